What follows belongs to an exercise in optimizing a design on an open flow for small area; a production flow would make more cautious choices.
At most, simulation tests tie the RTL to the original design; equivalence was not proved.
Order is by start time. A run may have started before the one above it ended, and the first run may already hold edits.
Some runs may be left out. An edit can pass the tests and still lose a function that they never use.
Function not checked in runs 3 to 6: the RTL went through the layout flow alone.
No activity file was given, so power comes from the tool's default toggle rates.

==> design.v <==
module clockdiv(
  input clk,
  input clr,
  output clk_25,
  output ce_25
);
  reg[1:0]count;
  always @(posedge clk)
    begin
      if(clr)
      count<=0;
      else count<=count+1'b1;
    end
  assign clk_25 =count[1];
  assign ce_25 = (count==2'd1);
endmodule
module vgaSync(
	input clk, 
	input ce, 
	input rst,
	output reg hs,
	output reg vs,
	output reg videoen,
	output reg [9:0]hc,
	output reg [9:0]vc
);
  reg vsenable;
  always @(posedge clk)
    begin
      if(rst==1)
        begin
      	  hc<=0;
      	  vsenable<=0;
      	end
      else if(ce)
      	begin
          if(hc==10'd799)
          begin
            hc<=0;
            vsenable<=1;
          end
           else
              begin
                hc <= hc + 1'b1;
                vsenable <= 0;
              end
        end
    end
  always@ (*)
    begin
      if(hc<96)
        hs=0;
      else
        hs=1;
    end
  always@(posedge clk)
    begin
      if(rst==1)
        vc<=0;
      else if(ce)
        if(vsenable==1)
          begin
            if(vc==10'd520)
              vc<=0;
            else
              vc<=vc+1'b1;
          end
    end
  always @(*)
    begin
      if(vc<2)
        vs=0;
      else
        vs=1;
    end
  always @(*)
    begin 
      if((hc<10'd784)&&(hc>=10'd144)&&(vc<10'd511)&&(vc>=10'd31))
      videoen=1;
      else 
      videoen=0;
    end
endmodule
module vgaRGB(
  input [9:0]hc,
  input [9:0]vc,
  input clk, 
  input ce, 
  input rst,
  input videoen,
  input up,
  input start,
  output reg[2:0]r,
  output reg[2:0]g,
  output reg[1:0]b,
  output reg pass
  );
  reg [31:0]clkdiv;
  wire flyclk,sjclk,difficultclk,pipemoveclk;
  always@ (posedge clk)
    begin 
      if(rst==1)
        clkdiv <= 0;
      else if(ce)
        clkdiv <= clkdiv+1'b1;
    end
 reg [9:0]ubird;
 reg [9:0]dbird; 
 reg [9:0]ublock;
 reg [9:0]lblock;
 reg [9:0]rblock; 
 assign flyclk=ce && clkdiv[4:0]==5'h0f; 
 reg firstup;  
 reg strtgame;
 always @(posedge clk)begin
     if(rst==1)begin
        strtgame <= 0;
        firstup <= 1;
        ubird <= 10'd150;
        dbird <= 10'd181;
     end
     else if(flyclk)begin
     if(up==1)begin  
        strtgame <= 1;
     end
     if(strtgame==0)
       begin
         ubird <= 10'd150;
         dbird <= 10'd181;
       end
     else
       begin
         if(up==1&&ubird>10'd31) 
           begin
             if(firstup==1)
               begin
                 ubird <= ubird-10'd80;
                 dbird <= dbird-10'd80;
                 firstup<=0;
               end
             else if(dbird<10'd510)
               begin
                 ubird <= ubird+10'd15;
                 dbird <= dbird+10'd15;
               end
           end
          else if(dbird<10'd510)
            begin
              ubird <= ubird+10'd15;
              dbird <= dbird+10'd15;
              firstup <= 1;
            end
       end
     end
   end
 assign sjclk=ce && clkdiv[0]==1'b0; 
 reg [9:0]usuiji;
 always @(posedge clk)
   begin
     if(rst==1)
       usuiji<=10'd150;
     else if(sjclk)
       begin
         usuiji <= usuiji+1'b1;
         if(usuiji == 10'd400)
           usuiji <= 10'd35;
       end
   end
assign difficultclk = ce && clkdiv[9:0]==10'h1ff; 
reg [3:0]speed;
always @(posedge clk)
  begin
    if(rst)
        speed <= 8;
     else if(difficultclk)
      begin
        if(speed < 15)        
           speed <= speed + 1'b1;
      end
end
assign pipemoveclk = flyclk; 
always @ (posedge clk)
begin
   if(rst)
       begin
          lblock <= 10'd800;
          rblock <= 10'd850;
          ublock <= 10'd50;
        end
   else if(pipemoveclk)
    begin
     if(strtgame==0)
       begin
          lblock <= 10'd800;
          rblock <= 10'd850;
          ublock <= 10'd50;
        end
    else
      begin
        lblock <= lblock - speed;
        rblock <= rblock - speed;
        if(rblock < 140)
          begin
              lblock <= 10'd800;
              rblock <= 10'd850;
              ublock <= usuiji;   
           end
      end
    end
end
reg success;
reg first ; 
always @ (posedge clk)
begin
   if(rst)
       begin
         success <= 1;
         pass<=0;
         first <= 1;
       end
   else if(flyclk)
    begin
    if(lblock < 231 && rblock > 200) 
       begin
          if((ubird < ublock || dbird > (ublock + 150))&&start) 
            begin
             success <= 0;
             pass <= 0;
            end
             else if( first == 1&&success==1)
             begin
               pass <= 1; 
               first <= 0;
             end 
        end
     else if(dbird>=510)
       begin
         success<=0;
         pass<=0;
       end
     else
       begin
        first <= 1;
        pass <= 0;
       end
    end
end
always @ (posedge clk )
begin
 if(rst)
  begin
      r <= 3'b000;
      g <= 3'b000;
      b <= 2'b00;
  end
 else if(ce)
 begin
  if(videoen == 1)begin
       if(success == 0 && start==1)begin
          if(vc < 511 && vc >=31 && hc < 784 && hc >=144)
            begin
               r <= 3'b111;
               g <= 3'b000;
               b <= 2'b00;
            end
          else
            begin
               r <= 3'b000;
               g <= 3'b000;
               b <= 2'b00;
            end
       end
       else if(start==1 && success==1)begin
          if(vc < dbird && vc > ubird && hc < 231 && hc > 200)
            begin               
              r <= 3'b111;
              g <= 3'b000;
              b <= 2'b00;
            end
          else if(hc < rblock && hc > lblock && (vc >( ublock + 150) || vc < ublock))
            begin
              r <= 3'b000;
              g <= 3'b111;
              b <= 2'b00;
            end
          else
            begin
              r <= 3'b000;
              g <= 3'b001;
              b <= 2'b11;
            end
        end
  end  
  else begin
      r <= 3'b000;
      g <= 3'b000;
      b <= 2'b00;
    end
 end
end
endmodule
module seg_decoder(
    input clk,
    input [3:0] num,
    output reg [6:0] code
    );
always@(posedge clk)
begin
	case(num)
	4'b0000:
		code <= 7'b0000001;
	4'b0001:
		code <= 7'b1001111;
	4'b0010:
		code <= 7'b0010010;
	4'b0011:
		code <= 7'b0000110;
	4'b0100:
		code <= 7'b1001100;
	4'b0101:
		code <= 7'b0100100;
	4'b0110:
		code <= 7'b0100000;
	4'b0111:
		code <= 7'b0001111;
	4'b1000:
		code <= 7'b0000000;
	4'b1001:
		code <= 7'b0000100;
	default:
		code <= code;
	endcase
end
endmodule
module seven_seg(
    input clk,
	 input rst,
	 input pass,
    output reg [7:0] seg_select,
    output reg [6:0] seven_seg
    );
reg [3:0] num0;
reg [3:0] num1;
reg [3:0] num2;
reg [3:0] num3;
reg [1:0] cnt;
reg [6:0] clk_cnt;
reg sclk;
wire sclk_rise = (clk_cnt == 127) && (sclk == 0);
always@(posedge clk)
begin
	if(rst)
	begin
		sclk <= 0;
		clk_cnt <= 0;
	end
	else if(clk_cnt == 127)
	begin
		sclk <= ~sclk;
		clk_cnt <= 0;
	end
	else
		clk_cnt <= clk_cnt + 1;
end
wire [6:0] out0;
wire [6:0] out1;
wire [6:0] out2;
wire [6:0] out3;
seg_decoder seg0(
	.clk(clk),
	.num(num0),
	.code(out0)
	);
seg_decoder seg1(
	.clk(clk),
	.num(num1),
	.code(out1)
	);
seg_decoder seg2(
	.clk(clk),
	.num(num2),
	.code(out2)
	);
seg_decoder seg3(
	.clk(clk),
	.num(num3),
	.code(out3)
	);
always@(posedge clk)
begin
	if(rst)  
	begin
		cnt <= 0;
		seven_seg <= 7'b1111111;
		seg_select <= 8'b11111111;
	end
	else if(sclk_rise)
	begin
		case(cnt)
		2'b00:
		begin
			seven_seg <= out0;
			seg_select <= 8'b11111110;
		end	
		2'b01:
		begin
			seven_seg <= out1;
			seg_select <= 8'b11111101;
		end
		2'b10:
		begin
			seven_seg <= out2;
			seg_select <= 8'b11111011;
		end
		2'b11:
		begin
			seven_seg <= out3;
			seg_select <= 8'b11110111;
		end
		default:
		begin
			seven_seg <= seven_seg;
			seg_select <= seg_select;
		end
		endcase
		cnt <= cnt + 1;	
		if(cnt == 2'b11)
			cnt<=0;
	end
end
reg pass_d;
always@(posedge clk)
begin
	if(rst)
	begin
		pass_d <= 0;
		num0 <= 0;
		num1 <= 0;
		num2 <= 0;
		num3 <=0;
	end
	else
	begin
	pass_d <= pass;
	if(pass && !pass_d)
	begin
	if(num0 == 9)
	begin
		num0 <= 0;
		if(num1 == 9)
		begin
			num1 <= 0;
			if(num2 == 9)
			begin
				num2 <= 0;
				if(num3 == 9)
					num3 <= 0;
				else
					num3 <= num3 + 1;
			end
			else
				num2 <= num2 + 1;
		end
		else
			num1 <= num1 + 1;
	end
	else
		num0 <= num0 + 1;
	end
	end
end
endmodule
module  buffer_music  (  audio , clk , rst , button ) ;
output     audio ;
input      clk ;
input      rst ;
input      button ;
reg   [ 23 : 0 ]    counter4Hz , counter6MHz;
reg   [ 13 : 0 ]   count , origin ;
reg   audiof ;
reg    clk_6MHz, clk_4Hz;
reg   [ 4 : 0 ]   j ;
reg   [ 7 : 0 ]   len ;
reg   [ 7 : 0 ]   len_next ;
wire   tick_6MHz = ( counter6MHz == 2 ) && ! clk_6MHz ;     
wire   tick_4Hz = ( counter4Hz == 24999 ) && ! clk_4Hz ;    
assign  audio =  button ?  audiof : 1'b1 ;  
always @ ( posedge  clk )begin                
  if ( rst )begin
    counter6MHz <= 0 ;
    clk_6MHz <= 0 ;
  end
  else if ( counter6MHz == 2 )begin  
    counter6MHz <= 0 ;
    clk_6MHz <= ~ clk_6MHz ;
   end
   else begin    
        counter6MHz <= counter6MHz + 1 ;
   end
end
always @ ( posedge  clk )                   
begin
  if ( rst )begin
       counter4Hz <= 0 ;
       clk_4Hz <= 0 ;
  end
  else if ( counter4Hz == 24999 )begin
       counter4Hz <= 0 ;
        clk_4Hz <= ~ clk_4Hz ;
    end
    else begin
        counter4Hz <= counter4Hz + 1 ;
    end
end
always @ ( posedge  clk )begin
  if ( rst )begin
    count <= 0 ;
    audiof <= 0 ;
  end
  else if ( tick_6MHz )begin
    if ( count == 16383 )begin
        count <= origin ;
        audiof <= ~ audiof ;
    end
    else begin
        count <= count + 1 ;
    end
  end
end
always @ ( posedge  clk )begin
  if ( rst )
    origin <= 0 ;
  else if ( tick_4Hz )
     case ( j )
    'd0 : origin <= 'b0 ;
    'd1 : origin <= 'd4916 ;    
    'd2 : origin <= 'd6168 ;
    'd3 : origin <= 'd7281 ;
    'd4 : origin <= 'd7791 ;
    'd5 : origin <= 'd8730 ;
    'd6 : origin <= 'd9565 ;
    'd7 : origin <= 'd10310 ;
    'd8 : origin <= 'd010647 ;    
    'd9 : origin <= 'd011272 ;
    'd10 : origin <= 'd011831 ;
    'd11 : origin <= 'd012087 ;
    'd12 : origin <= 'd012556 ;
    'd13 : origin <= 'd012974 ;
    'd14 : origin <= 'd013346 ;
    'd15 : origin <= 'd13516 ;    
    'd16 : origin <= 'd13829 ;
    'd17 : origin <= 'd14108 ;
    'd18 : origin <= 'd11535 ;
    'd19 : origin <= 'd14470 ;
    'd20 : origin <= 'd14678 ;
    'd21 : origin <= 'd14864 ;
    default : origin <= 'd011111 ;
   endcase             
end
always @ ( * )begin
   if ( len == 246 )
      len_next = 0 ;
   else
      len_next = len + 1 ;
end
always @ ( posedge  clk )begin    
  if ( rst )begin
   len <= 0 ;
   j <= 0 ;
  end
  else if ( tick_4Hz )begin
   len <= len_next ;
  case ( len_next )
   0 : j <= 12 ; 1 : j <= 12 ; 2 : j <= 12 ; 3 : j <= 12 ; 4 : j <= 12 ;
   5 : j <= 12 ; 6 : j <= 13 ; 7 : j <= 13 ; 8 : j <= 12 ; 9 : j <= 12 ;
   10 : j <= 11 ; 11 : j <= 10 ; 12 : j <= 10 ; 13 : j <= 9 ; 14 : j <= 9 ;
   15 : j <= 1 ; 16 : j <= 1 ; 17 : j <= 1 ; 18 : j <= 1 ; 19 : j <= 9 ;
   20 : j <= 9 ; 21 : j <= 5 ; 22 : j <= 5 ; 23 : j <= 5 ; 24 : j <= 5 ;
   25 : j <= 5 ; 26 : j <= 5 ; 27 : j <= 6 ; 28 : j <= 6 ; 29 : j <= 6 ;
   30 : j <= 6 ; 31 : j <= 5 ; 32 : j <= 5 ; 33 : j <= 5 ; 34 : j <= 5 ;
   35 : j <= 8 ;
   36 : j <= 8 ;
   37 : j <= 10 ;
   38 : j <= 12 ;
   39 : j <= 12 ;
   40 : j <= 10 ;
   41 : j <= 10 ;
   42 : j <= 13 ;
   43 : j <= 13 ;
   44 : j <= 13 ;
   45 : j <= 13 ;
   46 : j <= 13 ;
   47 : j <= 13 ;
   48 : j <= 13 ;
   49 : j <= 13 ;
   50 : j <= 12 ;
   51 : j <= 12 ;
   52 : j <= 12 ;
   53 : j <= 12 ;
   54 : j <= 13 ;
   55 : j <= 13 ;
   56 : j <= 12 ;
   57 : j <= 12 ;
   58 : j <= 12 ;
   59 : j <= 12 ;
   60 : j <= 12 ;
   61 : j <= 10 ;
   62 : j <= 10 ;
   63 : j <= 8 ;
   64 : j <= 8 ;
   65 : j <= 9 ;
   66 : j <= 9 ;
   67 : j <= 9 ;
   68 : j <= 9 ;
   69 : j <= 10 ;
   70 : j <= 10 ;
   71 : j <= 12 ;
   72 : j <= 12 ;
   73 : j <= 9 ;
   74 : j <= 9 ;
   75 : j <= 9 ;
   76 : j <= 9 ;
   77 : j <= 12 ;
   78 : j <= 12 ;
   79 : j <= 12 ;
   80 : j <= 12 ;
   81 : j <= 12 ;
   82 : j <= 12 ;
   83 : j <= 13 ;
   84 : j <= 13 ;
   85 : j <= 12 ;
   86 : j <= 12 ;
   87 : j <= 11 ;
   88 : j <= 10 ;
   89 : j <= 10 ;
   90 : j <= 9 ;
   91 : j <= 9 ;
   92 : j <= 8 ;
   93 : j <= 8 ;
   94 : j <= 8 ;
   95 : j <= 8 ;
   96 : j <= 8 ;
   97 : j <= 9 ;
   98 : j <= 9 ;
   99 : j <= 5 ;
   100 : j <= 5 ;
   101 : j <= 5 ;
   102 : j <= 5 ;
   103 : j <= 6 ;
   104 : j <= 6 ;
   105 : j <= 6 ;
   106 : j <= 6 ;
   107 : j <= 5 ;
   108 : j <= 5 ;
   109 : j <= 5 ;
   110 : j <= 5 ;
   111 : j <= 8 ;
   112 : j <= 8 ;
   113 : j <= 10 ;
   114 : j <= 12 ;
   115 : j <= 12 ;
   116 : j <= 13 ;
   117 : j <= 13 ;
   118 : j <= 10 ;
   119 : j <= 10 ;
   120 : j <= 10 ;
   121 : j <= 10 ;
   122 : j <= 10 ;
   123 : j <= 10 ;
   124 : j <= 10 ;
   125 : j <= 10 ;
   126 : j <= 12 ;
   127 : j <= 12 ;
   128 : j <= 12 ;
   129 : j <= 12 ;
   130 : j <= 12 ;
   131 : j <= 12 ;
   132 : j <= 13 ;
   133 : j <= 13 ;
   134 : j <= 12 ;
   135 : j <= 12 ;
   136 : j <= 12 ;
   137 : j <= 12 ;
   138 : j <= 10 ;
   139 : j <= 10 ;
   140 : j <= 9 ;
   141 : j <= 9 ;
   142 : j <= 9 ;
   143 : j <= 9 ;
   144 : j <= 10 ;
   145 : j <= 10 ;
   146 : j <= 13 ;
   147 : j <= 13 ;
   148 : j <= 12 ;
   149 : j <= 12 ;
   150 : j <= 12 ;
   151 : j <= 12 ;
   152 : j <= 10 ;
   153 : j <= 10 ;
   154 : j <= 10 ;
   155 : j <= 10 ;
   156 : j <= 10 ;
   157 : j <= 10 ;
   158 : j <= 10 ;
   159 : j <= 10 ;
   160 : j <= 10 ;
   161 : j <= 10 ;
   162 : j <= 10 ;
   163 : j <= 10 ;
   164 : j <= 10 ;
   165 : j <= 9 ;
   166 : j <= 10 ;
   167 : j <= 9 ;
   168 : j <= 8 ;
   169 : j <= 6 ;
   170 : j <= 5 ;
   171 : j <= 8 ;
   172 : j <= 10 ;
   173 : j <= 12 ;
   174 : j <= 13 ;
   175 : j <= 12 ;
   175 : j <= 12 ;
   176 : j <= 0 ;
   177 : j <= 0 ;
   178 : j <= 9 ;
   179 : j <= 10 ;
   180 : j <= 10 ;
   181 : j <= 9 ;
   182 : j <= 8 ;
   183 : j <= 9 ;
   184 : j <= 9 ;
   185 : j <= 0 ;
   186 : j <= 5 ;
   187 : j <= 10 ;
   188 : j <= 10 ;
   189 : j <= 10 ;
   190 : j <= 10 ;
   191 : j <= 9 ;
   192 : j <= 9 ;
   193 : j <= 10 ;
   194 : j <= 10 ;
   195 : j <= 9 ;
   196 : j <= 10 ;
   197 : j <= 9 ;
   198 : j <= 8 ;
   199 : j <= 6 ;
   200 : j <= 6 ;
   201 : j <= 0 ;
   202 : j <= 5 ;
   203 : j <= 12 ;
   204 : j <= 12 ;
   205 : j <= 12 ;
   206 : j <= 12 ;
   207 : j <= 13 ;
   208 : j <= 13 ;
   209 : j <= 13 ;
   210 : j <= 12 ;
   211 : j <= 12 ;
   212 : j <= 9 ;
   213 : j <= 9 ;
   214 : j <= 12 ;
   215 : j <= 12 ;
   216 : j <= 0 ;
   217 : j <= 0 ;
   218 : j <= 13 ;
   219 : j <= 13 ;
   220 : j <= 12 ;
   221 : j <= 13 ;
   222 : j <= 10 ;
   223 : j <= 10 ;
   224 : j <= 0 ;
   225 : j <= 0 ;
   226 : j <= 9 ;
   227 : j <= 12 ;
   228 : j <= 10 ;
   228 : j <= 8 ;
   229 : j <= 9 ;
   230 : j <= 9 ;
   231 : j <= 0 ;
   232 : j <= 0 ;
   233 : j <= 5 ;
   234 : j <= 0 ;
   235 : j <= 8 ;
   236 : j <= 0 ;
   237 : j <= 12 ;
   238 : j <= 12 ;
   239 : j <= 0 ;
   240 : j <= 0 ;
   241 : j <= 9 ;
   242 : j <= 9 ;
   243 : j <= 13 ;
   244 : j <= 13 ;
   245 : j <= 12 ;
   246 : j <= 12 ;
  endcase
  end
end
endmodule
module flappybird(
  input  clk_100,
  input rst,
  input up,
  input start,
  input button,
  output wire audio,
  output wire[2:0]r,
  output wire[2:0]g,
  output wire[1:0]b,
  output wire hs,
  output wire vs,
  output wire[6:0]seven_seg,
  output wire[7:0]seg_select
);
  wire clk_25;
  wire ce_25; 
  wire ven; 
  wire[9:0]hc;
  wire[9:0]vc;
  wire pass;
  clockdiv clock(
    .clk(clk_100),
    .clr(rst),
    .clk_25(clk_25),
    .ce_25(ce_25)
  	);
  vgaSync syn(
  	.clk(clk_100),
  	.ce(ce_25),
  	.rst(rst),
  	.hs(hs),
    .vs(vs),
  	.videoen(ven),
  	.hc(hc),
  	.vc(vc)
  	);
  vgaRGB rgb(
  	.hc(hc),
  	.vc(vc),
  	.clk(clk_100),
  	.ce(ce_25),
  	.rst(rst),
  	.up(up),
  	.start(start),
  	.videoen(ven),
  	.r(r),
  	.g(g),
  	.b(b),
  	.pass(pass)
  	);
 seven_seg sc(
  	.pass(pass),
  	.clk(clk_100),
  	.rst(rst),
  	.seven_seg(seven_seg),
  	.seg_select(seg_select)
  	);
buffer_music mu(
    .audio(audio),
    .clk(clk_100),
    .rst(rst),
    .button(button)
);
endmodule
==> run.sh <==
#!/bin/bash
# synth_recipe.tcl (not shown) runs the flow's synth.tcl, then flattens the netlist and writes it again
# the make line also repeats each setting of config.mk as NAME=value (left out here)
make -C /OpenROAD-flow-scripts/flow DESIGN_CONFIG=/design/flow/config.mk WORK_HOME=/design/flow/orfs CLKGATE_MAP_FILE= SYNTH_SCRIPT=/design/flow/synth_recipe.tcl finish
==> config.mk <==
export PLATFORM = sky130hd
export DESIGN_NAME = flappybird
export DESIGN_NICKNAME = flappybird
export VERILOG_FILES = /design/flow/design.v
export SDC_FILE = /design/flow/constraint.sdc
export NUM_CORES = 4
export LEC_CHECK = 0
export CAP_MARGIN = 20
export CORE_MARGIN = 2
export CORE_UTILIZATION = 40
export PLACE_DENSITY = 0.6
export SLEW_MARGIN = 20
==> constraint.sdc <==
create_clock -name core_clock -period 10.0 [get_ports {clk_100}]
set_input_delay 2.0000 -clock core_clock [delete_from_list [all_inputs] [get_ports {clk_100}]]
set_output_delay 2.0000 -clock core_clock [all_outputs]
set_load 0.01 [all_outputs]
==> flow_summary.ini, run 1 <==
[synthesis]
yosysSeqAreaShare_pct = 33.3
ys_top_cells_by_area = dfxtp_1 (28%), ha_1 (9.2%), nor2_1 (5.8%)
synth_mux_area_share_pct = 0.998
synth_top_family_by_area = simple AND/OR/NAND/NOR gates
synth_area_sq_um = 16700
synth_seq_cells = 263
synthCells = 2071
synth.top_cell.area_share_pct = 28.2
synth_edf_count = 28
synth-async-reset-ratio_pct = 0
yosysMostFrequentCell = nor2_1
synth_cell_type_count = 103
syn_area_per_cell_sq_um = 8.05
synth-main-ff-cell = dfxtp_1
synth_compound_area_share_pct = 19.1
yosys_warnings = 6
synth-adder-area-share_pct = 9.53
synth_simple_gate_area_share_pct = 24.2
yosys.area.top_type = dfxtp_1
synth_xor_area_share_pct = 7.36
synth_commonest_cells = nor2_1 (256), dfxtp_1 (235), nand2_1 (195)

[clocking]
cts_root_buffer = clkbuf_16
cts_buffer_depth = 3
clkTransAtPathRegs_ns = 0.06
cts_resized = 0
cts.sinks = 263
cts_buffers = 31
cts_tree = done
cts_hold_buf = 0
htreeDepth = 1
postCtsSetupBuffers = 0
clkLatencyLatePin_ns = 0.59

[grt]
grt_max_degree = 70
grt_pass1_vias = 13900
grt_use_total_pct = 19.7
antenna_found_initial = 0
grt_pass1_wl_mm = 71.8
grt_overflow = 0

[cells_and_area]
syn_to_final_growth_pct = 9.63
drive_above_1_share_pct = 5.50
fillCellCount = 4119
diodes = 0
nets = 2158

[route]
vias = 14700
via_per_inst = 5.67
drt-initial-drc-count = 991
routedWlPerCell_um = 16.8
drt-total-wl_mm = 43.5
drtAntennaViolNets = 0
drc = 0
drtPass1Iterations = 5

[floorplanning]
row_count = 74
start_util_pct = 40.7
die_x_um = 208
io_pins = 31
die_y_um = 208
dieArea_sq_um = 43300
coreArea_sq_um = 41000

[critical_path]
cp.required_ns = 8.00
reg2reg_to = mu.j[0]$_SDFFE_PP0P_
r2r_start = mu.len[1]$_SDFFE_PP0P_
crit_path_end_kind = output port
criticalPathCategory = in2out
regToRegSetupSlack_ns = 5.58
reg2reg_depth = 11
startpoint_type = primary input
path_max_fanout = 1
crit_arrival_ns = 3.01

[outcome]
status = finished clean

[sta]
fin_tns_setup_ns = 0
final.period_utilization_pct = 50.1
slew_violations = 0
hold_viol_final = 0
fin_crit_ns = 5.01
hold_slack_ns = 0.430
worst_slew_pin_slew_ns = 1.07
setup_viol = 0
rsz0062_at_grt = no
worst_clock_skew_ns = 0.0163
max_freq_mhz = 200
maxSlewHeadroom_pct = 27.7

[hold_path]
hold_class = reg2reg
hold_depth = 1
hp-start = clock.count[0]$_SDFF_PP0_
hold_end = clock.count[0]$_SDFF_PP0_

[power_and_ir_drop]
p_leak_nw = 6.98
irDropWorstVdd_v = 0.000127
p_per_area_nw_per_um2 = 130

[placement]
place.gp.congestion = 0.952
hpwl_mm = 31.1
portBuffers = 26

[run]
max_cap_viol_count = 0
-- metal layers --
metal / track usage [%] / share of wire, % / routed length [um]
met1: 27.8 / 48 / 20900
met2: 31.9 / 45 / 19400
met3: 2.25 / 5.0 / 2180
met4: 5.23 / 2.2 / 976
met5: 0 / 0 / 0
-- cell type report --
class / instances / area, sq um / share of cell area [%]
multi-input cells: 1601 / 10200 / 55.9
clock inverters: 16 / 200 / 1.10
clock buffers: 42 / 930 / 5.09
repair buffers: 40 / 367 / 2.01
inverters: 91 / 355 / 1.94
flip-flops and latches: 263 / 5550 / 30.3
well taps: 532 / 666 / 3.64
-- per-stage QoR --
| step | setup slack (ns) | cells | total power, mW | area, sq um | utilization [%] |
|---|---|---|---|---|---|
| floorplan | 5.91 | 2074 | 1.16 | 16700 | - |
| global placement | 4.99 | 2526 | 1.17 | 17100 | 41.8 |
| detailed placement | 4.99 | 2526 | 1.18 | 17100 | 41.8 |
| CTS | 4.98 | 2584 | 2.41 | 18300 | 44.5 |
| global route | 4.93 | 2585 | 2.46 | 18300 | 44.6 |
| finish | 4.99 | 2585 | 2.38 | 18300 | 44.6 |
-- cell usage in the layout, fill, tap and decap left out, drive strengths merged, types with 15 or more instances in the layout --
master	netlist	routed
nand2b	37	37
clkbuf	79	42
a31oi	19	19
and3	35	35
clkdlybuf4s50	0	25
nor2	257	257
nor2b	29	29
a211oi	28	28
edfxtp	28	28
ha	123	123
o211ai	21	21
inv	90	91
nor4	29	29
xnor2	74	74
nand3	80	80
or3	23	23
dfxtp	235	235
nand2	196	196
a21oi	131	131
buf	40	15
nor3	75	75
nand4	29	29
o21ai	124	124
a22oi	16	16
a21o	27	27
xor2	61	61
-- power by group --
group	internal (mW)	leakage (nW)	switching [mW]	total [mW]
registers	1.07	2.23	0.0107	1.08
clock network	0.754	0.561	0.471	1.23
logic	0.0229	4.19	0.0453	0.0682
-- worst max-delay path, cell delays in order --
cell             delay, ns
clkdlybuf4s50_1       0.40
nand2b_1              0.07
clkdlybuf4s50_1       0.53
-- sequential cells by signal, indices dropped and copies added, names as in the netlist, 14 cells and up --
register and count:
mu.count 14, mu.counter4Hz 24, mu.counter6MHz 24, mu.origin 14
-- worst max path at each step --
| stage | from | endpoint | slack, ns | cells past startpoint |
|---|---|---|---|---|
| after floorplan | button | audio | 5.91 | 1 |
| after global placement | button | audio | 4.99 | 3 |
| after detailed placement | button | audio | 4.99 | 3 |
| after CTS | button | audio | 4.98 | 3 |
| after global routing | button | audio | 4.93 | 3 |
| final | button | audio | 4.99 | 3 |
-- cell families after synthesis --
| group | after synthesis |
|---|---|
| simple gates | 839 |
| compound gates | 482 |
| flops | 263 |
| buf+inv | 210 |
| xor+xnor | 135 |
| fa+ha+maj | 126 |
| mux | 15 |
| other cells | 1 |
==> inputs of run 2 (changes only) <==
==> design.v (replaced) <==
module flappybird(
  input  clk_100,
  input  rst,
  input  up,
  input  start,
  input  button,
  output wire audio,
  output wire [2:0] r,
  output wire [2:0] g,
  output wire [1:0] b,
  output wire hs,
  output wire vs,
  output wire [6:0] seven_seg,
  output wire [7:0] seg_select
);
  reg [11:0] m;
  always @(posedge clk_100)
    if (rst) m <= 12'd2;
    else     m <= m + 1'b1;
  wire ce     = (m[1:0] == 2'd3);         
  wire flyclk = (m[6:0] == 7'd63);        
  wire sjclk  = (m[2:0] == 3'd3);         
  wire diffck = (m == 12'd2047);          
  wire sclk_rise = (m[7:0] == 8'h81);     
  reg [4:0] hh;
  reg [9:0] vc;
  reg vsen;
  wire [9:0] hc = {hh, m[6:2]};
  wire hwrap = (hh == 5'd24) && (m[6:0] == 7'h7f);    
  always @(posedge clk_100)
    if (rst) begin
      hh <= 5'd0;
      vsen <= 1'b0;
      vc <= 10'd0;
    end else if (ce) begin
      if (m[6:2] == 5'd31) hh <= hwrap ? 5'd0 : hh + 1'b1;
      vsen <= hwrap;
      if (vsen) vc <= (vc == 10'd520) ? 10'd0 : vc + 1'b1;
    end
  assign hs = (hh >= 5'd3);               
  assign vs = (vc >= 10'd2);
  wire videoen = (hc >= 10'd144) && (hc < 10'd784) && (vc >= 10'd31) && (vc < 10'd511);
  reg [9:0] ub;         
  reg       firstup, strtgame;
  reg [9:0] rb;         
  reg [9:0] gap;        
  reg [2:0] spd;        
  reg [8:0] rnd_hi;     
  reg       success, first;
  wire [9:0] rnd = {rnd_hi, m[3] ^ m[2]};
  wire bird_low  = (ub >= 10'd479) && (ub <= 10'd992);    
  wire [9:0] ug  = ub - gap;
  wire coll_geom = (ug > 10'd119) && (ub < 10'd993);       
  wire in_pipe   = (rb >= 10'd201) && (rb <= 10'd280);    
  always @(posedge clk_100)
    if (rst) rnd_hi <= 9'd75;
    else if (sjclk) begin
      if (m[3]) rnd_hi <= rnd_hi + 1'b1;
      else if (rnd_hi == 9'd200) rnd_hi <= 9'd17;
    end
  always @(posedge clk_100)
    if (rst) spd <= 3'd0;
    else if (diffck && spd != 3'd7) spd <= spd + 1'b1;
  always @(posedge clk_100)
    if (rst) begin
      strtgame <= 1'b0;
      firstup <= 1'b1;
      ub <= 10'd150;
    end else if (flyclk) begin
      if (up) strtgame <= 1'b1;
      if (!strtgame) ub <= 10'd150;
      else if (up && ub > 10'd31) begin
        if (firstup) begin
          ub <= ub - 10'd80;
          firstup <= 1'b0;
        end else if (!bird_low) ub <= ub + 10'd15;
      end else if (!bird_low) begin
        ub <= ub + 10'd15;
        firstup <= 1'b1;
      end
    end
  always @(posedge clk_100)
    if (rst) begin
      rb <= 10'd850;
      gap <= 10'd50;
    end else if (flyclk) begin
      if (!strtgame) begin
        rb <= 10'd850;
        gap <= 10'd50;
      end else if (rb < 10'd140) begin
        rb <= 10'd850;
        gap <= rnd;
      end else
        rb <= rb - {6'd1, spd};
    end
  wire score = flyclk && in_pipe && !(coll_geom && start) && first && success;
  always @(posedge clk_100)
    if (rst) begin
      success <= 1'b1;
      first <= 1'b1;
    end else if (flyclk) begin
      if (in_pipe) begin
        if (coll_geom && start) success <= 1'b0;
        else if (first && success) first <= 1'b0;
      end else if (bird_low) success <= 1'b0;
      else first <= 1'b1;
    end
  wire [9:0] tb_ = vc - ub - 10'd1;
  wire bird_px = (tb_ < 10'd30) && (hc >= 10'd201) && (hc <= 10'd230);
  wire [9:0] tp_ = rb - hc - 10'd1;
  wire [9:0] tv_ = vc - gap;
  wire pipe_px = (tp_ <= 10'd48) && (tv_ > 10'd150);
  reg [1:0] col;
  always @(posedge clk_100)
    if (rst) col <= 2'd0;
    else if (ce) begin
      if (!videoen) col <= 2'd0;
      else if (start) begin
        if (!success || bird_px) col <= 2'd1;
        else if (pipe_px) col <= 2'd2;
        else col <= 2'd3;
      end
    end
  wire red = (col == 2'd1), grn = (col == 2'd2), bgc = (col == 2'd3);
  assign r = {3{red}};
  assign g = {grn, grn, col[1]};
  assign b = {2{bgc}};
  reg [3:0] n0, n1, n2, n3;
  always @(posedge clk_100)
    if (rst) begin
      n0 <= 4'd0; n1 <= 4'd0; n2 <= 4'd0; n3 <= 4'd0;
    end else if (score) begin
      if (n0 == 4'd9) begin
        n0 <= 4'd0;
        if (n1 == 4'd9) begin
          n1 <= 4'd0;
          if (n2 == 4'd9) begin
            n2 <= 4'd0;
            n3 <= (n3 == 4'd9) ? 4'd0 : n3 + 1'b1;
          end else n2 <= n2 + 1'b1;
        end else n1 <= n1 + 1'b1;
      end else n0 <= n0 + 1'b1;
    end
  reg [1:0] sh;         
  reg [3:0] dig;        
  wire [1:0] shn = sh + 1'b1;
  always @(posedge clk_100)
    if (rst) begin
      sh <= 2'd3;
      dig <= 4'd15;
    end else if (sclk_rise) begin
      sh <= shn;
      case (shn)
        2'd0: dig <= n0;
        2'd1: dig <= n1;
        2'd2: dig <= n2;
        default: dig <= n3;
      endcase
    end
  reg [6:0] seg;
  always @(*)
    case (dig)
      4'd0: seg = 7'b0000001;
      4'd1: seg = 7'b1001111;
      4'd2: seg = 7'b0010010;
      4'd3: seg = 7'b0000110;
      4'd4: seg = 7'b1001100;
      4'd5: seg = 7'b0100100;
      4'd6: seg = 7'b0100000;
      4'd7: seg = 7'b0001111;
      4'd8: seg = 7'b0000000;
      4'd9: seg = 7'b0000100;
      default: seg = 7'b1111111;
    endcase
  assign seven_seg = seg;
  wire shown = (dig != 4'd15);
  assign seg_select = {4'b1111, ~(shown && sh == 2'd3), ~(shown && sh == 2'd2),
                       ~(shown && sh == 2'd1), ~(shown && sh == 2'd0)};
  reg [1:0] t;
  always @(posedge clk_100)
    if (rst) t <= 2'd0;
    else t <= (t == 2'd2) ? 2'd0 : t + 1'b1;
  wire tick6 = (t == 2'd2) && !m[0];
  reg [11:0] nc;
  always @(posedge clk_100)
    if (rst) nc <= 12'hfff;
    else if (m[3:0] == 4'd1) nc <= (nc == 12'h4c5) ? 12'hfff : {nc[10:0], nc[11] ^ nc[10]};
  wire tick4 = (m[3:0] == 4'd9) && (nc == 12'h848);
  reg [7:0] nidx;
  always @(posedge clk_100)
    if (rst) nidx <= 8'd254;
    else if (tick4) nidx <= (nidx == 8'd246) ? 8'd0 : nidx + 1'b1;
  reg [3:0] ncode;
  reg [14:0] nload;
always @(*) case (nidx)
  8'd0: ncode = 4'd8;
  8'd1: ncode = 4'd8;
  8'd2: ncode = 4'd8;
  8'd3: ncode = 4'd8;
  8'd4: ncode = 4'd8;
  8'd5: ncode = 4'd9;
  8'd6: ncode = 4'd9;
  8'd7: ncode = 4'd8;
  8'd8: ncode = 4'd8;
  8'd9: ncode = 4'd7;
  8'd10: ncode = 4'd6;
  8'd11: ncode = 4'd6;
  8'd12: ncode = 4'd5;
  8'd13: ncode = 4'd5;
  8'd14: ncode = 4'd1;
  8'd15: ncode = 4'd1;
  8'd16: ncode = 4'd1;
  8'd17: ncode = 4'd1;
  8'd18: ncode = 4'd5;
  8'd19: ncode = 4'd5;
  8'd20: ncode = 4'd2;
  8'd21: ncode = 4'd2;
  8'd22: ncode = 4'd2;
  8'd23: ncode = 4'd2;
  8'd24: ncode = 4'd2;
  8'd25: ncode = 4'd2;
  8'd26: ncode = 4'd3;
  8'd27: ncode = 4'd3;
  8'd28: ncode = 4'd3;
  8'd29: ncode = 4'd3;
  8'd30: ncode = 4'd2;
  8'd31: ncode = 4'd2;
  8'd32: ncode = 4'd2;
  8'd33: ncode = 4'd2;
  8'd34: ncode = 4'd4;
  8'd35: ncode = 4'd4;
  8'd36: ncode = 4'd6;
  8'd37: ncode = 4'd8;
  8'd38: ncode = 4'd8;
  8'd39: ncode = 4'd6;
  8'd40: ncode = 4'd6;
  8'd41: ncode = 4'd9;
  8'd42: ncode = 4'd9;
  8'd43: ncode = 4'd9;
  8'd44: ncode = 4'd9;
  8'd45: ncode = 4'd9;
  8'd46: ncode = 4'd9;
  8'd47: ncode = 4'd9;
  8'd48: ncode = 4'd9;
  8'd49: ncode = 4'd8;
  8'd50: ncode = 4'd8;
  8'd51: ncode = 4'd8;
  8'd52: ncode = 4'd8;
  8'd53: ncode = 4'd9;
  8'd54: ncode = 4'd9;
  8'd55: ncode = 4'd8;
  8'd56: ncode = 4'd8;
  8'd57: ncode = 4'd8;
  8'd58: ncode = 4'd8;
  8'd59: ncode = 4'd8;
  8'd60: ncode = 4'd6;
  8'd61: ncode = 4'd6;
  8'd62: ncode = 4'd4;
  8'd63: ncode = 4'd4;
  8'd64: ncode = 4'd5;
  8'd65: ncode = 4'd5;
  8'd66: ncode = 4'd5;
  8'd67: ncode = 4'd5;
  8'd68: ncode = 4'd6;
  8'd69: ncode = 4'd6;
  8'd70: ncode = 4'd8;
  8'd71: ncode = 4'd8;
  8'd72: ncode = 4'd5;
  8'd73: ncode = 4'd5;
  8'd74: ncode = 4'd5;
  8'd75: ncode = 4'd5;
  8'd76: ncode = 4'd8;
  8'd77: ncode = 4'd8;
  8'd78: ncode = 4'd8;
  8'd79: ncode = 4'd8;
  8'd80: ncode = 4'd8;
  8'd81: ncode = 4'd8;
  8'd82: ncode = 4'd9;
  8'd83: ncode = 4'd9;
  8'd84: ncode = 4'd8;
  8'd85: ncode = 4'd8;
  8'd86: ncode = 4'd7;
  8'd87: ncode = 4'd6;
  8'd88: ncode = 4'd6;
  8'd89: ncode = 4'd5;
  8'd90: ncode = 4'd5;
  8'd91: ncode = 4'd4;
  8'd92: ncode = 4'd4;
  8'd93: ncode = 4'd4;
  8'd94: ncode = 4'd4;
  8'd95: ncode = 4'd4;
  8'd96: ncode = 4'd5;
  8'd97: ncode = 4'd5;
  8'd98: ncode = 4'd2;
  8'd99: ncode = 4'd2;
  8'd100: ncode = 4'd2;
  8'd101: ncode = 4'd2;
  8'd102: ncode = 4'd3;
  8'd103: ncode = 4'd3;
  8'd104: ncode = 4'd3;
  8'd105: ncode = 4'd3;
  8'd106: ncode = 4'd2;
  8'd107: ncode = 4'd2;
  8'd108: ncode = 4'd2;
  8'd109: ncode = 4'd2;
  8'd110: ncode = 4'd4;
  8'd111: ncode = 4'd4;
  8'd112: ncode = 4'd6;
  8'd113: ncode = 4'd8;
  8'd114: ncode = 4'd8;
  8'd115: ncode = 4'd9;
  8'd116: ncode = 4'd9;
  8'd117: ncode = 4'd6;
  8'd118: ncode = 4'd6;
  8'd119: ncode = 4'd6;
  8'd120: ncode = 4'd6;
  8'd121: ncode = 4'd6;
  8'd122: ncode = 4'd6;
  8'd123: ncode = 4'd6;
  8'd124: ncode = 4'd6;
  8'd125: ncode = 4'd8;
  8'd126: ncode = 4'd8;
  8'd127: ncode = 4'd8;
  8'd128: ncode = 4'd8;
  8'd129: ncode = 4'd8;
  8'd130: ncode = 4'd8;
  8'd131: ncode = 4'd9;
  8'd132: ncode = 4'd9;
  8'd133: ncode = 4'd8;
  8'd134: ncode = 4'd8;
  8'd135: ncode = 4'd8;
  8'd136: ncode = 4'd8;
  8'd137: ncode = 4'd6;
  8'd138: ncode = 4'd6;
  8'd139: ncode = 4'd5;
  8'd140: ncode = 4'd5;
  8'd141: ncode = 4'd5;
  8'd142: ncode = 4'd5;
  8'd143: ncode = 4'd6;
  8'd144: ncode = 4'd6;
  8'd145: ncode = 4'd9;
  8'd146: ncode = 4'd9;
  8'd147: ncode = 4'd8;
  8'd148: ncode = 4'd8;
  8'd149: ncode = 4'd8;
  8'd150: ncode = 4'd8;
  8'd151: ncode = 4'd6;
  8'd152: ncode = 4'd6;
  8'd153: ncode = 4'd6;
  8'd154: ncode = 4'd6;
  8'd155: ncode = 4'd6;
  8'd156: ncode = 4'd6;
  8'd157: ncode = 4'd6;
  8'd158: ncode = 4'd6;
  8'd159: ncode = 4'd6;
  8'd160: ncode = 4'd6;
  8'd161: ncode = 4'd6;
  8'd162: ncode = 4'd6;
  8'd163: ncode = 4'd6;
  8'd164: ncode = 4'd5;
  8'd165: ncode = 4'd6;
  8'd166: ncode = 4'd5;
  8'd167: ncode = 4'd4;
  8'd168: ncode = 4'd3;
  8'd169: ncode = 4'd2;
  8'd170: ncode = 4'd4;
  8'd171: ncode = 4'd6;
  8'd172: ncode = 4'd8;
  8'd173: ncode = 4'd9;
  8'd174: ncode = 4'd8;
  8'd175: ncode = 4'd0;
  8'd176: ncode = 4'd0;
  8'd177: ncode = 4'd5;
  8'd178: ncode = 4'd6;
  8'd179: ncode = 4'd6;
  8'd180: ncode = 4'd5;
  8'd181: ncode = 4'd4;
  8'd182: ncode = 4'd5;
  8'd183: ncode = 4'd5;
  8'd184: ncode = 4'd0;
  8'd185: ncode = 4'd2;
  8'd186: ncode = 4'd6;
  8'd187: ncode = 4'd6;
  8'd188: ncode = 4'd6;
  8'd189: ncode = 4'd6;
  8'd190: ncode = 4'd5;
  8'd191: ncode = 4'd5;
  8'd192: ncode = 4'd6;
  8'd193: ncode = 4'd6;
  8'd194: ncode = 4'd5;
  8'd195: ncode = 4'd6;
  8'd196: ncode = 4'd5;
  8'd197: ncode = 4'd4;
  8'd198: ncode = 4'd3;
  8'd199: ncode = 4'd3;
  8'd200: ncode = 4'd0;
  8'd201: ncode = 4'd2;
  8'd202: ncode = 4'd8;
  8'd203: ncode = 4'd8;
  8'd204: ncode = 4'd8;
  8'd205: ncode = 4'd8;
  8'd206: ncode = 4'd9;
  8'd207: ncode = 4'd9;
  8'd208: ncode = 4'd9;
  8'd209: ncode = 4'd8;
  8'd210: ncode = 4'd8;
  8'd211: ncode = 4'd5;
  8'd212: ncode = 4'd5;
  8'd213: ncode = 4'd8;
  8'd214: ncode = 4'd8;
  8'd215: ncode = 4'd0;
  8'd216: ncode = 4'd0;
  8'd217: ncode = 4'd9;
  8'd218: ncode = 4'd9;
  8'd219: ncode = 4'd8;
  8'd220: ncode = 4'd9;
  8'd221: ncode = 4'd6;
  8'd222: ncode = 4'd6;
  8'd223: ncode = 4'd0;
  8'd224: ncode = 4'd0;
  8'd225: ncode = 4'd5;
  8'd226: ncode = 4'd8;
  8'd227: ncode = 4'd6;
  8'd228: ncode = 4'd5;
  8'd229: ncode = 4'd5;
  8'd230: ncode = 4'd0;
  8'd231: ncode = 4'd0;
  8'd232: ncode = 4'd2;
  8'd233: ncode = 4'd0;
  8'd234: ncode = 4'd4;
  8'd235: ncode = 4'd0;
  8'd236: ncode = 4'd8;
  8'd237: ncode = 4'd8;
  8'd238: ncode = 4'd0;
  8'd239: ncode = 4'd0;
  8'd240: ncode = 4'd5;
  8'd241: ncode = 4'd5;
  8'd242: ncode = 4'd9;
  8'd243: ncode = 4'd9;
  8'd244: ncode = 4'd8;
  8'd245: ncode = 4'd8;
  8'd246: ncode = 4'd8;
  8'd247: ncode = 4'd0;
  8'd248: ncode = 4'd0;
  8'd249: ncode = 4'd0;
  8'd250: ncode = 4'd0;
  8'd251: ncode = 4'd0;
  8'd252: ncode = 4'd0;
  8'd253: ncode = 4'd0;
  8'd254: ncode = 4'd0;
  8'd255: ncode = 4'd0;
endcase
always @(*) case (ncode)
  4'd0: nload = 15'h7fff;  
  4'd1: nload = 15'h190c;  
  4'd2: nload = 15'h73ad;  
  4'd3: nload = 15'h0730;  
  4'd4: nload = 15'h1eed;  
  4'd5: nload = 15'h7ccb;  
  4'd6: nload = 15'h2715;  
  4'd7: nload = 15'h3f76;  
  4'd8: nload = 15'h4bc6;  
  4'd9: nload = 15'h4175;  
  default: nload = 15'h7fff;
endcase
  reg [14:0] tc;
  reg audiof;
  always @(posedge clk_100)
    if (rst) begin
      tc <= 15'h7fff;
      audiof <= 1'b0;
    end else if (tick6) begin
      if (tc == 15'h007f) begin
        tc <= nload;
        audiof <= ~audiof;
      end else
        tc <= {tc[13:0], tc[14] ^ tc[13]};
    end
  assign audio = button ? audiof : 1'b1;
endmodule
==> run 2 against run 1 <==
Net effect: critical path type unchanged; fmax up 0.32%; wire length down 37%; via count shrank 34%; sequential cell count shrank 116; global-route usage about the same; largest cell class unchanged; still clean on timing, DRC and antenna.
==> flow_summary.ini, run 2 <==
[clocking]
cts.sinks = 147
cts_buffer_depth = 2
clkLatencyLatePin_ns = 0.44
cts_resized = 0
postCtsSetupBuffers = 0
cts_tree = done
cts_root_buffer = clkbuf_16
cts_hold_buf = 0
clkTransAtPathRegs_ns = 0.06
htreeDepth = 4
cts_buffers = 17

[route]
routedWlPerCell_um = 16.0
drtPass1Iterations = 5
drt-initial-drc-count = 834
route.met2.wl_mm = 12.3
vias = 9638
drtAntennaViolNets = 0
drt-met1-wl_mm = 13.1
dr_wl_met3_mm = 1.20
via_per_inst = 5.67
drt-total-wl_mm = 27.2
topRoutingLayerUsed = met4
drc = 0

[cells_and_area]
largest_reg_flops = 15
largestRegisters = tc: 15 flops, m: 12 flops, nc: 12 flops
syn_to_final_growth_pct = 9.67
drive_above_1_share_pct = 4.69
layout_commonest_cell = dfxtp_1
fillCellCount = 2616
nets = 1462
multiInputGateArea_sq_um = 6920
layout_common_cells = dfxtp_1 (147), nand2_1 (142), nor2_1 (132)
regMostFlops = tc
diodes = 0
ff_latch_area_sq_um = 2940

[sta]
fin_tns_setup_ns = 0
worst_clock_skew_ns = 0.0152
hold_slack_ns = 0.423
rsz0062_at_grt = no
setup_viol = 0
final.period_utilization_pct = 49.9
maxSlewHeadroom_pct = 36.8
fin_crit_ns = 4.99
slew_violations = 0
worst_slew_pin_slew_ns = 0.942
hold_viol_final = 0
max_freq_mhz = 200

[synthesis]
ys_top_cells_by_area = dfxtp_1 (28%), ha_1 (12%), a21oi_1 (5.5%)
yosys.area.top_type = dfxtp_1
syn_area_per_cell_sq_um = 7.67
yosys_warnings = 1
synth_area_sq_um = 10500
synth.top_cell.area_share_pct = 28.1
synthCells = 1367
synth_simple_gate_area_share_pct = 23.6
synth_xor_area_share_pct = 5.43
synth_cell_type_count = 87
synth_top_family_by_area = simple AND/OR/NAND/NOR gates
synth_compound_area_share_pct = 22.5
synth_seq_cells = 147
yosysMostFrequentCell = dfxtp_1
synth-adder-area-share_pct = 13.0
yosysSeqAreaShare_pct = 28.1
synth_mux_area_share_pct = 1.28
synth_edf_count = 0
synth-main-ff-cell = dfxtp_1
synth_commonest_cells = dfxtp_1 (147), nand2_1 (142), nor2_1 (132)
synth-async-reset-ratio_pct = 0

[floorplanning]
io_pins = 31
die_y_um = 166
row_count = 59
die_x_um = 166
start_util_pct = 40.5
dieArea_sq_um = 27500
coreArea_sq_um = 25900

[run]
max_cap_viol_count = 0

[power_and_ir_drop]
irDropWorstVdd_v = 0.000111
p_leak_nw = 4.57
p_per_area_nw_per_um2 = 115

[critical_path]
crit_path_end_kind = output port
slowest_delay_ns = 0.53
crit_arrival_ns = 2.99
critPathSlowestCell = clkdlybuf4s50_1
regToRegSetupSlack_ns = 5.86
startpoint_type = primary input
path_cells = clkdlybuf4s50_1, nand2b_1, clkdlybuf4s50_1
cp.required_ns = 8.00
critPathTopFamily = buffers and inverters
crit_buf_inv = 2
path_max_fanout = 1
cpMostUsedCell = clkdlybuf4s50_1
criticalPathCategory = in2out

[grt]
grt_use_total_pct = 19.7
grt_overflow = 0
grt_pass1_vias = 9063
antenna_found_initial = 0
grt_pass1_wl_mm = 45.3
grt_max_degree = 51

[hold_path]
hold_class = reg2reg

[placement]
hpwl_mm = 19.5
place.gp.congestion = 0.919
portBuffers = 26

[outcome]
status = finished clean
-- run 2: cell types whose count changed in the layout (fill, tap and decap cells not counted), sizes merged, moves of 29 or more --
cell   previous run  this run
nor2            257       132
dfxtp           235       147
nand2           196       143
xnor2            74        32
nor3             75        44
nand3            80        51
-- run 2: logic make-up (layout without fill, tap and decap cells) --
group           after synthesis  after routing
fa+ha+maj                   106            106
buf+inv                     154            148
flops                       147            147
compound gates              374            374
xor+xnor                     65             65
simple gates                507            507
mux                          13             13
other cells                   1              4
-- run 2: area by class of cell --
| type | count | area share [%] |
|---|---|---|
| repair buffers | 34 | 2.74 |
| clock inverters | 14 | 1.37 |
| well taps | 335 | 3.64 |
| clock buffers | 18 | 3.82 |
| inverters | 82 | 2.68 |
| multi-input cells | 1069 | 60.2 |
| flip-flops and latches | 147 | 25.6 |
-- run 2: per-stage QoR --
step / std cells / utilization [%] / area, sq um / power, mW / setup slack (ns)
2_1_floorplan: 1370 / - / 10500 / 0.659 / 5.59
3_3_place_gp: 1667 / 42.1 / 10900 / 0.673 / 4.79
3_5_place_dp: 1667 / 42.1 / 10900 / 0.674 / 4.78
4_1_cts: 1699 / 44.4 / 11500 / 1.34 / 5.00
5_1_grt: 1699 / 44.4 / 11500 / 1.37 / 4.87
6_report: 1699 / 44.4 / 11500 / 1.32 / 5.01
-- run 2: power breakdown --
group | switching (mW) | internal (mW) | leakage [nW]
clock | 0.281 | 0.381 | 0.298
sequential | 0.00875 | 0.596 | 1.19
combinational | 0.0367 | 0.0197 | 3.08
-- run 2: metal layers --
metal	track usage, %	vias to the layer above
met5	0	-
li1	-	4849
met3	3.07	46
met2	31.9	234
met1	26.6	4509
met4	7.15	0
-- run 2: path summary, 6_finish.rpt --
check,start,to,depth (start not counted)
setup / recovery,button,audio,3
hold / removal,t[0]$_SDFF_PP0_,t[0]$_SDFF_PP0_,1
hold reg to reg,t[0]$_SDFF_PP0_,t[0]$_SDFF_PP0_,1
setup reg to reg,m[2]$_SDFF_PP0_,ncode[1]$_DFF_P_,11
==> inputs of run 3 (changes only) <==
==> design.v (replaced) <==
module fb_mel_rom ( 
    x0, x1, x2, x3, x4, x5, x6, x7,
    z0, z1, z2, z3  );
  input  x0, x1, x2, x3, x4, x5, x6, x7;
  output z0, z1, z2, z3;
  wire new_n13, new_n14, new_n15, new_n16, new_n17, new_n18, new_n19,
    new_n20, new_n21, new_n22, new_n23, new_n24, new_n25, new_n26, new_n27,
    new_n28, new_n29, new_n30, new_n31, new_n32, new_n33, new_n34, new_n35,
    new_n36, new_n37, new_n38, new_n39, new_n40, new_n41, new_n42, new_n43,
    new_n44, new_n45, new_n46, new_n47, new_n48, new_n49, new_n50, new_n51,
    new_n52, new_n53, new_n54, new_n55, new_n56, new_n57, new_n58, new_n59,
    new_n60, new_n61, new_n62, new_n63, new_n64, new_n65, new_n66, new_n67,
    new_n68, new_n69, new_n70, new_n71, new_n72, new_n73, new_n74, new_n75,
    new_n76, new_n77, new_n78, new_n79, new_n80, new_n81, new_n82, new_n83,
    new_n84, new_n85, new_n86, new_n87, new_n88, new_n89, new_n90, new_n91,
    new_n92, new_n93, new_n94, new_n95, new_n96, new_n97, new_n98, new_n99,
    new_n100, new_n101, new_n102, new_n103, new_n104, new_n105, new_n106,
    new_n107, new_n108, new_n109, new_n110, new_n111, new_n112, new_n113,
    new_n114, new_n115, new_n116, new_n117, new_n118, new_n119, new_n120,
    new_n121, new_n122, new_n123, new_n124, new_n125, new_n126, new_n127,
    new_n128, new_n129, new_n130, new_n131, new_n132, new_n133, new_n134,
    new_n135, new_n136, new_n137, new_n138, new_n139, new_n140, new_n141,
    new_n142, new_n143, new_n144, new_n145, new_n146, new_n147, new_n148,
    new_n149, new_n150, new_n151, new_n152, new_n153, new_n154, new_n155,
    new_n156, new_n157, new_n158, new_n159, new_n160, new_n161, new_n162,
    new_n163, new_n164, new_n165, new_n166, new_n167, new_n168, new_n169,
    new_n170, new_n171, new_n172, new_n173, new_n174, new_n175, new_n176,
    new_n177, new_n178, new_n179, new_n180, new_n181, new_n182, new_n183,
    new_n184, new_n185, new_n186, new_n187, new_n188, new_n189, new_n190,
    new_n191, new_n192, new_n193, new_n194, new_n195, new_n196, new_n197,
    new_n198, new_n199, new_n200, new_n201, new_n202, new_n203, new_n204,
    new_n205, new_n206, new_n207, new_n208, new_n209, new_n210, new_n211,
    new_n212, new_n213, new_n214, new_n215, new_n216, new_n217, new_n218,
    new_n219, new_n220, new_n221, new_n222, new_n223, new_n224, new_n225,
    new_n226, new_n227, new_n228, new_n229, new_n230, new_n231, new_n232,
    new_n233, new_n234, new_n235, new_n236, new_n237, new_n238, new_n239,
    new_n240, new_n241, new_n242, new_n243, new_n244, new_n245, new_n246,
    new_n247, new_n248, new_n249, new_n250, new_n251, new_n252, new_n253,
    new_n254, new_n255, new_n256, new_n257, new_n258, new_n259, new_n260,
    new_n261, new_n262, new_n263, new_n264, new_n265, new_n266, new_n267,
    new_n268, new_n269, new_n270, new_n271, new_n272, new_n273, new_n274,
    new_n275, new_n276, new_n277, new_n278, new_n279, new_n280, new_n281,
    new_n282, new_n283, new_n284, new_n285, new_n286, new_n287, new_n288,
    new_n289, new_n290, new_n291, new_n292, new_n293, new_n294, new_n295,
    new_n296, new_n297, new_n298, new_n299, new_n300, new_n301, new_n302,
    new_n303, new_n304, new_n305, new_n306, new_n307, new_n308, new_n309,
    new_n310, new_n311, new_n312, new_n313, new_n314, new_n315, new_n316,
    new_n317, new_n318, new_n319, new_n320, new_n321, new_n322, new_n323,
    new_n324, new_n325, new_n326, new_n327, new_n328, new_n329, new_n330,
    new_n331, new_n332, new_n333, new_n334, new_n335, new_n336, new_n337,
    new_n338, new_n339, new_n340, new_n341, new_n342, new_n343, new_n344,
    new_n345, new_n346, new_n347, new_n348, new_n349, new_n350, new_n351,
    new_n352, new_n353, new_n354, new_n355, new_n356, new_n357, new_n358,
    new_n359, new_n360, new_n361, new_n362, new_n363, new_n364, new_n365,
    new_n366, new_n367, new_n368, new_n369, new_n370, new_n371, new_n372,
    new_n373, new_n374, new_n375, new_n376, new_n377, new_n378, new_n379,
    new_n380, new_n381, new_n382, new_n383, new_n384, new_n385, new_n386,
    new_n387, new_n388, new_n389, new_n390, new_n391, new_n392, new_n393,
    new_n394, new_n395, new_n396, new_n397, new_n398, new_n399, new_n400,
    new_n401, new_n402, new_n403, new_n404, new_n405, new_n406, new_n407,
    new_n408, new_n409, new_n410, new_n411, new_n412, new_n413, new_n414,
    new_n415, new_n416, new_n417, new_n418, new_n419, new_n420, new_n421,
    new_n422, new_n423, new_n424, new_n425, new_n426, new_n427, new_n428,
    new_n429, new_n430, new_n431, new_n432, new_n433, new_n434, new_n435,
    new_n436, new_n437, new_n438, new_n439, new_n440, new_n441, new_n442,
    new_n443, new_n444, new_n445, new_n446, new_n447, new_n448, new_n449,
    new_n450, new_n451, new_n452, new_n453, new_n454, new_n455, new_n456,
    new_n457, new_n458, new_n459, new_n460, new_n461, new_n462, new_n463,
    new_n464, new_n465, new_n466, new_n467, new_n468, new_n469, new_n470,
    new_n471, new_n472, new_n473, new_n474, new_n475, new_n476, new_n477,
    new_n478, new_n479, new_n480, new_n481, new_n482, new_n483, new_n484,
    new_n485, new_n486, new_n487, new_n488, new_n489, new_n490, new_n491,
    new_n492, new_n494, new_n495, new_n496, new_n497, new_n498, new_n499,
    new_n500, new_n501, new_n502, new_n503, new_n504, new_n506, new_n507,
    new_n508, new_n509, new_n510, new_n511;
  assign new_n13 = ~x1 & ~x3;
  assign new_n14 = ~x2 & x4;
  assign new_n15 = ~x7 & new_n14;
  assign new_n16 = x5 & new_n15;
  assign new_n17 = x5 & ~x7;
  assign new_n18 = new_n14 & new_n17;
  assign new_n19 = ~x0 & x5;
  assign new_n20 = x0 & ~x5;
  assign new_n21 = ~x6 & x7;
  assign new_n22 = ~new_n20 & new_n21;
  assign new_n23 = ~new_n19 & ~new_n22;
  assign new_n24 = x4 & ~new_n23;
  assign new_n25 = ~new_n19 & ~new_n21;
  assign new_n26 = x4 & ~new_n20;
  assign new_n27 = ~new_n25 & new_n26;
  assign new_n28 = ~new_n470 & ~new_n471;
  assign new_n29 = new_n13 & ~new_n28;
  assign new_n30 = ~x0 & ~x5;
  assign new_n31 = x1 & ~x3;
  assign new_n32 = ~x6 & new_n31;
  assign new_n33 = ~x4 & new_n32;
  assign new_n34 = new_n30 & new_n33;
  assign new_n35 = x6 & ~x7;
  assign new_n36 = ~new_n21 & ~new_n35;
  assign new_n37 = x1 & x3;
  assign new_n38 = ~x5 & new_n37;
  assign new_n39 = ~new_n36 & new_n38;
  assign new_n40 = new_n14 & new_n39;
  assign new_n41 = new_n14 & new_n38;
  assign new_n42 = ~new_n36 & new_n41;
  assign new_n43 = ~x2 & new_n37;
  assign new_n44 = x4 & ~x5;
  assign new_n45 = ~new_n36 & new_n44;
  assign new_n46 = new_n43 & new_n45;
  assign new_n47 = ~new_n34 & ~new_n472;
  assign new_n48 = ~x1 & x3;
  assign new_n49 = new_n30 & new_n48;
  assign new_n50 = ~x6 & ~x7;
  assign new_n51 = new_n49 & new_n50;
  assign new_n52 = x6 & x7;
  assign new_n53 = new_n37 & new_n52;
  assign new_n54 = ~x5 & new_n53;
  assign new_n55 = ~new_n51 & ~new_n54;
  assign new_n56 = ~x4 & ~new_n55;
  assign new_n57 = new_n47 & ~new_n56;
  assign new_n58 = x6 & new_n30;
  assign new_n59 = ~x2 & ~x4;
  assign new_n60 = new_n58 & new_n59;
  assign new_n61 = x3 & new_n60;
  assign new_n62 = x3 & new_n59;
  assign new_n63 = new_n58 & new_n62;
  assign new_n64 = x2 & x4;
  assign new_n65 = x6 & new_n64;
  assign new_n66 = ~x0 & new_n13;
  assign new_n67 = new_n65 & new_n66;
  assign new_n68 = ~new_n473 & ~new_n67;
  assign new_n69 = ~x5 & new_n59;
  assign new_n70 = ~new_n13 & ~new_n37;
  assign new_n71 = new_n69 & new_n70;
  assign new_n72 = new_n37 & new_n59;
  assign new_n73 = ~x0 & new_n72;
  assign new_n74 = ~x0 & new_n59;
  assign new_n75 = new_n37 & new_n74;
  assign new_n76 = x2 & ~x4;
  assign new_n77 = x5 & new_n48;
  assign new_n78 = new_n76 & new_n77;
  assign new_n79 = ~new_n474 & ~new_n78;
  assign new_n80 = ~new_n71 & new_n79;
  assign new_n81 = ~new_n71 & ~new_n78;
  assign new_n82 = ~new_n474 & new_n81;
  assign new_n83 = new_n35 & ~new_n475;
  assign new_n84 = new_n30 & new_n31;
  assign new_n85 = new_n19 & ~new_n36;
  assign new_n86 = new_n13 & new_n85;
  assign new_n87 = ~new_n84 & ~new_n86;
  assign new_n88 = ~x2 & ~new_n87;
  assign new_n89 = ~new_n83 & ~new_n88;
  assign new_n90 = new_n68 & new_n89;
  assign new_n91 = new_n57 & new_n90;
  assign new_n92 = x0 & x5;
  assign new_n93 = new_n14 & new_n31;
  assign new_n94 = x2 & new_n48;
  assign new_n95 = ~new_n93 & ~new_n94;
  assign new_n96 = new_n92 & ~new_n95;
  assign new_n97 = x6 & new_n96;
  assign new_n98 = x6 & new_n92;
  assign new_n99 = ~new_n95 & new_n98;
  assign new_n100 = new_n76 & new_n92;
  assign new_n101 = ~x1 & ~x7;
  assign new_n102 = ~new_n32 & ~new_n101;
  assign new_n103 = new_n100 & ~new_n102;
  assign new_n104 = x2 & new_n20;
  assign new_n105 = ~x4 & new_n104;
  assign new_n106 = new_n20 & new_n76;
  assign new_n107 = x1 & new_n21;
  assign new_n108 = ~new_n37 & ~new_n107;
  assign new_n109 = new_n477 & ~new_n108;
  assign new_n110 = ~new_n103 & ~new_n109;
  assign new_n111 = ~new_n476 & new_n110;
  assign new_n112 = ~x3 & ~x4;
  assign new_n113 = ~new_n43 & ~new_n112;
  assign new_n114 = new_n50 & new_n92;
  assign new_n115 = ~new_n113 & new_n114;
  assign new_n116 = ~x4 & new_n20;
  assign new_n117 = new_n19 & new_n76;
  assign new_n118 = ~new_n116 & ~new_n117;
  assign new_n119 = new_n37 & ~new_n118;
  assign new_n120 = new_n50 & new_n119;
  assign new_n121 = new_n37 & new_n50;
  assign new_n122 = ~new_n118 & new_n121;
  assign new_n123 = ~new_n115 & ~new_n478;
  assign new_n124 = new_n13 & new_n52;
  assign new_n125 = ~x2 & new_n20;
  assign new_n126 = new_n124 & new_n125;
  assign new_n127 = ~new_n69 & new_n118;
  assign new_n128 = new_n21 & ~new_n127;
  assign new_n129 = new_n48 & new_n128;
  assign new_n130 = new_n21 & new_n48;
  assign new_n131 = ~new_n127 & new_n130;
  assign new_n132 = ~new_n126 & ~new_n479;
  assign new_n133 = new_n123 & new_n132;
  assign new_n134 = new_n111 & new_n133;
  assign new_n135 = new_n91 & new_n134;
  assign new_n136 = ~new_n29 & new_n135;
  assign new_n137 = ~x4 & new_n51;
  assign new_n138 = ~x4 & new_n50;
  assign new_n139 = new_n49 & new_n138;
  assign new_n140 = ~x2 & new_n84;
  assign new_n141 = ~new_n480 & ~new_n140;
  assign new_n142 = ~x2 & new_n86;
  assign new_n143 = ~x2 & new_n13;
  assign new_n144 = new_n19 & new_n143;
  assign new_n145 = ~new_n36 & new_n144;
  assign new_n146 = ~new_n479 & ~new_n481;
  assign new_n147 = new_n141 & new_n146;
  assign new_n148 = ~new_n103 & ~new_n115;
  assign new_n149 = ~new_n472 & ~new_n109;
  assign new_n150 = new_n148 & new_n149;
  assign new_n151 = ~new_n29 & new_n150;
  assign new_n152 = new_n147 & new_n151;
  assign new_n153 = ~x4 & new_n53;
  assign new_n154 = ~x5 & new_n153;
  assign new_n155 = ~new_n67 & ~new_n126;
  assign new_n156 = ~new_n473 & new_n155;
  assign new_n157 = ~new_n154 & new_n156;
  assign new_n158 = ~new_n34 & ~new_n476;
  assign new_n159 = ~new_n478 & new_n158;
  assign new_n160 = ~new_n83 & new_n159;
  assign new_n161 = new_n157 & new_n160;
  assign new_n162 = new_n152 & new_n161;
  assign new_n163 = ~new_n473 & new_n141;
  assign new_n164 = ~new_n103 & new_n155;
  assign new_n165 = new_n163 & new_n164;
  assign new_n166 = ~new_n29 & ~new_n479;
  assign new_n167 = new_n165 & new_n166;
  assign new_n168 = ~new_n115 & ~new_n154;
  assign new_n169 = ~new_n109 & ~new_n481;
  assign new_n170 = new_n168 & new_n169;
  assign new_n171 = ~new_n476 & ~new_n478;
  assign new_n172 = new_n47 & new_n171;
  assign new_n173 = new_n170 & new_n172;
  assign new_n174 = ~new_n83 & new_n173;
  assign new_n175 = new_n167 & new_n174;
  assign new_n176 = new_n20 & new_n64;
  assign new_n177 = x7 & new_n176;
  assign new_n178 = ~x3 & ~x7;
  assign new_n179 = ~x6 & new_n178;
  assign new_n180 = ~x3 & new_n50;
  assign new_n181 = ~new_n124 & ~new_n483;
  assign new_n182 = ~new_n107 & new_n181;
  assign new_n183 = ~new_n107 & ~new_n483;
  assign new_n184 = ~new_n124 & new_n183;
  assign new_n185 = ~new_n107 & ~new_n124;
  assign new_n186 = ~new_n483 & new_n185;
  assign new_n187 = new_n117 & ~new_n484;
  assign new_n188 = new_n13 & new_n76;
  assign new_n189 = ~x5 & ~x6;
  assign new_n190 = x0 & new_n21;
  assign new_n191 = ~new_n189 & ~new_n190;
  assign new_n192 = ~x6 & ~new_n19;
  assign new_n193 = ~new_n17 & new_n192;
  assign new_n194 = new_n188 & new_n485;
  assign new_n195 = ~new_n187 & ~new_n194;
  assign new_n196 = ~new_n177 & new_n195;
  assign new_n197 = x4 & new_n92;
  assign new_n198 = x3 & new_n21;
  assign new_n199 = ~new_n124 & ~new_n198;
  assign new_n200 = new_n197 & ~new_n199;
  assign new_n201 = ~new_n66 & ~new_n77;
  assign new_n202 = x6 & ~new_n201;
  assign new_n203 = new_n20 & new_n35;
  assign new_n204 = ~x5 & new_n21;
  assign new_n205 = ~new_n203 & ~new_n204;
  assign new_n206 = ~x1 & ~new_n205;
  assign new_n207 = ~x0 & x6;
  assign new_n208 = ~x1 & ~x5;
  assign new_n209 = ~new_n207 & new_n208;
  assign new_n210 = ~new_n36 & new_n209;
  assign new_n211 = ~new_n202 & ~new_n486;
  assign new_n212 = new_n14 & ~new_n211;
  assign new_n213 = ~new_n200 & ~new_n212;
  assign new_n214 = x4 & new_n50;
  assign new_n215 = ~new_n64 & ~new_n214;
  assign new_n216 = new_n38 & ~new_n215;
  assign new_n217 = ~x2 & ~new_n50;
  assign new_n218 = new_n44 & ~new_n217;
  assign new_n219 = new_n37 & new_n218;
  assign new_n220 = new_n37 & new_n44;
  assign new_n221 = ~new_n217 & new_n220;
  assign new_n222 = new_n52 & new_n59;
  assign new_n223 = new_n50 & new_n64;
  assign new_n224 = ~new_n222 & ~new_n223;
  assign new_n225 = x3 & ~new_n224;
  assign new_n226 = ~new_n52 & ~new_n64;
  assign new_n227 = ~new_n50 & ~new_n59;
  assign new_n228 = x3 & ~new_n227;
  assign new_n229 = x3 & new_n50;
  assign new_n230 = ~new_n62 & ~new_n229;
  assign new_n231 = ~new_n226 & ~new_n488;
  assign new_n232 = ~new_n153 & ~new_n489;
  assign new_n233 = x5 & ~new_n232;
  assign new_n234 = ~new_n487 & ~new_n233;
  assign new_n235 = new_n213 & new_n234;
  assign new_n236 = new_n196 & new_n235;
  assign new_n237 = new_n20 & new_n50;
  assign new_n238 = new_n70 & new_n237;
  assign new_n239 = ~new_n14 & new_n19;
  assign new_n240 = ~new_n125 & ~new_n239;
  assign new_n241 = new_n32 & ~new_n240;
  assign new_n242 = new_n64 & new_n77;
  assign new_n243 = ~x2 & new_n49;
  assign new_n244 = ~new_n242 & ~new_n243;
  assign new_n245 = ~x6 & ~new_n244;
  assign new_n246 = ~new_n241 & ~new_n245;
  assign new_n247 = ~new_n238 & new_n246;
  assign new_n248 = x0 & ~x6;
  assign new_n249 = ~new_n20 & ~new_n248;
  assign new_n250 = x4 & ~new_n249;
  assign new_n251 = x5 & x6;
  assign new_n252 = x0 & x4;
  assign new_n253 = ~new_n251 & new_n252;
  assign new_n254 = new_n19 & new_n59;
  assign new_n255 = ~new_n490 & ~new_n254;
  assign new_n256 = new_n48 & ~new_n255;
  assign new_n257 = ~x4 & new_n19;
  assign new_n258 = ~new_n197 & ~new_n257;
  assign new_n259 = new_n37 & ~new_n258;
  assign new_n260 = ~new_n30 & ~new_n92;
  assign new_n261 = x2 & new_n31;
  assign new_n262 = ~new_n260 & new_n261;
  assign new_n263 = ~x1 & new_n477;
  assign new_n264 = ~new_n262 & ~new_n263;
  assign new_n265 = ~new_n259 & new_n264;
  assign new_n266 = x6 & ~new_n265;
  assign new_n267 = ~new_n256 & ~new_n266;
  assign new_n268 = new_n52 & new_n116;
  assign new_n269 = new_n31 & new_n268;
  assign new_n270 = new_n20 & new_n52;
  assign new_n271 = ~x4 & new_n31;
  assign new_n272 = new_n270 & new_n271;
  assign new_n273 = new_n31 & new_n52;
  assign new_n274 = new_n116 & new_n273;
  assign new_n275 = new_n30 & new_n50;
  assign new_n276 = x2 & ~new_n70;
  assign new_n277 = new_n275 & new_n276;
  assign new_n278 = x2 & new_n275;
  assign new_n279 = ~new_n70 & new_n278;
  assign new_n280 = x2 & new_n30;
  assign new_n281 = new_n50 & ~new_n70;
  assign new_n282 = new_n280 & new_n281;
  assign new_n283 = ~new_n491 & ~new_n492;
  assign new_n284 = new_n267 & new_n283;
  assign new_n285 = new_n247 & new_n284;
  assign new_n286 = new_n236 & new_n285;
  assign new_n287 = ~new_n200 & ~new_n238;
  assign new_n288 = ~new_n487 & new_n287;
  assign new_n289 = ~new_n245 & new_n288;
  assign new_n290 = ~new_n266 & new_n289;
  assign new_n291 = ~new_n212 & ~new_n233;
  assign new_n292 = ~new_n187 & ~new_n256;
  assign new_n293 = ~new_n241 & ~new_n492;
  assign new_n294 = ~new_n177 & ~new_n491;
  assign new_n295 = ~new_n194 & new_n294;
  assign new_n296 = new_n293 & new_n295;
  assign new_n297 = new_n292 & new_n296;
  assign new_n298 = new_n291 & new_n297;
  assign new_n299 = new_n290 & new_n298;
  assign new_n300 = ~new_n238 & ~new_n491;
  assign new_n301 = ~new_n177 & ~new_n487;
  assign new_n302 = new_n300 & new_n301;
  assign new_n303 = new_n293 & new_n302;
  assign new_n304 = ~new_n187 & ~new_n245;
  assign new_n305 = new_n303 & new_n304;
  assign new_n306 = ~new_n194 & ~new_n200;
  assign new_n307 = ~new_n256 & new_n306;
  assign new_n308 = ~new_n233 & new_n307;
  assign new_n309 = ~new_n212 & ~new_n266;
  assign new_n310 = new_n308 & new_n309;
  assign new_n311 = new_n305 & new_n310;
  assign new_n312 = x2 & new_n92;
  assign new_n313 = new_n52 & new_n312;
  assign new_n314 = ~new_n48 & ~new_n101;
  assign new_n315 = new_n100 & ~new_n314;
  assign new_n316 = x5 & ~new_n52;
  assign new_n317 = ~new_n270 & ~new_n316;
  assign new_n318 = new_n13 & ~new_n317;
  assign new_n319 = ~x5 & ~new_n52;
  assign new_n320 = ~new_n20 & new_n52;
  assign new_n321 = new_n13 & ~new_n320;
  assign new_n322 = ~new_n319 & new_n321;
  assign new_n323 = new_n30 & ~new_n50;
  assign new_n324 = ~new_n237 & ~new_n323;
  assign new_n325 = x1 & ~new_n324;
  assign new_n326 = ~new_n494 & ~new_n325;
  assign new_n327 = new_n14 & ~new_n326;
  assign new_n328 = x0 & new_n53;
  assign new_n329 = x1 & new_n92;
  assign new_n330 = x0 & x1;
  assign new_n331 = x5 & new_n330;
  assign new_n332 = new_n50 & new_n495;
  assign new_n333 = x1 & new_n114;
  assign new_n334 = ~new_n328 & ~new_n496;
  assign new_n335 = new_n59 & ~new_n334;
  assign new_n336 = new_n35 & new_n69;
  assign new_n337 = new_n31 & new_n336;
  assign new_n338 = new_n31 & new_n35;
  assign new_n339 = new_n69 & new_n338;
  assign new_n340 = ~new_n13 & new_n477;
  assign new_n341 = ~x6 & new_n340;
  assign new_n342 = ~x6 & ~new_n13;
  assign new_n343 = new_n477 & new_n342;
  assign new_n344 = ~new_n497 & ~new_n498;
  assign new_n345 = ~new_n335 & new_n344;
  assign new_n346 = ~new_n327 & new_n345;
  assign new_n347 = ~new_n315 & new_n346;
  assign new_n348 = ~new_n315 & ~new_n335;
  assign new_n349 = ~new_n498 & new_n348;
  assign new_n350 = ~new_n497 & new_n349;
  assign new_n351 = ~new_n315 & new_n344;
  assign new_n352 = ~new_n335 & new_n351;
  assign new_n353 = ~new_n327 & new_n499;
  assign new_n354 = new_n53 & new_n92;
  assign new_n355 = new_n500 & ~new_n354;
  assign new_n356 = ~new_n313 & new_n355;
  assign new_n357 = new_n58 & new_n188;
  assign new_n358 = new_n49 & new_n59;
  assign new_n359 = ~new_n357 & ~new_n358;
  assign new_n360 = new_n14 & new_n19;
  assign new_n361 = ~new_n70 & new_n360;
  assign new_n362 = new_n359 & ~new_n361;
  assign new_n363 = new_n356 & new_n362;
  assign new_n364 = new_n64 & new_n203;
  assign new_n365 = new_n35 & new_n176;
  assign new_n366 = x6 & new_n100;
  assign new_n367 = ~new_n501 & ~new_n366;
  assign new_n368 = ~x3 & ~new_n367;
  assign new_n369 = new_n33 & ~new_n260;
  assign new_n370 = ~new_n140 & ~new_n369;
  assign new_n371 = ~new_n368 & new_n370;
  assign new_n372 = x5 & new_n70;
  assign new_n373 = ~new_n330 & ~new_n372;
  assign new_n374 = new_n65 & ~new_n373;
  assign new_n375 = new_n37 & new_n64;
  assign new_n376 = x0 & new_n375;
  assign new_n377 = x3 & new_n64;
  assign new_n378 = new_n330 & new_n377;
  assign new_n379 = ~new_n107 & ~new_n229;
  assign new_n380 = new_n20 & ~new_n379;
  assign new_n381 = x2 & new_n380;
  assign new_n382 = new_n104 & ~new_n379;
  assign new_n383 = ~new_n502 & ~new_n503;
  assign new_n384 = ~new_n374 & new_n383;
  assign new_n385 = new_n371 & new_n384;
  assign new_n386 = new_n363 & new_n385;
  assign new_n387 = ~new_n313 & ~new_n357;
  assign new_n388 = ~new_n369 & new_n387;
  assign new_n389 = ~new_n354 & ~new_n361;
  assign new_n390 = ~new_n503 & new_n389;
  assign new_n391 = new_n388 & new_n390;
  assign new_n392 = ~new_n140 & ~new_n502;
  assign new_n393 = ~new_n358 & new_n392;
  assign new_n394 = ~new_n374 & new_n393;
  assign new_n395 = new_n391 & new_n394;
  assign new_n396 = ~new_n368 & new_n395;
  assign new_n397 = ~new_n361 & ~new_n502;
  assign new_n398 = new_n359 & new_n397;
  assign new_n399 = ~new_n140 & ~new_n313;
  assign new_n400 = ~new_n503 & new_n399;
  assign new_n401 = new_n398 & new_n400;
  assign new_n402 = ~new_n33 & ~new_n328;
  assign new_n403 = ~new_n260 & ~new_n402;
  assign new_n404 = ~new_n368 & ~new_n403;
  assign new_n405 = ~new_n374 & new_n404;
  assign new_n406 = new_n401 & new_n405;
  assign new_n407 = new_n500 & new_n504;
  assign new_n408 = ~new_n84 & new_n500;
  assign new_n409 = new_n53 & new_n197;
  assign new_n410 = ~new_n77 & ~new_n495;
  assign new_n411 = new_n65 & ~new_n410;
  assign new_n412 = ~new_n48 & ~new_n330;
  assign new_n413 = new_n64 & new_n251;
  assign new_n414 = ~new_n412 & new_n413;
  assign new_n415 = ~x1 & new_n313;
  assign new_n416 = ~new_n506 & ~new_n415;
  assign new_n417 = ~new_n409 & new_n416;
  assign new_n418 = new_n408 & new_n417;
  assign new_n419 = ~x1 & ~x6;
  assign new_n420 = ~new_n178 & ~new_n419;
  assign new_n421 = new_n176 & ~new_n420;
  assign new_n422 = ~x2 & new_n48;
  assign new_n423 = ~new_n261 & ~new_n422;
  assign new_n424 = ~x0 & ~new_n423;
  assign new_n425 = ~x5 & new_n64;
  assign new_n426 = ~x4 & new_n92;
  assign new_n427 = ~new_n425 & ~new_n426;
  assign new_n428 = new_n31 & ~new_n427;
  assign new_n429 = ~new_n64 & ~new_n92;
  assign new_n430 = x4 & x5;
  assign new_n431 = new_n31 & ~new_n430;
  assign new_n432 = ~new_n429 & new_n431;
  assign new_n433 = ~new_n424 & ~new_n507;
  assign new_n434 = ~new_n421 & new_n433;
  assign new_n435 = ~x5 & new_n32;
  assign new_n436 = x4 & new_n435;
  assign new_n437 = new_n32 & new_n44;
  assign new_n438 = new_n30 & new_n76;
  assign new_n439 = ~x3 & new_n438;
  assign new_n440 = ~x3 & new_n76;
  assign new_n441 = new_n30 & new_n440;
  assign new_n442 = new_n112 & new_n280;
  assign new_n443 = ~new_n508 & ~new_n509;
  assign new_n444 = ~new_n31 & new_n360;
  assign new_n445 = new_n443 & ~new_n444;
  assign new_n446 = new_n434 & new_n445;
  assign new_n447 = new_n418 & new_n446;
  assign new_n448 = ~new_n84 & ~new_n409;
  assign new_n449 = ~new_n506 & new_n448;
  assign new_n450 = ~new_n508 & ~new_n444;
  assign new_n451 = ~new_n421 & ~new_n509;
  assign new_n452 = new_n450 & new_n451;
  assign new_n453 = ~new_n415 & ~new_n507;
  assign new_n454 = new_n452 & new_n453;
  assign new_n455 = new_n449 & new_n454;
  assign new_n456 = ~new_n424 & new_n455;
  assign new_n457 = ~new_n84 & ~new_n506;
  assign new_n458 = new_n176 & new_n178;
  assign new_n459 = ~new_n409 & ~new_n458;
  assign new_n460 = new_n457 & new_n459;
  assign new_n461 = ~new_n424 & new_n460;
  assign new_n462 = ~x6 & new_n176;
  assign new_n463 = ~new_n313 & ~new_n462;
  assign new_n464 = ~x1 & ~new_n463;
  assign new_n465 = ~new_n507 & ~new_n444;
  assign new_n466 = new_n443 & new_n465;
  assign new_n467 = ~new_n464 & new_n466;
  assign new_n468 = new_n461 & new_n467;
  assign new_n469 = new_n500 & new_n510;
  assign new_n470 = new_n18 | new_n16;
  assign new_n471 = new_n27 | new_n24;
  assign new_n472 = new_n40 | new_n46 | new_n42;
  assign new_n473 = new_n63 | new_n61;
  assign new_n474 = new_n75 | new_n73;
  assign new_n475 = new_n82 | new_n80;
  assign new_n476 = new_n99 | new_n97;
  assign new_n477 = new_n106 | new_n105;
  assign new_n478 = new_n122 | new_n120;
  assign new_n479 = new_n131 | new_n129;
  assign new_n480 = new_n139 | new_n137;
  assign new_n481 = new_n145 | new_n142;
  assign new_n482 = new_n136 | new_n175 | new_n162;
  assign new_n483 = new_n180 | new_n179;
  assign new_n484 = new_n182 | new_n186 | new_n184;
  assign new_n485 = new_n193 | ~new_n191;
  assign new_n486 = new_n210 | new_n206;
  assign new_n487 = new_n216 | new_n221 | new_n219;
  assign new_n488 = new_n230 | ~new_n228;
  assign new_n489 = new_n231 | new_n225;
  assign new_n490 = new_n253 | new_n250;
  assign new_n491 = new_n269 | new_n274 | new_n272;
  assign new_n492 = new_n277 | new_n282 | new_n279;
  assign z1 = new_n286 | new_n311 | new_n299;
  assign new_n494 = new_n322 | new_n318;
  assign new_n495 = new_n331 | new_n329;
  assign new_n496 = new_n333 | new_n332;
  assign new_n497 = new_n339 | new_n337;
  assign new_n498 = new_n343 | new_n341;
  assign new_n499 = new_n352 | new_n350;
  assign new_n500 = new_n353 | new_n347;
  assign new_n501 = new_n365 | new_n364;
  assign new_n502 = new_n378 | new_n376;
  assign new_n503 = new_n382 | new_n381;
  assign new_n504 = new_n406 | new_n396;
  assign z2 = new_n407 | new_n386;
  assign new_n506 = new_n414 | new_n411;
  assign new_n507 = new_n432 | new_n428;
  assign new_n508 = new_n437 | new_n436;
  assign new_n509 = new_n439 | new_n442 | new_n441;
  assign new_n510 = new_n468 | new_n456;
  assign new_n511 = new_n469 | new_n447;
  assign z0 = ~new_n482;
  assign z3 = ~new_n511;
endmodule
module fb_tone_rom ( 
    x0, x1, x2, x3,
    z00, z01, z02, z03, z04, z05, z06, z07, z08, z09, z10, z11, z12, z13,
    z14  );
  input  x0, x1, x2, x3;
  output z00, z01, z02, z03, z04, z05, z06, z07, z08, z09, z10, z11, z12, z13,
    z14;
  wire new_n20, new_n21, new_n22, new_n23, new_n24, new_n25, new_n26,
    new_n27, new_n28, new_n29, new_n30, new_n31, new_n32, new_n33, new_n34,
    new_n35, new_n36, new_n37, new_n38, new_n39, new_n40, new_n41, new_n42,
    new_n43, new_n44, new_n45, new_n46, new_n47, new_n48, new_n49, new_n50,
    new_n51, new_n52, new_n53, new_n54, new_n55, new_n56, new_n57, new_n58,
    new_n59, new_n60, new_n61, new_n62, new_n63, new_n64, new_n65, new_n66,
    new_n67, new_n68, new_n69, new_n70, new_n71, new_n72, new_n73, new_n74,
    new_n75, new_n76, new_n77, new_n78, new_n79, new_n80, new_n81, new_n82,
    new_n83, new_n84, new_n85, new_n86, new_n87, new_n88, new_n89, new_n90,
    new_n91, new_n92, new_n93, new_n94, new_n95, new_n96, new_n97, new_n98,
    new_n99, new_n100, new_n101, new_n102, new_n103, new_n104, new_n105,
    new_n106, new_n107, new_n108, new_n109, new_n110, new_n111;
  assign new_n20 = ~x0 & ~x1;
  assign new_n21 = x3 & new_n20;
  assign new_n22 = ~x0 & x3;
  assign new_n23 = ~x1 & new_n22;
  assign new_n24 = ~x2 & x3;
  assign new_n25 = x0 & x1;
  assign new_n26 = new_n24 & new_n25;
  assign new_n27 = ~new_n98 & ~new_n26;
  assign new_n28 = x2 & ~x3;
  assign new_n29 = x1 & new_n28;
  assign new_n30 = new_n27 & ~new_n29;
  assign new_n31 = ~x1 & new_n28;
  assign new_n32 = new_n27 & ~new_n31;
  assign new_n33 = ~new_n98 & ~new_n24;
  assign new_n34 = x0 & ~x1;
  assign new_n35 = new_n28 & new_n34;
  assign new_n36 = x0 & new_n28;
  assign new_n37 = ~x1 & new_n36;
  assign new_n38 = new_n33 & ~new_n99;
  assign new_n39 = ~x0 & x1;
  assign new_n40 = ~new_n34 & ~new_n39;
  assign new_n41 = new_n28 & ~new_n40;
  assign new_n42 = ~new_n20 & new_n28;
  assign new_n43 = ~new_n25 & new_n42;
  assign new_n44 = ~new_n24 & ~new_n100;
  assign new_n45 = x3 & new_n39;
  assign new_n46 = x1 & new_n22;
  assign new_n47 = new_n24 & ~new_n34;
  assign new_n48 = ~new_n31 & ~new_n47;
  assign new_n49 = ~new_n101 & new_n48;
  assign new_n50 = ~new_n101 & ~new_n47;
  assign new_n51 = ~new_n31 & new_n50;
  assign new_n52 = ~new_n31 & ~new_n101;
  assign new_n53 = ~new_n47 & new_n52;
  assign new_n54 = ~x0 & x2;
  assign new_n55 = ~new_n22 & ~new_n31;
  assign new_n56 = ~new_n54 & new_n55;
  assign new_n57 = ~new_n22 & ~new_n54;
  assign new_n58 = ~new_n31 & new_n57;
  assign new_n59 = ~x1 & new_n24;
  assign new_n60 = ~new_n28 & ~new_n59;
  assign new_n61 = ~new_n54 & new_n60;
  assign new_n62 = ~new_n28 & ~new_n54;
  assign new_n63 = ~new_n59 & new_n62;
  assign new_n64 = x1 & new_n24;
  assign new_n65 = new_n28 & new_n39;
  assign new_n66 = ~new_n64 & ~new_n65;
  assign new_n67 = ~new_n98 & new_n66;
  assign new_n68 = ~new_n98 & ~new_n64;
  assign new_n69 = ~new_n65 & new_n68;
  assign new_n70 = ~new_n98 & ~new_n65;
  assign new_n71 = ~new_n64 & new_n70;
  assign new_n72 = ~new_n42 & ~new_n47;
  assign new_n73 = ~new_n22 & ~new_n36;
  assign new_n74 = new_n20 & new_n24;
  assign new_n75 = x2 & new_n101;
  assign new_n76 = new_n28 & ~new_n39;
  assign new_n77 = ~new_n75 & ~new_n76;
  assign new_n78 = ~new_n74 & new_n77;
  assign new_n79 = ~new_n74 & ~new_n76;
  assign new_n80 = ~new_n75 & new_n79;
  assign new_n81 = x2 & new_n20;
  assign new_n82 = ~x1 & new_n54;
  assign new_n83 = new_n24 & ~new_n25;
  assign new_n84 = ~new_n28 & ~new_n83;
  assign new_n85 = ~new_n107 & new_n84;
  assign new_n86 = ~new_n28 & ~new_n107;
  assign new_n87 = ~new_n83 & new_n86;
  assign new_n88 = ~new_n100 & ~new_n74;
  assign new_n89 = ~new_n26 & new_n88;
  assign new_n90 = ~new_n39 & new_n47;
  assign new_n91 = ~new_n100 & ~new_n90;
  assign new_n92 = x0 & new_n29;
  assign new_n93 = new_n25 & new_n28;
  assign new_n94 = ~new_n107 & ~new_n110;
  assign new_n95 = ~new_n47 & new_n94;
  assign new_n96 = ~new_n47 & ~new_n107;
  assign new_n97 = ~new_n110 & new_n96;
  assign new_n98 = new_n23 | new_n21;
  assign new_n99 = new_n37 | new_n35;
  assign new_n100 = new_n43 | new_n41;
  assign new_n101 = new_n46 | new_n45;
  assign new_n102 = new_n49 | new_n53 | new_n51;
  assign new_n103 = new_n58 | new_n56;
  assign new_n104 = new_n63 | new_n61;
  assign new_n105 = new_n67 | new_n71 | new_n69;
  assign new_n106 = new_n80 | new_n78;
  assign new_n107 = new_n82 | new_n81;
  assign new_n108 = new_n87 | new_n85;
  assign new_n109 = new_n91 | new_n89;
  assign new_n110 = new_n93 | new_n92;
  assign new_n111 = new_n97 | new_n95;
  assign z00 = ~new_n30;
  assign z01 = ~new_n32;
  assign z02 = ~new_n38;
  assign z03 = ~new_n44;
  assign z04 = ~new_n102;
  assign z05 = ~new_n103;
  assign z06 = ~new_n104;
  assign z07 = ~new_n105;
  assign z08 = ~new_n72;
  assign z09 = ~new_n73;
  assign z10 = ~new_n106;
  assign z11 = ~new_n33;
  assign z12 = ~new_n108;
  assign z13 = ~new_n109;
  assign z14 = ~new_n111;
endmodule
module flappybird(
  input  clk_100,
  input  rst,
  input  up,
  input  start,
  input  button,
  output wire audio,
  output wire [2:0] r,
  output wire [2:0] g,
  output wire [1:0] b,
  output wire hs,
  output wire vs,
  output wire [6:0] seven_seg,
  output wire [7:0] seg_select
);
  reg [11:0] m;
  always @(posedge clk_100)
    if (rst) m <= 12'd2;
    else     m <= m + 1'b1;
  wire ce     = (m[1:0] == 2'd3);         
  wire flyclk = (m[6:0] == 7'd63);        
  wire sjclk  = (m[2:0] == 3'd3);         
  wire diffck = (m == 12'd2047);          
  wire sclk_rise = (m[7:0] == 8'h81);     
  reg [4:0] hh;
  reg [9:0] vc;
  reg vsen;
  wire [9:0] hc = {hh, m[6:2]};
  wire hwrap = (hh == 5'd24) && (m[6:0] == 7'h7f);    
  always @(posedge clk_100)
    if (rst) begin
      hh <= 5'd0;
      vsen <= 1'b0;
      vc <= 10'd0;
    end else if (ce) begin
      if (m[6:2] == 5'd31) hh <= hwrap ? 5'd0 : hh + 1'b1;
      vsen <= hwrap;
      if (vsen) vc <= (vc == 10'd520) ? 10'd0 : vc + 1'b1;
    end
  assign hs = (hh >= 5'd3);               
  assign vs = (vc >= 10'd2);
  wire videoen = (hc >= 10'd144) && (hc < 10'd784) && (vc >= 10'd31) && (vc < 10'd511);
  reg [9:0] ub;         
  reg       firstup, strtgame;
  reg [9:0] rb;         
  reg [9:0] gap;        
  reg [2:0] spd;        
  reg [8:0] rnd_hi;     
  reg       success, first;
  wire [9:0] rnd = {rnd_hi, m[3] ^ m[2]};
  wire bird_low  = (ub >= 10'd479) && (ub <= 10'd992);    
  wire [9:0] ug  = ub - gap;
  wire coll_geom = (ug > 10'd119) && (ub < 10'd993);       
  wire in_pipe   = (rb >= 10'd201) && (rb <= 10'd280);    
  always @(posedge clk_100)
    if (rst) rnd_hi <= 9'd75;
    else if (sjclk) begin
      if (m[3]) rnd_hi <= rnd_hi + 1'b1;
      else if (rnd_hi == 9'd200) rnd_hi <= 9'd17;
    end
  always @(posedge clk_100)
    if (rst) spd <= 3'd0;
    else if (diffck && spd != 3'd7) spd <= spd + 1'b1;
  always @(posedge clk_100)
    if (rst) begin
      strtgame <= 1'b0;
      firstup <= 1'b1;
      ub <= 10'd150;
    end else if (flyclk) begin
      if (up) strtgame <= 1'b1;
      if (!strtgame) ub <= 10'd150;
      else if (up && ub > 10'd31) begin
        if (firstup) begin
          ub <= ub - 10'd80;
          firstup <= 1'b0;
        end else if (!bird_low) ub <= ub + 10'd15;
      end else if (!bird_low) begin
        ub <= ub + 10'd15;
        firstup <= 1'b1;
      end
    end
  always @(posedge clk_100)
    if (rst) begin
      rb <= 10'd850;
      gap <= 10'd50;
    end else if (flyclk) begin
      if (!strtgame) begin
        rb <= 10'd850;
        gap <= 10'd50;
      end else if (rb < 10'd140) begin
        rb <= 10'd850;
        gap <= rnd;
      end else
        rb <= rb - {6'd1, spd};
    end
  wire score = flyclk && in_pipe && !(coll_geom && start) && first && success;
  always @(posedge clk_100)
    if (rst) begin
      success <= 1'b1;
      first <= 1'b1;
    end else if (flyclk) begin
      if (in_pipe) begin
        if (coll_geom && start) success <= 1'b0;
        else if (first && success) first <= 1'b0;
      end else if (bird_low) success <= 1'b0;
      else first <= 1'b1;
    end
  wire [9:0] tb_ = vc - ub - 10'd1;
  wire bird_px = (tb_ < 10'd30) && (hc >= 10'd201) && (hc <= 10'd230);
  wire [9:0] tp_ = rb - hc - 10'd1;
  wire [9:0] tv_ = vc - gap;
  wire pipe_px = (tp_ <= 10'd48) && (tv_ > 10'd150);
  reg [1:0] col;
  always @(posedge clk_100)
    if (rst) col <= 2'd0;
    else if (ce) begin
      if (!videoen) col <= 2'd0;
      else if (start) begin
        if (!success || bird_px) col <= 2'd1;
        else if (pipe_px) col <= 2'd2;
        else col <= 2'd3;
      end
    end
  wire red = (col == 2'd1), grn = (col == 2'd2), bgc = (col == 2'd3);
  assign r = {3{red}};
  assign g = {grn, grn, col[1]};
  assign b = {2{bgc}};
  reg [3:0] n0, n1, n2, n3;
  always @(posedge clk_100)
    if (rst) begin
      n0 <= 4'd0; n1 <= 4'd0; n2 <= 4'd0; n3 <= 4'd0;
    end else if (score) begin
      if (n0 == 4'd9) begin
        n0 <= 4'd0;
        if (n1 == 4'd9) begin
          n1 <= 4'd0;
          if (n2 == 4'd9) begin
            n2 <= 4'd0;
            n3 <= (n3 == 4'd9) ? 4'd0 : n3 + 1'b1;
          end else n2 <= n2 + 1'b1;
        end else n1 <= n1 + 1'b1;
      end else n0 <= n0 + 1'b1;
    end
  reg [1:0] sh;         
  reg [3:0] dig;        
  wire [1:0] shn = sh + 1'b1;
  always @(posedge clk_100)
    if (rst) begin
      sh <= 2'd3;
      dig <= 4'd15;
    end else if (sclk_rise) begin
      sh <= shn;
      case (shn)
        2'd0: dig <= n0;
        2'd1: dig <= n1;
        2'd2: dig <= n2;
        default: dig <= n3;
      endcase
    end
  wire [6:0] seg = (dig == 4'd0) ? 7'b0000001 :
                   (dig == 4'd1) ? 7'b1001111 :
                   (dig == 4'd2) ? 7'b0010010 :
                   (dig == 4'd3) ? 7'b0000110 :
                   (dig == 4'd4) ? 7'b1001100 :
                   (dig == 4'd5) ? 7'b0100100 :
                   (dig == 4'd6) ? 7'b0100000 :
                   (dig == 4'd7) ? 7'b0001111 :
                   (dig == 4'd8) ? 7'b0000000 :
                   (dig == 4'd9) ? 7'b0000100 : 7'b1111111;
  assign seven_seg = seg;
  wire shown = (dig != 4'd15);
  assign seg_select = {4'b1111, ~(shown && sh == 2'd3), ~(shown && sh == 2'd2),
                       ~(shown && sh == 2'd1), ~(shown && sh == 2'd0)};
  reg [1:0] t;
  always @(posedge clk_100)
    if (rst) t <= 2'd0;
    else t <= (t == 2'd2) ? 2'd0 : t + 1'b1;
  wire tick6 = (t == 2'd2) && !m[0];
  reg [11:0] nc;
  always @(posedge clk_100)
    if (rst) nc <= 12'hfff;
    else if (m[3:0] == 4'd1) nc <= (nc == 12'h4c5) ? 12'hfff : {nc[10:0], nc[11] ^ nc[10]};
  wire tick4 = (m[3:0] == 4'd9) && (nc == 12'h848);
  reg [7:0] nidx;
  localparam [7:0] NIDX_BEG = 8'd0, NIDX_END = 8'd246, NIDX_RST = 8'd254;
  always @(posedge clk_100)
    if (rst) nidx <= NIDX_RST;
    else if (tick4) nidx <= (nidx == NIDX_END) ? NIDX_BEG : nidx + 1'b1;
  wire [3:0] ncode;
  wire [14:0] nload;
fb_mel_rom mel_rom(nidx[7], nidx[6], nidx[5], nidx[4], nidx[3], nidx[2], nidx[1], nidx[0],
                     ncode[3], ncode[2], ncode[1], ncode[0]);
  fb_tone_rom tone_rom(ncode[3], ncode[2], ncode[1], ncode[0],
                       nload[14], nload[13], nload[12], nload[11], nload[10], nload[9], nload[8], nload[7],
                       nload[6], nload[5], nload[4], nload[3], nload[2], nload[1], nload[0]);
  reg [14:0] tc;
  reg audiof;
  always @(posedge clk_100)
    if (rst) begin
      tc <= 15'h7fff;
      audiof <= 1'b0;
    end else if (tick6) begin
      if (tc == 15'h007f) begin
        tc <= nload;
        audiof <= ~audiof;
      end else
        tc <= {tc[13:0], tc[14] ^ tc[13]};
    end
  assign audio = button ? audiof : 1'b1;
endmodule
==> flow/run.sh (new file) <==
#!/bin/bash
# Standard ORFS layout, but synthesis maps the logic for area: an area-oriented ABC script in
# place of the speed script, and no half/full-adder cell mapping. Registers, their names and
# cell types are those of the standard synthesis (same synth_recipe.tcl, same flop mapping).
set -euo pipefail
rm -rf myscripts
cp -r "$FLOW_HOME/scripts" myscripts
cp flow/abc_area.script myscripts/abc_speed.script
bash standard.sh SCRIPTS_DIR="$PWD/myscripts" ADDER_MAP_FILE= synth > synth.log 2>&1
bash standard.sh > layout.log 2>&1
==> flow/abc_area.script (new file) <==
strash
dc2
dch -f
amap
topo
==> standard.sh (new file) <==
#!/bin/bash
# synth_recipe.tcl (not shown) runs the flow's synth.tcl, then flattens the netlist and writes it again
# the make line also repeats each setting of config.mk as NAME=value (left out here)
make -C /OpenROAD-flow-scripts/flow DESIGN_CONFIG=/design/flow/config.mk WORK_HOME=/design/flow/orfs CLKGATE_MAP_FILE= SYNTH_SCRIPT=/design/flow/synth_recipe.tcl "${@:-finish}"
removed: run.sh
==> run 3 against run 2 <==
Net effect: still clean; sequential power down 7.9%; clock-buffer cell count rose by 4; fmax down 5.5%; first-iteration DRC count shrank 6.4%; wire length shrank 18%; utilization increased by 2.3 points; synthesized cell count decreased by 16%; clock power shrank 2%; worst hold slack gained 0.0075 ns; global-route usage grew 2.6 points; power shrank 6.2%; largest cell class unchanged.
==> flow_summary.ini, run 3 <==
[power_and_ir_drop]
p_switching_mw = 0.280
p_leak_nw = 2.96
p_int_mw = 0.962
pwr-share-clk_pct = 52.1
seqPwrFrac_pct = 44.8
p_per_area_nw_per_um2 = 136
combPwrFrac_pct = 3.1
power_mw = 1.24
switching_share_pct = 22.5
irDropWorstVdd_v = 0.000123

[grt]
grt_overflow = 0
grt_use_total_pct = 22.3
grt_pass1_wl_mm = 37.7
grt_max_degree = 49
antenna_found_initial = 0
grt_pass1_vias = 7715

[floorplanning]
row_count = 51
dieArea_sq_um = 21000
io_pins = 31
die_x_um = 145
die_y_um = 145
start_util_pct = 40.7
coreArea_sq_um = 19500

[cells_and_area]
diodes = 0
syn_to_final_growth_pct = 14.8
regMostFlops = tc
layout_common_cells = nor2_1 (238), clkinv_1 (176), dfxtp_1 (136)
largestRegisters = tc: 15 flops, m: 12 flops, nc: 12 flops
nets = 1203
ff_latch_area_sq_um = 2720
fillCellCount = 1997
layout_commonest_cell = nor2_1
multiInputGateArea_sq_um = 4460
drive_above_1_share_pct = 3.30
largest_reg_flops = 15

[placement]
portBuffers = 26
hpwl_mm = 16.5
place.gp.congestion = 0.990

[sta]
setup_viol = 0
max_freq_mhz = 189
rsz0062_at_grt = no
slew_violations = 0
worst_slew_pin_slew_ns = 0.926
hold_viol_final = 0
fin_tns_setup_ns = 0
maxSlewHeadroom_pct = 37.8
final.period_utilization_pct = 52.8
fin_crit_ns = 5.28
worst_clock_skew_ns = 0.0113

[critical_path]
cp.required_ns = 10.33
crit_path_end_kind = flip-flop
critPathSlowestCell = or4_1
crit_buf_inv = 2
startpoint_type = flip-flop
critPathTopFamily = simple AND/OR/NAND/NOR gates
path_depth = 23
crit_arrival_ns = 5.61
path_cells = clkinv_1, a211oi_1, a221oi_1, a21oi_1, nor2_1, a21oi_1, nor2_1, a21oi_1, nor2_1, a21oi_1, clkinv_1, o2111ai_1, o21ai_0, or4_1, a31oi_1, nand3_1, nor4_1, nand3_1, nor3_1, nand3_1, nor2_1, nand2_1, a222oi_1
regToRegSetupSlack_ns = 4.72
criticalPathCategory = reg2reg
path_max_fanout = 4
reg2reg_depth = 23
slowest_delay_ns = 0.53

[synthesis]
synth_mux_area_share_pct = 0
syn_area_per_cell_sq_um = 6.86
synth_commonest_cells = nor2_1 (238), clkinv_1 (176), dfxtp_1 (136)
synth_compound_area_share_pct = 30.9
synth_simple_gate_area_share_pct = 25.3
synth-async-reset-ratio_pct = 0
synth_seq_cells = 136
synth_xor_area_share_pct = 0
synth_cell_type_count = 46
synth.top_cell.area_share_pct = 34.3
synth-main-ff-cell = dfxtp_1
yosys.area.top_type = dfxtp_1
synth-adder-area-share_pct = 0
ys_top_cells_by_area = dfxtp_1 (34%), nor2_1 (11%), clkinv_1 (8.3%)
synthCells = 1155
yosys_warnings = 1
synth_edf_count = 0
synth_top_family_by_area = compound AO/OA/AOI/OAI gates
yosysSeqAreaShare_pct = 34.3
synth_area_sq_um = 7930
yosysMostFrequentCell = nor2_1

[route]
vias = 8468
via_per_inst = 5.74
dr_wl_met3_mm = 1.27
drtAntennaViolNets = 0
drtPass1Iterations = 8
topRoutingLayerUsed = met4
route.met2.wl_mm = 9.81
routedWlPerCell_um = 15.1
drt-met1-wl_mm = 10.8
drt-initial-drc-count = 781
drc = 0
drt-total-wl_mm = 22.4

[clocking]
htreeDepth = 4
clkLatencyLatePin_ns = 0.43
cts_buffer_depth = 2
cts_resized = 0
cts_hold_buf = 0
cts.sinks = 136
cts_root_buffer = clkbuf_16
cts_buffers = 17
clkTransAtPathRegs_ns = 0.06
postCtsSetupBuffers = 0
cts_tree = done

[hold_path]
hold_class = reg2reg
hold_depth = 1

[run]
max_cap_viol_count = 0

[outcome]
status = finished clean
## run 3: cell types whose count changed after synthesis, sizes merged, moves of 17 or more
cell,previous run,this run
a21oi,117,73
clkbuf,45,0
clkinv,0,176
ha,101,0
inv,82,0
nand2,143,89
nand2b,19,1
nand3,51,23
nor2,132,238
o21ai,103,69
o221ai,4,33
o22ai,14,31
xnor2,32,0
xor2,33,0
## run 3: logic make-up after synthesis
logic type,count (synthesis)
compound gates,365
buf+inv,188
flops,136
other cells,1
simple gates,465
## run 3: worst paths after layout
path	from	endpoint
setup / recovery	gap[1]$_SDFFE_PP1P_	n3[3]$_SDFFE_PP0P_
hold / removal	t[0]$_SDFF_PP0_	t[0]$_SDFF_PP0_
setup reg to reg	gap[1]$_SDFFE_PP1P_	n3[3]$_SDFFE_PP0P_
hold reg to reg	t[0]$_SDFF_PP0_	t[0]$_SDFF_PP0_
## run 3: cell type report
type | instances | area share [%]
clock inverters | 10 | 1.29
inverters | 176 | 7.26
multi-input cells | 834 | 49.1
flip-flops and latches | 136 | 29.9
repair buffers | 33 | 3.38
clock buffers | 22 | 5.43
well taps | 265 | 3.64
## run 3: routing by layer
layer	global-route usage (%)	vias to the layer above
met5	0	-
met3	4.15	41
met4	6.75	0
met2	34.1	266
li1	-	4309
met1	31.9	3852
## run 3: through the flow
step                      hold slack (ns)  setup slack (ns)  cells  util [%]  area, sq um
after global routing                0.465              4.06   1476      46.8         9100
after floorplan                     0.406              5.61   1158         -         7940
after CTS                           0.431              4.72   1476      46.8         9100
after detailed placement            0.422              4.78   1444      43.6         8490
after global placement              0.417              4.87   1444      43.6         8490
final                               0.430              4.72   1476      46.8         9100
## run 3: worst reg2reg max path, delay by kind of cell, from the launching register on
family,cells,cell delay [ns]
buffers and inverters,2,0.24
AND/OR/NAND/NOR,11,2.65
AO/OA/AOI/OAI,10,1.95
flip-flops,1,0.36
## run 3: power by group through the flow
stage               Clock, mW  Sequential (mW)  Combinational, mW
floorplan                   0            0.566             0.0253
global placement            0            0.568             0.0392
detailed placement          0            0.568             0.0392
CTS                     0.658            0.556             0.0393
global route            0.687            0.557             0.0442
finish                  0.647            0.556             0.0391
==> inputs of run 4 (changes only) <==
==> flow/abc_area.script (replaced) <==
strash
dc2
&get -n
&deepsyn -T 150
&put
dch -f
amap
topo
==> run 4 against run 3 <==
Net effect: die area down 7.3%; highest routed layer unchanged; critical path type is now in2out; utilization increased by 0.18 points; first-iteration DRC count is 30% lower.
==> flow_summary.ini, run 4 <==
[power_and_ir_drop]
irDropWorstVdd_v = 0.000110
p_per_area_nw_per_um2 = 146
power_mw = 1.23
p_leak_nw = 2.83

[placement]
place.gp.congestion = 0.936
dpl_cell_area_sq_um = 7810
portBuffers = 26
hpwl_mm = 14.5

[route]
drt-initial-drc-count = 548
routedWlPerCell_um = 14.4
drc = 0
drtPass1Iterations = 6
drtAntennaViolNets = 0
vias = 7489
drt-total-wl_mm = 19.3
via_per_inst = 5.58

[run]
max_cap_viol_count = 0

[grt]
grt_pass1_wl_mm = 32.7
antenna_found_initial = 0
grt_use_total_pct = 20.2
grt_overflow = 0
grt_pass1_vias = 6834
grt_max_degree = 41

[floorplanning]
io_pins = 31
die_x_um = 139
row_count = 49
start_util_pct = 40.8
die_y_um = 139
coreArea_sq_um = 18000
dieArea_sq_um = 19400

[cells_and_area]
nets = 1105
drive_above_1_share_pct = 3.32
syn_to_final_growth_pct = 15.0
layout_common_cells = nor2_1 (257), clkinv_1 (148), dfxtp_1 (136)
diodes = 0
fin_util_pct = 46.9
stdcell_area_sq_um = 8430
layout_commonest_cell = nor2_1
largest_reg_flops = 15
regMostFlops = tc
largestRegisters = tc: 15 flops, m: 12 flops, nc: 12 flops

[synthesis]
synth_area_sq_um = 7330
synth-main-ff-cell = dfxtp_1
synthCells = 1062
synth_seq_cells = 136
synth.top_cell.area_share_pct = 37.1
syn_area_per_cell_sq_um = 6.90
synth_edf_count = 0
yosys_warnings = 1
synth-async-reset-ratio_pct = 0
ys_top_cells_by_area = dfxtp_1 (37%), nor2_1 (13%), clkinv_1 (7.6%)
synth_commonest_cells = nor2_1 (257), clkinv_1 (148), dfxtp_1 (136)
yosysMostFrequentCell = nor2_1
yosysSeqAreaShare_pct = 37.1
synth_cell_type_count = 50
yosys.area.top_type = dfxtp_1

[critical_path]
path_cells = clkdlybuf4s50_1, nand2_1, clkdlybuf4s50_1
cp.required_ns = 8.00
cpMostUsedCell = clkdlybuf4s50_1
crit_arrival_ns = 2.99
critPathTopFamily = buffers and inverters
startpoint_type = primary input
critPathSlowestCell = clkdlybuf4s50_1
regToRegSetupSlack_ns = 5.09
reg2reg_to = tc[11]$_SDFFE_PP1P_
slowest_delay_ns = 0.52
path_max_fanout = 1
crit_buf_inv = 2
r2r_start = nidx[1]$_SDFFE_PP1P_
reg2reg_depth = 19
criticalPathCategory = in2out
crit_path_end_kind = output port

[clocking]
clkTransAtPathRegs_ns = 0.06
cts_buffer_depth = 2
cts_root_buffer = clkbuf_16
cts_resized = 0
clkLatencyLatePin_ns = 0.42
cts.sinks = 136
cts_tree = done
cts_hold_buf = 0
postCtsSetupBuffers = 0
cts_buffers = 17
htreeDepth = 4

[sta]
fin_crit_ns = 4.99
final.period_utilization_pct = 49.9
worst_clock_skew_ns = 0.00575
max_freq_mhz = 201
fin_tns_setup_ns = 0
rsz0062_at_grt = no
worst_slew_pin_slew_ns = 0.765
hold_slack_ns = 0.425
maxSlewHeadroom_pct = 48.3
setup_viol = 0
slew_violations = 0
hold_viol_final = 0

[hold_path]
hp-start = t[0]$_SDFF_PP0_
hold_end = t[0]$_SDFF_PP0_
hold_depth = 1
hold_class = reg2reg

[outcome]
status = finished clean
[run 4: through the flow]
step	std cells	setup slack, ns
after global routing	1342	4.51
after floorplan	1065	5.68
final	1342	5.01
after CTS	1342	5.00
after detailed placement	1310	4.77
after global placement	1310	4.93
[run 4: final cells by class]
cell class	instances	area, sq um
tap	229	287
fill	1813	9530
inverter	148	556
multi-input combinational	769	3990
timing repair buffer	28	270
clock inverter	14	171
clock buffer	18	439
sequential	136	2720
[run 4: worst max-delay path by stage]
stage                                from                  to  slack (ns)  cells after the start
after floorplan                        up  ub[9]$_SDFFE_PP0N_        5.68                     15
after global placement                 up  ub[9]$_SDFFE_PP0N_        4.93                     16
after detailed placement               up  ub[9]$_SDFFE_PP0N_        4.77                     16
after CTS                          button               audio        5.00                      3
after global routing      m[0]$_SDFF_PP0_  ub[9]$_SDFFE_PP0N_        4.51                     22
final                              button               audio        5.01                      3
[run 4: per-layer routing]
metal | part of all wire [%] | up-vias | track usage, % | routed length, um
li1 | - | 3871 | - | -
met1 | 49 | 3348 | 28.3 | 9420
met2 | 44 | 236 | 31.4 | 8520
met3 | 5.4 | 34 | 3.65 | 1050
met4 | 1.4 | 0 | 6.86 | 276
met5 | 0 | - | 0 | 0
[run 4: power breakdown]
group	switching, mW	internal [mW]
Sequential	0.00342	0.546
Clock	0.248	0.401
Combinational	0.0234	0.0109
[run 4: kinds of logic (layout without fill, tap and decap cells)]
kind of cell / Yosys count / after routing / share of synthesized area [%]
buf+inv: 160 / 208 / 8.81
flops: 136 / 136 / 37.1
other cells: 1 / 4 / 0.0512
compound gates: 303 / 303 / 26.8
simple gates: 461 / 461 / 27.1
xor+xnor: 1 / 1 / 0.120
==> inputs of run 5 (changes only) <==
--- a/flow/run.sh
+++ b/flow/run.sh
@@ -4,2 +4,3 @@
 # cell types are those of the standard synthesis (same synth_recipe.tcl, same flop mapping).
+# Clock tree: smaller buffers and no dummy loads.
 set -euo pipefail
@@ -9,2 +10,2 @@
 bash standard.sh SCRIPTS_DIR="$PWD/myscripts" ADDER_MAP_FILE= synth > synth.log 2>&1
-bash standard.sh > layout.log 2>&1
+bash standard.sh "CTS_ARGS=-sink_clustering_enable -repair_clock_nets -dont_use_dummy_load -buf_list sky130_fd_sc_hd__clkbuf_4 -sink_clustering_size 30 -sink_clustering_max_diameter 120" > layout.log 2>&1
==> flow/abc_area.script (replaced) <==
strash
dc2
dch -f
amap
topo
==> run 5 against run 4 <==
Net effect: critical path type is now reg2reg; highest routed layer unchanged; sequential power is 1% higher; die area is 7.9% higher; largest power group is now sequential cells; power is 31% lower; still clean.
==> flow_summary.ini, run 5 <==
[critical_path]
criticalPathCategory = reg2reg
crit_arrival_ns = 5.70
crit_path_end_kind = flip-flop
cp.required_ns = 10.44
path_max_fanout = 4
startpoint_type = flip-flop

[synthesis]
synth-async-reset-ratio_pct = 0
synth_commonest_cells = nor2_1 (238), clkinv_1 (176), dfxtp_1 (136)
yosysSeqAreaShare_pct = 34.3
yosysMostFrequentCell = nor2_1
ys_top_cells_by_area = dfxtp_1 (34%), nor2_1 (11%), clkinv_1 (8.3%)
synthCells = 1155
synth_seq_cells = 136
synth.top_cell.area_share_pct = 34.3
yosys_warnings = 1
yosys.area.top_type = dfxtp_1
synth-main-ff-cell = dfxtp_1
synth_area_sq_um = 7930
syn_area_per_cell_sq_um = 6.86
synth_edf_count = 0
synth_cell_type_count = 46

[sta]
final.period_utilization_pct = 52.6
rsz0062_at_grt = no
finalWorstSetupSlack_ns = 4.74
slew_violations = 0
worst_clock_skew_ns = 0.0366
maxSlewHeadroom_pct = 37.8
setup_viol = 0
hold_viol_final = 0
worst_slew_pin_slew_ns = 0.925
fin_tns_setup_ns = 0
fin_crit_ns = 5.26
max_freq_mhz = 190

[clocking]
cts_hold_buf = 0
clkLatencyLatePin_ns = 0.53
cts_tree = done
postCtsSetupBuffers = 0
cts_buffers = 17
clkTransAtPathRegs_ns = 0.12
cts_buffer_depth = 2
htreeDepth = 4
cts_root_buffer = clkbuf_4
cts_resized = 0
cts.sinks = 136

[power_and_ir_drop]
irDropWorstVdd_v = 0.0000833
p_switching_mw = 0.206
p_leak_nw = 2.75
p_per_area_nw_per_um2 = 98.0
pwr-share-clk_pct = 29.7
combPwrFrac_pct = 4.6
p_int_mw = 0.639
switching_share_pct = 24.3
seqPwrFrac_pct = 65.7

[cells_and_area]
regMostFlops = tc
layout_common_cells = nor2_1 (238), clkinv_1 (176), dfxtp_1 (136)
syn_to_final_growth_pct = 8.71
nets = 1203
fin_util_pct = 44.3
drive_above_1_share_pct = 2.09
largestRegisters = tc: 15 flops, m: 12 flops, nc: 12 flops
largest_reg_flops = 15
stdcell_area_sq_um = 8620
layout_commonest_cell = nor2_1

[route]
routedWlPerCell_um = 15.0
vias = 8436
drc = 0
drt-initial-drc-count = 790
drtPass1Iterations = 5
drtAntennaViolNets = 0
via_per_inst = 5.77
drt-total-wl_mm = 21.9

[floorplanning]
start_util_pct = 40.7
io_pins = 31
die_x_um = 145
dieArea_sq_um = 21000
die_y_um = 145
row_count = 51
coreArea_sq_um = 19500

[grt]
grt_use_total_pct = 21.8
grt_max_degree = 49
grt_pass1_vias = 7645
antenna_found_initial = 1
grt_overflow = 0
grt_pass1_wl_mm = 37.1

[placement]
portBuffers = 26
place.gp.congestion = 0.990
pre_cts_ws_ns = 4.78
dpl_cell_area_sq_um = 8490
hpwl_mm = 16.5

[hold_path]
hold_class = reg2reg

[outcome]
status = finished clean

[run]
max_cap_viol_count = 0
-- run 5: changes by cell type after synthesis, moves of 8 or more --
cell,before,now
a21oi_1,58,73
nand2_1,68,89
o22a_1,15,1
clkinv_1,148,176
nor2_1,257,238
o21ai_0,81,69
a311oi_1,0,9
a22oi_1,7,21
o221ai_1,8,33
a2111oi_0,4,12
-- run 5: kinds of logic after synthesis --
group	Yosys count	share of synthesized area, %
buffers and inverters	188	9.47
DFF	136	34.3
other	1	0.0473
AOI/OAI and AO/OA	365	30.9
and+or+nand+nor	465	25.3
-- run 5: power by group through the flow --
| stage | sequential [mW] | clock, mW | combinational (mW) |
|---|---|---|---|
| after floorplan | 0.566 | 0 | 0.0253 |
| after global placement | 0.568 | 0 | 0.0392 |
| after detailed placement | 0.568 | 0 | 0.0392 |
| after CTS | 0.555 | 0.262 | 0.0392 |
| after global routing | 0.557 | 0.287 | 0.0442 |
| final | 0.555 | 0.251 | 0.0389 |
-- run 5: path summary, 6_finish.rpt --
check / start / endpoint / slack [ns] / cells past startpoint
setup / recovery: gap[1]$_SDFFE_PP1P_ / n3[3]$_SDFFE_PP0P_ / 4.74 / 23
hold / removal: t[0]$_SDFF_PP0_ / t[0]$_SDFF_PP0_ / 0.43 / 1
setup reg to reg: gap[1]$_SDFFE_PP1P_ / n3[3]$_SDFFE_PP0P_ / 4.74 / 23
hold reg to reg: t[0]$_SDFF_PP0_ / t[0]$_SDFF_PP0_ / 0.43 / 1
-- run 5: area by class of cell --
cell class / count / area [sq um]
inverters: 176 / 661
clock buffers: 17 / 128
multi-input cells: 834 / 4460
fillers: 2050 / 10800
flip-flops and latches: 136 / 2720
repair buffers: 33 / 308
well taps: 265 / 332
diodes: 1 / 2.50
-- run 5: stage by stage --
stage / cells / total power [mW] / hold WS (ns)
finish: 1462 / 0.845 / 0.435
global route: 1462 / 0.888 / 0.471
CTS: 1461 / 0.857 / 0.435
detailed placement: 1444 / 0.607 / 0.422
global placement: 1444 / 0.607 / 0.417
floorplan: 1158 / 0.591 / 0.406
-- run 5: per-layer routing --
layer	vias up	GRT usage, %	part of all wire [%]	wire length [um]
li1	4287	-	-	-
met1	3845	31.5	49	10600
met2	265	33.4	44	9580
met3	39	3.92	5.9	1290
met4	0	6.13	1.7	379
met5	-	0	0	0
-- run 5: worst max-delay path, stage by stage, from the launching register on --
cell and delay, ns:
dfxtp_1 0.38, clkinv_1 0.13, a211oi_1 0.23, a221oi_1 0.08, a21oi_1 0.18, nor2_1 0.09
a21oi_1 0.17, nor2_1 0.07, a21oi_1 0.17, nor2_1 0.08, a21oi_1 0.18, clkinv_1 0.11
o2111ai_1 0.21, o21ai_0 0.12, or4_1 0.53, a31oi_1 0.30, nand3_1 0.20, nor4_1 0.52
nand3_1 0.21, nor3_1 0.42, nand3_1 0.23, nor2_1 0.17, nand2_1 0.09, a222oi_1 0.32
==> inputs of run 6 (changes only) <==
--- a/flow/run.sh
+++ b/flow/run.sh
@@ -10,2 +10,2 @@
 bash standard.sh SCRIPTS_DIR="$PWD/myscripts" ADDER_MAP_FILE= synth > synth.log 2>&1
-bash standard.sh "CTS_ARGS=-sink_clustering_enable -repair_clock_nets -dont_use_dummy_load -buf_list sky130_fd_sc_hd__clkbuf_4 -sink_clustering_size 30 -sink_clustering_max_diameter 120" > layout.log 2>&1
+bash standard.sh "BUFFER_PORTS_ARGS=-buffer_cell sky130_fd_sc_hd__buf_1" "CTS_ARGS=-sink_clustering_enable -repair_clock_nets -dont_use_dummy_load -buf_list sky130_fd_sc_hd__clkbuf_4 -sink_clustering_size 30 -sink_clustering_max_diameter 120" > layout.log 2>&1
--- a/config.mk
+++ b/config.mk
@@ -9,4 +9,4 @@
 export CORE_MARGIN = 2
-export CORE_UTILIZATION = 40
-export PLACE_DENSITY = 0.6
+export CORE_UTILIZATION = 60
+export PLACE_DENSITY = 0.75
 export SLEW_MARGIN = 20
==> run 6 against run 5 <==
Net effect: critical endpoint unchanged; cell area shrank 3.1%; sequential share of layout area grew 1.0 points; still clean; sequential cell count is the same; first-iteration DRC count up 41%; sequential power hardly changed; die area decreased by 33%; cell count shrank 6.3%.
==> flow_summary.ini, run 6 <==
[outcome]
status = finished clean

[cells_and_area]
layout_common_cells = nor2_1 (238), clkinv_1 (176), dfxtp_1 (136)
largestRegisters = tc: 15 flops, m: 12 flops, nc: 12 flops
layout_commonest_cell = nor2_1
nets = 1204
fillCellCount = 1161
largest_reg_flops = 15
syn_to_final_growth_pct = 5.37
drive_above_1_share_pct = 2.17
regMostFlops = tc

[placement]
portBuffers = 26
hpwl_mm = 16.0
place.gp.congestion = 1.09

[critical_path]
startpoint_type = flip-flop
crit_arrival_ns = 5.69
critPathSlowestCell = nor4_1
crit_path_end_kind = flip-flop
crit_buf_inv = 2
path_max_fanout = 4
slowest_delay_ns = 0.57
criticalPathCategory = reg2reg
cp.required_ns = 10.48
path_cells = clkinv_1, a211oi_1, a221oi_1, a21oi_1, nor2_1, a21oi_1, nor2_1, a21oi_1, nor2_1, a21oi_1, clkinv_1, o2111ai_1, o21ai_0, or4_1, a31oi_1, nand3_1, nor4_1, nand3_1, nor3_1, nand3_1, nor2_1, nand2_1, a222oi_1
critPathTopFamily = simple AND/OR/NAND/NOR gates

[grt]
grt_max_degree = 50
grt_pass1_vias = 7767
grt_use_total_pct = 30.9
grt_overflow = 0
grt_pass1_wl_mm = 36.3
antenna_found_initial = 1

[clocking]
cts_resized = 0
cts.sinks = 136
clkLatencyLatePin_ns = 0.57
cts_buffer_depth = 2
htreeDepth = 4
cts_tree = done
cts_root_buffer = clkbuf_4
cts_buffers = 17
clkTransAtPathRegs_ns = 0.12
postCtsSetupBuffers = 0
cts_hold_buf = 0

[synthesis]
syn_area_per_cell_sq_um = 6.86
synth_commonest_cells = nor2_1 (238), clkinv_1 (176), dfxtp_1 (136)
synth-async-reset-ratio_pct = 0
ys_top_cells_by_area = dfxtp_1 (34%), nor2_1 (11%), clkinv_1 (8.3%)
yosysSeqAreaShare_pct = 34.3
synth_edf_count = 0
synth.top_cell.area_share_pct = 34.3
yosys_warnings = 1
yosys.area.top_type = dfxtp_1
synth-main-ff-cell = dfxtp_1
synth_seq_cells = 136
synth_cell_type_count = 46
synthCells = 1155
synth_area_sq_um = 7930
yosysMostFrequentCell = nor2_1

[power_and_ir_drop]
p_per_area_nw_per_um2 = 101
seqPwrFrac_pct = 66.0
combPwrFrac_pct = 4.4
pwr-share-clk_pct = 29.6
power_mw = 0.842
p_leak_nw = 2.69
p_switching_mw = 0.204
irDropWorstVdd_v = 0.000101
switching_share_pct = 24.3
p_int_mw = 0.638

[floorplanning]
row_count = 41
start_util_pct = 62.1
die_y_um = 119
coreArea_sq_um = 12800
io_pins = 31
dieArea_sq_um = 14100
die_x_um = 119

[sta]
final.period_utilization_pct = 52.2
slew_violations = 0
fin_tns_setup_ns = 0
maxSlewHeadroom_pct = 49.2
worst_clock_skew_ns = 0.0408
fin_crit_ns = 5.22
setup_viol = 0
max_freq_mhz = 192
worst_slew_pin_slew_ns = 0.755
hold_viol_final = 0
rsz0062_at_grt = no

[route]
routedWlPerCell_um = 15.8
vias = 8691
drt-initial-drc-count = 1113
drt-total-wl_mm = 21.6
drtPass1Iterations = 8
drc = 0
via_per_inst = 6.34
drtAntennaViolNets = 0

[run]
max_cap_viol_count = 0

[hold_path]
hold_class = reg2reg
run 6: cell types whose count changed in the layout (fill, tap and decap cells not counted), sizes merged:
| cell | delta |
|---|---|
| clkbuf | +1 |
| clkdlybuf4s50 | -25 |
| buf | +25 |
run 6: per-layer routing:
layer | track usage [%] | routed length [um]
met5 | 0 | 0
met4 | 11.5 | 523
met3 | 6.90 | 1700
met2 | 46.8 | 9470
met1 | 42.9 | 9940
run 6: power by group through the flow:
stage	Sequential, mW	Clock [mW]	Combinational, mW
3_3_place_gp	0.567	0	0.0365
4_1_cts	0.555	0.255	0.0369
6_report	0.555	0.249	0.0372
3_5_place_dp	0.568	0	0.0369
5_1_grt	0.557	0.275	0.0419
2_1_floorplan	0.566	0	0.0253
run 6: worst paths after layout:
path                                           end  cells after the start                 from  slack, ns
worst max-delay path            n3[3]$_SDFFE_PP0P_                     23  gap[1]$_SDFFE_PP1P_       4.78
worst min-delay path               t[0]$_SDFF_PP0_                      1      t[1]$_SDFF_PP0_       0.42
worst max register to register  n3[3]$_SDFFE_PP0P_                     23  gap[1]$_SDFFE_PP1P_       4.78
worst min register to register     t[0]$_SDFF_PP0_                      1      t[1]$_SDFF_PP0_       0.42
run 6: metrics by stage:
step	instance area [sq um]	setup slack [ns]	hold slack (ns)	utilization (%)	std cells
global route	8350	4.15	0.456	65.4	1370
global placement	8220	4.98	0.422	64.4	1352
finish	8350	4.78	0.420	65.4	1370
floorplan	7940	5.61	0.406	-	1158
CTS	8350	4.87	0.421	65.4	1369
detailed placement	8220	4.90	0.423	64.4	1352
run 6: logic make-up after synthesis:
logic type,Yosys count,synth area share [%]
and+or+nand+nor,465,25.3
other,1,0.0473
DFF,136,34.3
AOI/OAI and AO/OA,365,30.9
buffers and inverters,188,9.47
run 6: layout make-up:
type | count | area (sq um) | share of cell area, %
Multi-Input combinational cell | 834 | 4460 | 53.5
Antenna cell | 1 | 2.50 | 0.0300
Inverter | 176 | 661 | 7.91
Tap cell | 172 | 215 | 2.58
Sequential cell | 136 | 2720 | 32.6
Clock buffer | 17 | 128 | 1.53
Timing Repair Buffer | 34 | 159 | 1.90
==> inputs of run 7 (changes only) <==
--- a/design.v
+++ b/design.v
@@ -580,125 +580,96 @@
     z00, z01, z02, z03, z04, z05, z06, z07, z08, z09, z10, z11, z12, z13,
-    z14  );
+    z14, z15, z16  );
   input  x0, x1, x2, x3;
   output z00, z01, z02, z03, z04, z05, z06, z07, z08, z09, z10, z11, z12, z13,
-    z14;
-  wire new_n20, new_n21, new_n22, new_n23, new_n24, new_n25, new_n26,
-    new_n27, new_n28, new_n29, new_n30, new_n31, new_n32, new_n33, new_n34,
-    new_n35, new_n36, new_n37, new_n38, new_n39, new_n40, new_n41, new_n42,
-    new_n43, new_n44, new_n45, new_n46, new_n47, new_n48, new_n49, new_n50,
-    new_n51, new_n52, new_n53, new_n54, new_n55, new_n56, new_n57, new_n58,
-    new_n59, new_n60, new_n61, new_n62, new_n63, new_n64, new_n65, new_n66,
-    new_n67, new_n68, new_n69, new_n70, new_n71, new_n72, new_n73, new_n74,
-    new_n75, new_n76, new_n77, new_n78, new_n79, new_n80, new_n81, new_n82,
-    new_n83, new_n84, new_n85, new_n86, new_n87, new_n88, new_n89, new_n90,
-    new_n91, new_n92, new_n93, new_n94, new_n95, new_n96, new_n97, new_n98,
-    new_n99, new_n100, new_n101, new_n102, new_n103, new_n104, new_n105,
-    new_n106, new_n107, new_n108, new_n109, new_n110, new_n111;
-  assign new_n20 = ~x0 & ~x1;
-  assign new_n21 = x3 & new_n20;
-  assign new_n22 = ~x0 & x3;
-  assign new_n23 = ~x1 & new_n22;
-  assign new_n24 = ~x2 & x3;
-  assign new_n25 = x0 & x1;
-  assign new_n26 = new_n24 & new_n25;
-  assign new_n27 = ~new_n98 & ~new_n26;
-  assign new_n28 = x2 & ~x3;
-  assign new_n29 = x1 & new_n28;
-  assign new_n30 = new_n27 & ~new_n29;
-  assign new_n31 = ~x1 & new_n28;
-  assign new_n32 = new_n27 & ~new_n31;
-  assign new_n33 = ~new_n98 & ~new_n24;
-  assign new_n34 = x0 & ~x1;
-  assign new_n35 = new_n28 & new_n34;
-  assign new_n36 = x0 & new_n28;
-  assign new_n37 = ~x1 & new_n36;
-  assign new_n38 = new_n33 & ~new_n99;
-  assign new_n39 = ~x0 & x1;
-  assign new_n40 = ~new_n34 & ~new_n39;
-  assign new_n41 = new_n28 & ~new_n40;
-  assign new_n42 = ~new_n20 & new_n28;
-  assign new_n43 = ~new_n25 & new_n42;
-  assign new_n44 = ~new_n24 & ~new_n100;
-  assign new_n45 = x3 & new_n39;
-  assign new_n46 = x1 & new_n22;
-  assign new_n47 = new_n24 & ~new_n34;
-  assign new_n48 = ~new_n31 & ~new_n47;
-  assign new_n49 = ~new_n101 & new_n48;
-  assign new_n50 = ~new_n101 & ~new_n47;
-  assign new_n51 = ~new_n31 & new_n50;
-  assign new_n52 = ~new_n31 & ~new_n101;
-  assign new_n53 = ~new_n47 & new_n52;
-  assign new_n54 = ~x0 & x2;
-  assign new_n55 = ~new_n22 & ~new_n31;
-  assign new_n56 = ~new_n54 & new_n55;
-  assign new_n57 = ~new_n22 & ~new_n54;
-  assign new_n58 = ~new_n31 & new_n57;
-  assign new_n59 = ~x1 & new_n24;
-  assign new_n60 = ~new_n28 & ~new_n59;
-  assign new_n61 = ~new_n54 & new_n60;
-  assign new_n62 = ~new_n28 & ~new_n54;
-  assign new_n63 = ~new_n59 & new_n62;
-  assign new_n64 = x1 & new_n24;
-  assign new_n65 = new_n28 & new_n39;
-  assign new_n66 = ~new_n64 & ~new_n65;
-  assign new_n67 = ~new_n98 & new_n66;
-  assign new_n68 = ~new_n98 & ~new_n64;
-  assign new_n69 = ~new_n65 & new_n68;
-  assign new_n70 = ~new_n98 & ~new_n65;
-  assign new_n71 = ~new_n64 & new_n70;
-  assign new_n72 = ~new_n42 & ~new_n47;
-  assign new_n73 = ~new_n22 & ~new_n36;
-  assign new_n74 = new_n20 & new_n24;
-  assign new_n75 = x2 & new_n101;
-  assign new_n76 = new_n28 & ~new_n39;
-  assign new_n77 = ~new_n75 & ~new_n76;
-  assign new_n78 = ~new_n74 & new_n77;
-  assign new_n79 = ~new_n74 & ~new_n76;
-  assign new_n80 = ~new_n75 & new_n79;
-  assign new_n81 = x2 & new_n20;
-  assign new_n82 = ~x1 & new_n54;
-  assign new_n83 = new_n24 & ~new_n25;
-  assign new_n84 = ~new_n28 & ~new_n83;
-  assign new_n85 = ~new_n107 & new_n84;
-  assign new_n86 = ~new_n28 & ~new_n107;
-  assign new_n87 = ~new_n83 & new_n86;
-  assign new_n88 = ~new_n100 & ~new_n74;
-  assign new_n89 = ~new_n26 & new_n88;
-  assign new_n90 = ~new_n39 & new_n47;
-  assign new_n91 = ~new_n100 & ~new_n90;
-  assign new_n92 = x0 & new_n29;
-  assign new_n93 = new_n25 & new_n28;
-  assign new_n94 = ~new_n107 & ~new_n110;
-  assign new_n95 = ~new_n47 & new_n94;
-  assign new_n96 = ~new_n47 & ~new_n107;
-  assign new_n97 = ~new_n110 & new_n96;
-  assign new_n98 = new_n23 | new_n21;
-  assign new_n99 = new_n37 | new_n35;
-  assign new_n100 = new_n43 | new_n41;
-  assign new_n101 = new_n46 | new_n45;
-  assign new_n102 = new_n49 | new_n53 | new_n51;
-  assign new_n103 = new_n58 | new_n56;
-  assign new_n104 = new_n63 | new_n61;
-  assign new_n105 = new_n67 | new_n71 | new_n69;
-  assign new_n106 = new_n80 | new_n78;
-  assign new_n107 = new_n82 | new_n81;
-  assign new_n108 = new_n87 | new_n85;
-  assign new_n109 = new_n91 | new_n89;
-  assign new_n110 = new_n93 | new_n92;
-  assign new_n111 = new_n97 | new_n95;
-  assign z00 = ~new_n30;
-  assign z01 = ~new_n32;
-  assign z02 = ~new_n38;
-  assign z03 = ~new_n44;
-  assign z04 = ~new_n102;
-  assign z05 = ~new_n103;
-  assign z06 = ~new_n104;
-  assign z07 = ~new_n105;
-  assign z08 = ~new_n72;
-  assign z09 = ~new_n73;
-  assign z10 = ~new_n106;
-  assign z11 = ~new_n33;
-  assign z12 = ~new_n108;
-  assign z13 = ~new_n109;
-  assign z14 = ~new_n111;
+    z14, z15, z16;
+  wire new_n22, new_n23, new_n24, new_n25, new_n26, new_n27, new_n28,
+    new_n29, new_n30, new_n31, new_n32, new_n33, new_n34, new_n35, new_n36,
+    new_n37, new_n38, new_n39, new_n40, new_n41, new_n42, new_n43, new_n44,
+    new_n45, new_n46, new_n47, new_n48, new_n49, new_n50, new_n51, new_n52,
+    new_n53, new_n54, new_n55, new_n56, new_n57, new_n58, new_n59, new_n60,
+    new_n61, new_n62, new_n63, new_n64, new_n65, new_n66, new_n67, new_n68,
+    new_n69, new_n70, new_n71, new_n72, new_n73, new_n74, new_n75, new_n76,
+    new_n77, new_n78, new_n79, new_n80, new_n81, new_n82, new_n83, new_n84,
+    new_n86;
+  assign new_n22 = ~x0 & ~x1;
+  assign new_n23 = x2 & ~x3;
+  assign new_n24 = ~new_n22 & new_n23;
+  assign new_n25 = x3 & new_n22;
+  assign new_n26 = ~x2 & x3;
+  assign new_n27 = ~new_n25 & ~new_n26;
+  assign new_n28 = ~new_n24 & new_n27;
+  assign new_n29 = ~new_n24 & ~new_n26;
+  assign new_n30 = ~new_n25 & new_n29;
+  assign new_n31 = ~x0 & x1;
+  assign new_n32 = x2 & new_n31;
+  assign new_n33 = ~new_n26 & ~new_n32;
+  assign new_n34 = ~x0 & x3;
+  assign new_n35 = new_n33 & ~new_n34;
+  assign new_n36 = ~x1 & new_n26;
+  assign new_n37 = x0 & ~x1;
+  assign new_n38 = new_n23 & ~new_n37;
+  assign new_n39 = ~new_n36 & ~new_n38;
+  assign new_n40 = new_n23 & new_n37;
+  assign new_n41 = ~new_n32 & ~new_n40;
+  assign new_n42 = new_n22 & new_n26;
+  assign new_n43 = new_n41 & ~new_n42;
+  assign new_n44 = new_n26 & ~new_n37;
+  assign new_n45 = x3 & new_n31;
+  assign new_n46 = x1 & new_n34;
+  assign new_n47 = ~new_n44 & ~new_n80;
+  assign new_n48 = x2 & new_n34;
+  assign new_n49 = new_n26 & ~new_n31;
+  assign new_n50 = ~new_n48 & ~new_n49;
+  assign new_n51 = ~new_n40 & new_n50;
+  assign new_n52 = x0 & x1;
+  assign new_n53 = ~new_n22 & ~new_n52;
+  assign new_n54 = new_n26 & ~new_n53;
+  assign new_n55 = ~new_n31 & new_n44;
+  assign new_n56 = ~new_n24 & ~new_n81;
+  assign new_n57 = new_n41 & new_n50;
+  assign new_n58 = new_n22 & new_n23;
+  assign new_n59 = ~new_n36 & ~new_n58;
+  assign new_n60 = ~new_n80 & new_n59;
+  assign new_n61 = ~new_n36 & ~new_n80;
+  assign new_n62 = ~new_n58 & new_n61;
+  assign new_n63 = x3 & new_n32;
+  assign new_n64 = x2 & new_n80;
+  assign new_n65 = ~x1 & new_n23;
+  assign new_n66 = ~new_n83 & ~new_n65;
+  assign new_n67 = ~new_n42 & new_n66;
+  assign new_n68 = ~new_n42 & ~new_n65;
+  assign new_n69 = ~new_n83 & new_n68;
+  assign new_n70 = ~new_n32 & ~new_n44;
+  assign new_n71 = ~x0 & new_n26;
+  assign new_n72 = ~x2 & new_n34;
+  assign new_n73 = x0 & new_n23;
+  assign new_n74 = new_n70 & ~new_n73;
+  assign new_n75 = new_n23 & ~new_n53;
+  assign new_n76 = ~new_n31 & new_n38;
+  assign new_n77 = ~new_n44 & ~new_n86;
+  assign new_n78 = new_n33 & ~new_n65;
+  assign new_n79 = new_n30 | new_n28;
+  assign new_n80 = new_n46 | new_n45;
+  assign new_n81 = new_n55 | new_n54;
+  assign new_n82 = new_n62 | new_n60;
+  assign new_n83 = new_n64 | new_n63;
+  assign new_n84 = new_n69 | new_n67;
+  assign z13 = new_n72 | new_n71;
+  assign new_n86 = new_n76 | new_n75;
+  assign z00 = ~new_n79;
+  assign z01 = ~new_n35;
+  assign z02 = ~new_n39;
+  assign z03 = ~new_n43;
+  assign z04 = ~new_n43;
+  assign z05 = ~new_n47;
+  assign z06 = ~new_n51;
+  assign z07 = ~new_n56;
+  assign z08 = ~new_n57;
+  assign z09 = ~new_n82;
+  assign z10 = ~new_n84;
+  assign z11 = ~new_n39;
+  assign z12 = ~new_n70;
+  assign z14 = ~new_n74;
+  assign z15 = ~new_n77;
+  assign z16 = ~new_n78;
 endmodule
@@ -847,11 +818,8 @@
     end
-  reg [1:0] sh;         
+  wire [1:0] sh = m[9:8] - {1'b0, (m[7:0] < 8'd130)};
   reg [3:0] dig;        
-  wire [1:0] shn = sh + 1'b1;
+  wire [1:0] shn = m[9:8];    
   always @(posedge clk_100)
-    if (rst) begin
-      sh <= 2'd3;
-      dig <= 4'd15;
-    end else if (sclk_rise) begin
-      sh <= shn;
+    if (rst) dig <= 4'd15;
+    else if (sclk_rise) begin
       case (shn)
@@ -877,7 +845,2 @@
                        ~(shown && sh == 2'd1), ~(shown && sh == 2'd0)};
-  reg [1:0] t;
-  always @(posedge clk_100)
-    if (rst) t <= 2'd0;
-    else t <= (t == 2'd2) ? 2'd0 : t + 1'b1;
-  wire tick6 = (t == 2'd2) && !m[0];
   reg [11:0] nc;
@@ -893,3 +856,3 @@
   wire [3:0] ncode;
-  wire [14:0] nload;
+  wire [16:0] nload;
 fb_mel_rom mel_rom(nidx[7], nidx[6], nidx[5], nidx[4], nidx[3], nidx[2], nidx[1], nidx[0],
@@ -897,5 +860,5 @@
   fb_tone_rom tone_rom(ncode[3], ncode[2], ncode[1], ncode[0],
-                       nload[14], nload[13], nload[12], nload[11], nload[10], nload[9], nload[8], nload[7],
+                       nload[16], nload[15], nload[14], nload[13], nload[12], nload[11], nload[10], nload[9], nload[8], nload[7],
                        nload[6], nload[5], nload[4], nload[3], nload[2], nload[1], nload[0]);
-  reg [14:0] tc;
+  reg [16:0] tc;
   reg audiof;
@@ -903,11 +866,9 @@
     if (rst) begin
-      tc <= 15'h7fff;
+      tc <= 17'h1fff8;
       audiof <= 1'b0;
-    end else if (tick6) begin
-      if (tc == 15'h007f) begin
-        tc <= nload;
-        audiof <= ~audiof;
-      end else
-        tc <= {tc[13:0], tc[14] ^ tc[13]};
-    end
+    end else if (tc == 17'h1fe0c) begin
+      tc <= nload;
+      audiof <= ~audiof;
+    end else
+      tc <= {tc[15:0], tc[16] ^ tc[13]};
   assign audio = button ? audiof : 1'b1;
==> flow/run.sh (replaced) <==
#!/bin/bash
# Standard ORFS layout with three changes to how it is made:
#  - synthesis maps the logic for area: flow/abc_area.script replaces ABC's speed script, and
#    no half/full-adder cells are mapped (ADDER_MAP_FILE empty). The synthesis script, the
#    flip-flop mapping and hence the registers (names, cell types) are the standard ones.
#  - port buffers are buf_1 cells (every input and output port still gets its buffer);
#  - the clock tree uses clkbuf_4 cells and no dummy loads.
set -euo pipefail
rm -rf myscripts
cp -r "$FLOW_HOME/scripts" myscripts
cp flow/abc_area.script myscripts/abc_speed.script
bash standard.sh SCRIPTS_DIR="$PWD/myscripts" ADDER_MAP_FILE= synth > synth.log 2>&1
bash standard.sh "BUFFER_PORTS_ARGS=-buffer_cell sky130_fd_sc_hd__buf_1" \
  "CTS_ARGS=-sink_clustering_enable -repair_clock_nets -dont_use_dummy_load -buf_list sky130_fd_sc_hd__clkbuf_4 -sink_clustering_size 20 -sink_clustering_max_diameter 100" \
  > layout.log 2>&1
==> flow/abc_area.script (replaced) <==
strash
dc2
&get -n
&deepsyn -T 150
&put
dch -f
amap
mfs3 -a
topo
==> run 7 against run 6 <==
Net effect: the flow now stops in synthesis.
==> flow_summary.ini, run 7 <==
[outcome]
status = aborted with a tool error
haltStage = synthesis
stop_error = ERROR: ABC failed with status 6

[synthesis]
yosys_warnings = 1
==> inputs of run 8 (changes only) <==
--- a/design.v
+++ b/design.v
@@ -726,4 +726,6 @@
   wire bird_low  = (ub >= 10'd479) && (ub <= 10'd992);    
-  wire [9:0] ug  = ub - gap;
-  wire coll_geom = (ug > 10'd119) && (ub < 10'd993);       
+  wire [9:0] tv_ = ((m[1:0] == 2'd2) ? ub : vc) - gap;
+  reg coll_geom;                                         
+  always @(posedge clk_100)
+    if (m[6:0] == 7'd62) coll_geom <= (tv_ > 10'd119) && (ub < 10'd993);
   wire in_pipe   = (rb >= 10'd201) && (rb <= 10'd280);    
@@ -785,3 +787,2 @@
   wire [9:0] tp_ = rb - hc - 10'd1;
-  wire [9:0] tv_ = vc - gap;
   wire pipe_px = (tp_ <= 10'd48) && (tv_ > 10'd150);
--- a/flow/run.sh
+++ b/flow/run.sh
@@ -5,2 +5,3 @@
 #    flip-flop mapping and hence the registers (names, cell types) are the standard ones.
+#    If ABC fails with that script, synthesis is rerun with flow/abc_area_safe.script.
 #  - port buffers are buf_1 cells (every input and output port still gets its buffer);
@@ -11,3 +12,6 @@
 cp flow/abc_area.script myscripts/abc_speed.script
-bash standard.sh SCRIPTS_DIR="$PWD/myscripts" ADDER_MAP_FILE= synth > synth.log 2>&1
+if ! bash standard.sh SCRIPTS_DIR="$PWD/myscripts" ADDER_MAP_FILE= synth > synth.log 2>&1; then
+  cp flow/abc_area_safe.script myscripts/abc_speed.script
+  bash standard.sh SCRIPTS_DIR="$PWD/myscripts" ADDER_MAP_FILE= synth > synth_safe.log 2>&1
+fi
 bash standard.sh "BUFFER_PORTS_ARGS=-buffer_cell sky130_fd_sc_hd__buf_1" \
==> flow/abc_area.script (replaced) <==
strash
dc2
&get -n
&deepsyn -T 150
&put
dch -f
amap
topo
==> flow/abc_area_safe.script (new file) <==
strash
dc2
dch -f
amap
topo
==> run 8 against run 7 <==
Net effect: the run now finishes clean.
==> flow_summary.ini, run 8 <==
[sta]
final.period_utilization_pct = 45.7
maxSlewHeadroom_pct = 32.1
hold_viol_final = 0
max_freq_mhz = 219
worst_slew_pin_slew_ns = 1.01
worst_clock_skew_ns = 0.0388
setup_viol = 0
fin_crit_ns = 4.57
fin_tns_setup_ns = 0
rsz0062_at_grt = no
slew_violations = 0

[grt]
grt_use_total_pct = 29.6
grt_max_degree = 39
grt_overflow = 0
grt_pass1_wl_mm = 31.0
antenna_found_initial = 0
grt_pass1_vias = 6700

[synthesis]
synth_area_sq_um = 7240
synth-async-reset-ratio_pct = 0
ys_top_cells_by_area = dfxtp_1 (37%), nor2_1 (11%), clkinv_1 (8.0%)
synth-main-ff-cell = dfxtp_1
synth_commonest_cells = nor2_1 (217), clkinv_1 (154), dfxtp_1 (134)
yosys.area.top_type = dfxtp_1
synth_seq_cells = 135
yosysSeqAreaShare_pct = 37.5
syn_area_per_cell_sq_um = 7.10
synthCells = 1020
synth.top_cell.area_share_pct = 37.0
yosysMostFrequentCell = nor2_1
yosys_warnings = 1
synth_edf_count = 1
synth_cell_type_count = 50

[floorplanning]
io_pins = 31
die_x_um = 114
die_y_um = 114
coreArea_sq_um = 11900
start_util_pct = 60.8
dieArea_sq_um = 13000
row_count = 40

[critical_path]
cp.required_ns = 10.40
path_cells = clkinv_1, nor2_1, clkinv_1, nor2_1, nor4_1, a21oi_1, o21ai_0, nor2_1, nor2_1, a311oi_1, nor3b_1, o21bai_1, o2111ai_1, nor2_1, clkinv_1, a21oi_1, nor2_1, o221ai_1, nor2b_1, o21ai_0
reg2reg_depth = 20
crit_path_end_kind = flip-flop
criticalPathCategory = reg2reg
crit_arrival_ns = 4.97
path_max_fanout = 13
cpMostUsedCell = nor2_1
startpoint_type = flip-flop
critPathSlowestCell = dfxtp_1
slowest_delay_ns = 0.66

[placement]
portBuffers = 26
hpwl_mm = 14.1
place.gp.congestion = 1.03

[run]
max_cap_viol_count = 0

[power_and_ir_drop]
irDropWorstVdd_v = 0.0000711
power_mw = 0.835
p_per_area_nw_per_um2 = 110
p_leak_nw = 2.58

[clocking]
cts.sinks = 135
cts_resized = 0
cts_hold_buf = 0
htreeDepth = 4
cts_tree = done
clkTransAtPathRegs_ns = 0.11
clkLatencyLatePin_ns = 0.53
postCtsSetupBuffers = 0
cts_buffers = 17
cts_root_buffer = clkbuf_4
cts_buffer_depth = 2

[cells_and_area]
fin_util_pct = 63.8
syn_to_final_growth_pct = 4.99
layout_common_cells = nor2_1 (217), clkinv_1 (154), dfxtp_1 (134)
drive_above_1_share_pct = 2.08
diodes = 0
nets = 1065
largest_reg_flops = 17
regMostFlops = tc
layout_commonest_cell = nor2_1
largestRegisters = tc: 17 flops, m: 12 flops, nc: 12 flops

[route]
drc = 0
vias = 7401
drt-total-wl_mm = 18.6
via_per_inst = 6.14
routedWlPerCell_um = 15.4
drtPass1Iterations = 8
drtAntennaViolNets = 0
drt-initial-drc-count = 615

[outcome]
status = finished clean

[hold_path]
hold_depth = 1
hold_class = reg2reg
run 8: layer usage:
| metal | wire length [um] | GRT usage (%) | share of wire [%] |
|---|---|---|---|
| met5 | 0 | 0 | 0 |
| met4 | 629 | 13.6 | 3.4 |
| met3 | 1220 | 6.54 | 6.5 |
| met2 | 8680 | 48.8 | 47 |
| met1 | 8090 | 37.2 | 43 |
run 8: metrics by stage:
stage | cell area [sq um] | setup WS (ns) | instances | hold slack [ns]
floorplan | 7250 | 5.76 | 1023 | 0.401
global placement | 7480 | 5.39 | 1188 | 0.433
detailed placement | 7480 | 5.21 | 1188 | 0.440
CTS | 7600 | 5.47 | 1205 | 0.468
global route | 7600 | 4.83 | 1205 | 0.489
finish | 7600 | 5.43 | 1205 | 0.463
run 8: cell families after synthesis:
| kind of cell | after synthesis | share of synthesized area (%) |
|---|---|---|
| and+or+nand+nor | 418 | 25.4 |
| AOI/OAI and AO/OA | 300 | 27.8 |
| buffers and inverters | 166 | 9.23 |
| DFF | 135 | 37.5 |
| other | 1 | 0.0518 |
run 8: area by class of cell:
class                      instances  area [sq um]
fill                            1156          4310
sequential                       135          2710
tap                              147           184
clock buffer                      17           128
timing repair buffer              30           129
multi-input combinational        722          3870
inverter                         154           578
run 8: path summary, 6_finish.rpt:
kind | startpoint | endpoint | slack [ns]
hold / removal | m[0]$_SDFF_PP0_ | m[0]$_SDFF_PP0_ | 0.46
hold reg to reg | m[0]$_SDFF_PP0_ | m[0]$_SDFF_PP0_ | 0.46
setup / recovery | nidx[3]$_SDFFE_PP1P_ | tc[10]$_SDFF_PP1_ | 5.43
setup reg to reg | nidx[3]$_SDFFE_PP1P_ | tc[10]$_SDFF_PP1_ | 5.43
run 8: critical path, delay by kind of cell (launching register included):
kind                   cells  cell delay, ns
buffers and inverters      3            0.77
AOI/OAI and AO/OA          8            1.48
and+or+nand+nor            9            1.53
DFF                        1            0.66
run 8: power breakdown:
part,internal (mW),switching (mW)
Combinational,0.0154,0.0363
Sequential,0.542,0.00239
Clock,0.0777,0.161
Total,0.635,0.200
==> inputs of run 9 (changes only) <==
--- a/design.v
+++ b/design.v
@@ -720,3 +720,4 @@
   reg [9:0] rb;         
-  reg [9:0] gap;        
+  reg [8:0] gap_hi;     
+  wire [9:0] gap = {gap_hi, 1'b0};
   reg [2:0] spd;        
@@ -724,3 +725,2 @@
   reg       success, first;
-  wire [9:0] rnd = {rnd_hi, m[3] ^ m[2]};
   wire bird_low  = (ub >= 10'd479) && (ub <= 10'd992);    
@@ -761,3 +761,3 @@
       rb <= 10'd850;
-      gap <= 10'd50;
+      gap_hi <= 9'd25;
     end else if (flyclk) begin
@@ -765,6 +765,6 @@
         rb <= 10'd850;
-        gap <= 10'd50;
+        gap_hi <= 9'd25;
       end else if (rb < 10'd140) begin
         rb <= 10'd850;
-        gap <= rnd;
+        gap_hi <= rnd_hi;
       end else
--- a/flow/run.sh
+++ b/flow/run.sh
@@ -7,3 +7,3 @@
 #  - port buffers are buf_1 cells (every input and output port still gets its buffer);
-#  - the clock tree uses clkbuf_4 cells and no dummy loads.
+#  - the clock tree uses clkbuf_8 cells and no dummy loads.
 set -euo pipefail
@@ -17,3 +17,3 @@
 bash standard.sh "BUFFER_PORTS_ARGS=-buffer_cell sky130_fd_sc_hd__buf_1" \
-  "CTS_ARGS=-sink_clustering_enable -repair_clock_nets -dont_use_dummy_load -buf_list sky130_fd_sc_hd__clkbuf_4 -sink_clustering_size 20 -sink_clustering_max_diameter 100" \
+  "CTS_ARGS=-sink_clustering_enable -repair_clock_nets -dont_use_dummy_load -buf_list sky130_fd_sc_hd__clkbuf_8" \
   > layout.log 2>&1
==> flow/abc_area.script (replaced) <==
strash
dc2
&get -n
&deepsyn -T 300
&put
dch -f
amap
topo
==> run 9 against run 8 <==
Net effect: utilization increased by 2.1 points; cell count fell by 1.4%; synthesized cell count down 1.2%; die area decreased by 1.9%; clock power rose by 37%; global-route usage increased by 0.35 points; power grew 9.4%; clock-buffer cell count is the same; sequential share of layout area down 0.052 points; worst hold slack got worse by 0.015 ns; wire length decreased by 0.20%; via count is 1.8% lower; critical path type unchanged; largest power group unchanged.
==> flow_summary.ini, run 9 <==
[sta]
fin_tns_setup_ns = 0
setup_viol = 0
max_freq_mhz = 200
slew_violations = 0
hold_viol_final = 0
worst_slew_pin_slew_ns = 1.03
worst_clock_skew_ns = 0.0235
rsz0062_at_grt = no
final.period_utilization_pct = 50.0
maxSlewHeadroom_pct = 30.6
fin_crit_ns = 5.00

[cells_and_area]
layout_common_cells = nor2_1 (232), clkinv_1 (134), dfxtp_1 (133)
largest_reg_flops = 17
ff_latch_area_sq_um = 2690
largestRegisters = tc: 17 flops, m: 12 flops, nc: 12 flops
fillCellCount = 1024
layout_commonest_cell = nor2_1
nets = 1052
drive_above_1_share_pct = 2.01
syn_to_final_growth_pct = 6.41
regMostFlops = tc
stdcell_area_sq_um = 7560
fin_cells = 1188
multiInputGateArea_sq_um = 3830
diodes = 0

[critical_path]
path_cells = clkinv_1, nor2_1, clkinv_1, o22ai_1, nor2_1, a21oi_1, nor2b_1, o21ai_0, nor2b_1, nand2_1, o21ai_0, nand2_1, o21ai_0, nor2b_1, nor2_1, o21ai_0, o21bai_1, a2111oi_0, o22a_1, nor2_1, o21bai_1
startpoint_type = flip-flop
reg2reg_to = col[0]$_SDFFE_PP0P_
crit_path_start = m[1]$_SDFF_PP1_
regToRegSetupSlack_ns = 5.00
criticalPathCategory = reg2reg
r2r_start = m[1]$_SDFF_PP1_
crit_arrival_ns = 5.32
cp.required_ns = 10.32
crit_path_end_kind = flip-flop
reg2reg_depth = 21
path_max_fanout = 11
critPathSlowestCell = a2111oi_0
setup.worst_path.end = col[0]$_SDFFE_PP0P_
slowest_delay_ns = 0.82

[floorplanning]
start_util_pct = 61.9
coreArea_sq_um = 11500
row_count = 39
die_x_um = 113
dieArea_sq_um = 12700
io_pins = 31
die_y_um = 113

[synthesis]
synth_area_sq_um = 7100
synth-main-ff-cell = dfxtp_1
synth_edf_count = 1
synth_cell_type_count = 52
yosysMostFrequentCell = nor2_1
synthCells = 1008
yosys_warnings = 1
synth.top_cell.area_share_pct = 37.5
synth-async-reset-ratio_pct = 0
yosys.area.top_type = dfxtp_1
synth_seq_cells = 134
ys_top_cells_by_area = dfxtp_1 (37%), nor2_1 (12%), clkinv_1 (7.1%)
synth_commonest_cells = nor2_1 (232), clkinv_1 (134), dfxtp_1 (133)
syn_area_per_cell_sq_um = 7.05
yosysSeqAreaShare_pct = 37.9

[run]
max_cap_viol_count = 0

[placement]
portBuffers = 26
dp.cells = 1171
dpl_cell_area_sq_um = 7320
hpwl_mm = 13.8
place.gp.congestion = 0.986

[route]
drtAntennaViolNets = 0
vias = 7269
drc = 0
via_per_inst = 6.12
drtPass1Iterations = 8
drt-initial-drc-count = 857
routedWlPerCell_um = 15.6
drt-total-wl_mm = 18.6

[power_and_ir_drop]
power_mw = 0.913
p_per_area_nw_per_um2 = 121
p_leak_nw = 2.55
irDropWorstVdd_v = 0.000130

[clocking]
cts_buffer_depth = 2
cts_buffers = 17
postCtsSetupBuffers = 0
clkLatencyLatePin_ns = 0.46
cts_tree = done
htreeDepth = 4
clkTransAtPathRegs_ns = 0.07
cts_hold_buf = 0
cts.sinks = 134
cts_resized = 0
cts_root_buffer = clkbuf_8

[grt]
grt_pass1_wl_mm = 31.0
antenna_found_initial = 0
grt_pass1_vias = 6727
grt_max_degree = 40
grt_overflow = 0
grt_use_total_pct = 30.0

[hold_path]
hold_class = reg2reg

[outcome]
status = finished clean
[run 9: cell types whose count changed in the layout (fill, tap and decap cells not counted), sizes merged, moves of 4 or more]
cell    change
clkinv     -20
nor2       +15
nor2b       +4
o221ai      -6
nand4       +5
a32oi       -4
o211a       -5
or3         -6
nand2       +7
o211ai      -5
a21oi       +8
[run 9: cells by family (layout without fill, tap and decap cells)]
family	count (synthesis)	in the layout	synth area share, %
other cells	1	4	0.0528
simple gates	440	440	27.1
compound gates	287	287	26.6
flops	134	134	37.9
buf+inv	146	180	8.35
[run 9: layout make-up]
cell class	count	share of cell area (%)
Inverter	134	6.65
Timing Repair Buffer	29	1.61
Tap cell	143	2.37
Multi-Input combinational cell	731	50.7
Clock buffer	17	3.10
Sequential cell	134	35.6
[run 9: report_power, final]
group / total [mW] / internal, mW / switching [mW]
Sequential: 0.539 / 0.537 / 0.00168
Combinational: 0.0477 / 0.0145 / 0.0332
Clock: 0.327 / 0.149 / 0.178
Total: 0.913 / 0.701 / 0.212
[run 9: through the flow]
stage,hold slack (ns),utilization (%),setup slack (ns)
after floorplan,0.407,-,5.91
after global placement,0.421,63.9,5.23
after detailed placement,0.433,63.9,5.08
after CTS,0.450,65.9,5.07
after global routing,0.470,65.9,4.40
final,0.448,65.9,5.00
[run 9: worst min path at each step]
stage | startpoint | endpoint | slack (ns) | cells past startpoint
2_1_floorplan | tc[8]$_SDFF_PP1_ | tc[9]$_SDFF_PP1_ | 0.41 | 1
3_3_place_gp | tc[4]$_SDFF_PP1_ | tc[5]$_SDFF_PP1_ | 0.42 | 1
3_5_place_dp | tc[4]$_SDFF_PP1_ | tc[5]$_SDFF_PP1_ | 0.43 | 1
4_1_cts | m[0]$_SDFF_PP0_ | m[0]$_SDFF_PP0_ | 0.45 | 1
5_1_grt | tc[4]$_SDFF_PP1_ | tc[5]$_SDFF_PP1_ | 0.47 | 1
6_report | tc[4]$_SDFF_PP1_ | tc[5]$_SDFF_PP1_ | 0.45 | 1
[run 9: critical path, delay by kind of cell (launching register included)]
kind | cells | cell delay (ns)
AO/OA/AOI/OAI | 10 | 2.42
buffers and inverters | 2 | 0.63
flip-flops | 1 | 0.34
AND/OR/NAND/NOR | 9 | 1.50
[run 9: layer usage]
metal	global-route usage, %	up-vias	share of wire (%)	wire length (um)
met2	48.3	284	46	8560
met3	6.43	66	6.2	1150
li1	-	3655	-	-
met1	38.2	3264	44	8270
met5	0	-	0	0
met4	14.6	0	3.3	609
==> inputs of run 10 (changes only) <==
==> design.v (replaced) <==
module fb_mel_rom ( 
    x0, x1, x2, x3, x4, x5, x6, x7,
    z0, z1, z2, z3  );
  input  x0, x1, x2, x3, x4, x5, x6, x7;
  output z0, z1, z2, z3;
  wire new_n13, new_n14, new_n15, new_n16, new_n17, new_n18, new_n19,
    new_n20, new_n21, new_n22, new_n23, new_n24, new_n25, new_n26, new_n27,
    new_n28, new_n29, new_n30, new_n31, new_n32, new_n33, new_n34, new_n35,
    new_n36, new_n37, new_n38, new_n39, new_n40, new_n41, new_n42, new_n43,
    new_n44, new_n45, new_n46, new_n47, new_n48, new_n49, new_n50, new_n51,
    new_n52, new_n53, new_n54, new_n55, new_n56, new_n57, new_n58, new_n59,
    new_n60, new_n61, new_n62, new_n63, new_n64, new_n65, new_n66, new_n67,
    new_n68, new_n69, new_n70, new_n71, new_n72, new_n73, new_n74, new_n75,
    new_n76, new_n77, new_n78, new_n79, new_n80, new_n81, new_n82, new_n83,
    new_n84, new_n85, new_n86, new_n87, new_n88, new_n89, new_n90, new_n91,
    new_n92, new_n93, new_n94, new_n95, new_n96, new_n97, new_n98, new_n99,
    new_n100, new_n101, new_n102, new_n103, new_n104, new_n105, new_n106,
    new_n107, new_n108, new_n109, new_n110, new_n111, new_n112, new_n113,
    new_n114, new_n115, new_n116, new_n117, new_n118, new_n119, new_n120,
    new_n121, new_n122, new_n123, new_n124, new_n125, new_n126, new_n127,
    new_n128, new_n129, new_n130, new_n131, new_n132, new_n133, new_n134,
    new_n135, new_n136, new_n137, new_n138, new_n139, new_n140, new_n141,
    new_n142, new_n143, new_n144, new_n145, new_n146, new_n147, new_n148,
    new_n149, new_n150, new_n151, new_n152, new_n153, new_n154, new_n155,
    new_n156, new_n157, new_n158, new_n159, new_n160, new_n161, new_n162,
    new_n163, new_n164, new_n165, new_n166, new_n167, new_n168, new_n169,
    new_n170, new_n171, new_n172, new_n173, new_n174, new_n175, new_n176,
    new_n177, new_n178, new_n179, new_n180, new_n181, new_n182, new_n183,
    new_n184, new_n185, new_n186, new_n187, new_n188, new_n189, new_n190,
    new_n191, new_n192, new_n193, new_n194, new_n195, new_n196, new_n197,
    new_n198, new_n199, new_n200, new_n201, new_n202, new_n203, new_n204,
    new_n205, new_n206, new_n207, new_n208, new_n209, new_n210, new_n211,
    new_n212, new_n213, new_n214, new_n215, new_n216, new_n217, new_n218,
    new_n219, new_n220, new_n221, new_n222, new_n223, new_n224, new_n225,
    new_n226, new_n227, new_n228, new_n229, new_n230, new_n231, new_n232,
    new_n233, new_n234, new_n235, new_n236, new_n237, new_n238, new_n239,
    new_n240, new_n241, new_n242, new_n243, new_n244, new_n245, new_n246,
    new_n247, new_n248, new_n249, new_n250, new_n251, new_n252, new_n253,
    new_n254, new_n255, new_n256, new_n257, new_n258, new_n259, new_n260,
    new_n261, new_n262, new_n263, new_n264, new_n265, new_n266, new_n267,
    new_n268, new_n269, new_n270, new_n271, new_n272, new_n273, new_n274,
    new_n275, new_n276, new_n277, new_n278, new_n279, new_n280, new_n281,
    new_n282, new_n283, new_n284, new_n285, new_n286, new_n287, new_n288,
    new_n289, new_n290, new_n291, new_n292, new_n293, new_n294, new_n295,
    new_n296, new_n297, new_n298, new_n299, new_n300, new_n301, new_n302,
    new_n303, new_n304, new_n305, new_n306, new_n307, new_n308, new_n309,
    new_n310, new_n311, new_n312, new_n313, new_n314, new_n315, new_n316,
    new_n317, new_n318, new_n319, new_n320, new_n321, new_n322, new_n323,
    new_n324, new_n325, new_n326, new_n327, new_n328, new_n329, new_n330,
    new_n331, new_n332, new_n333, new_n334, new_n335, new_n336, new_n337,
    new_n338, new_n339, new_n340, new_n341, new_n342, new_n343, new_n344,
    new_n345, new_n346, new_n347, new_n348, new_n349, new_n350, new_n351,
    new_n352, new_n353, new_n354, new_n355, new_n356, new_n357, new_n358,
    new_n359, new_n360, new_n361, new_n362, new_n363, new_n364, new_n365,
    new_n366, new_n367, new_n368, new_n369, new_n370, new_n371, new_n372,
    new_n373, new_n374, new_n375, new_n376, new_n377, new_n378, new_n379,
    new_n380, new_n381, new_n382, new_n383, new_n384, new_n385, new_n386,
    new_n387, new_n388, new_n389, new_n390, new_n391, new_n392, new_n393,
    new_n394, new_n395, new_n396, new_n397, new_n398, new_n399, new_n400,
    new_n401, new_n402, new_n403, new_n404, new_n405, new_n406, new_n407,
    new_n408, new_n409, new_n410, new_n411, new_n412, new_n413, new_n414,
    new_n415, new_n416, new_n417, new_n418, new_n419, new_n420, new_n421,
    new_n422, new_n423, new_n424, new_n425, new_n426, new_n427, new_n428,
    new_n429, new_n430, new_n431, new_n432, new_n433, new_n434, new_n435,
    new_n436, new_n437, new_n438, new_n439, new_n440, new_n441, new_n442,
    new_n443, new_n444, new_n445, new_n446, new_n447, new_n448, new_n449,
    new_n450, new_n451, new_n452, new_n453, new_n454, new_n455, new_n456,
    new_n457, new_n458, new_n459, new_n460, new_n461, new_n462, new_n463,
    new_n464, new_n465, new_n466, new_n467, new_n468, new_n469, new_n470,
    new_n471, new_n472, new_n473, new_n474, new_n475, new_n476, new_n477,
    new_n478, new_n479, new_n480, new_n481, new_n482, new_n483, new_n484,
    new_n485, new_n486, new_n487, new_n488, new_n489, new_n490, new_n491,
    new_n492, new_n493, new_n494, new_n495, new_n496, new_n497, new_n498,
    new_n499, new_n500, new_n501, new_n502, new_n503, new_n504, new_n505,
    new_n506, new_n507, new_n508, new_n509, new_n510, new_n511, new_n512,
    new_n513, new_n514, new_n515, new_n516, new_n517, new_n518, new_n519,
    new_n520, new_n521, new_n522, new_n523, new_n524, new_n525, new_n526,
    new_n527, new_n528, new_n529, new_n530, new_n531, new_n533, new_n534,
    new_n535, new_n536, new_n537, new_n538, new_n539, new_n540, new_n542,
    new_n543, new_n544, new_n545, new_n546, new_n547, new_n548, new_n549,
    new_n550, new_n551, new_n552, new_n553, new_n554, new_n555, new_n556,
    new_n557, new_n558, new_n559, new_n560, new_n561, new_n562, new_n563,
    new_n564, new_n565, new_n566, new_n567, new_n568, new_n569, new_n570;
  assign new_n13 = ~x0 & x1;
  assign new_n14 = x4 & x7;
  assign new_n15 = x3 & new_n14;
  assign new_n16 = x3 & x7;
  assign new_n17 = x4 & new_n16;
  assign new_n18 = x5 & new_n517;
  assign new_n19 = x2 & x3;
  assign new_n20 = ~x4 & ~x7;
  assign new_n21 = ~x5 & ~x6;
  assign new_n22 = new_n20 & new_n21;
  assign new_n23 = ~new_n19 & new_n22;
  assign new_n24 = ~new_n19 & new_n20;
  assign new_n25 = new_n21 & new_n24;
  assign new_n26 = ~new_n19 & new_n21;
  assign new_n27 = new_n20 & new_n26;
  assign new_n28 = ~new_n18 & ~new_n518;
  assign new_n29 = new_n13 & ~new_n28;
  assign new_n30 = x0 & ~x1;
  assign new_n31 = x4 & new_n30;
  assign new_n32 = x2 & ~x3;
  assign new_n33 = x5 & new_n32;
  assign new_n34 = x5 & x6;
  assign new_n35 = ~x3 & new_n34;
  assign new_n36 = ~new_n33 & ~new_n35;
  assign new_n37 = new_n31 & ~new_n36;
  assign new_n38 = x5 & new_n31;
  assign new_n39 = ~x2 & ~x6;
  assign new_n40 = ~x3 & ~new_n39;
  assign new_n41 = new_n38 & new_n40;
  assign new_n42 = x4 & new_n19;
  assign new_n43 = ~new_n30 & new_n42;
  assign new_n44 = new_n34 & new_n43;
  assign new_n45 = ~new_n30 & new_n34;
  assign new_n46 = new_n42 & new_n45;
  assign new_n47 = ~x2 & ~x3;
  assign new_n48 = ~x4 & new_n47;
  assign new_n49 = x0 & x1;
  assign new_n50 = new_n21 & ~new_n49;
  assign new_n51 = ~x0 & ~x1;
  assign new_n52 = ~new_n34 & new_n51;
  assign new_n53 = ~new_n50 & ~new_n52;
  assign new_n54 = new_n48 & ~new_n53;
  assign new_n55 = ~new_n50 & ~new_n51;
  assign new_n56 = ~new_n34 & new_n48;
  assign new_n57 = ~new_n55 & new_n56;
  assign new_n58 = ~new_n21 & ~new_n51;
  assign new_n59 = ~new_n34 & ~new_n49;
  assign new_n60 = new_n48 & new_n59;
  assign new_n61 = ~new_n58 & new_n60;
  assign new_n62 = ~new_n520 & ~new_n521;
  assign new_n63 = ~new_n519 & new_n62;
  assign new_n64 = new_n20 & new_n47;
  assign new_n65 = ~x2 & new_n20;
  assign new_n66 = ~x3 & new_n65;
  assign new_n67 = ~x0 & new_n34;
  assign new_n68 = ~x1 & x6;
  assign new_n69 = ~new_n67 & ~new_n68;
  assign new_n70 = new_n522 & ~new_n69;
  assign new_n71 = x5 & ~x6;
  assign new_n72 = ~x4 & x7;
  assign new_n73 = new_n71 & new_n72;
  assign new_n74 = new_n20 & new_n34;
  assign new_n75 = ~new_n73 & ~new_n74;
  assign new_n76 = x3 & ~new_n75;
  assign new_n77 = x0 & new_n76;
  assign new_n78 = x0 & x3;
  assign new_n79 = ~new_n75 & new_n78;
  assign new_n80 = ~new_n70 & ~new_n523;
  assign new_n81 = new_n13 & new_n34;
  assign new_n82 = x1 & x5;
  assign new_n83 = x6 & new_n82;
  assign new_n84 = x1 & new_n34;
  assign new_n85 = ~x0 & new_n524;
  assign new_n86 = ~x5 & x6;
  assign new_n87 = ~new_n71 & ~new_n86;
  assign new_n88 = new_n49 & ~new_n87;
  assign new_n89 = ~new_n525 & ~new_n88;
  assign new_n90 = new_n19 & ~new_n89;
  assign new_n91 = ~x4 & new_n30;
  assign new_n92 = x2 & new_n34;
  assign new_n93 = x3 & ~new_n34;
  assign new_n94 = ~new_n92 & ~new_n93;
  assign new_n95 = new_n91 & ~new_n94;
  assign new_n96 = ~x2 & new_n34;
  assign new_n97 = ~x3 & ~new_n34;
  assign new_n98 = new_n91 & ~new_n97;
  assign new_n99 = ~new_n96 & new_n98;
  assign new_n100 = new_n91 & ~new_n96;
  assign new_n101 = ~new_n97 & new_n100;
  assign new_n102 = ~new_n90 & ~new_n526;
  assign new_n103 = new_n80 & new_n102;
  assign new_n104 = new_n63 & new_n103;
  assign new_n105 = x0 & new_n19;
  assign new_n106 = new_n86 & new_n105;
  assign new_n107 = ~x7 & new_n106;
  assign new_n108 = ~x7 & new_n30;
  assign new_n109 = x2 & new_n108;
  assign new_n110 = new_n21 & new_n109;
  assign new_n111 = ~new_n107 & ~new_n110;
  assign new_n112 = x2 & new_n30;
  assign new_n113 = new_n21 & new_n112;
  assign new_n114 = ~new_n106 & ~new_n113;
  assign new_n115 = ~x7 & ~new_n114;
  assign new_n116 = new_n13 & new_n71;
  assign new_n117 = x4 & ~x7;
  assign new_n118 = new_n116 & new_n117;
  assign new_n119 = ~x2 & new_n118;
  assign new_n120 = ~x2 & new_n117;
  assign new_n121 = new_n116 & new_n120;
  assign new_n122 = ~new_n527 & ~new_n528;
  assign new_n123 = ~x2 & x4;
  assign new_n124 = new_n116 & new_n123;
  assign new_n125 = new_n114 & ~new_n124;
  assign new_n126 = ~x7 & ~new_n125;
  assign new_n127 = x7 & new_n47;
  assign new_n128 = x4 & ~new_n47;
  assign new_n129 = ~new_n127 & ~new_n128;
  assign new_n130 = new_n525 & ~new_n129;
  assign new_n131 = new_n30 & new_n73;
  assign new_n132 = ~new_n130 & ~new_n131;
  assign new_n133 = new_n19 & new_n21;
  assign new_n134 = new_n32 & new_n71;
  assign new_n135 = ~new_n133 & ~new_n134;
  assign new_n136 = x0 & new_n14;
  assign new_n137 = ~new_n135 & new_n136;
  assign new_n138 = new_n30 & new_n32;
  assign new_n139 = ~x3 & new_n112;
  assign new_n140 = new_n14 & new_n530;
  assign new_n141 = x6 & new_n140;
  assign new_n142 = x6 & new_n14;
  assign new_n143 = new_n530 & new_n142;
  assign new_n144 = ~new_n137 & ~new_n531;
  assign new_n145 = new_n132 & new_n144;
  assign new_n146 = ~new_n529 & new_n145;
  assign new_n147 = new_n104 & new_n146;
  assign new_n148 = ~new_n29 & new_n147;
  assign new_n149 = ~new_n29 & ~new_n531;
  assign new_n150 = ~new_n527 & ~new_n131;
  assign new_n151 = ~new_n90 & new_n150;
  assign new_n152 = new_n149 & new_n151;
  assign new_n153 = ~new_n521 & ~new_n526;
  assign new_n154 = ~new_n520 & ~new_n528;
  assign new_n155 = ~new_n519 & new_n154;
  assign new_n156 = ~new_n130 & ~new_n137;
  assign new_n157 = new_n80 & new_n156;
  assign new_n158 = new_n155 & new_n157;
  assign new_n159 = new_n153 & new_n158;
  assign new_n160 = new_n152 & new_n159;
  assign new_n161 = ~new_n520 & ~new_n131;
  assign new_n162 = ~new_n130 & new_n161;
  assign new_n163 = ~new_n29 & new_n162;
  assign new_n164 = ~new_n90 & new_n163;
  assign new_n165 = ~new_n70 & ~new_n526;
  assign new_n166 = ~new_n519 & new_n165;
  assign new_n167 = ~new_n523 & ~new_n137;
  assign new_n168 = ~new_n521 & ~new_n531;
  assign new_n169 = new_n167 & new_n168;
  assign new_n170 = new_n166 & new_n169;
  assign new_n171 = ~new_n529 & new_n170;
  assign new_n172 = new_n164 & new_n171;
  assign new_n173 = x7 & new_n42;
  assign new_n174 = new_n14 & new_n19;
  assign new_n175 = new_n116 & new_n533;
  assign new_n176 = ~x3 & new_n30;
  assign new_n177 = new_n73 & new_n176;
  assign new_n178 = ~x3 & new_n131;
  assign new_n179 = new_n21 & new_n117;
  assign new_n180 = x4 & new_n21;
  assign new_n181 = x4 & ~x5;
  assign new_n182 = ~x6 & new_n181;
  assign new_n183 = ~x7 & new_n535;
  assign new_n184 = new_n530 & new_n536;
  assign new_n185 = ~new_n534 & ~new_n184;
  assign new_n186 = ~new_n175 & new_n185;
  assign new_n187 = new_n31 & new_n47;
  assign new_n188 = new_n34 & new_n187;
  assign new_n189 = new_n34 & new_n47;
  assign new_n190 = new_n31 & new_n189;
  assign new_n191 = new_n65 & ~new_n71;
  assign new_n192 = new_n30 & new_n191;
  assign new_n193 = ~x2 & new_n30;
  assign new_n194 = new_n20 & new_n193;
  assign new_n195 = ~new_n71 & new_n194;
  assign new_n196 = new_n20 & ~new_n71;
  assign new_n197 = new_n193 & new_n196;
  assign new_n198 = ~new_n537 & ~new_n538;
  assign new_n199 = new_n32 & new_n34;
  assign new_n200 = ~x2 & x3;
  assign new_n201 = ~new_n34 & new_n200;
  assign new_n202 = ~new_n199 & ~new_n201;
  assign new_n203 = new_n91 & ~new_n202;
  assign new_n204 = ~new_n19 & ~new_n96;
  assign new_n205 = new_n98 & new_n204;
  assign new_n206 = ~new_n19 & new_n526;
  assign new_n207 = x2 & new_n117;
  assign new_n208 = new_n14 & ~new_n19;
  assign new_n209 = ~new_n207 & ~new_n208;
  assign new_n210 = ~x4 & new_n19;
  assign new_n211 = ~new_n48 & ~new_n210;
  assign new_n212 = new_n209 & new_n211;
  assign new_n213 = ~new_n14 & ~new_n19;
  assign new_n214 = ~new_n42 & ~new_n213;
  assign new_n215 = ~new_n48 & ~new_n207;
  assign new_n216 = ~new_n214 & new_n215;
  assign new_n217 = new_n525 & ~new_n540;
  assign new_n218 = ~new_n539 & ~new_n217;
  assign new_n219 = new_n198 & new_n218;
  assign new_n220 = new_n186 & new_n219;
  assign new_n221 = ~new_n184 & ~new_n537;
  assign new_n222 = ~new_n538 & ~new_n539;
  assign new_n223 = new_n221 & new_n222;
  assign new_n224 = x7 & new_n116;
  assign new_n225 = new_n42 & new_n224;
  assign new_n226 = ~new_n534 & ~new_n225;
  assign new_n227 = ~new_n217 & new_n226;
  assign new_n228 = new_n223 & new_n227;
  assign new_n229 = ~new_n534 & new_n198;
  assign new_n230 = ~new_n184 & ~new_n225;
  assign new_n231 = new_n229 & new_n230;
  assign new_n232 = new_n218 & new_n231;
  assign new_n233 = new_n14 & new_n176;
  assign new_n234 = new_n72 & new_n105;
  assign new_n235 = new_n32 & new_n136;
  assign new_n236 = ~new_n234 & ~new_n235;
  assign new_n237 = ~new_n233 & new_n236;
  assign new_n238 = x1 & ~x2;
  assign new_n239 = ~x3 & new_n136;
  assign new_n240 = x0 & ~x3;
  assign new_n241 = new_n14 & new_n240;
  assign new_n242 = ~new_n238 & new_n542;
  assign new_n243 = ~new_n234 & ~new_n242;
  assign new_n244 = new_n21 & ~new_n543;
  assign new_n245 = ~x5 & new_n47;
  assign new_n246 = new_n108 & new_n245;
  assign new_n247 = ~new_n244 & ~new_n246;
  assign new_n248 = ~x1 & new_n32;
  assign new_n249 = ~new_n112 & ~new_n248;
  assign new_n250 = new_n71 & ~new_n249;
  assign new_n251 = ~x5 & new_n49;
  assign new_n252 = x0 & new_n21;
  assign new_n253 = ~new_n251 & ~new_n252;
  assign new_n254 = x0 & ~x5;
  assign new_n255 = ~new_n68 & new_n254;
  assign new_n256 = ~x3 & new_n544;
  assign new_n257 = ~x5 & ~new_n68;
  assign new_n258 = new_n240 & new_n257;
  assign new_n259 = ~new_n250 & ~new_n545;
  assign new_n260 = new_n20 & ~new_n259;
  assign new_n261 = x0 & new_n34;
  assign new_n262 = ~new_n49 & ~new_n261;
  assign new_n263 = new_n48 & ~new_n262;
  assign new_n264 = ~x1 & ~new_n34;
  assign new_n265 = new_n48 & ~new_n264;
  assign new_n266 = x0 & new_n265;
  assign new_n267 = x0 & new_n48;
  assign new_n268 = ~new_n264 & new_n267;
  assign new_n269 = ~new_n260 & ~new_n546;
  assign new_n270 = new_n247 & new_n269;
  assign new_n271 = new_n117 & new_n251;
  assign new_n272 = ~x5 & new_n117;
  assign new_n273 = new_n49 & new_n272;
  assign new_n274 = x1 & ~x5;
  assign new_n275 = x0 & new_n117;
  assign new_n276 = new_n274 & new_n275;
  assign new_n277 = ~new_n224 & ~new_n547;
  assign new_n278 = new_n31 & new_n71;
  assign new_n279 = x1 & new_n21;
  assign new_n280 = ~x6 & new_n274;
  assign new_n281 = ~new_n524 & ~new_n548;
  assign new_n282 = new_n14 & ~new_n281;
  assign new_n283 = x1 & new_n14;
  assign new_n284 = new_n87 & new_n283;
  assign new_n285 = ~new_n278 & ~new_n549;
  assign new_n286 = new_n277 & new_n285;
  assign new_n287 = ~new_n224 & ~new_n278;
  assign new_n288 = ~new_n547 & ~new_n549;
  assign new_n289 = new_n287 & new_n288;
  assign new_n290 = new_n200 & ~new_n550;
  assign new_n291 = new_n14 & new_n71;
  assign new_n292 = ~x4 & new_n21;
  assign new_n293 = ~x4 & ~x5;
  assign new_n294 = ~x6 & new_n293;
  assign new_n295 = ~new_n291 & ~new_n551;
  assign new_n296 = x2 & new_n49;
  assign new_n297 = ~new_n295 & new_n296;
  assign new_n298 = ~new_n290 & ~new_n297;
  assign new_n299 = ~x0 & new_n517;
  assign new_n300 = x7 & new_n19;
  assign new_n301 = ~new_n14 & ~new_n300;
  assign new_n302 = new_n13 & ~new_n301;
  assign new_n303 = ~x4 & ~new_n19;
  assign new_n304 = new_n13 & ~new_n303;
  assign new_n305 = x7 & new_n304;
  assign new_n306 = x7 & new_n13;
  assign new_n307 = ~new_n303 & new_n306;
  assign new_n308 = ~new_n299 & ~new_n552;
  assign new_n309 = new_n86 & ~new_n308;
  assign new_n310 = ~x0 & new_n32;
  assign new_n311 = new_n73 & new_n310;
  assign new_n312 = ~new_n309 & ~new_n311;
  assign new_n313 = new_n298 & new_n312;
  assign new_n314 = new_n270 & new_n313;
  assign new_n315 = ~x4 & new_n86;
  assign new_n316 = x6 & new_n293;
  assign new_n317 = ~new_n535 & ~new_n553;
  assign new_n318 = new_n51 & ~new_n317;
  assign new_n319 = ~x1 & new_n72;
  assign new_n320 = ~new_n51 & new_n117;
  assign new_n321 = ~new_n319 & ~new_n320;
  assign new_n322 = new_n86 & ~new_n321;
  assign new_n323 = ~new_n318 & ~new_n322;
  assign new_n324 = new_n32 & ~new_n323;
  assign new_n325 = new_n42 & new_n116;
  assign new_n326 = ~new_n324 & ~new_n325;
  assign new_n327 = x4 & new_n86;
  assign new_n328 = x6 & new_n181;
  assign new_n329 = ~x2 & new_n554;
  assign new_n330 = x5 & new_n533;
  assign new_n331 = x5 & new_n19;
  assign new_n332 = new_n14 & new_n331;
  assign new_n333 = ~new_n329 & ~new_n555;
  assign new_n334 = new_n51 & ~new_n333;
  assign new_n335 = ~new_n16 & new_n525;
  assign new_n336 = ~new_n334 & ~new_n335;
  assign new_n337 = new_n326 & new_n336;
  assign new_n338 = ~new_n49 & ~new_n283;
  assign new_n339 = new_n71 & ~new_n338;
  assign new_n340 = new_n13 & new_n536;
  assign new_n341 = ~new_n339 & ~new_n340;
  assign new_n342 = new_n47 & ~new_n341;
  assign new_n343 = ~x1 & new_n21;
  assign new_n344 = ~new_n82 & ~new_n343;
  assign new_n345 = ~x1 & ~new_n21;
  assign new_n346 = ~new_n274 & ~new_n345;
  assign new_n347 = new_n522 & new_n556;
  assign new_n348 = ~new_n342 & ~new_n347;
  assign new_n349 = ~new_n14 & new_n548;
  assign new_n350 = new_n30 & new_n553;
  assign new_n351 = new_n86 & new_n91;
  assign new_n352 = ~new_n72 & ~new_n117;
  assign new_n353 = new_n524 & ~new_n352;
  assign new_n354 = ~new_n557 & ~new_n353;
  assign new_n355 = ~new_n349 & new_n354;
  assign new_n356 = ~new_n349 & ~new_n557;
  assign new_n357 = ~new_n353 & new_n356;
  assign new_n358 = ~new_n20 & new_n524;
  assign new_n359 = ~new_n548 & ~new_n358;
  assign new_n360 = ~new_n14 & ~new_n359;
  assign new_n361 = ~new_n557 & ~new_n360;
  assign new_n362 = new_n19 & ~new_n558;
  assign new_n363 = x0 & new_n16;
  assign new_n364 = new_n524 & new_n363;
  assign new_n365 = new_n34 & new_n49;
  assign new_n366 = new_n16 & new_n365;
  assign new_n367 = new_n30 & ~new_n75;
  assign new_n368 = ~x2 & new_n367;
  assign new_n369 = ~new_n75 & new_n193;
  assign new_n370 = ~new_n559 & ~new_n560;
  assign new_n371 = ~new_n362 & new_n370;
  assign new_n372 = new_n348 & new_n371;
  assign new_n373 = new_n337 & new_n372;
  assign new_n374 = new_n314 & new_n373;
  assign new_n375 = ~new_n546 & ~new_n335;
  assign new_n376 = ~new_n334 & new_n375;
  assign new_n377 = ~new_n244 & ~new_n260;
  assign new_n378 = new_n376 & new_n377;
  assign new_n379 = ~new_n324 & ~new_n342;
  assign new_n380 = ~new_n309 & ~new_n362;
  assign new_n381 = new_n379 & new_n380;
  assign new_n382 = ~new_n246 & ~new_n311;
  assign new_n383 = ~new_n325 & ~new_n559;
  assign new_n384 = new_n382 & new_n383;
  assign new_n385 = ~new_n246 & ~new_n559;
  assign new_n386 = ~new_n311 & ~new_n325;
  assign new_n387 = new_n385 & new_n386;
  assign new_n388 = ~new_n297 & ~new_n560;
  assign new_n389 = ~new_n347 & new_n388;
  assign new_n390 = ~new_n290 & new_n389;
  assign new_n391 = new_n561 & new_n390;
  assign new_n392 = new_n381 & new_n391;
  assign new_n393 = new_n378 & new_n392;
  assign new_n394 = ~new_n260 & ~new_n290;
  assign new_n395 = new_n379 & new_n394;
  assign new_n396 = ~new_n309 & ~new_n334;
  assign new_n397 = ~new_n244 & new_n396;
  assign new_n398 = ~new_n297 & ~new_n347;
  assign new_n399 = ~new_n335 & new_n398;
  assign new_n400 = ~new_n546 & ~new_n560;
  assign new_n401 = new_n561 & new_n400;
  assign new_n402 = new_n399 & new_n401;
  assign new_n403 = new_n397 & new_n402;
  assign new_n404 = ~new_n362 & new_n403;
  assign new_n405 = new_n395 & new_n404;
  assign new_n406 = x2 & new_n14;
  assign new_n407 = ~new_n65 & ~new_n406;
  assign new_n408 = new_n548 & ~new_n407;
  assign new_n409 = ~x3 & new_n86;
  assign new_n410 = ~new_n47 & ~new_n409;
  assign new_n411 = new_n136 & ~new_n410;
  assign new_n412 = x2 & ~new_n86;
  assign new_n413 = new_n542 & ~new_n412;
  assign new_n414 = ~new_n51 & new_n71;
  assign new_n415 = ~new_n67 & ~new_n414;
  assign new_n416 = new_n517 & ~new_n415;
  assign new_n417 = ~new_n563 & ~new_n416;
  assign new_n418 = ~new_n408 & new_n417;
  assign new_n419 = ~x6 & new_n108;
  assign new_n420 = ~new_n91 & ~new_n419;
  assign new_n421 = x3 & ~new_n420;
  assign new_n422 = new_n296 & new_n554;
  assign new_n423 = x5 & ~x7;
  assign new_n424 = new_n87 & ~new_n423;
  assign new_n425 = new_n47 & ~new_n424;
  assign new_n426 = x7 & new_n34;
  assign new_n427 = ~new_n21 & new_n47;
  assign new_n428 = ~new_n426 & new_n427;
  assign new_n429 = new_n71 & new_n207;
  assign new_n430 = ~x5 & new_n65;
  assign new_n431 = ~new_n429 & ~new_n430;
  assign new_n432 = ~new_n564 & new_n431;
  assign new_n433 = ~new_n564 & ~new_n430;
  assign new_n434 = ~new_n429 & new_n433;
  assign new_n435 = x0 & ~new_n565;
  assign new_n436 = ~new_n422 & ~new_n435;
  assign new_n437 = ~new_n421 & new_n436;
  assign new_n438 = new_n418 & new_n437;
  assign new_n439 = ~new_n42 & ~new_n127;
  assign new_n440 = new_n524 & ~new_n439;
  assign new_n441 = new_n51 & new_n245;
  assign new_n442 = new_n13 & new_n293;
  assign new_n443 = ~new_n525 & ~new_n442;
  assign new_n444 = ~new_n34 & ~new_n293;
  assign new_n445 = new_n13 & ~new_n444;
  assign new_n446 = x2 & new_n566;
  assign new_n447 = ~new_n441 & ~new_n446;
  assign new_n448 = ~new_n440 & new_n447;
  assign new_n449 = new_n34 & new_n117;
  assign new_n450 = ~x1 & ~new_n293;
  assign new_n451 = ~new_n449 & ~new_n450;
  assign new_n452 = new_n200 & ~new_n451;
  assign new_n453 = ~new_n49 & ~new_n51;
  assign new_n454 = ~new_n13 & ~new_n30;
  assign new_n455 = ~x5 & new_n567;
  assign new_n456 = x4 & new_n455;
  assign new_n457 = new_n181 & new_n567;
  assign new_n458 = x6 & new_n72;
  assign new_n459 = ~x4 & x5;
  assign new_n460 = ~new_n458 & ~new_n459;
  assign new_n461 = x1 & ~new_n460;
  assign new_n462 = x1 & ~x4;
  assign new_n463 = x6 & x7;
  assign new_n464 = ~x5 & ~new_n463;
  assign new_n465 = new_n462 & ~new_n464;
  assign new_n466 = ~x5 & ~x7;
  assign new_n467 = ~new_n21 & new_n462;
  assign new_n468 = ~new_n466 & new_n467;
  assign new_n469 = ~new_n38 & ~new_n569;
  assign new_n470 = ~new_n568 & new_n469;
  assign new_n471 = ~x3 & ~new_n470;
  assign new_n472 = ~new_n452 & ~new_n471;
  assign new_n473 = new_n49 & new_n551;
  assign new_n474 = ~x2 & new_n473;
  assign new_n475 = new_n39 & new_n293;
  assign new_n476 = new_n49 & new_n475;
  assign new_n477 = new_n39 & new_n49;
  assign new_n478 = new_n293 & new_n477;
  assign new_n479 = x4 & new_n310;
  assign new_n480 = ~new_n522 & ~new_n479;
  assign new_n481 = ~x6 & ~new_n480;
  assign new_n482 = ~new_n570 & ~new_n481;
  assign new_n483 = new_n472 & new_n482;
  assign new_n484 = new_n448 & new_n483;
  assign new_n485 = new_n438 & new_n484;
  assign new_n486 = ~new_n440 & ~new_n452;
  assign new_n487 = ~new_n435 & new_n486;
  assign new_n488 = ~new_n421 & new_n487;
  assign new_n489 = ~new_n563 & ~new_n441;
  assign new_n490 = ~new_n422 & ~new_n570;
  assign new_n491 = ~new_n408 & new_n490;
  assign new_n492 = new_n489 & new_n491;
  assign new_n493 = ~new_n481 & new_n492;
  assign new_n494 = ~new_n416 & ~new_n446;
  assign new_n495 = ~new_n471 & new_n494;
  assign new_n496 = new_n493 & new_n495;
  assign new_n497 = new_n488 & new_n496;
  assign new_n498 = x2 & new_n13;
  assign new_n499 = ~new_n570 & ~new_n498;
  assign new_n500 = ~new_n444 & ~new_n499;
  assign new_n501 = ~new_n422 & ~new_n441;
  assign new_n502 = ~new_n563 & new_n501;
  assign new_n503 = ~new_n481 & new_n502;
  assign new_n504 = ~new_n500 & new_n503;
  assign new_n505 = ~x3 & ~new_n38;
  assign new_n506 = ~new_n568 & ~new_n569;
  assign new_n507 = new_n505 & new_n506;
  assign new_n508 = x3 & ~new_n91;
  assign new_n509 = ~new_n419 & new_n508;
  assign new_n510 = ~new_n507 & ~new_n509;
  assign new_n511 = ~new_n416 & ~new_n440;
  assign new_n512 = ~new_n408 & ~new_n452;
  assign new_n513 = new_n511 & new_n512;
  assign new_n514 = ~new_n435 & new_n513;
  assign new_n515 = ~new_n510 & new_n514;
  assign new_n516 = new_n504 & new_n515;
  assign new_n517 = new_n17 | new_n15;
  assign new_n518 = new_n23 | new_n27 | new_n25;
  assign new_n519 = new_n41 | new_n37;
  assign new_n520 = new_n46 | new_n44;
  assign new_n521 = new_n54 | new_n61 | new_n57;
  assign new_n522 = new_n66 | new_n64;
  assign new_n523 = new_n79 | new_n77;
  assign new_n524 = new_n84 | new_n83;
  assign new_n525 = new_n85 | new_n81;
  assign new_n526 = new_n95 | new_n101 | new_n99;
  assign new_n527 = new_n115 | ~new_n111;
  assign new_n528 = new_n121 | new_n119;
  assign new_n529 = new_n126 | ~new_n122;
  assign new_n530 = new_n139 | new_n138;
  assign new_n531 = new_n143 | new_n141;
  assign z0 = new_n148 | new_n172 | new_n160;
  assign new_n533 = new_n174 | new_n173;
  assign new_n534 = new_n178 | new_n177;
  assign new_n535 = new_n182 | new_n180;
  assign new_n536 = new_n183 | new_n179;
  assign new_n537 = new_n190 | new_n188;
  assign new_n538 = new_n192 | new_n197 | new_n195;
  assign new_n539 = new_n203 | new_n206 | new_n205;
  assign new_n540 = new_n216 | new_n212;
  assign z1 = new_n220 | new_n232 | new_n228;
  assign new_n542 = new_n241 | new_n239;
  assign new_n543 = new_n243 | new_n237;
  assign new_n544 = new_n255 | ~new_n253;
  assign new_n545 = new_n258 | new_n256;
  assign new_n546 = new_n263 | new_n268 | new_n266;
  assign new_n547 = new_n271 | new_n276 | new_n273;
  assign new_n548 = new_n280 | new_n279;
  assign new_n549 = new_n284 | new_n282;
  assign new_n550 = new_n289 | new_n286;
  assign new_n551 = new_n294 | new_n292;
  assign new_n552 = new_n302 | new_n307 | new_n305;
  assign new_n553 = new_n316 | new_n315;
  assign new_n554 = new_n328 | new_n327;
  assign new_n555 = new_n332 | new_n330;
  assign new_n556 = new_n346 | ~new_n344;
  assign new_n557 = new_n351 | new_n350;
  assign new_n558 = new_n355 | new_n361 | new_n357;
  assign new_n559 = new_n366 | new_n364;
  assign new_n560 = new_n369 | new_n368;
  assign new_n561 = new_n387 | new_n384;
  assign new_n562 = new_n374 | new_n405 | new_n393;
  assign new_n563 = new_n413 | new_n411;
  assign new_n564 = new_n428 | new_n425;
  assign new_n565 = new_n434 | new_n432;
  assign new_n566 = new_n445 | ~new_n443;
  assign new_n567 = new_n454 | ~new_n453;
  assign new_n568 = new_n457 | new_n456;
  assign new_n569 = new_n461 | new_n468 | new_n465;
  assign new_n570 = new_n474 | new_n478 | new_n476;
  assign z3 = new_n485 | new_n516 | new_n497;
  assign z2 = ~new_n562;
endmodule
module fb_tone_rom ( 
    x0, x1, x2, x3,
    z00, z01, z02, z03, z04, z05, z06, z07, z08, z09, z10, z11, z12, z13,
    z14, z15, z16  );
  input  x0, x1, x2, x3;
  output z00, z01, z02, z03, z04, z05, z06, z07, z08, z09, z10, z11, z12, z13,
    z14, z15, z16;
  wire new_n22, new_n23, new_n24, new_n25, new_n26, new_n27, new_n28,
    new_n29, new_n30, new_n31, new_n32, new_n33, new_n34, new_n35, new_n36,
    new_n37, new_n38, new_n39, new_n40, new_n41, new_n42, new_n43, new_n44,
    new_n45, new_n46, new_n47, new_n48, new_n49, new_n50, new_n51, new_n52,
    new_n53, new_n54, new_n55, new_n56, new_n57, new_n58, new_n59, new_n60,
    new_n61, new_n62, new_n63, new_n64, new_n65, new_n66, new_n67, new_n68,
    new_n69, new_n70, new_n71, new_n72, new_n73, new_n74, new_n75, new_n76,
    new_n77, new_n78, new_n79, new_n80, new_n81, new_n82, new_n83, new_n84,
    new_n85, new_n86, new_n87, new_n88, new_n89, new_n90, new_n91, new_n92,
    new_n93, new_n94, new_n95, new_n96, new_n97, new_n98, new_n99,
    new_n100, new_n101, new_n102, new_n103, new_n104, new_n105, new_n106,
    new_n107, new_n108, new_n109, new_n110, new_n111, new_n112, new_n113,
    new_n114, new_n115, new_n116, new_n117, new_n118, new_n119, new_n120,
    new_n121, new_n122, new_n123, new_n125, new_n127, new_n128;
  assign new_n22 = ~x0 & x2;
  assign new_n23 = ~x3 & new_n22;
  assign new_n24 = ~x0 & ~x3;
  assign new_n25 = x2 & new_n24;
  assign new_n26 = ~x1 & new_n112;
  assign new_n27 = x0 & x1;
  assign new_n28 = x2 & new_n27;
  assign new_n29 = ~new_n26 & ~new_n28;
  assign new_n30 = ~x0 & x1;
  assign new_n31 = ~x1 & ~new_n24;
  assign new_n32 = x2 & ~new_n31;
  assign new_n33 = x1 & x2;
  assign new_n34 = ~new_n112 & ~new_n33;
  assign new_n35 = ~new_n30 & ~new_n113;
  assign new_n36 = ~x0 & ~x2;
  assign new_n37 = x3 & new_n36;
  assign new_n38 = ~x2 & x3;
  assign new_n39 = ~x0 & new_n38;
  assign new_n40 = ~x2 & ~x3;
  assign new_n41 = x2 & x3;
  assign new_n42 = ~new_n40 & ~new_n41;
  assign new_n43 = x1 & ~new_n42;
  assign new_n44 = ~new_n115 & ~new_n43;
  assign new_n45 = ~new_n114 & new_n44;
  assign new_n46 = new_n27 & new_n41;
  assign new_n47 = x3 & new_n28;
  assign new_n48 = ~x0 & new_n42;
  assign new_n49 = x1 & new_n40;
  assign new_n50 = ~new_n48 & ~new_n49;
  assign new_n51 = ~new_n116 & new_n50;
  assign new_n52 = ~new_n116 & ~new_n48;
  assign new_n53 = ~new_n49 & new_n52;
  assign new_n54 = ~x0 & x3;
  assign new_n55 = new_n43 & ~new_n54;
  assign new_n56 = ~new_n48 & ~new_n55;
  assign new_n57 = ~x1 & new_n48;
  assign new_n58 = new_n27 & ~new_n41;
  assign new_n59 = ~new_n57 & ~new_n58;
  assign new_n60 = x1 & new_n22;
  assign new_n61 = ~new_n112 & ~new_n60;
  assign new_n62 = ~x1 & x3;
  assign new_n63 = new_n22 & ~new_n62;
  assign new_n64 = new_n27 & new_n40;
  assign new_n65 = ~x3 & new_n27;
  assign new_n66 = ~x2 & new_n65;
  assign new_n67 = ~new_n118 & ~new_n119;
  assign new_n68 = x1 & x3;
  assign new_n69 = new_n36 & new_n68;
  assign new_n70 = x1 & new_n115;
  assign new_n71 = new_n30 & new_n38;
  assign new_n72 = ~new_n112 & ~new_n120;
  assign new_n73 = ~new_n116 & new_n72;
  assign new_n74 = x1 & new_n41;
  assign new_n75 = x2 & new_n68;
  assign new_n76 = ~x1 & new_n115;
  assign new_n77 = ~new_n112 & ~new_n76;
  assign new_n78 = x1 & ~x3;
  assign new_n79 = ~new_n65 & new_n78;
  assign new_n80 = ~x0 & new_n78;
  assign new_n81 = new_n77 & ~new_n122;
  assign new_n82 = ~new_n121 & new_n81;
  assign new_n83 = ~new_n24 & ~new_n41;
  assign new_n84 = x1 & ~new_n83;
  assign new_n85 = new_n77 & ~new_n84;
  assign new_n86 = ~new_n26 & ~new_n121;
  assign new_n87 = ~new_n65 & new_n86;
  assign new_n88 = new_n113 & ~new_n65;
  assign new_n89 = ~new_n122 & ~new_n88;
  assign new_n90 = ~new_n43 & new_n77;
  assign new_n91 = ~x2 & new_n68;
  assign new_n92 = ~new_n48 & ~new_n91;
  assign new_n93 = x0 & new_n91;
  assign new_n94 = ~x2 & new_n27;
  assign new_n95 = x3 & new_n94;
  assign new_n96 = ~new_n118 & ~new_n125;
  assign new_n97 = new_n27 & ~new_n42;
  assign new_n98 = new_n72 & ~new_n97;
  assign new_n99 = ~new_n26 & ~new_n120;
  assign new_n100 = x1 & ~new_n120;
  assign new_n101 = ~new_n72 & ~new_n100;
  assign new_n102 = ~new_n112 & ~new_n65;
  assign new_n103 = ~x0 & new_n68;
  assign new_n104 = ~new_n33 & ~new_n103;
  assign new_n105 = new_n102 & new_n104;
  assign new_n106 = new_n88 & ~new_n103;
  assign new_n107 = ~new_n114 & ~new_n91;
  assign new_n108 = ~new_n48 & ~new_n68;
  assign new_n109 = ~new_n94 & new_n108;
  assign new_n110 = ~new_n68 & ~new_n94;
  assign new_n111 = ~new_n48 & new_n110;
  assign new_n112 = new_n25 | new_n23;
  assign new_n113 = new_n34 | ~new_n32;
  assign new_n114 = new_n35 | ~new_n29;
  assign new_n115 = new_n39 | new_n37;
  assign new_n116 = new_n47 | new_n46;
  assign new_n117 = new_n51 | new_n56 | new_n53;
  assign new_n118 = new_n63 | ~new_n61;
  assign new_n119 = new_n66 | new_n64;
  assign new_n120 = new_n69 | new_n71 | new_n70;
  assign new_n121 = new_n75 | new_n74;
  assign new_n122 = new_n80 | new_n79;
  assign new_n123 = new_n85 | new_n82;
  assign z07 = new_n89 | ~new_n87;
  assign new_n125 = new_n95 | new_n93;
  assign z13 = new_n101 | ~new_n99;
  assign new_n127 = new_n106 | new_n105;
  assign new_n128 = new_n111 | new_n109;
  assign z00 = ~new_n45;
  assign z01 = ~new_n117;
  assign z02 = ~new_n59;
  assign z03 = ~new_n67;
  assign z04 = ~new_n67;
  assign z05 = ~new_n73;
  assign z06 = ~new_n123;
  assign z08 = ~new_n90;
  assign z09 = ~new_n92;
  assign z10 = ~new_n96;
  assign z11 = ~new_n59;
  assign z12 = ~new_n98;
  assign z14 = ~new_n127;
  assign z15 = ~new_n107;
  assign z16 = ~new_n128;
endmodule
module flappybird(
  input  clk_100,
  input  rst,
  input  up,
  input  start,
  input  button,
  output wire audio,
  output wire [2:0] r,
  output wire [2:0] g,
  output wire [1:0] b,
  output wire hs,
  output wire vs,
  output wire [6:0] seven_seg,
  output wire [7:0] seg_select
);
  reg [11:0] m;
  always @(posedge clk_100)
    if (rst) m <= 12'd2;
    else     m <= m + 1'b1;
  wire ce     = (m[1:0] == 2'd3);         
  wire flyclk = (m[6:0] == 7'd63);        
  wire sjclk  = (m[2:0] == 3'd3);         
  wire diffck = (m == 12'd2047);          
  wire sclk_rise = (m[7:0] == 8'h81);     
  reg [4:0] hh;
  reg [9:0] vc;
  reg vsen;
  wire [9:0] hc = {hh, m[6:2]};
  wire hwrap = (hh == 5'd24) && (m[6:0] == 7'h7f);    
  always @(posedge clk_100)
    if (rst) begin
      hh <= 5'd0;
      vsen <= 1'b0;
      vc <= 10'd0;
    end else if (ce) begin
      if (m[6:2] == 5'd31) hh <= hwrap ? 5'd0 : hh + 1'b1;
      vsen <= hwrap;
      if (vsen) vc <= (vc == 10'd520) ? 10'd0 : vc + 1'b1;
    end
  assign hs = (hh >= 5'd3);               
  assign vs = (vc >= 10'd2);
  wire videoen = (hc >= 10'd144) && (hc < 10'd784) && (vc >= 10'd31) && (vc < 10'd511);
  reg [9:0] ub;         
  reg       firstup, strtgame;
  reg [9:0] rb;         
  reg [8:0] gap_hi;     
  wire [9:0] gap = {gap_hi, 1'b0};
  reg [2:0] spd;        
  reg [8:0] rnd_hi;     
  reg       success, first;
  wire bird_low  = (ub >= 10'd479) && (ub <= 10'd992);    
  wire [9:0] tv_ = ((m[1:0] == 2'd2) ? ub : vc) - gap;
  reg coll_geom;                                         
  always @(posedge clk_100)
    if (m[6:0] == 7'd62) coll_geom <= (tv_ > 10'd119) && (ub < 10'd993);
  wire in_pipe   = (rb >= 10'd201) && (rb <= 10'd280);    
  always @(posedge clk_100)
    if (rst) rnd_hi <= 9'd75;
    else if (sjclk) begin
      if (m[3]) rnd_hi <= rnd_hi + 1'b1;
      else if (rnd_hi == 9'd200) rnd_hi <= 9'd17;
    end
  always @(posedge clk_100)
    if (rst) spd <= 3'd0;
    else if (diffck && spd != 3'd7) spd <= spd + 1'b1;
  always @(posedge clk_100)
    if (rst) begin
      strtgame <= 1'b0;
      firstup <= 1'b1;
      ub <= 10'd150;
    end else if (flyclk) begin
      if (up) strtgame <= 1'b1;
      if (!strtgame) ub <= 10'd150;
      else if (up && ub > 10'd31) begin
        if (firstup) begin
          ub <= ub - 10'd80;
          firstup <= 1'b0;
        end else if (!bird_low) ub <= ub + 10'd15;
      end else if (!bird_low) begin
        ub <= ub + 10'd15;
        firstup <= 1'b1;
      end
    end
  always @(posedge clk_100)
    if (rst) begin
      rb <= 10'd850;
      gap_hi <= 9'd25;
    end else if (flyclk) begin
      if (!strtgame) begin
        rb <= 10'd850;
        gap_hi <= 9'd25;
      end else if (rb < 10'd140) begin
        rb <= 10'd850;
        gap_hi <= rnd_hi;
      end else
        rb <= rb - {6'd1, spd};
    end
  wire score = flyclk && in_pipe && !(coll_geom && start) && first && success;
  always @(posedge clk_100)
    if (rst) begin
      success <= 1'b1;
      first <= 1'b1;
    end else if (flyclk) begin
      if (in_pipe) begin
        if (coll_geom && start) success <= 1'b0;
        else if (first && success) first <= 1'b0;
      end else if (bird_low) success <= 1'b0;
      else first <= 1'b1;
    end
  wire [9:0] tb_ = vc - ub - 10'd1;
  wire bird_px = (tb_ < 10'd30) && (hc >= 10'd201) && (hc <= 10'd230);
  wire [9:0] tp_ = rb - hc - 10'd1;
  wire pipe_px = (tp_ <= 10'd48) && (tv_ > 10'd150);
  reg [1:0] col;
  always @(posedge clk_100)
    if (rst) col <= 2'd0;
    else if (ce) begin
      if (!videoen) col <= 2'd0;
      else if (start) begin
        if (!success || bird_px) col <= 2'd1;
        else if (pipe_px) col <= 2'd2;
        else col <= 2'd3;
      end
    end
  wire red = (col == 2'd1), grn = (col == 2'd2), bgc = (col == 2'd3);
  assign r = {3{red}};
  assign g = {grn, grn, col[1]};
  assign b = {2{bgc}};
  reg [3:0] n0, n1, n2, n3;
  always @(posedge clk_100)
    if (rst) begin
      n0 <= 4'd0; n1 <= 4'd0; n2 <= 4'd0; n3 <= 4'd0;
    end else if (score) begin
      if (n0 == 4'd9) begin
        n0 <= 4'd0;
        if (n1 == 4'd9) begin
          n1 <= 4'd0;
          if (n2 == 4'd9) begin
            n2 <= 4'd0;
            n3 <= (n3 == 4'd9) ? 4'd0 : n3 + 1'b1;
          end else n2 <= n2 + 1'b1;
        end else n1 <= n1 + 1'b1;
      end else n0 <= n0 + 1'b1;
    end
  wire [1:0] sh = m[9:8] - {1'b0, (m[7:0] < 8'd130)};
  reg [3:0] dig;        
  wire [1:0] shn = m[9:8];    
  always @(posedge clk_100)
    if (rst) dig <= 4'd15;
    else if (sclk_rise) begin
      case (shn)
        2'd0: dig <= n0;
        2'd1: dig <= n1;
        2'd2: dig <= n2;
        default: dig <= n3;
      endcase
    end
  wire [6:0] seg = (dig == 4'd0) ? 7'b0000001 :
                   (dig == 4'd1) ? 7'b1001111 :
                   (dig == 4'd2) ? 7'b0010010 :
                   (dig == 4'd3) ? 7'b0000110 :
                   (dig == 4'd4) ? 7'b1001100 :
                   (dig == 4'd5) ? 7'b0100100 :
                   (dig == 4'd6) ? 7'b0100000 :
                   (dig == 4'd7) ? 7'b0001111 :
                   (dig == 4'd8) ? 7'b0000000 :
                   (dig == 4'd9) ? 7'b0000100 : 7'b1111111;
  assign seven_seg = seg;
  wire shown = (dig != 4'd15);
  assign seg_select = {4'b1111, ~(shown && sh == 2'd3), ~(shown && sh == 2'd2),
                       ~(shown && sh == 2'd1), ~(shown && sh == 2'd0)};
  reg [11:0] nc;
  always @(posedge clk_100)
    if (rst) nc <= 12'hfff;
    else if (m[3:0] == 4'd1) nc <= (nc == 12'h4c5) ? 12'hfff : {nc[10:0], nc[11] ^ nc[10]};
  wire tick4 = (m[3:0] == 4'd9) && (nc == 12'h848);
  reg [7:0] nidx;
  localparam [7:0] NIDX_BEG = 8'd151, NIDX_END = 8'd141, NIDX_RST = 8'd149;
  always @(posedge clk_100)
    if (rst) nidx <= NIDX_RST;
    else if (tick4) nidx <= (nidx == NIDX_END) ? NIDX_BEG : nidx + 1'b1;
  wire [3:0] ncode;
  wire [16:0] nload;
fb_mel_rom mel_rom(nidx[7], nidx[6], nidx[5], nidx[4], nidx[3], nidx[2], nidx[1], nidx[0],
                     ncode[3], ncode[2], ncode[1], ncode[0]);
  fb_tone_rom tone_rom(ncode[3], ncode[2], ncode[1], ncode[0],
                       nload[16], nload[15], nload[14], nload[13], nload[12], nload[11], nload[10], nload[9], nload[8], nload[7],
                       nload[6], nload[5], nload[4], nload[3], nload[2], nload[1], nload[0]);
  reg [16:0] tc;
  reg audiof;
  always @(posedge clk_100)
    if (rst) begin
      tc <= 17'h1fff8;
      audiof <= 1'b0;
    end else if (tc == 17'h1fe0c) begin
      tc <= nload;
      audiof <= ~audiof;
    end else
      tc <= {tc[15:0], tc[16] ^ tc[13]};
  assign audio = button ? audiof : 1'b1;
endmodule
==> flow/run.sh (replaced) <==
#!/bin/bash
# Standard ORFS layout with three changes to how it is made:
#  - synthesis maps the logic for area: an area-oriented ABC script (flow/abc_*.script) replaces
#    ABC's speed script, and no half/full-adder cells are mapped (ADDER_MAP_FILE empty). The
#    synthesis script, the flip-flop mapping and hence the registers (names, cell types) are the
#    standard ones. Synthesis is run with scripts a and b (c if both fail) and the one with the
#    smaller cell area is kept; each attempt's output is in synth_<x>.log.
#  - port buffers are buf_1 cells (every input and output port still gets its buffer);
#  - the clock tree uses clkbuf_8 cells and no dummy loads.
set -uo pipefail
rm -rf myscripts
cp -r "$FLOW_HOME/scripts" myscripts
STAT=orfs/reports/sky130hd/flappybird/base/synth_stat.txt
best=""; best_area=""
for x in a b c; do
  if [[ $x == c && -n $best ]]; then break; fi
  rm -rf orfs
  cp flow/abc_$x.script myscripts/abc_speed.script
  if bash standard.sh SCRIPTS_DIR="$PWD/myscripts" ADDER_MAP_FILE= synth > synth_$x.log 2>&1 && [[ -f $STAT ]]; then
    area=$(awk '/Chip area for module/ {print $NF}' $STAT | tail -1)
    echo "synthesis $x: area $area" >> synth_choice.log
    if [[ -z $best ]] || awk "BEGIN {exit !($area < $best_area)}"; then
      rm -rf orfs_best; mv orfs orfs_best; best=$x; best_area=$area
    fi
  else
    echo "synthesis $x: failed" >> synth_choice.log
  fi
done
[[ -n $best ]] || exit 1
echo "kept $best" >> synth_choice.log
rm -rf orfs; mv orfs_best orfs
set -e
bash standard.sh "BUFFER_PORTS_ARGS=-buffer_cell sky130_fd_sc_hd__buf_1" \
  "CTS_ARGS=-sink_clustering_enable -repair_clock_nets -dont_use_dummy_load -buf_list sky130_fd_sc_hd__clkbuf_8" \
  > layout.log 2>&1
==> flow/abc_a.script (new file) <==
strash
dc2
&get -n
&deepsyn -T 150
&put
dch -f
amap
mfs3 -a -e
topo
==> flow/abc_b.script (new file) <==
strash
dc2
&get -n
&deepsyn -T 150
&put
dch -f
amap
topo
==> flow/abc_c.script (new file) <==
strash
dc2
dch -f
amap
topo
removed: flow/abc_area.script
removed: flow/abc_area_safe.script
==> run 10 against run 9 <==
Net effect: via count down 0.59%; clock-buffer cell count unchanged; critical path depth shrank 5; synthesized cell count decreased by 1.2%; worst hold slack worse by 0.040 ns; power rose by 0.19%; combinational power fell by 2%; critical endpoint is now tc[5]$_SDFF_PP1_; still clean; non-clock buffer count up 2; utilization increased by 0.098 points; first-iteration DRC count shrank 34%.
==> flow_summary.ini, run 10 <==
[clocking]
cts_hold_buf = 0
cts_buffer_depth = 2
cts_root_buffer = clkbuf_8
clkLatencyLatePin_ns = 0.45
cts_tree = done
htreeDepth = 4
postCtsSetupBuffers = 0
clkTransAtPathRegs_ns = 0.07
cts.sinks = 134
cts_resized = 0
cts_buffers = 17

[sta]
slew_violations = 0
finalWorstSetupSlack_ns = 5.38
worst_slew_pin_slew_ns = 0.819
hold_viol_final = 0
worst_clock_skew_ns = 0.0242
fin_tns_setup_ns = 0
max_freq_mhz = 217
fin_crit_ns = 4.62
rsz0062_at_grt = no
setup_viol = 0
maxSlewHeadroom_pct = 44.7
final.period_utilization_pct = 46.2

[grt]
grt_pass1_vias = 6520
grt_overflow = 0
antenna_found_initial = 0
grt_use_total_pct = 29.4
grt_pass1_wl_mm = 30.4
grt_max_degree = 45

[critical_path]
crit_path_end_kind = flip-flop
cp.required_ns = 10.33
criticalPathCategory = reg2reg
startpoint_type = flip-flop
reg2reg_depth = 16
crit_arrival_ns = 4.95
path_max_fanout = 12

[power_and_ir_drop]
irDropWorstVdd_v = 0.000131
switching_share_pct = 23.4
pwr-share-clk_pct = 35.9
p_leak_nw = 2.50
p_int_mw = 0.701
combPwrFrac_pct = 5.1
p_per_area_nw_per_um2 = 121
seqPwrFrac_pct = 59.0
p_switching_mw = 0.214

[run]
max_cap_viol_count = 0

[cells_and_area]
largestRegisters = tc: 17 flops, m: 12 flops, nc: 12 flops
stdcell_area_sq_um = 7570
layout_common_cells = nor2_1 (222), dfxtp_1 (133), clkinv_1 (126)
largest_reg_flops = 17
nets = 1042
drive_above_1_share_pct = 2.32
regMostFlops = tc
fin_util_pct = 66.0
syn_to_final_growth_pct = 6.74
layout_commonest_cell = nor2_1
diodes = 0

[placement]
place.gp.congestion = 1.08
portBuffers = 26
hpwl_mm = 13.4
pre_cts_ws_ns = 5.25
dpl_cell_area_sq_um = 7330

[synthesis]
synth-async-reset-ratio_pct = 0
synth_commonest_cells = nor2_1 (222), dfxtp_1 (133), clkinv_1 (126)
synth_edf_count = 1
synthCells = 996
yosysMostFrequentCell = nor2_1
syn_area_per_cell_sq_um = 7.12
synth_area_sq_um = 7090
synth-main-ff-cell = dfxtp_1
synth_cell_type_count = 55
yosys_warnings = 1
yosys.area.top_type = dfxtp_1
yosysSeqAreaShare_pct = 38.0
synth.top_cell.area_share_pct = 37.5
synth_seq_cells = 134
ys_top_cells_by_area = dfxtp_1 (38%), nor2_1 (12%), clkinv_1 (6.7%)

[floorplanning]
row_count = 39
coreArea_sq_um = 11500
die_y_um = 113
io_pins = 31
dieArea_sq_um = 12700
die_x_um = 113
start_util_pct = 61.8

[route]
routedWlPerCell_um = 15.3
vias = 7226
drt-initial-drc-count = 565
drtAntennaViolNets = 0
via_per_inst = 6.13
drc = 0
drtPass1Iterations = 5
drt-total-wl_mm = 18.0

[hold_path]
hold_depth = 1
hold_class = reg2reg

[outcome]
status = finished clean
run 10: changes by cell type in the layout (fill, tap and decap cells not counted), moves of 5 or more:
cell      delta
a21oi_1      -9
a32oi_1      +5
clkinv_1     -8
nand2b_1     +5
nand4_1      -8
nor2_1      -10
o22ai_1      +8
run 10: layout make-up:
| type | instances | area (sq um) |
|---|---|---|
| well taps | 143 | 179 |
| fillers | 1033 | 3900 |
| multi-input cells | 727 | 3850 |
| repair buffers | 31 | 136 |
| inverters | 126 | 473 |
| clock buffers | 17 | 234 |
| flip-flops and latches | 134 | 2690 |
run 10: worst paths after layout:
check,startpoint,endpoint,slack (ns)
setup / recovery,nidx[4]$_SDFFE_PP1P_,tc[5]$_SDFF_PP1_,5.38
hold / removal,tc[7]$_SDFF_PP1_,tc[8]$_SDFF_PP1_,0.41
setup reg to reg,nidx[4]$_SDFFE_PP1P_,tc[5]$_SDFF_PP1_,5.38
hold reg to reg,tc[7]$_SDFF_PP1_,tc[8]$_SDFF_PP1_,0.41
run 10: per-layer routing:
layer	vias to the layer above	share of wire (%)	track usage, %
li1	3614	-	-
met1	3269	46	39.2
met2	306	44	46.3
met3	37	7.6	7.39
met4	0	2.1	11.4
met5	-	0	0
run 10: worst max-delay path, stage by stage, from the launching register on:
cell and delay [ns]:
dfxtp_1 0.60, clkinv_1 0.37, nor2_1 0.32, clkinv_1 0.15
a32oi_1 0.25, nor2_1 0.10, a31o_1 0.20, o2111ai_1 0.19
a221oi_1 0.12, o41ai_2 0.52, clkinv_1 0.18, o22ai_1 0.37
a31oi_1 0.19, o22a_1 0.24, o21ai_0 0.25, o221ai_1 0.20
or2_0 0.26
run 10: cell families (layout without fill, tap and decap cells):
logic type	Yosys count	count (layout)	synth area share, %
xor+xnor	2	2	0.247
buf+inv	138	174	7.94
other cells	1	4	0.0529
compound gates	292	292	27.4
flops	134	134	38.0
simple gates	429	429	26.4
run 10: power by group through the flow:
stage	registers, mW	logic, mW	clock network [mW]
after CTS	0.540	0.0460	0.334
after global placement	0.551	0.0458	0
after global routing	0.540	0.0524	0.354
after detailed placement	0.552	0.0458	0
after floorplan	0.551	0.0320	0
final	0.540	0.0466	0.329
run 10: metrics by stage:
stage	total power [mW]	cells	hold slack [ns]
after global routing	0.946	1178	0.454
after global placement	0.597	1161	0.416
after CTS	0.919	1178	0.420
after detailed placement	0.597	1161	0.417
final	0.915	1178	0.408
after floorplan	0.583	999	0.401
==> inputs of run 11 (changes only) <==
==> flow/run.sh (replaced) <==
#!/bin/bash
set -uo pipefail
rm -rf myscripts
cp -r "$FLOW_HOME/scripts" myscripts
STAT=orfs/reports/sky130hd/flappybird/base/synth_stat.txt
best=""; best_area=""
for x in a b c; do
  if [[ $x == c && -n $best ]]; then break; fi
  rm -rf orfs
  cp flow/abc_$x.script myscripts/abc_speed.script
  if bash standard.sh SCRIPTS_DIR="$PWD/myscripts" ADDER_MAP_FILE= synth > synth_$x.log 2>&1 && [[ -f $STAT ]]; then
    area=$(awk '/Chip area for module/ {print $NF}' $STAT | tail -1)
    echo "synthesis $x: area $area" >> synth_choice.log
    if [[ -z $best ]] || awk "BEGIN {exit !($area < $best_area)}"; then
      rm -rf orfs_best; mv orfs orfs_best; best=$x; best_area=$area
    fi
  else
    echo "synthesis $x: failed" >> synth_choice.log
  fi
done
[[ -n $best ]] || exit 1
echo "kept $best" >> synth_choice.log
rm -rf orfs; mv orfs_best orfs
set -e
CTS="-sink_clustering_enable -repair_clock_nets -dont_use_dummy_load -buf_list"
bash standard.sh "BUFFER_PORTS_ARGS=-buffer_cell sky130_fd_sc_hd__buf_1" \
  "CTS_ARGS=$CTS sky130_fd_sc_hd__clkbuf_4" > layout.log 2>&1
R=orfs/results/sky130hd/flappybird/base
slew=$(SLEW_ODB=$R/6_final.odb SLEW_SDC=$R/6_final.sdc SLEW_SPEF=$R/6_final.spef \
  SLEW_LIB="$FLOW_HOME/platforms/sky130hd/lib/sky130_fd_sc_hd__tt_025C_1v80.lib" \
  openroad -no_init -exit flow/clkslew.tcl 2>&1 | tee slew.log | awk '/^CLK_PIN_SLEW_MAX/ {print $2}') || true
echo "clkbuf_4 clock tree: clock-pin slew ${slew:-unknown} ns" >> cts_choice.log
if [[ -z $slew ]] || awk "BEGIN {exit !($slew > 0.124)}"; then
  echo "redoing the clock tree with clkbuf_8" >> cts_choice.log
  bash standard.sh clean_cts clean_route clean_finish > clean.log 2>&1
  rm -f out/final.def
  bash standard.sh "BUFFER_PORTS_ARGS=-buffer_cell sky130_fd_sc_hd__buf_1" \
    "CTS_ARGS=$CTS sky130_fd_sc_hd__clkbuf_8" > layout_clkbuf_8.log 2>&1
fi
==> flow/clkslew.tcl (new file) <==
# Largest slew at a flip-flop clock pin (either edge, early or late), in ns, on the routed layout.
read_db $::env(SLEW_ODB)
read_liberty $::env(SLEW_LIB)
read_sdc $::env(SLEW_SDC)
read_spef $::env(SLEW_SPEF)
set_propagated_clock [all_clocks]
set worst 0
foreach pin [get_pins -hierarchical */CLK] {
  foreach a {max min} { foreach e {rise fall} {
    set s [get_property $pin slew_${a}_$e]
    if {[string is double -strict $s] && $s > $worst} { set worst $s }
  } }
}
puts "CLK_PIN_SLEW_MAX $worst"
==> run 11 against run 10 <==
Net effect: utilization shrank 0.82 points; critical path depth is the same; non-clock buffer count shrank 2; sequential power is essentially flat; cell area shrank 0.83%; fmax shrank 5.6%; wire length grew 0.34%; clock skew grew 0.012 ns; sequential cell count is the same; clock power shrank 27%.
==> flow_summary.ini, run 11 <==
[floorplanning]
die_x_um = 113
io_pins = 31
die_y_um = 113
start_util_pct = 62.2
coreArea_sq_um = 11500
row_count = 39
dieArea_sq_um = 12800

[clocking]
clkLatencyLatePin_ns = 0.51
cts_hold_buf = 0
cts_tree = done
clkTransAtPathRegs_ns = 0.10
htreeDepth = 4
cts_root_buffer = clkbuf_4
cts_buffer_depth = 2
cts_buffers = 17
cts.sinks = 134
postCtsSetupBuffers = 0
cts_resized = 0

[power_and_ir_drop]
power_mw = 0.824
irDropWorstVdd_v = 0.0000956
p_int_mw = 0.628
p_per_area_nw_per_um2 = 110
combPwrFrac_pct = 5.5
p_switching_mw = 0.196
seqPwrFrac_pct = 65.4
switching_share_pct = 23.8
p_leak_nw = 2.41
pwr-share-clk_pct = 29.0

[critical_path]
path_cells = clkinv_1, nor2_1, clkinv_1, a32oi_1, nor2_1, a31o_1, o2111ai_1, a221oi_1, o41ai_1, clkinv_1, o22ai_1, a31oi_1, o22a_1, o21ai_0, o221ai_1, or2_0
slowest_delay_ns = 0.64
cpMostUsedCell = clkinv_1
crit_path_end_kind = flip-flop
criticalPathCategory = reg2reg
critPathSlowestCell = o41ai_1
reg2reg_depth = 16
cp.required_ns = 10.38
crit_arrival_ns = 5.27
path_max_fanout = 12
startpoint_type = flip-flop

[synthesis]
yosysSeqAreaShare_pct = 37.6
syn_area_per_cell_sq_um = 7.09
yosys.area.top_type = dfxtp_1
synth_area_sq_um = 7160
synth-main-ff-cell = dfxtp_1
synth-async-reset-ratio_pct = 0
synth_cell_type_count = 55
ys_top_cells_by_area = dfxtp_1 (37%), nor2_1 (12%), clkinv_1 (7.5%)
synthCells = 1009
yosys_warnings = 1
synth_commonest_cells = nor2_1 (223), clkinv_1 (143), dfxtp_1 (133)
yosysMostFrequentCell = nor2_1
synth_seq_cells = 134
synth.top_cell.area_share_pct = 37.2
synth_edf_count = 1

[sta]
fin_tns_setup_ns = 0
fin_crit_ns = 4.89
rsz0062_at_grt = no
maxSlewHeadroom_pct = 35.5
worst_slew_pin_slew_ns = 0.943
slew_violations = 0
final.period_utilization_pct = 48.9
setup_viol = 0
worst_clock_skew_ns = 0.0366
hold_viol_final = 0
max_freq_mhz = 204

[route]
drt-total-wl_mm = 18.1
drt-initial-drc-count = 624
via_per_inst = 6.17
drtPass1Iterations = 18
drc = 0
vias = 7336
drtAntennaViolNets = 0
routedWlPerCell_um = 15.2

[cells_and_area]
syn_to_final_growth_pct = 4.88
diodes = 0
stdcell_area_sq_um = 7510
largestRegisters = tc: 17 flops, m: 12 flops, nc: 12 flops
drive_above_1_share_pct = 2.01
largest_reg_flops = 17
nets = 1053
fillCellCount = 1067
layout_common_cells = nor2_1 (223), clkinv_1 (143), dfxtp_1 (133)
fin_util_pct = 65.2
regMostFlops = tc
layout_commonest_cell = nor2_1

[placement]
hpwl_mm = 13.5
place.gp.congestion = 0.999
portBuffers = 26
dpl_cell_area_sq_um = 7380

[grt]
grt_pass1_vias = 6704
antenna_found_initial = 0
grt_use_total_pct = 29.5
grt_pass1_wl_mm = 31.2
grt_overflow = 0
grt_max_degree = 43

[hold_path]
hold_class = reg2reg
hold_depth = 1

[run]
max_cap_viol_count = 0

[outcome]
status = finished clean
==> run 11: cell count changes in the layout (fill, tap and decap cells not counted), sizes merged, moves of 3 or more <==
cell | before | now
nand2 | 75 | 72
a21oi | 46 | 42
nand2b | 6 | 1
nor4 | 13 | 16
clkinv | 126 | 143
o21ai | 72 | 69
nor2b | 14 | 9
nor3 | 46 | 49
==> run 11: worst max-delay path: cells and delay by family (launching register included) <==
family / cells / cell delay, ns
flip-flops: 1 / 0.60
AND/OR/NAND/NOR: 3 / 0.67
AO/OA/AOI/OAI: 10 / 2.70
buffers and inverters: 3 / 0.78
==> run 11: layout make-up <==
cell class              instances  area, sq um  area share [%]
flip-flops and latches        134         2690            35.9
inverters                     143          537            7.15
well taps                     143          179            2.38
multi-input cells             723         3850            51.3
clock buffers                  17          128            1.70
repair buffers                 29          121            1.62
==> run 11: per-stage QoR <==
step	setup slack (ns)	hold WS, ns	cells
5_1_grt	4.62	0.474	1189
2_1_floorplan	5.91	0.419	1012
4_1_cts	5.23	0.445	1189
6_report	5.11	0.448	1189
3_3_place_gp	5.23	0.438	1172
3_5_place_dp	5.28	0.446	1172
==> run 11: layer usage <==
metal	vias to the layer above	track usage [%]	part of all wire (%)
met3	43	7.12	7.5
met5	-	0	0
met4	0	8.86	2.5
li1	3664	-	-
met1	3326	38.9	44
met2	303	48.1	46
==> run 11: final timing paths <==
kind	endpoint	startpoint	slack [ns]
min	tc[4]$_SDFF_PP1_	tc[3]$_SDFF_PP1_	0.45
max reg2reg	tc[5]$_SDFF_PP1_	nidx[4]$_SDFFE_PP1P_	5.11
min reg2reg	tc[4]$_SDFF_PP1_	tc[3]$_SDFF_PP1_	0.45
max	tc[5]$_SDFF_PP1_	nidx[4]$_SDFFE_PP1P_	5.11
==> run 11: cells by family (layout without fill, tap and decap cells) <==
group,after synthesis,in the layout,share of synthesized area (%)
xor+xnor,1,1,0.122
buf+inv,155,189,8.76
flops,134,134,37.6
other cells,1,4,0.0524
compound gates,294,294,27.6
simple gates,424,424,25.8
==> run 11: power groups by stage <==
stage / Combinational, mW / Sequential [mW] / Clock [mW]
3_3_place_gp: 0.0447 / 0.552 / 0
3_5_place_dp: 0.0447 / 0.552 / 0
4_1_cts: 0.0449 / 0.539 / 0.246
5_1_grt: 0.0517 / 0.540 / 0.267
6_report: 0.0455 / 0.539 / 0.239
2_1_floorplan: 0.0319 / 0.551 / 0
==> inputs of run 12 (changes only) <==
--- a/flow/run.sh
+++ b/flow/run.sh
@@ -6,3 +6,3 @@
 best=""; best_area=""
-for x in a b c; do
+for x in a a2 b c; do
   if [[ $x == c && -n $best ]]; then break; fi
==> flow/abc_a2.script (new file) <==
strash
dc2
&get -n
&deepsyn -T 150 -S 5
&put
dch -f
amap
mfs3 -a -e
topo
==> run 12 against run 11 <==
Net effect: critical path depth up 7; utilization down 0.49 points; sequential power about the same; sequential share of layout area up 0.58 points; cell count down 1.3%; critical path type unchanged.
==> flow_summary.ini, run 12 <==
[clocking]
cts_buffers = 17
cts_tree = done
cts_resized = 0
cts.sinks = 134
cts_root_buffer = clkbuf_4
clkLatencyLatePin_ns = 0.54
cts_buffer_depth = 2
clkTransAtPathRegs_ns = 0.11
cts_hold_buf = 0
postCtsSetupBuffers = 0
htreeDepth = 4

[outcome]
status = finished clean

[grt]
grt_pass1_vias = 6337
grt_max_degree = 46
grt_pass1_wl_mm = 29.8
grt_overflow = 0
antenna_found_initial = 1
grt_use_total_pct = 28.9

[power_and_ir_drop]
seqPwrFrac_pct = 64.7
p_per_area_nw_per_um2 = 113
switching_share_pct = 24.5
combPwrFrac_pct = 5.9
p_switching_mw = 0.204
p_leak_nw = 2.50
pwr-share-clk_pct = 29.3
p_int_mw = 0.631
irDropWorstVdd_v = 0.0000965

[critical_path]
critPathTopFamily = compound AO/OA/AOI/OAI gates
critPathSlowestCell = dfxtp_1
startpoint_type = flip-flop
cp.required_ns = 10.42
criticalPathCategory = reg2reg
crit_arrival_ns = 5.74
crit_path_end_kind = flip-flop
path_max_fanout = 15
slowest_delay_ns = 0.69
path_cells = clkinv_1, nor2_1, clkinv_1, nor2_1, o21ai_0, o311a_1, a31o_1, o311a_1, o221ai_1, nor2_1, a311oi_1, o21ai_0, a222oi_1, nor2b_1, nand2_1, o21ai_0, nand2b_1, nor2_1, o21ai_0, o21bai_1, a211oi_1, nor2_1, o21ai_0
crit_buf_inv = 2

[route]
vias = 7065
via_per_inst = 6.02
routedWlPerCell_um = 15.1
drt-total-wl_mm = 17.7
drtAntennaViolNets = 0
drtPass1Iterations = 5
drc = 0
drt-initial-drc-count = 684

[floorplanning]
row_count = 39
start_util_pct = 61.5
die_x_um = 112
die_y_um = 112
io_pins = 31
dieArea_sq_um = 12600
coreArea_sq_um = 11400

[synthesis]
synth.top_cell.area_share_pct = 37.9
syn_area_per_cell_sq_um = 7.09
synth-main-ff-cell = dfxtp_1
synth_simple_gate_area_share_pct = 27.9
yosys.area.top_type = dfxtp_1
synth_top_family_by_area = simple AND/OR/NAND/NOR gates
ys_top_cells_by_area = dfxtp_1 (38%), nor2_1 (11%), o21ai_0 (6.4%)
synth_commonest_cells = nor2_1 (197), dfxtp_1 (133), clkinv_1 (113)
yosys_warnings = 1
yosysSeqAreaShare_pct = 38.3
yosysMostFrequentCell = nor2_1
synth-async-reset-ratio_pct = 0
synthCells = 991
synth_compound_area_share_pct = 26.4
synth_edf_count = 1
synth-adder-area-share_pct = 0
synth_seq_cells = 134
synth_xor_area_share_pct = 0
synth_area_sq_um = 7030
synth_cell_type_count = 51
synth_mux_area_share_pct = 0

[sta]
final.period_utilization_pct = 53.1
worst_slew_pin_slew_ns = 0.945
worst_clock_skew_ns = 0.0216
max_freq_mhz = 188
fin_tns_setup_ns = 0
slew_violations = 0
rsz0062_at_grt = no
hold_viol_final = 0
hold_slack_ns = 0.428
fin_crit_ns = 5.31
setup_viol = 0
maxSlewHeadroom_pct = 36.4

[cells_and_area]
drive_above_1_share_pct = 2.14
nets = 1036
syn_to_final_growth_pct = 5.11
largest_reg_flops = 17
fin_util_pct = 64.7
layout_common_cells = nor2_1 (197), dfxtp_1 (133), clkinv_1 (113)
regMostFlops = tc
multiInputGateArea_sq_um = 3830
fin_cells = 1173
largestRegisters = tc: 17 flops, m: 12 flops, nc: 12 flops
layout_commonest_cell = nor2_1
fillCellCount = 1039
ff_latch_area_sq_um = 2690

[placement]
place.gp.congestion = 0.988
dp.cells = 1155
portBuffers = 26
hpwl_mm = 13.2

[run]
max_cap_viol_count = 0

[hold_path]
hold_class = reg2reg
[run 12: logic make-up (layout without fill, tap and decap cells)]
logic type	Yosys count	after routing
other	1	5
buffers and inverters	125	160
AO/OA/AOI/OAI	291	291
flip-flops	134	134
AND/OR/NAND/NOR	440	440
[run 12: through the flow]
| stage | cell area (sq um) | worst slack (ns) | power (mW) |
|---|---|---|---|
| after floorplan | 7040 | 5.84 | 0.588 |
| after global placement | 7260 | 4.94 | 0.601 |
| after detailed placement | 7260 | 4.92 | 0.602 |
| after CTS | 7380 | 4.88 | 0.841 |
| after global routing | 7390 | 4.23 | 0.868 |
| final | 7390 | 4.69 | 0.835 |
[run 12: power groups by stage]
stage	Combinational, mW	Clock [mW]	Sequential, mW
after detailed placement	0.0489	0	0.553
final	0.0497	0.245	0.540
after global placement	0.0483	0	0.553
after global routing	0.0557	0.271	0.541
after CTS	0.0490	0.252	0.540
after floorplan	0.0362	0	0.552
[run 12: worst paths after layout]
| path | start | end | slack [ns] | cells past startpoint |
|---|---|---|---|---|
| max | nidx[5]$_SDFFE_PP0P_ | tc[6]$_SDFF_PP1_ | 4.69 | 23 |
| min | tc[11]$_SDFF_PP1_ | tc[12]$_SDFF_PP1_ | 0.43 | 2 |
| max reg2reg | nidx[5]$_SDFFE_PP0P_ | tc[6]$_SDFF_PP1_ | 4.69 | 23 |
| min reg2reg | tc[11]$_SDFF_PP1_ | tc[12]$_SDFF_PP1_ | 0.43 | 2 |
[run 12: cell type report]
type	count	share of cell area [%]
multi-input combinational	735	51.9
sequential	134	36.4
inverter	113	5.74
tap	143	2.42
timing repair buffer	30	1.74
clock buffer	17	1.73
antenna	1	0.0339
[run 12: worst reg2reg max path, delay by kind of cell, from the launching register on]
family | cells | cell delay [ns]
AO/OA/AOI/OAI | 13 | 2.54
flip-flops | 1 | 0.69
buffers and inverters | 2 | 0.52
AND/OR/NAND/NOR | 8 | 1.48
[run 12: per-layer routing]
layer  vias to the layer above  part of all wire, %  GRT usage, %
met2                       267                   43          42.0
met5                         -                    0             0
li1                       3615                    -             -
met3                        41                  7.6          6.10
met4                         0                  2.6          12.7
met1                      3142                   47          41.5
==> inputs of run 13 (changes only) <==
--- a/flow/run.sh
+++ b/flow/run.sh
@@ -6,3 +6,3 @@
 best=""; best_area=""
-for x in a a2 b c; do
+for x in a a2 a3 b c; do
   if [[ $x == c && -n $best ]]; then break; fi
==> flow/abc_a3.script (new file) <==
strash
dc2
&get -n
&deepsyn -T 150 -S 9
&put
dch -f
amap
mfs3 -a -e
topo
==> run 13 against run 12 <==
Net effect: clock skew increased by 0.027 ns; sequential power barely moved; largest cell class unchanged; worst hold slack better by 0.011 ns; via count shrank 0.91%; critical path type unchanged; still clean on timing, DRC and antenna; wire length down 3.8%; highest routed layer unchanged; fmax rose by 0.88%; cell area is 0.37% higher; global-route usage fell by 1.1 points; power is 1.2% lower.
==> flow_summary.ini, run 13 <==
[critical_path]
r2r_start = nidx[7]$_SDFFE_PP1P_
crit_path_start = nidx[7]$_SDFFE_PP1P_
critPathSlowestCell = dfxtp_1
cpMostUsedCell = o21ai_0
path_cells = clkinv_1, nor2_1, clkinv_1, o221a_1, o21ai_0, or3b_1, o31ai_1, nor2_1, nand2_1, o21ai_0, a221oi_1, clkinv_1, a31oi_1, o21ai_0, nor2_1, nand2_1, o21ai_0, nand2_1, nor2_1, o21ai_0, o21bai_1, nor3_1, nor2_1, o21ai_0
startpoint_type = flip-flop
crit_path_end_kind = flip-flop
cp.required_ns = 10.42
crit_arrival_ns = 5.69
slowest_delay_ns = 0.52
path_max_fanout = 10
criticalPathCategory = reg2reg

[cells_and_area]
diodes = 0
fin_util_pct = 64.7
drive_above_1_share_pct = 2.24
fillCellCount = 1066
layout_common_cells = nor2_1 (213), dfxtp_1 (133), clkinv_1 (113)
largestRegisters = tc: 17 flops, m: 12 flops, nc: 12 flops
layout_commonest_cell = nor2_1
syn_to_final_growth_pct = 5.16
fin_cells = 1171
largest_reg_flops = 17
regMostFlops = tc
nets = 1035

[placement]
pre_cts_ws_ns = 4.86
dp.cells = 1154
place.gp.congestion = 1.02
portBuffers = 26
hpwl_mm = 12.9

[floorplanning]
coreArea_sq_um = 11500
dieArea_sq_um = 12600
die_y_um = 112
start_util_pct = 61.5
row_count = 39
die_x_um = 112
io_pins = 31

[route]
vias = 7001
drt-total-wl_mm = 17.1
drc = 0
drtPass1Iterations = 5
via_per_inst = 5.98
drtAntennaViolNets = 0
routedWlPerCell_um = 14.6
drt-initial-drc-count = 520

[hold_path]
hold_class = reg2reg
hp-start = tc[10]$_SDFF_PP1_

[power_and_ir_drop]
power_mw = 0.825
p_per_area_nw_per_um2 = 111
irDropWorstVdd_v = 0.000103
p_leak_nw = 2.49

[synthesis]
synth.top_cell.area_share_pct = 37.8
syn_area_per_cell_sq_um = 7.13
synthCells = 989
yosys_warnings = 1
synth-async-reset-ratio_pct = 0
yosysMostFrequentCell = nor2_1
synth_seq_cells = 134
ys_top_cells_by_area = dfxtp_1 (38%), nor2_1 (11%), clkinv_1 (6.0%)
yosysSeqAreaShare_pct = 38.2
synth_edf_count = 1
yosys.area.top_type = dfxtp_1
synth_commonest_cells = nor2_1 (213), dfxtp_1 (133), clkinv_1 (113)
synth_area_sq_um = 7050
synth_cell_type_count = 52
synth-main-ff-cell = dfxtp_1

[grt]
grt_use_total_pct = 27.8
antenna_found_initial = 0
grt_pass1_vias = 6268
grt_max_degree = 48
grt_overflow = 0
grt_pass1_wl_mm = 28.7

[outcome]
status = finished clean

[sta]
rsz0062_at_grt = no
fin_tns_setup_ns = 0
worst_clock_skew_ns = 0.0490
finalWorstSetupSlack_ns = 4.73
final.period_utilization_pct = 52.7
maxSlewHeadroom_pct = 55.3
max_freq_mhz = 190
hold_viol_final = 0
slew_violations = 0
worst_slew_pin_slew_ns = 0.670
setup_viol = 0
fin_crit_ns = 5.27

[clocking]
postCtsSetupBuffers = 0
cts.sinks = 134
cts_buffers = 17
clkTransAtPathRegs_ns = 0.11
cts_root_buffer = clkbuf_4
htreeDepth = 4
clkLatencyLatePin_ns = 0.56
cts_tree = done
cts_hold_buf = 0
cts_buffer_depth = 2
cts_resized = 0

[run]
max_cap_viol_count = 0
[run 13: cell count changes after synthesis, sizes merged, moves of 6 or more]
cell   delta
nor3      -9
a21oi     -6
nor2     +16
o21ai    -13
nor2b     -6
[run 13: final cells by class]
cell class                 instances  area [sq um]  area share [%]
multi-input combinational        733          3850            52.0
timing repair buffer              31           136            1.84
sequential                       134          2690            36.3
inverter                         113           424            5.72
clock buffer                      17           128            1.72
tap                              143           179            2.41
[run 13: path summary, 6_finish.rpt]
path                       end  slack [ns]  cells past startpoint
min          tc[11]$_SDFF_PP1_        0.44                      2
max reg2reg   tc[6]$_SDFF_PP1_        4.73                     24
max           tc[6]$_SDFF_PP1_        4.73                     24
min reg2reg  tc[11]$_SDFF_PP1_        0.44                      2
[run 13: per-layer routing]
layer	GRT usage (%)	up-vias	wire [um]
met2	44.5	247	7850
li1	-	3612	-
met1	35.6	3094	7670
met3	6.43	48	1020
met5	0	-	0
met4	13.0	0	522
[run 13: logic make-up (layout without fill, tap and decap cells)]
family / after synthesis / in the layout / synth area share, %
AO/OA/AOI/OAI: 290 / 290 / 27.1
buffers and inverters: 125 / 161 / 7.29
other: 1 / 4 / 0.0532
AND/OR/NAND/NOR: 439 / 439 / 27.4
flip-flops: 134 / 134 / 38.2
[run 13: metrics by stage]
step	instance area, sq um	hold slack, ns
finish	7410	0.440
global route	7410	0.445
global placement	7290	0.426
floorplan	7060	0.410
CTS	7410	0.446
detailed placement	7290	0.443
[run 13: worst max-delay path, delay by kind of cell, from the launching register on]
kind                   cells  cell delay, ns
AOI/OAI and AO/OA         11            2.05
buffers and inverters      3            0.68
DFF                        1            0.52
and+or+nand+nor           10            1.90
[run 13: report_power, final]
part | switching [mW] | leakage, nW | internal (mW)
Sequential | 0.00296 | 1.08 | 0.537
Combinational | 0.0305 | 1.33 | 0.0131
Clock | 0.164 | 0.0782 | 0.0774
Total | 0.197 | 2.49 | 0.628

==> port drivers added, routing unchanged <==
No port has a modelled driver above. Below, the same layouts with a new extraction and two added sets of constraints.
Step 1 (the two cells are an assumption about what drives the block):
set clk [get_ports {clk_100}]
set_driving_cell -lib_cell sky130_fd_sc_hd__clkbuf_16 $clk
set_driving_cell -lib_cell sky130_fd_sc_hd__buf_2 [delete_from_list [all_inputs] $clk]
Step 2 times the ports against the registers' clock, not the clock port: input delays grow and output delays shrink by t, the midpoint of the rising clock arrivals with the driver on.
Three values: ideal, step 1, step 2; two values: the first two.
run	t (ns)	setup WS [ns]	latest minus earliest clock arrival (ns)	slew at the worst register clock pin (ns)	worst slew at a driven data input, ns
run 1	0.640	4.992 / 4.971 / 4.971	0.016 / 0.016	0.07 / 0.07	0.03
run 2	0.481	5.008 / 4.986 / 4.691	0.018 / 0.019	0.07 / 0.07	0.03
run 3	0.467	4.715 / 4.715 / 4.715	0.012 / 0.012	0.06 / 0.06	0.03
run 4	0.461	5.013 / 4.990 / 4.722	0.006 / 0.006	0.06 / 0.06	0.03
run 5	0.545	4.736 / 4.736 / 4.736	0.037 / 0.037	0.12 / 0.12	0.03
run 6	0.587	4.783 / 4.783 / 4.783	0.041 / 0.042	0.12 / 0.12	0.03
run 8	0.540	5.430 / 5.430 / 5.144	0.049 / 0.049	0.13 / 0.13	0.03
run 9	0.478	5.000 / 5.000 / 5.000	0.032 / 0.032	0.08 / 0.08	0.05
run 10	0.477	5.384 / 5.384 / 5.358	0.031 / 0.031	0.08 / 0.08	0.03
run 11	0.533	5.108 / 5.108 / 5.108	0.042 / 0.042	0.12 / 0.12	0.03
run 12	0.569	4.686 / 4.686 / 4.686	0.021 / 0.022	0.11 / 0.11	0.04
run 13	0.569	4.732 / 4.732 / 4.732	0.049 / 0.049	0.12 / 0.12	0.03
After both steps every run listed still meets setup and hold. For run 2, which loses most, drivers alone change the setup slack by -0.022 ns; drivers and shift together by -0.317 ns.
